This is an optimization exercise on Yosys and OpenROAD, whose aim is small area, not a production implementation.
In this exercise RTL edits were held to simulation tests only and were not proved equivalent to the original.
The runs stand in the order in which they began. Some may have run side by side, so a run need not build on the results above it, and the first need not be the original design.
Some runs may be left out. An edit can pass the tests and still lose a function that they never use.
Power figures rest on the tool's default switching activity, not on a simulated workload.

[design/flow/run.sh]
#!/bin/bash
# synth_recipe.tcl (not shown) runs the flow's synth.tcl, then flattens the netlist and writes it again
# the make line also repeats each setting of config.mk as NAME=value (left out here)
make -C /OpenROAD-flow-scripts/flow DESIGN_CONFIG=/design/flow/config.mk WORK_HOME=/design/flow/orfs CLKGATE_MAP_FILE= SYNTH_SCRIPT=/design/flow/synth_recipe.tcl finish
[design/flow/config.mk]
export PLATFORM = sky130hd
export DESIGN_NAME = cpu
export DESIGN_NICKNAME = cpu
export VERILOG_FILES = /design/flow/design.v
export SDC_FILE = /design/flow/constraint.sdc
export NUM_CORES = 4
export LEC_CHECK = 0
export CAP_MARGIN = 20
export CORE_MARGIN = 2
export CORE_UTILIZATION = 40
export SLEW_MARGIN = 20
[design/flow/constraint.sdc]
create_clock -name core_clock -period 8.0 [get_ports {clk}]
set_input_delay 1.6000 -clock core_clock [delete_from_list [all_inputs] [get_ports {clk}]]
set_output_delay 1.6000 -clock core_clock [all_outputs]
set_load 0.01 [all_outputs]
[design/flow/design.v]
`timescale 1ns / 1ps
module cpu(
    input clk,
    input reset,
    input  [47-1 : 0] instr,    
    output [10-1 : 0]     pc,
    output                       dwe,      
    output [5-1 : 0]      dwaddr,
    output [31:0]                dwdata
);
reg [10-1 : 0] pc_r, newpc;
assign pc = pc_r;
reg [31:0] Data [0:32 - 1];
reg [47-1 : 0] command_1, command_2, command_3;
wire [5 - 1 : 0] op_2 = command_2 [47 - 1 -: 5];
wire [5 - 1 : 0] op_3 = command_3 [47 - 1 -: 5];
wire [10 - 1 : 0] addr1 = command_2[47 - 1 - 5                           -: 10];
wire [10 - 1 : 0] addr2 = command_2[47 - 1 - 5 - 10              -: 10];
wire [10 - 1 : 0] addr3 = command_2[47 - 1 - 5 - 10 - 10 -: 10];
wire [10 - 1 : 0] new_pc_addr = command_3 [47 - 1 - 5 -: 10];
wire [10 - 1 : 0] addr_to_load = command_3 [47 - 1 - 5  -: 10];
wire [31:0] literal = command_3 [47 - 1 - 5 - 10 -: 32];
reg [31:0] Reg_A, newReg_A;
reg [31:0] Reg_B, newReg_B;
reg [31:0] Reg_C, newReg_C;
reg flag_f, new_flag_f;
reg flag_is_pol, new_flag_is_pol;
integer i;
always@(posedge clk)
    if(reset)
        pc_r <= 0;
    else
        pc_r <= newpc;
always @(posedge clk)
begin
    if(reset)
        begin
            Reg_A <= 0;
            Reg_B <= 0;
            Reg_C <= 0;
            flag_f <= 0;
            flag_is_pol <= 1;
        end
    else
        begin
            Reg_A <= newReg_A;
            Reg_B <= newReg_B;
            Reg_C <= newReg_C;
            flag_f <= new_flag_f;
            flag_is_pol <= new_flag_is_pol;
        end
end
always @*
begin
    newReg_A = Reg_A;
    newReg_B = Reg_B;
    newReg_C = Reg_C;
    case(op_2)
        2, 3:
            begin
                newReg_A = Data[addr1[5-1:0]];
            end
        8,5:
            begin
                newReg_A = Data[addr1[5-1:0]];
                newReg_B = Data[addr2[5-1:0]];
            end
        4:
            begin
                newReg_A = Data[addr1[5-1:0]];
                newReg_B = Data[addr2[5-1:0]];
                newReg_C = Data[addr3[5-1:0]];
            end
        default: ;
    endcase
end
reg        we;
reg [31:0] wdata;
always @*
begin
    we = 1'b1;
    wdata = 32'b0;
    case(op_3)
        2:   wdata = Reg_A + 1;
        3:   wdata = Reg_A - 1;
        9: wdata = {31'b0, flag_is_pol};
        1:   wdata = literal;
        default: we = 1'b0;
    endcase
end
always @(posedge clk)
begin
    if(reset)
        begin
            for(i = 0; i < 32; i = i + 1)
                Data[i] <= 32'b0;
        end
    else if(we)
        Data[addr_to_load[5-1:0]] <= wdata;
end
assign dwe    = we;
assign dwaddr = addr_to_load[5-1:0];
assign dwdata = wdata;
wire bit_ab = (Reg_B < 32) ? Reg_A[Reg_B[4:0]] : 1'b0;
wire bit_ac = (Reg_C < 32) ? Reg_A[Reg_C[4:0]] : 1'b0;
always @*
begin
    new_flag_f = flag_f;
    new_flag_is_pol = flag_is_pol;
    case(op_3)
        5:
            new_flag_f = bit_ab;
        8:
            new_flag_f = (Reg_A < Reg_B || Reg_A == Reg_B);
        4:
            if(bit_ab != bit_ac)
                new_flag_is_pol = 0;
        default: ;
    endcase
end
always@*
begin
    if(( op_3 == 6 && flag_f)||op_3 == 7)
        newpc = new_pc_addr;
    else
        newpc = pc_r + 1;
end
always@(posedge clk)
begin
    if(reset)
        begin
            command_1 <= 0;
            command_2 <= 0;
            command_3 <= 0;
        end
    else
        begin
            command_1 <= instr;
            command_2 <= command_1;
            command_3 <= command_2;
        end
end
endmodule
==> flow_metrics.env, run 1 <==
export IMPL_hold_class="register to register"
export IMPL_hold_violations=0
export IMPL_cts_sinks=1273
export IMPL_route_detailed_vias_per_inst=6.644
export IMPL_cts_buffers_inserted=146
export IMPL_cp_cell_sequence="nand2b_1, nor3_2, nand2_1, inv_1, buf_4, ha_1, nand2_1, or3_1, a311oi_1, nand4b_1, and3_1, or2_1, inv_1, clkdlybuf4s50_1"
export IMPL_cp_data_arrival_time_ns=5.20
export IMPL_synth_edff_count=1024
export IMPL_fmaxAchievable_mhz=147.0
export IMPL_track_usage_pct=30.82
export IMPL_largest_net_degree_at_the_start_of_global_routing=131
export IMPL_setup_tns_ns=0
export IMPL_worstPathRequired_ns=6.40
export IMPL_layout_cells_non_filler=7401
export IMPL_synth_lib_cells_used_distinct=79
export IMPL_num_io_pins=97
export IMPL_timing_final_crit_share_pct=85.05
export IMPL_die_h_microns=426.7
export IMPL_rows=155
export IMPL_grt_overflow_total=0
export IMPL_clk_latency_ns=0.81
export IMPL_maxCapViolCount=0
export IMPL_status="timing/DRC/antenna clean"
export IMPL_netSwitchingFraction_pct=25.88
export IMPL_yosys_area_top_type="edfxtp_1"
export IMPL_path_delay_family="simple AND/OR/NAND/NOR gates"
export IMPL_port_buffer_count=96
export IMPL_drc_errors=0
export IMPL_actual_transition_at_the_worst_max_transition_pin_ns=1.228
export IMPL_clk_path_buf_depth=3
export IMPL_post_cts_hold_buffer_count=0
export IMPL_criticalPathCategory="register to output pin"
export IMPL_critical_path_peak_fanout=30
export IMPL_drt_iter0_drc=7228
export IMPL_syn_to_final_growth_pct=11.48
export IMPL_crit_path_end_kind="output pin"
export IMPL_synthArstFlopShare_pct=0
export IMPL_synth_ff_latch_count=1273
export IMPL_drt_pass1_iterations=6
export IMPL_drv_slew=0
export IMPL_critical_path_max_stage_delay_ns=0.62
export IMPL_clock_transition_at_the_registers_of_the_reported_paths_ns=0.06
export IMPL_tritoncts="yes"
export IMPL_synth_warning_count=1
export IMPL_antenna_found_initial=15
export IMPL_yosys_top_cells_area="edfxtp_1 43%, mux4_2 28%, dfxtp_1 7.0%, nor2_1 6.1%, mux2i_1 4.7%"
export IMPL_clock_root_buffer="clkbuf_16"
export IMPL_reg2reg_setup_slack_ns=3.37
export IMPL_total_wire_length_microns=280100
export IMPL_syn_mean_instance_area_sq_um=14.22
export IMPL_sequential_element_share_of_the_synthesized_area_pct=50.00
export IMPL_avgRoutedWirePerCell_microns=37.84
export IMPL_skew_ns=0.02856
export IMPL_final_setup_viol_count=0
export IMPL_sequential_cell_fraction_of_total_power_pct=47.5
export IMPL_vias_after_detailed_routing=49170
export IMPL_slowest_stage="and3_1"
export IMPL_fill_cells=15780
export IMPL_synth_cell_area_sq_um=71470
export IMPL_clkPwrFrac_pct=41.2
export IMPL_place_detailed_instances=7117
export IMPL_synth_net_count=5140
export IMPL_grt_pass1_wl_microns=387100
export IMPL_p_switching_uw=4169
export IMPL_leak_pwr_uw=0.02470
export IMPL_floorplan_initialDensity_pct=40.14
export IMPL_grt_pass1_vias=48400
export IMPL_die_w_microns=426.7
export IMPL_core_area_sq_um=178000
export IMPL_cts_htree_levels=4
export IMPL_postSynthCellCount=5027
export IMPL_drive_above_1_share_pct=27.84
export IMPL_critical_path_buf_inv_count=4
export IMPL_place_hpwl_microns=165000
export IMPL_design_die_area_sq_um=182100
export IMPL_vdd_drop_max_mv=0.2306
export IMPL_combinationalPowerShare_pct=11.3
export IMPL_detail_route_antenna_nets=0
export IMPL_cellPowerDensity_nw_per_um2=202.2
export IMPL_critical_path_startpoint_type="register"
export IMPL_period_minus_slack_ns=6.804
export IMPL_maxSlewHeadroom_pct=17.93
export IMPL_power_report_internal_total_uw=11940
export IMPL_layout_nets=5024
export IMPL_post_cts_setup_buffer_count=0
export IMPL_dominantRegCellSynth="edfxtp_1"
export IMPL_rsz0062_at_grt="no"
export IMPL_cts_resized=0
export IMPL_share_of_the_synthesized_area_in_the_top_cell_type_pct=43.02
export IMPL_gp_congestion=0.9026
[metal layers]
layer	GRT usage, %	vias to the layer above	share of wire (%)
met5	0	-	0.024
li1	-	19270	-
met3	7.660	828	12
met4	21.25	12	8.4
met1	38.24	25480	34
met2	47.57	3581	45
[registers in the layout, indices dropped and copies added, names as in the netlist, 10 cells and up]
signal	flops
command_2	47
command_3	47
Reg_A	32
pc_r	10
Reg_C	32
Reg_B	32
command_1	47
Data	1024
[placed cells by master (no fill, tap or decap), types with 32 or more instances in the layout]
cell,netlist,layout
nor2_1,1167,1166
clkbuf_1,328,43
inv_1,74,74
a21oi_1,43,41
clkbuf_16,0,150
a211oi_1,112,110
clkdlybuf4s50_1,0,95
ha_1,63,63
buf_4,9,146
edfxtp_1,1024,1024
dfxtp_1,249,234
nand2_2,0,32
nand2_1,80,48
mux2i_1,339,339
mux4_2,898,898
nor2b_1,148,146
[layout make-up]
class	instances	area, sq um	share of cell area [%]
Tap cell	2355	2947	3.698
Clock buffer	201	4025	5.052
Sequential cell	1273	35780	44.91
Inverter	75	281.5	0.3533
Clock inverter	69	616.8	0.7742
Timing Repair Buffer	256	2342	2.940
Antenna cell	13	32.53	0.04083
Multi-Input combinational cell	3159	33650	42.23
[kinds of logic (layout without fill, tap and decap cells)]
group           Yosys count  after routing  synth area share (%)
compound gates          285            285                 2.885
xor+xnor                 29             29                0.3554
fa+ha+maj                64             64                 1.131
buf+inv                 595            601                 3.463
flops                  1273           1273                 50.00
mux                    1239           1239                 33.08
other cells               0             13                     0
simple gates           1542           1542                 9.089
[worst register-to-register path, cell delays in order, from the launching register on]
cell and delay, ns:
dfxtp_1 0.33, nand2b_1 0.18, nor3_2 0.15, nand2_1 0.15
inv_1 0.08, buf_4 0.35, ha_1 0.40, nand2_1 0.11
or3_1 0.43, a311oi_1 0.45, nand4b_1 0.28, and3_1 0.62
or2_1 0.34, buf_4 0.36, nor2_1 0.13
[path summary, 6_finish.rpt]
| path | start | end | cells after the start |
|---|---|---|---|
| worst min-delay path | command_1[36] | command_2[36] | 1 |
| worst min register to register | command_1[36] | command_2[36] | 1 |
| worst max-delay path | command_3[46] | dwdata[31] | 14 |
| worst max register to register | command_3[46] | Data[24][31] | 14 |
[cells in the mapped netlist, types with 42 or more instances]
master / count
inv_1: 74
ha_1: 63
clkbuf_1: 328
mux4_2: 898
nor2_1: 1167
nand2_1: 80
mux2i_1: 339
buf_1: 42
a21oi_1: 43
nor2b_1: 148
a211oi_1: 112
buf_2: 134
dfxtp_1: 249
edfxtp_1: 1024
[power by group through the flow]
stage | Sequential [uW] | Clock [uW] | Combinational, uW
CTS | 7640 | 6670 | 1790
floorplan | 7640 | 0 | 1190
detailed placement | 7780 | 0 | 1790
global placement | 7770 | 0 | 1770
global route | 7680 | 6920 | 1880
finish | 7650 | 6630 | 1830
[through the flow]
step | cell area, sq um | total power (uW) | setup slack [ns] | utilization [%] | hold slack (ns)
finish | 79680 | 16110 | 1.196 | 44.75 | 0.4310
global route | 79670 | 16470 | 0.9072 | 44.75 | 0.4328
CTS | 79620 | 16110 | 1.207 | 44.72 | 0.4241
detailed placement | 74980 | 9567 | 2.067 | 42.11 | 0.4231
global placement | 74970 | 9539 | 2.075 | 42.11 | 0.4167
floorplan | 71470 | 8823 | 1.830 | - | 0.4138
==> run 2, diff against run 1 <==
==> design/flow/design.v (replaced) <==
`timescale 1ns / 1ps
module cpu(
    input clk,
    input reset,
    input  [46:0] instr,    
    output [9:0]  pc,
    output        dwe,      
    output [4:0]  dwaddr,
    output [31:0] dwdata
);
localparam LOAD = 4'd1, INCR = 4'd2, DECR = 4'd3, CHCKPOL = 4'd4, FINDSTRT = 4'd5,
           JMPF = 4'd6, JMP = 4'd7, CMPR = 4'd8, WRTRES = 4'd9;
wire [4:0] op_in = instr[46:42];
wire       op_ok = ~op_in[4] & ~(op_in[3] & (op_in[2] | op_in[1]));
reg  [3:0]  op1, op2;
reg  [36:0] p1, p2;
always @(posedge clk) begin
    op1 <= (op_ok & ~reset) ? op_in[3:0] : 4'd0;
    op2 <= reset ? 4'd0 : op1;
    p1  <= {instr[36:5], instr[43] ? instr[41:37] : instr[4:0]};
    p2  <= p1;
end
reg  [31:0] mem [0:31];
reg  [31:0] big;             
reg        we3, take3;
reg [4:0]  waddr3;
reg [31:0] data3;
wire [31:0] wd     = data3 & {32{~reset}};
wire        wd_big = (|data3[31:5]) & ~reset;
genvar w;
generate
    for (w = 0; w < 32; w = w + 1) begin : g_mem
        wire en = reset | (we3 & (waddr3 == w));
        always @(posedge clk)
            if (en) begin
                mem[w] <= wd;
                big[w] <= wd_big;
            end
    end
endgenerate
wire [4:0] ra1 = p2[36:32];
wire [4:0] ra2 = p2[26:22];
wire [4:0] ra3 = p2[16:12];
reg [31:0] A, B;
reg [4:0]  C;
reg        bigC;
integer k;
always @* begin
    A = 32'd0; B = 32'd0; C = 5'd0; bigC = 1'b0;
    for (k = 0; k < 32; k = k + 1) begin
        A    = A    | (mem[k]      & {32{ra1 == k}});
        B    = B    | (mem[k]      & {32{ra2 == k}});
        C    = C    | (mem[k][4:0] & {5{ra3 == k}});
        bigC = bigC | (big[k]      &    (ra3 == k));
    end
end
wire bigB   = |B[31:5];
wire bit_ab = ~bigB & A[B[4:0]];
wire bit_ac = ~bigC & A[C];
wire is_inc  = (op2 == INCR);
wire is_dec  = (op2 == DECR);
wire is_wr   = (op2 == WRTRES);
wire [32:0] cy;
assign cy[0] = 1'b1;
genvar b;
generate
    for (b = 0; b < 32; b = b + 1) begin : g_incdec
        assign cy[b+1] = cy[b] & (A[b] ^ is_dec);
    end
endgenerate
wire [31:0] incdec = A ^ cy[31:0];
reg flag_f, flag_is_pol;
always @(posedge clk) begin
    if (reset) begin
        flag_f      <= 1'b0;
        flag_is_pol <= 1'b1;
    end else begin
        if (op2 == FINDSTRT) flag_f <= bit_ab;
        if (op2 == CMPR)     flag_f <= (A <= B);
        if (op2 == CHCKPOL && bit_ab != bit_ac) flag_is_pol <= 1'b0;
    end
end
always @(posedge clk) begin
    we3    <= ~reset & (op2 == LOAD || is_inc || is_dec || is_wr);
    take3  <= ~reset & (op2 == JMP || (op2 == JMPF && flag_f));
    waddr3 <= p2[36:32];
    data3  <= (is_inc | is_dec) ? incdec :
              is_wr             ? {31'd0, flag_is_pol} :
                                  p2[31:0];
end
reg [9:0] pc_r;
always @(posedge clk)
    if (reset)
        pc_r <= 10'd0;
    else if (take3)
        pc_r <= {data3[4:0], waddr3};
    else
        pc_r <= pc_r + 10'd1;
assign pc     = pc_r;
assign dwe    = we3;
assign dwaddr = waddr3;
assign dwdata = data3;
endmodule
==> flow_metrics.env, run 2 <==
export IMPL_routed_wl_met2_microns=133400
export IMPL_share_of_the_synthesized_area_in_the_top_cell_type_pct=57.00
export IMPL_skew_ns=0.05047
export IMPL_layout_nets=4634
export IMPL_yosys_area_top_type="edfxtp_1"
export IMPL_power_report_internal_total_uw=11410
export IMPL_postSynthCellCount=4407
export IMPL_drv_slew=0
export IMPL_drt_iter0_drc=12090
export IMPL_slowest_stage="mux2i_1"
export IMPL_post_cts_setup_buffer_count=0
export IMPL_grt_pass1_wl_microns=446200
export IMPL_synth_cell_area_sq_um=55630
export IMPL_clock_transition_at_the_registers_of_the_reported_paths_ns=0.06
export IMPL_dr_wl_met3_microns=58540
export IMPL_vdd_drop_max_mv=0.2012
export IMPL_clock_root_buffer="clkbuf_16"
export IMPL_worstPathRequired_ns=8.69
export IMPL_max_flop_register="mem"
export IMPL_min_path_cells=0
export IMPL_floorplan_initialDensity_pct=40.36
export IMPL_total_wire_length_microns=345000
export IMPL_clk_latency_ns=0.84
export IMPL_synth_warning_count=2
export IMPL_grt_overflow_total=0
export IMPL_clk_path_buf_depth=3
export IMPL_place_detailed_instances=6208
export IMPL_critical_path_peak_fanout=31
export IMPL_maxCapViolCount=0
export IMPL_hold_violations=0
export IMPL_actual_transition_at_the_worst_max_transition_pin_ns=1.432
export IMPL_reg2reg_setup_slack_ns=0.59
export IMPL_cellPowerDensity_nw_per_um2=248.2
export IMPL_cts_sinks=1189
export IMPL_crit_path_end_kind="register"
export IMPL_cts_buffers_inserted=135
export IMPL_sequential_element_share_of_the_synthesized_area_pct=61.79
export IMPL_antenna_found_initial=48
export IMPL_maxSlewHeadroom_pct=4.199
export IMPL_drc_errors=0
export IMPL_path_delay_family="compound AO/OA/AOI/OAI gates"
export IMPL_syn_mean_instance_area_sq_um=12.62
export IMPL_setup_tns_ns=0
export IMPL_layout_cells_non_filler=6497
export IMPL_p_switching_uw=4693
export IMPL_largest_reg_flops=1024
export IMPL_hold_class="register to register"
export IMPL_track_usage_pct=47.43
export IMPL_synth_top_cells_by_count="1056 x edfxtp_1, 466 x a22oi_1, 309 x and3_1"
export IMPL_holdPathEnd="p2[21]"
export IMPL_rr_worst_depth=18
export IMPL_port_buffer_count=96
export IMPL_die_h_microns=376.9
export IMPL_timing_rr_start="p2[32]"
export IMPL_cp_cell_sequence="buf_4, mux2i_1, o32ai_1, a221o_1, or3_1, or4b_1, ha_1, a21o_1, a21o_1, a21oi_1, nor2b_1, o21ai_0, nand2b_1, a21oi_1, nor2b_1, a2111oi_0, and3b_1, o31ai_1"
export IMPL_clkPwrFrac_pct=40.2
export IMPL_design_die_area_sq_um=142100
export IMPL_sequential_cell_fraction_of_total_power_pct=47.0
export IMPL_synth_lib_cells_used_distinct=96
export IMPL_layout_commonest_cell="edfxtp_1"
export IMPL_rows=136
export IMPL_rsz0062_at_grt="no"
export IMPL_detail_route_antenna_nets=0
export IMPL_tritoncts="yes"
export IMPL_synth_ff_latch_count=1189
export IMPL_num_io_pins=97
export IMPL_vias_after_detailed_routing=52000
export IMPL_largest_net_degree_at_the_start_of_global_routing=57
export IMPL_dominantRegCellSynth="edfxtp_1"
export IMPL_status="timing/DRC/antenna clean"
export IMPL_grt_pass1_vias=47070
export IMPL_reg_top3="mem: 1024 flops, p1: 37 flops, p2: 37 flops"
export IMPL_place_hpwl_microns=218500
export IMPL_drive_above_1_share_pct=15.55
export IMPL_route_detailed_vias_per_inst=8.004
export IMPL_yosysMostFrequentCell="edfxtp_1"
export IMPL_timing_final_crit_share_pct=92.63
export IMPL_critical_path_buf_inv_count=1
export IMPL_final_setup_viol_count=0
export IMPL_period_minus_slack_ns=7.411
export IMPL_layout_cells_most_common_list="1056 x edfxtp_1, 466 x a22oi_1, 308 x and3_1"
export IMPL_avgRoutedWirePerCell_microns=53.10
export IMPL_cts_resized=0
export IMPL_top_sig_layer="met5"
export IMPL_critical_path_startpoint_type="register"
export IMPL_syn_to_final_growth_pct=16.66
export IMPL_fmaxAchievable_mhz=134.9
export IMPL_post_cts_hold_buffer_count=0
export IMPL_die_w_microns=376.9
export IMPL_synth_net_count=4489
export IMPL_leak_pwr_uw=0.02376
export IMPL_netSwitchingFraction_pct=29.14
export IMPL_cp_data_arrival_time_ns=8.10
export IMPL_synth_edff_count=1056
export IMPL_synthArstFlopShare_pct=0
export IMPL_core_area_sq_um=137800
export IMPL_gp_congestion=1.076
export IMPL_critical_path_max_stage_delay_ns=0.94
export IMPL_crit_reg2reg_capture="flag_f"
export IMPL_criticalPathCategory="register to register"
export IMPL_drt_pass1_iterations=13
export IMPL_wl_met1_microns=118100
export IMPL_hold_start="p1[21]"
export IMPL_yosys_top_cells_area="edfxtp_1 57%, a22oi_1 6.3%, dfxtp_1 4.8%, and3_1 3.5%, mux2i_1 2.4%"
export IMPL_combinationalPowerShare_pct=12.7
export IMPL_cts_htree_levels=4
-- run 2: changes by cell type after synthesis, moves of 93 or more --
cell       before  now
a2111oi_0       1   94
nor2_1       1167  153
nand4_1        19  139
mux2i_1       339  135
a22oi_1        20  466
nand3_1        17  269
dfxtp_1       249  133
and3_1          7  309
mux4_2        898    4
-- run 2: worst max path at each step --
| stage | start | endpoint | slack [ns] | depth (start not counted) |
|---|---|---|---|---|
| 6_report | p2[32] | flag_f | 0.59 | 18 |
| 2_1_floorplan | p2[32] | flag_f | 3.51 | 21 |
| 3_5_place_dp | p2[26] | flag_f | 1.10 | 17 |
| 3_3_place_gp | p2[26] | flag_f | 0.79 | 16 |
| 5_1_grt | p2[26] | flag_f | 0.69 | 17 |
| 4_1_cts | p2[26] | flag_f | 1.09 | 17 |
-- run 2: power groups by stage --
| stage | combinational, uW | clock, uW | sequential (uW) |
|---|---|---|---|
| after global routing | 1990 | 6700 | 7570 |
| final | 2050 | 6480 | 7570 |
| after CTS | 1870 | 6470 | 7540 |
| after global placement | 1860 | 0 | 7680 |
| after detailed placement | 1860 | 0 | 7660 |
| after floorplan | 886 | 0 | 7460 |
-- run 2: cell type report --
class | count | area (sq um)
antenna | 42 | 105.1
clock buffer | 170 | 3561
clock inverter | 76 | 984.7
fill | 12270 | 72940
inverter | 30 | 112.6
multi-input combinational | 2832 | 20450
sequential | 1189 | 34400
tap | 1794 | 2245
timing repair buffer | 364 | 3034
-- run 2: stage by stage --
stage	setup WS, ns	hold WS (ns)	power (uW)	util [%]	area [sq um]
finish	0.5895	0.3222	16110	47.08	64900
detailed placement	1.101	0.3132	9522	43.66	60180
global placement	0.7881	0.3124	9536	43.59	60080
CTS	1.090	0.3230	15870	46.96	64720
global route	0.6857	0.3296	16270	47.02	64810
floorplan	3.509	0.3096	8342	-	55630
-- run 2: cell families after synthesis --
| kind of cell | Yosys count | synth area share [%] |
|---|---|---|
| xor gates and xnor gates | 52 | 0.8187 |
| DFF | 1189 | 61.79 |
| muxes | 192 | 3.664 |
| and+or+nand+nor | 1470 | 15.00 |
| AOI/OAI and AO/OA | 1085 | 15.00 |
| buffers and inverters | 386 | 2.980 |
| adders and majority gates | 33 | 0.7422 |
-- run 2: metal layers --
| layer | up-vias | global-route usage (%) |
|---|---|---|
| met2 | 6308 | 62.91 |
| met1 | 25450 | 58.20 |
| met5 | - | 1.647 |
| met3 | 1936 | 22.89 |
| li1 | 18270 | - |
| met4 | 40 | 37.29 |
==> run 3, diff against run 2 <==
--- a/design/flow/design.v
+++ b/design/flow/design.v
@@ -38,22 +38,43 @@
             end
     end
 endgenerate
+genvar b;
 wire [4:0] ra1 = p2[36:32];
 wire [4:0] ra2 = p2[26:22];
 wire [4:0] ra3 = p2[16:12];
-reg [31:0] A, B;
-reg [4:0]  C;
-reg        bigC;
-integer k;
-always @* begin
-    A = 32'd0; B = 32'd0; C = 5'd0; bigC = 1'b0;
-    for (k = 0; k < 32; k = k + 1) begin
-        A    = A    | (mem[k]      & {32{ra1 == k}});
-        B    = B    | (mem[k]      & {32{ra2 == k}});
-        C    = C    | (mem[k][4:0] & {5{ra3 == k}});
-        bigC = bigC | (big[k]      &    (ra3 == k));
+wire [31:0] s1, s2, s3;
+genvar w2;
+generate
+    for (w2 = 0; w2 < 32; w2 = w2 + 1) begin : g_sel
+        assign s1[w2] = (ra1 == w2);
+        assign s2[w2] = (ra2 == w2);
+        assign s3[w2] = (ra3 == w2);
     end
-end
+endgenerate
+wire [31:0] col [0:32];
+generate
+    for (b = 0; b < 32; b = b + 1) begin : g_col
+        for (w2 = 0; w2 < 32; w2 = w2 + 1) begin : g_w
+            assign col[b][w2] = mem[w2][b];
+        end
+    end
+    for (w2 = 0; w2 < 32; w2 = w2 + 1) begin : g_wbig
+        assign col[32][w2] = big[w2];
+    end
+endgenerate
+wire [31:0] A, B;
+wire [4:0]  C;
+wire        bigC;
+generate
+    for (b = 0; b < 32; b = b + 1) begin : g_rd
+        rd_or32 u_a (.s(s1), .d(col[b]), .y(A[b]));
+        rd_or32 u_b (.s(s2), .d(col[b]), .y(B[b]));
+        if (b < 5) begin : g_c
+            rd_or32 u_c (.s(s3), .d(col[b]), .y(C[b]));
+        end
+    end
+endgenerate
+rd_or32 u_bigc (.s(s3), .d(col[32]), .y(bigC));
 wire bigB   = |B[31:5];
 wire bit_ab = ~bigB & A[B[4:0]];
 wire bit_ac = ~bigC & A[C];
@@ -62,7 +83,6 @@
 wire is_wr   = (op2 == WRTRES);
 wire [32:0] cy;
 assign cy[0] = 1'b1;
-genvar b;
 generate
     for (b = 0; b < 32; b = b + 1) begin : g_incdec
         assign cy[b+1] = cy[b] & (A[b] ^ is_dec);
@@ -101,3 +121,31 @@
 assign dwaddr = waddr3;
 assign dwdata = data3;
 endmodule
+module rd_or32(input [31:0] s, input [31:0] d, output y);
+wire [10:0] g;
+genvar i;
+generate
+    for (i = 0; i < 10; i = i + 1) begin : g_aoi
+        rd_aoi222 u (.a0(s[3*i]), .b0(d[3*i]), .a1(s[3*i+1]), .b1(d[3*i+1]),
+                     .a2(s[3*i+2]), .b2(d[3*i+2]), .y(g[i]));
+    end
+endgenerate
+rd_aoi22 u_last (.a0(s[30]), .b0(d[30]), .a1(s[31]), .b1(d[31]), .y(g[10]));
+wire h0, h1, h2;
+rd_nand4 u_n0 (.a(g[0]), .b(g[1]), .c(g[2]), .d(g[3]), .y(h0));
+rd_nand4 u_n1 (.a(g[4]), .b(g[5]), .c(g[6]), .d(g[7]), .y(h1));
+rd_nand3 u_n2 (.a(g[8]), .b(g[9]), .c(g[10]), .y(h2));
+assign y = h0 | h1 | h2;
+endmodule
+module rd_aoi222(input a0, b0, a1, b1, a2, b2, output y);
+assign y = ~((a0 & b0) | (a1 & b1) | (a2 & b2));
+endmodule
+module rd_aoi22(input a0, b0, a1, b1, output y);
+assign y = ~((a0 & b0) | (a1 & b1));
+endmodule
+module rd_nand4(input a, b, c, d, output y);
+assign y = ~(a & b & c & d);
+endmodule
+module rd_nand3(input a, b, c, output y);
+assign y = ~(a & b & c);
+endmodule
--- a/design/flow/config.mk
+++ b/design/flow/config.mk
@@ -9,3 +9,4 @@
 export CORE_MARGIN = 2
 export CORE_UTILIZATION = 40
 export SLEW_MARGIN = 20
+export SYNTH_HIERARCHICAL = 1
==> flow_metrics.env, run 3 <==
export IMPL_die_h_microns=352.2
export IMPL_hold_violations=0
export IMPL_worstPathRequired_ns=8.60
export IMPL_timing_rr_start="p2[33]"
export IMPL_netSwitchingFraction_pct=24.51
export IMPL_drv_slew=0
export IMPL_post_cts_hold_buffer_count=0
export IMPL_status="timing/DRC/antenna clean"
export IMPL_use_met1_pct=37.64
export IMPL_critical_path_startpoint_type="register"
export IMPL_hold_class="register to register"
export IMPL_actual_transition_at_the_worst_max_transition_pin_ns=1.133
export IMPL_gr_max_usage_layer="met2"
export IMPL_drc_errors=0
export IMPL_maxCapViolCount=0
export IMPL_final_core_utilization_pct=47.59
export IMPL_rr_worst_depth=13
export IMPL_synth_top_cells_by_count="1056 x edfxtp_1, 700 x a222oi_1, 158 x nor2_1"
export IMPL_num_io_pins=97
export IMPL_reg_top3="mem: 1024 flops, p1: 37 flops, p2: 37 flops"
export IMPL_power_uw=14550
export IMPL_synth_compound_area_share_pct=17.68
export IMPL_place_hpwl_microns=109700
export IMPL_sequential_cell_fraction_of_total_power_pct=51.1
export IMPL_tritoncts="yes"
export IMPL_cts_htree_levels=3
export IMPL_clk_latency_ns=0.73
export IMPL_hold_start="p1[21]"
export IMPL_sequential_element_share_of_the_synthesized_area_pct=70.87
export IMPL_grt_pass1_vias=33710
export IMPL_critical_path_peak_fanout=32
export IMPL_cellPowerDensity_nw_per_um2=254.5
export IMPL_fmaxAchievable_mhz=193.5
export IMPL_setup_tns_ns=0
export IMPL_reg2reg_setup_slack_ns=2.83
export IMPL_synth_net_count=3075
export IMPL_floorplan_initialDensity_pct=40.38
export IMPL_synth_cell_area_sq_um=48500
export IMPL_synth_simple_gate_area_share_pct=7.883
export IMPL_layout_commonest_cell="edfxtp_1"
export IMPL_final_hold_worst_slack_ns=0.3219
export IMPL_largest_reg_flops=1024
export IMPL_yosysMostFrequentCell="edfxtp_1"
export IMPL_clk_path_buf_depth=3
export IMPL_use_met3_pct=7.426
export IMPL_track_usage_pct=28.55
export IMPL_gp_congestion=1.077
export IMPL_syn_mean_instance_area_sq_um=16.21
export IMPL_port_buffer_count=96
export IMPL_synth_edff_count=1056
export IMPL_seqCellArea_sq_um=34370
export IMPL_vdd_drop_max_mv=0.1798
export IMPL_share_of_synthesized_cell_area_in_full_adder_half_adder_and_majority_cells_pct=0.8513
export IMPL_period_minus_slack_ns=5.169
export IMPL_core_area_sq_um=120100
export IMPL_min_path_cells=0
export IMPL_timing_final_crit_share_pct=64.61
export IMPL_dominant_combinational_cell_family_by_area_after_synthesis="compound AO/OA/AOI/OAI gates"
export IMPL_skew_ns=0.01636
export IMPL_maxSlewHeadroom_pct=24.20
export IMPL_total_wire_length_microns=184100
export IMPL_clock_transition_at_the_registers_of_the_reported_paths_ns=0.06
export IMPL_postSynthCellCount=2993
export IMPL_globalRouteMet2Util_pct=42.00
export IMPL_mux_share_of_post_synthesis_cell_area_pct=1.001
export IMPL_syn_to_final_growth_pct=17.87
export IMPL_grt_overflow_total=0
export IMPL_crit_path_end_kind="register"
export IMPL_grt_pass1_wl_microns=255100
export IMPL_fill_cells=10170
export IMPL_drt_iter0_drc=9190
export IMPL_synth_ff_latch_count=1189
export IMPL_drt_pass1_iterations=14
export IMPL_detail_route_antenna_nets=0
export IMPL_crit_reg2reg_capture="flag_f"
export IMPL_layout_nets=3364
export IMPL_rows=127
export IMPL_design_die_area_sq_um=124100
export IMPL_final_setup_viol_count=0
export IMPL_clock_root_buffer="clkbuf_16"
export IMPL_synth_lib_cells_used_distinct=62
export IMPL_drive_above_1_share_pct=16.78
export IMPL_holdPathEnd="p2[21]"
export IMPL_yosys_top_cells_area="edfxtp_1 65%, a222oi_1 14%, dfxtp_1 5.5%, nand4_1 2.0%, a22oi_2 1.8%"
export IMPL_leak_pwr_uw=0.01906
export IMPL_dominantRegCellSynth="edfxtp_1"
export IMPL_avgRoutedWirePerCell_microns=36.81
export IMPL_route_detailed_vias_per_inst=7.236
export IMPL_synth_xor_area_share_pct=0.9390
export IMPL_multiInputGateArea_sq_um=14580
export IMPL_share_of_the_synthesized_area_in_the_top_cell_type_pct=65.38
export IMPL_clkPwrFrac_pct=40.3
export IMPL_p_switching_uw=3566
export IMPL_cts_buffers_inserted=119
export IMPL_max_flop_register="mem"
export IMPL_cts_sinks=1189
export IMPL_cts_resized=0
export IMPL_combinationalPowerShare_pct=8.6
export IMPL_rsz0062_at_grt="no"
export IMPL_antenna_found_initial=4
export IMPL_synth_warning_count=9
export IMPL_post_cts_setup_buffer_count=0
export IMPL_die_w_microns=352.2
export IMPL_criticalPathCategory="register to register"
export IMPL_vias_after_detailed_routing=36190
export IMPL_largest_net_degree_at_the_start_of_global_routing=52
export IMPL_cp_data_arrival_time_ns=5.76
export IMPL_yosys_area_top_type="edfxtp_1"
export IMPL_power_report_internal_total_uw=10980
export IMPL_layout_cells_most_common_list="1056 x edfxtp_1, 700 x a222oi_1, 153 x nand4_1"
export IMPL_synthArstFlopShare_pct=0
[run 3: kinds of logic after synthesis]
family	after synthesis
flops	1189
compound gates	882
simple gates	712
buf+inv	96
xor+xnor	52
fa+ha+maj	33
mux	29
[run 3: power groups by stage]
stage / Sequential [uW] / Clock, uW / Combinational (uW)
2_1_floorplan: 7480 / 0 / 647
3_3_place_gp: 7530 / 0 / 1200
3_5_place_dp: 7540 / 0 / 1210
4_1_cts: 7420 / 5920 / 1210
5_1_grt: 7460 / 6170 / 1300
6_report: 7430 / 5870 / 1250
[run 3: final cells by class]
cell class                      count  area share [%]
Sequential cell                  1189           60.13
Multi-Input combinational cell   1708           25.50
Clock buffer                      142           5.544
Tap cell                         1612           3.528
Timing Repair Buffer              229           3.419
Clock inverter                     82           1.639
Inverter                           35          0.2298
Antenna cell                        4         0.01751
[run 3: per-stage QoR]
step                setup slack (ns)  std cells  cell area, sq um
floorplan                      3.209       2993             48500
finish                         2.831       5001             57170
global route                   2.677       4998             57160
global placement               3.167       4773             53030
detailed placement             3.115       4773             53050
CTS                            3.103       4997             57150
[run 3: Yosys stat by module (local to each module, per instance)]
module,flops+latches,cells inside
rd_aoi22,0,1
rd_aoi222,0,1
rd_or32,0,1
rd_nand4,0,1
rd_nand3,0,1
cpu,1189,1943
[run 3: critical path, cell delays in order (launching register included)]
cell      delay (ns)
dfxtp_1         0.37
nand2b_1        0.80
nor2_4             0
buf_4           0.34
a222oi_1        0.50
nand4_1         0.35
or3_1           0.63
ha_1            0.37
nand4_1         0.09
or2_2           0.29
nor3_1          0.59
o21ai_0         0.32
nand4_1         0.25
a31oi_1         0.10
[run 3: layer usage]
layer	wire, microns	up-vias
met5	14	-
met3	26440	574
met1	64620	17780
li1	-	14520
met2	78800	3311
met4	14230	2
[run 3: worst max-delay path by stage]
| stage | start | slack [ns] | cells past startpoint | to |
|---|---|---|---|---|
| 6_report | p2[33] | 2.83 | 13 | flag_f |
| 5_1_grt | p2[33] | 2.68 | 12 | data3[28] |
| 4_1_cts | p2[36] | 3.10 | 13 | flag_f |
| 3_5_place_dp | p2[36] | 3.12 | 13 | flag_f |
| 3_3_place_gp | p2[36] | 3.17 | 13 | data3[27] |
| 2_1_floorplan | waddr3[2] | 3.21 | 3 | big[20] |
==> run 4, diff against run 3 <==
--- a/design/flow/config.mk
+++ b/design/flow/config.mk
@@ -8,5 +8,8 @@
 export CAP_MARGIN = 20
 export CORE_MARGIN = 2
 export CORE_UTILIZATION = 40
+export CTS_BUF_LIST = sky130_fd_sc_hd__clkbuf_16
+export CTS_CLUSTER_DIAMETER = 80
+export CTS_CLUSTER_SIZE = 24
 export SLEW_MARGIN = 20
 export SYNTH_HIERARCHICAL = 1
==> flow_metrics.env, run 4 <==
export IMPL_status="timing/DRC/antenna clean"
export IMPL_rows=127
export IMPL_vdd_drop_max_mv=0.2114
export IMPL_detail_route_antenna_nets=0
export IMPL_timing_rr_start="p2[34]"
export IMPL_skew_ns=0.03645
export IMPL_fill_cells=10400
export IMPL_drive_above_1_share_pct=13.66
export IMPL_postSynthCellCount=2993
export IMPL_routed_wl_met2_microns=78100
export IMPL_hold_class="register to register"
export IMPL_criticalPathCategory="register to register"
export IMPL_maxCapViolCount=0
export IMPL_synth_warning_count=9
export IMPL_yosys_top_cells_area="edfxtp_1 65%, a222oi_1 14%, dfxtp_1 5.5%, nand4_1 2.0%, a22oi_2 1.8%"
export IMPL_reg2reg_setup_slack_ns=2.70
export IMPL_power_uw=12020
export IMPL_setup_tns_ns=0
export IMPL_rsz0062_at_grt="no"
export IMPL_crit_reg2reg_capture="data3[31]"
export IMPL_dominantRegCellSynth="edfxtp_1"
export IMPL_synth_net_count=3075
export IMPL_design_die_area_sq_um=124100
export IMPL_actual_transition_at_the_worst_max_transition_pin_ns=1.165
export IMPL_clk_latency_ns=0.72
export IMPL_synth_lib_cells_used_distinct=62
export IMPL_tritoncts="yes"
export IMPL_route_detailed_vias_per_inst=7.312
export IMPL_top_sig_layer="met4"
export IMPL_gp_congestion=1.077
export IMPL_layout_cells_most_common_list="1056 x edfxtp_1, 700 x a222oi_1, 153 x nand4_1"
export IMPL_total_wire_length_microns=182500
export IMPL_hold_violations=0
export IMPL_wl_met1_microns=64310
export IMPL_grt_pass1_wl_microns=252700
export IMPL_syn_to_final_growth_pct=12.90
export IMPL_final_area_sq_um=54760
export IMPL_num_io_pins=97
export IMPL_die_w_microns=352.2
export IMPL_cts_sinks=1189
export IMPL_synth_cell_area_sq_um=48500
export IMPL_clock_transition_at_the_registers_of_the_reported_paths_ns=0.10
export IMPL_max_flop_register="mem"
export IMPL_largest_reg_flops=1024
export IMPL_vias_after_detailed_routing=35640
export IMPL_worstSetupStartpoint="p2[34]"
export IMPL_cts_htree_levels=2
export IMPL_dr_wl_met3_microns=25920
export IMPL_cts_resized=0
export IMPL_post_cts_hold_buffer_count=0
export IMPL_track_usage_pct=28.26
export IMPL_reg_top3="mem: 1024 flops, p1: 37 flops, p2: 37 flops"
export IMPL_synthArstFlopShare_pct=0
export IMPL_clk_path_buf_depth=3
export IMPL_grt_overflow_total=0
export IMPL_period_minus_slack_ns=5.297
export IMPL_sequential_element_share_of_the_synthesized_area_pct=70.87
export IMPL_critical_path_startpoint_type="register"
export IMPL_synth_top_cells_by_count="1056 x edfxtp_1, 700 x a222oi_1, 158 x nor2_1"
export IMPL_fmaxAchievable_mhz=188.8
export IMPL_maxSlewHeadroom_pct=22.05
export IMPL_layout_commonest_cell="edfxtp_1"
export IMPL_hold_start="p1[19]"
export IMPL_die_h_microns=352.2
export IMPL_rr_worst_depth=13
export IMPL_antenna_found_initial=2
export IMPL_critical_path_endpoint="data3[31]"
export IMPL_cellPowerDensity_nw_per_um2=219.5
export IMPL_synth_ff_latch_count=1189
export IMPL_port_buffer_count=96
export IMPL_drv_slew=0
export IMPL_drc_errors=0
export IMPL_placed_area_sq_um=53050
export IMPL_layout_nets=3303
export IMPL_share_of_the_synthesized_area_in_the_top_cell_type_pct=65.38
export IMPL_avgRoutedWirePerCell_microns=37.45
export IMPL_largest_net_degree_at_the_start_of_global_routing=52
export IMPL_grt_pass1_vias=33200
export IMPL_place_hpwl_microns=109700
export IMPL_final_setup_viol_count=0
export IMPL_yosysMostFrequentCell="edfxtp_1"
export IMPL_syn_mean_instance_area_sq_um=16.21
export IMPL_post_cts_setup_buffer_count=0
export IMPL_clock_root_buffer="clkbuf_16"
export IMPL_synth_edff_count=1056
export IMPL_drt_iter0_drc=9162
export IMPL_cp_data_arrival_time_ns=5.89
export IMPL_drt_pass1_iterations=15
export IMPL_floorplan_initialDensity_pct=40.38
export IMPL_core_area_sq_um=120100
export IMPL_crit_path_end_kind="register"
export IMPL_cts_buffers_inserted=57
export IMPL_worstPathRequired_ns=8.59
export IMPL_critical_path_peak_fanout=32
export IMPL_yosys_area_top_type="edfxtp_1"
export IMPL_leak_pwr_uw=0.01796
export IMPL_timing_final_crit_share_pct=66.21
-- run 4: how the worst min path moves through the flow --
stage	endpoint	slack, ns	cells past startpoint
2_1_floorplan	p2[0]	0.31	0
3_3_place_gp	p2[6]	0.31	0
3_5_place_dp	p2[15]	0.31	0
4_1_cts	p2[19]	0.32	0
5_1_grt	p2[7]	0.34	0
6_report	p2[19]	0.33	0
-- run 4: routing by layer --
layer / global-route usage [%] / up-vias
met5: 0 / -
met4: 18.07 / 0
met3: 6.887 / 538
met2: 41.69 / 3157
met1: 37.34 / 17660
li1: - / 14290
-- run 4: power breakdown --
part	internal, uW	leakage [uW]	switching (uW)	total, uW
clock	1370	0.000922	1980	3350
combinational	375	0.00506	879	1250
sequential	7180	0.0120	235	7420
total	8930	0.0180	3090	12000
-- run 4: through the flow --
step / cells / setup WS (ns) / util (%) / hold WS, ns
floorplan: 2993 / 3.209 / - / 0.3096
global placement: 4773 / 3.167 / 44.15 / 0.3111
detailed placement: 4773 / 3.115 / 44.16 / 0.3121
CTS: 4869 / 3.059 / 45.56 / 0.3221
global route: 4870 / 2.611 / 45.57 / 0.3403
finish: 4874 / 2.703 / 45.58 / 0.3252
-- run 4: cell families after synthesis --
group | count (synthesis) | share of synthesized area [%]
AND/OR/NAND/NOR | 712 | 7.883
flip-flops | 1189 | 70.87
buffers and inverters | 96 | 0.7816
XOR/XNOR | 52 | 0.9390
adder cells (fa/ha/maj) | 33 | 0.8513
AO/OA/AOI/OAI | 882 | 17.68
multiplexers | 29 | 1.001
-- run 4: critical path: stages (launching register included) --
cell and delay (ns):
dfxtp_1 0.50, nand3b_1 0.63, nor2_4 0.02, buf_4 0.30, a222oi_1 0.46, nand4_1 0.48
or3_1 0.67, nor4_1 0.49, nor4b_2 0.37, o221ai_2 0.22, or2_1 0.47, a2111oi_4 0.29
xnor2_1 0.16, o21ai_1 0.07
-- run 4: cell type report --
class / instances / area, sq um / area share, %
Sequential cell: 1189 / 34370 / 62.77
Timing Repair Buffer: 230 / 1974 / 3.606
Clock inverter: 36 / 178.9 / 0.3268
Clock buffer: 60 / 1501 / 2.742
Inverter: 35 / 131.4 / 0.2399
Antenna cell: 4 / 10.01 / 0.01828
Multi-Input combinational cell: 1708 / 14570 / 26.61
Tap cell: 1612 / 2017 / 3.683
-- run 4: modules after synthesis, one instance, submodules excluded --
module     flip-flops and latches  cells inside  times used
rd_nand3                        0             1          70
rd_aoi222                       0             1         700
rd_nand4                        0             1         140
cpu                          1189          1943           1
rd_aoi22                        0             1          70
rd_or32                         0             1          70
==> run 5, diff against run 4 <==
--- a/design/flow/config.mk
+++ b/design/flow/config.mk
@@ -8,8 +8,8 @@
 export CAP_MARGIN = 20
 export CORE_MARGIN = 2
 export CORE_UTILIZATION = 40
-export CTS_BUF_LIST = sky130_fd_sc_hd__clkbuf_16
-export CTS_CLUSTER_DIAMETER = 80
-export CTS_CLUSTER_SIZE = 24
+export CTS_BUF_LIST = sky130_fd_sc_hd__clkbuf_8
+export CTS_CLUSTER_DIAMETER = 60
+export CTS_CLUSTER_SIZE = 12
 export SLEW_MARGIN = 20
 export SYNTH_HIERARCHICAL = 1
==> flow_metrics.env, run 5 <==
export IMPL_cp_data_arrival_time_ns=5.85
export IMPL_maxSlewHeadroom_pct=22.46
export IMPL_hold_violations=0
export IMPL_synth_edff_count=1056
export IMPL_total_wire_length_microns=184000
export IMPL_combinationalPowerShare_pct=10.2
export IMPL_rows=127
export IMPL_reg2reg_setup_slack_ns=2.83
export IMPL_sequential_element_share_of_the_synthesized_area_pct=70.87
export IMPL_synth_warning_count=9
export IMPL_synth_top_cells_by_count="1056 x edfxtp_1, 700 x a222oi_1, 158 x nor2_1"
export IMPL_share_of_the_synthesized_area_in_the_top_cell_type_pct=65.38
export IMPL_yosys_area_top_type="edfxtp_1"
export IMPL_power_uw=12290
export IMPL_use_met1_pct=37.54
export IMPL_path_delay_family="simple AND/OR/NAND/NOR gates"
export IMPL_synth_lib_cells_used_distinct=62
export IMPL_largest_net_degree_at_the_start_of_global_routing=52
export IMPL_p_switching_uw=3267
export IMPL_reg_top3="mem: 1024 flops, p1: 37 flops, p2: 37 flops"
export IMPL_route_detailed_vias_per_inst=7.260
export IMPL_port_buffer_count=96
export IMPL_fmaxAchievable_mhz=193.4
export IMPL_critical_path_startpoint_type="register"
export IMPL_avgRoutedWirePerCell_microns=37.04
export IMPL_syn_mean_instance_area_sq_um=16.21
export IMPL_final_setup_viol_count=0
export IMPL_post_cts_setup_buffer_count=0
export IMPL_critical_path_max_stage_delay_ns=0.64
export IMPL_place_detailed_instances=4773
export IMPL_track_usage_pct=28.52
export IMPL_critical_path_buf_inv_count=1
export IMPL_clock_root_buffer="clkbuf_8"
export IMPL_drt_iter0_drc=9225
export IMPL_timing_rr_start="p2[34]"
export IMPL_timing_final_crit_share_pct=64.62
export IMPL_layout_cells_non_filler=4967
export IMPL_cts_buffers_inserted=116
export IMPL_postSynthCellCount=2993
export IMPL_critical_path_peak_fanout=32
export IMPL_die_h_microns=352.2
export IMPL_clkPwrFrac_pct=29.5
export IMPL_die_w_microns=352.2
export IMPL_synthArstFlopShare_pct=0
export IMPL_rsz0062_at_grt="no"
export IMPL_post_cts_hold_buffer_count=0
export IMPL_syn_to_final_growth_pct=13.66
export IMPL_criticalPathCategory="register to register"
export IMPL_hold_start="p1[11]"
export IMPL_sequential_cell_fraction_of_total_power_pct=60.3
export IMPL_actual_transition_at_the_worst_max_transition_pin_ns=1.159
export IMPL_synth_cell_area_sq_um=48500
export IMPL_hold_class="register to register"
export IMPL_netSwitchingFraction_pct=26.58
export IMPL_slowest_stage="or3_1"
export IMPL_power_report_internal_total_uw=9026
export IMPL_drt_pass1_iterations=22
export IMPL_layout_cells_most_common_list="1056 x edfxtp_1, 700 x a222oi_1, 153 x nand4_1"
export IMPL_detail_route_antenna_nets=0
export IMPL_gp_congestion=1.077
export IMPL_synth_ff_latch_count=1189
export IMPL_drv_slew=0
export IMPL_cts_htree_levels=3
export IMPL_worstPathRequired_ns=8.68
export IMPL_grt_pass1_wl_microns=255000
export IMPL_clk_path_buf_depth=3
export IMPL_use_met3_pct=7.213
export IMPL_layout_commonest_cell="edfxtp_1"
export IMPL_tritoncts="yes"
export IMPL_grt_overflow_total=0
export IMPL_period_minus_slack_ns=5.169
export IMPL_gr_max_usage_layer="met2"
export IMPL_cellPowerDensity_nw_per_um2=223.0
export IMPL_cts_resized=0
export IMPL_worstSetupStartpoint="p2[34]"
export IMPL_clk_latency_ns=0.84
export IMPL_crit_path_end_kind="register"
export IMPL_place_hpwl_microns=109700
export IMPL_drc_errors=0
export IMPL_layout_nets=3361
export IMPL_leak_pwr_uw=0.01824
export IMPL_grt_pass1_vias=33720
export IMPL_clock_transition_at_the_registers_of_the_reported_paths_ns=0.09
export IMPL_maxCapViolCount=0
export IMPL_skew_ns=0.03502
export IMPL_setup_tns_ns=0
export IMPL_drive_above_1_share_pct=15.36
export IMPL_num_io_pins=97
export IMPL_yosys_top_cells_area="edfxtp_1 65%, a222oi_1 14%, dfxtp_1 5.5%, nand4_1 2.0%, a22oi_2 1.8%"
export IMPL_vias_after_detailed_routing=36060
export IMPL_yosysMostFrequentCell="edfxtp_1"
export IMPL_largest_reg_flops=1024
export IMPL_vdd_drop_max_mv=0.1304
export IMPL_status="timing/DRC/antenna clean"
export IMPL_dominantRegCellSynth="edfxtp_1"
export IMPL_core_area_sq_um=120100
export IMPL_design_die_area_sq_um=124100
export IMPL_cp_cell_sequence="nand3b_1, nor2_4, buf_4, a222oi_1, nand4_1, or3_1, nor4_1, nor4b_2, o221ai_2, or2_1, a2111oi_4, xnor2_1, o21ai_1"
export IMPL_cts_sinks=1189
export IMPL_antenna_found_initial=3
export IMPL_max_flop_register="mem"
export IMPL_floorplan_initialDensity_pct=40.38
export IMPL_globalRouteMet2Util_pct=42.11
export IMPL_synth_net_count=3075
run 5: cell counts after synthesis:
Identical to the previous run, type by type.
run 5: cell families (layout without fill, tap and decap cells):
| logic type | count (synthesis) | count (layout) | synth area share (%) |
|---|---|---|---|
| mux | 29 | 29 | 1.001 |
| flops | 1189 | 1189 | 70.87 |
| fa+ha+maj | 33 | 33 | 0.8513 |
| buf+inv | 96 | 449 | 0.7816 |
| simple gates | 712 | 712 | 7.883 |
| xor+xnor | 52 | 52 | 0.9390 |
| compound gates | 882 | 882 | 17.68 |
| other cells | 0 | 9 | 0 |
run 5: metrics by stage:
stage          utilization [%]  worst slack [ns]  hold slack (ns)  instance area, sq um
6_report                 45.89             2.831           0.3180                 55130
5_1_grt                  45.88             2.662           0.3285                 55110
4_1_cts                  45.87             3.103           0.3232                 55100
3_5_place_dp             44.16             3.115           0.3121                 53050
3_3_place_gp             44.15             3.167           0.3111                 53030
2_1_floorplan                -             3.209           0.3096                 48500
run 5: Yosys stat by module (local to each module, per instance):
module	copies in the design	cells inside	flops+latches	cell area, sq um
rd_nand4	140	1	0	6.256
rd_aoi22	70	1	0	12.51
rd_nand3	70	1	0	5.005
rd_aoi222	700	1	0	10.01
cpu	1	1943	1189	38960
rd_or32	70	1	0	6.256
run 5: power groups by stage:
stage / combinational, uW / sequential, uW / clock [uW]
floorplan: 647 / 7480 / 0
global placement: 1200 / 7530 / 0
detailed placement: 1210 / 7540 / 0
CTS: 1210 / 7400 / 3660
global route: 1300 / 7450 / 3890
finish: 1260 / 7420 / 3620
run 5: final timing paths:
check,depth (start not counted),endpoint
min reg2reg,0,p2[11]
max reg2reg,13,data3[31]
min,0,p2[11]
max,13,data3[31]
run 5: final cells by class:
| class | count | area [sq um] |
|---|---|---|
| fill | 10400 | 65000 |
| sequential | 1189 | 34370 |
| multi-input combinational | 1708 | 14570 |
| tap | 1612 | 2017 |
| timing repair buffer | 229 | 1954 |
| clock buffer | 117 | 1610 |
| clock inverter | 68 | 446.7 |
| inverter | 35 | 131.4 |
| antenna | 9 | 22.52 |
run 5: routing by layer:
metal | vias up | routed length, microns
li1 | 14440 | -
met1 | 17640 | 64310
met2 | 3373 | 78550
met3 | 602 | 26580
met4 | 0 | 14570
met5 | - | 0
==> run 6, diff against run 5 <==
==> design/flow/flow/run.sh (new file) <==
#!/bin/bash
# Standard ORFS layout (standard.sh), with these changes:
#  - CTS with larger sink clusters, clkbuf_16 only, and no dummy loads
#  - port buffers of the smallest buffer cell
#  - power recovery (downsizing of gates off the critical paths) after global route
set -euo pipefail
CTS_ARGS="-sink_clustering_enable -repair_clock_nets -dont_use_dummy_load -sink_clustering_size 24 -sink_clustering_max_diameter 80 -buf_list sky130_fd_sc_hd__clkbuf_16"
bash standard.sh "CTS_ARGS=$CTS_ARGS" \
  "BUFFER_PORTS_ARGS=-buffer_cell sky130_fd_sc_hd__buf_1" \
  RECOVER_POWER=100 \
  finish > make_finish.log 2>&1
==> design/flow/standard.sh (new file) <==
#!/bin/bash
# synth_recipe.tcl (not shown) runs the flow's synth.tcl, then flattens the netlist and writes it again
# the make line also repeats each setting of config.mk as NAME=value (left out here)
make -C /OpenROAD-flow-scripts/flow DESIGN_CONFIG=/design/flow/config.mk WORK_HOME=/design/flow/orfs CLKGATE_MAP_FILE= SYNTH_SCRIPT=/design/flow/synth_recipe.tcl "${@:-finish}"
--- a/design/flow/config.mk
+++ b/design/flow/config.mk
@@ -8,8 +8,5 @@
 export CAP_MARGIN = 20
 export CORE_MARGIN = 2
 export CORE_UTILIZATION = 40
-export CTS_BUF_LIST = sky130_fd_sc_hd__clkbuf_8
-export CTS_CLUSTER_DIAMETER = 60
-export CTS_CLUSTER_SIZE = 12
 export SLEW_MARGIN = 20
 export SYNTH_HIERARCHICAL = 1
removed: design/flow/run.sh
==> flow_metrics.env, run 6 <==
export IMPL_syn_to_final_growth_pct=10.47
export IMPL_port_buffer_count=96
export IMPL_leak_pwr_uw=0.01723
export IMPL_layout_commonest_cell="edfxtp_1"
export IMPL_clock_transition_at_the_registers_of_the_reported_paths_ns=0.09
export IMPL_multiInputGateArea_sq_um=14450
export IMPL_rows=127
export IMPL_avgRoutedWirePerCell_microns=38.49
export IMPL_critical_path_peak_fanout=33
export IMPL_timing_final_crit_share_pct=82.17
export IMPL_place_hpwl_microns=111300
export IMPL_worstPathRequired_ns=8.25
export IMPL_violated_checks="max-capacitance violations, max-slew violations"
export IMPL_synth_ff_latch_count=1189
export IMPL_final_hold_worst_slack_ns=0.3308
export IMPL_layout_cells_most_common_list="1056 x edfxtp_1, 700 x a222oi_1, 153 x nand4_1"
export IMPL_routed_wl_met2_microns=79890
export IMPL_vdd_drop_max_mv=0.1764
export IMPL_cts_resized=0
export IMPL_die_h_microns=352.2
export IMPL_dr_wl_met3_microns=25730
export IMPL_clk_path_buf_depth=3
export IMPL_rsz0062_at_grt="no"
export IMPL_synth_top_cells_by_count="1056 x edfxtp_1, 700 x a222oi_1, 158 x nor2_1"
export IMPL_yosysMostFrequentCell="edfxtp_1"
export IMPL_drt_pass1_iterations=14
export IMPL_cts_htree_levels=2
export IMPL_clock_root_buffer="clkbuf_16"
export IMPL_setup_tns_ns=0
export IMPL_total_wire_length_microns=186000
export IMPL_final_core_utilization_pct=44.60
export IMPL_yosys_top_cells_area="edfxtp_1 65%, a222oi_1 14%, dfxtp_1 5.5%, nand4_1 2.0%, a22oi_2 1.8%"
export IMPL_synth_warning_count=9
export IMPL_status="complete, but fails checks"
export IMPL_floorplan_initialDensity_pct=40.38
export IMPL_layout_nets=3300
export IMPL_gp_congestion=0.9912
export IMPL_drt_iter0_drc=9511
export IMPL_hold_violations=0
export IMPL_drc_errors=0
export IMPL_route_detailed_vias_per_inst=7.444
export IMPL_vias_after_detailed_routing=35970
export IMPL_top_sig_layer="met5"
export IMPL_design_die_area_sq_um=124100
export IMPL_yosys_area_top_type="edfxtp_1"
export IMPL_crit_path_end_kind="register"
export IMPL_wl_met1_microns=65160
export IMPL_dominantRegCellSynth="edfxtp_1"
export IMPL_synth_lib_cells_used_distinct=62
export IMPL_postSynthCellCount=2993
export IMPL_post_cts_setup_buffer_count=0
export IMPL_actual_transition_at_the_worst_max_transition_pin_ns=3.879
export IMPL_cts_buffers_inserted=59
export IMPL_place_ws_ns=2.896
export IMPL_num_io_pins=97
export IMPL_reg2reg_setup_slack_ns=1.60
export IMPL_critical_path_startpoint_type="primary input"
export IMPL_largest_reg_flops=1024
export IMPL_seqCellArea_sq_um=34370
export IMPL_grt_pass1_vias=32950
export IMPL_antenna_found_initial=11
export IMPL_synth_net_count=3075
export IMPL_place_detailed_instances=4769
export IMPL_syn_mean_instance_area_sq_um=16.21
export IMPL_synthArstFlopShare_pct=0
export IMPL_sequential_element_share_of_the_synthesized_area_pct=70.87
export IMPL_reg_top3="mem: 1024 flops, p1: 37 flops, p2: 37 flops"
export IMPL_final_setup_viol_count=0
export IMPL_period_minus_slack_ns=6.573
export IMPL_share_of_the_synthesized_area_in_the_top_cell_type_pct=65.38
export IMPL_cts_sinks=1189
export IMPL_skew_ns=0.04852
export IMPL_maxCapViolCount=57
export IMPL_max_flop_register="mem"
export IMPL_drive_above_1_share_pct=11.04
export IMPL_maxSlewHeadroom_pct=-158.6
export IMPL_finalWorstSetupSlack_ns=1.427
export IMPL_grt_overflow_total=0
export IMPL_cp_data_arrival_time_ns=6.82
export IMPL_tritoncts="yes"
export IMPL_hold_class="register to register"
export IMPL_largest_net_degree_at_the_start_of_global_routing=53
export IMPL_layout_cells_non_filler=4832
export IMPL_drv_slew=1831
export IMPL_fmaxAchievable_mhz=152.1
export IMPL_post_cts_hold_buffer_count=0
export IMPL_grt_pass1_wl_microns=254400
export IMPL_cellPowerDensity_nw_per_um2=221.2
export IMPL_clk_latency_ns=0.72
export IMPL_die_w_microns=352.2
export IMPL_detail_route_antenna_nets=0
export IMPL_synth_edff_count=1056
export IMPL_fill_cells=10670
export IMPL_synth_cell_area_sq_um=48500
export IMPL_criticalPathCategory="primary input to register"
export IMPL_track_usage_pct=28.57
export IMPL_core_area_sq_um=120100
==> run 6: cell counts after synthesis <==
No cell type changed its count.
==> run 6: layout make-up <==
class / instances / share of cell area [%]
diodes: 4 / 0.01868
clock buffers: 59 / 2.755
inverters: 35 / 0.2452
multi-input cells: 1708 / 26.96
flip-flops and latches: 1189 / 64.15
well taps: 1612 / 3.764
repair buffers: 225 / 2.106
==> run 6: report_power, final <==
part,switching [uW],internal (uW)
Sequential,235,7210
Combinational,881,327
Clock,1900,1310
Total,3010,8840
==> run 6: stage by stage <==
| step | area (sq um) | total power (uW) |
|---|---|---|
| 2_1_floorplan | 48500 | 8122 |
| 3_3_place_gp | 52400 | 8709 |
| 3_5_place_dp | 52430 | 8725 |
| 4_1_cts | 53910 | 11820 |
| 5_1_grt | 53570 | 12160 |
| 6_report | 53580 | 11850 |
==> run 6: path summary, 6_finish.rpt <==
check	start	end	cells past startpoint
min	p1[9]	p2[9]	0
max	reset	mem[20][21]	6
min reg2reg	p1[9]	p2[9]	0
max reg2reg	p2[36]	data3[29]	13
==> run 6: per-layer routing <==
layer | global-route usage (%) | up-vias
met5 | 0 | -
met1 | 37.91 | 17770
met2 | 42.67 | 3374
met4 | 18.46 | 4
li1 | - | 14250
met3 | 5.920 | 568
==> run 6: critical path: stages <==
cell and delay, ns:
buf_2 0.07, clkbuf_1 0.99, inv_1 0.75, clkbuf_1 0.89, o41ai_2 0.20, clkbuf_1 2.20
==> run 6: per-module statistics from Yosys, one instance, submodules excluded <==
module / area [sq um] / cells / flip-flops and latches / copies in the design
rd_or32: 6.256 / 1 / 0 / 70
rd_nand3: 5.005 / 1 / 0 / 70
cpu: 38960 / 1943 / 1189 / 1
rd_aoi222: 10.01 / 1 / 0 / 700
rd_aoi22: 12.51 / 1 / 0 / 70
rd_nand4: 6.256 / 1 / 0 / 140
==> run 6: logic make-up after synthesis <==
family	share of synthesized area, %
flip-flops	70.87
AO/OA/AOI/OAI	17.68
AND/OR/NAND/NOR	7.883
buffers and inverters	0.7816
XOR/XNOR	0.9390
adder cells (fa/ha/maj)	0.8513
multiplexers	1.001
==> run 7, diff against run 6 <==
==> design/flow/run.sh (new file) <==
#!/bin/bash
# synth_recipe.tcl (not shown) runs the flow's synth.tcl, then flattens the netlist and writes it again
# the make line also repeats each setting of config.mk as NAME=value (left out here)
make -C /OpenROAD-flow-scripts/flow DESIGN_CONFIG=/design/flow/config.mk WORK_HOME=/design/flow/orfs CLKGATE_MAP_FILE= SYNTH_SCRIPT=/design/flow/synth_recipe.tcl finish
--- a/design/flow/config.mk
+++ b/design/flow/config.mk
@@ -7,6 +7,9 @@
 export LEC_CHECK = 0
 export CAP_MARGIN = 20
 export CORE_MARGIN = 2
-export CORE_UTILIZATION = 40
+export CORE_UTILIZATION = 60
+export CTS_BUF_LIST = sky130_fd_sc_hd__clkbuf_16
+export CTS_CLUSTER_DIAMETER = 80
+export CTS_CLUSTER_SIZE = 24
 export SLEW_MARGIN = 20
 export SYNTH_HIERARCHICAL = 1
removed: design/flow/flow/run.sh
removed: design/flow/standard.sh
==> flow_metrics.env, run 7 <==
export IMPL_status="timing/DRC/antenna clean"
export IMPL_period_minus_slack_ns=5.192
export IMPL_seqCellArea_sq_um=34370
export IMPL_timing_final_crit_share_pct=64.90
export IMPL_tritoncts="yes"
export IMPL_cts_sinks=1189
export IMPL_gp_congestion=1.025
export IMPL_post_cts_hold_buffer_count=0
export IMPL_criticalPathCategory="register to register"
export IMPL_maxCapViolCount=0
export IMPL_sequential_element_share_of_the_synthesized_area_pct=70.87
export IMPL_synth_lib_cells_used_distinct=62
export IMPL_synthArstFlopShare_pct=0
export IMPL_place_hpwl_microns=103700
export IMPL_rows=104
export IMPL_cts_resized=0
export IMPL_grt_overflow_total=0
export IMPL_actual_transition_at_the_worst_max_transition_pin_ns=1.145
export IMPL_synth_ff_latch_count=1189
export IMPL_cp_data_arrival_time_ns=5.73
export IMPL_share_of_the_synthesized_area_in_the_top_cell_type_pct=65.38
export IMPL_route_detailed_vias_per_inst=8.443
export IMPL_cts_buffers_inserted=57
export IMPL_die_h_microns=288.3
export IMPL_clk_latency_ns=0.69
export IMPL_yosys_top_cells_area="edfxtp_1 65%, a222oi_1 14%, dfxtp_1 5.5%, nand4_1 2.0%, a22oi_2 1.8%"
export IMPL_cts_htree_levels=2
export IMPL_clock_transition_at_the_registers_of_the_reported_paths_ns=0.10
export IMPL_max_flop_register="mem"
export IMPL_yosys_area_top_type="edfxtp_1"
export IMPL_maxSlewHeadroom_pct=23.49
export IMPL_synth_edff_count=1056
export IMPL_drc_errors=0
export IMPL_critical_path_startpoint_type="register"
export IMPL_critical_path_buf_inv_count=1
export IMPL_multiInputGateArea_sq_um=14410
export IMPL_hold_class="register to register"
export IMPL_cellPowerDensity_nw_per_um2=222.4
export IMPL_antenna_found_initial=4
export IMPL_reg_top3="mem: 1024 flops, p1: 37 flops, p2: 37 flops"
export IMPL_synth_warning_count=9
export IMPL_yosysMostFrequentCell="edfxtp_1"
export IMPL_clock_root_buffer="clkbuf_16"
export IMPL_detail_route_antenna_nets=0
export IMPL_num_io_pins=97
export IMPL_layout_cells_non_filler=4304
export IMPL_critical_path_peak_fanout=18
export IMPL_grt_pass1_wl_microns=244000
export IMPL_post_cts_setup_buffer_count=0
export IMPL_setup_tns_ns=0
export IMPL_port_buffer_count=96
export IMPL_worstPathRequired_ns=8.54
export IMPL_syn_to_final_growth_pct=11.00
export IMPL_avgRoutedWirePerCell_microns=40.53
export IMPL_rsz0062_at_grt="no"
export IMPL_layout_nets=3286
export IMPL_largest_net_degree_at_the_start_of_global_routing=52
export IMPL_fill_cells=5472
export IMPL_skew_ns=0.02320
export IMPL_slowest_stage="nand2b_1"
export IMPL_die_w_microns=288.3
export IMPL_critical_path_max_stage_delay_ns=0.65
export IMPL_place_detailed_instances=4202
export IMPL_drive_above_1_share_pct=13.14
export IMPL_design_die_area_sq_um=83130
export IMPL_floorplan_initialDensity_pct=60.41
export IMPL_track_usage_pct=41.25
export IMPL_core_area_sq_um=80290
export IMPL_final_setup_viol_count=0
export IMPL_synth_net_count=3075
export IMPL_fmaxAchievable_mhz=192.6
export IMPL_total_wire_length_microns=174400
export IMPL_drt_pass1_iterations=15
export IMPL_vdd_drop_max_mv=0.2358
export IMPL_largest_reg_flops=1024
export IMPL_leak_pwr_uw=0.01794
export IMPL_path_delay_family="simple AND/OR/NAND/NOR gates"
export IMPL_hold_violations=0
export IMPL_cp_cell_sequence="nand2b_1, nor2_4, buf_4, a222oi_1, nand4_1, or3_1, nor2_1, nor4b_1, o221ai_2, a211o_1, nor3_2, xnor2_1, o21ai_0"
export IMPL_grt_pass1_vias=34320
export IMPL_postSynthCellCount=2993
export IMPL_vias_after_detailed_routing=36340
export IMPL_layout_cells_most_common_list="1056 x edfxtp_1, 700 x a222oi_1, 153 x nand4_1"
export IMPL_syn_mean_instance_area_sq_um=16.21
export IMPL_synth_cell_area_sq_um=48500
export IMPL_layout_commonest_cell="edfxtp_1"
export IMPL_drt_iter0_drc=10200
export IMPL_dominantRegCellSynth="edfxtp_1"
export IMPL_crit_path_end_kind="register"
export IMPL_drv_slew=0
export IMPL_synth_top_cells_by_count="1056 x edfxtp_1, 700 x a222oi_1, 158 x nor2_1"
export IMPL_clk_path_buf_depth=3
==> run 7: cell counts after synthesis <==
No cell type changed its count.
==> run 7: per-stage QoR <==
stage | utilization [%] | total power [uW] | worst slack [ns] | hold WS (ns) | area, sq um
6_report | 67.06 | 11970 | 2.808 | 0.3275 | 53840
5_1_grt | 67.05 | 12260 | 2.630 | 0.3322 | 53830
4_1_cts | 66.87 | 11910 | 3.000 | 0.3327 | 53690
3_5_place_dp | 64.75 | 8728 | 3.010 | 0.3121 | 51990
3_3_place_gp | 64.69 | 8675 | 3.149 | 0.3101 | 51940
2_1_floorplan | - | 8122 | 3.209 | 0.3096 | 48500
==> run 7: cell families after synthesis <==
family | Yosys count | synth area share (%)
and+or+nand+nor | 712 | 7.883
DFF | 1189 | 70.87
adders and majority gates | 33 | 0.8513
buffers and inverters | 96 | 0.7816
muxes | 29 | 1.001
xor gates and xnor gates | 52 | 0.9390
AOI/OAI and AO/OA | 882 | 17.68
==> run 7: metal layers <==
layer / global-route usage [%] / wire length, microns
met1: 55.65 / 56520
met5: 0 / 11
met4: 28.23 / 15260
met3: 8.989 / 27560
met2: 60.50 / 75100
==> run 7: where the power goes <==
group | internal [uW] | total (uW) | switching [uW] | leakage (uW)
clock | 1390 | 3310 | 1930 | 0.000926
combinational | 374 | 1240 | 868 | 0.00503
sequential | 7180 | 7420 | 235 | 0.0120
total | 8940 | 12000 | 3030 | 0.0179
==> run 7: path summary, 6_finish.rpt <==
path	cells past startpoint	start	slack, ns	endpoint
min reg2reg	0	p1[3]	0.33	p2[3]
max reg2reg	13	p2[36]	2.81	data3[25]
min	0	p1[3]	0.33	p2[3]
max	13	p2[36]	2.81	data3[25]
==> run 7: Yosys stat by module, one instance, submodules excluded <==
module | times used | flip-flops and latches
cpu | 1 | 1189
rd_nand3 | 70 | 0
rd_or32 | 70 | 0
rd_aoi222 | 700 | 0
rd_aoi22 | 70 | 0
rd_nand4 | 140 | 0
==> run 7: layout make-up <==
class / count / share of cell area (%)
Timing Repair Buffer: 213 / 3.505
Sequential cell: 1189 / 63.85
Tap cell: 1060 / 2.464
Antenna cell: 3 / 0.01394
Multi-Input combinational cell: 1708 / 26.76
Clock buffer: 59 / 2.742
Inverter: 35 / 0.2440
Clock inverter: 37 / 0.4207
==> run 8, diff against run 7 <==
--- a/design/flow/design.v
+++ b/design/flow/design.v
@@ -76,19 +76,16 @@
 endgenerate
 rd_or32 u_bigc (.s(s3), .d(col[32]), .y(bigC));
 wire bigB   = |B[31:5];
-wire bit_ab = ~bigB & A[B[4:0]];
-wire bit_ac = ~bigC & A[C];
+wire sel_ab, sel_ac;
+bitsel32 u_selab (.a(A), .i(B[4:0]), .y(sel_ab));
+bitsel32 u_selac (.a(A), .i(C),      .y(sel_ac));
+wire bit_ab = ~bigB & sel_ab;
+wire bit_ac = ~bigC & sel_ac;
 wire is_inc  = (op2 == INCR);
 wire is_dec  = (op2 == DECR);
 wire is_wr   = (op2 == WRTRES);
-wire [32:0] cy;
-assign cy[0] = 1'b1;
-generate
-    for (b = 0; b < 32; b = b + 1) begin : g_incdec
-        assign cy[b+1] = cy[b] & (A[b] ^ is_dec);
-    end
-endgenerate
-wire [31:0] incdec = A ^ cy[31:0];
+wire [31:0] incdec;
+incdec32 u_incdec (.a(A), .dec(is_dec), .y(incdec));
 reg flag_f, flag_is_pol;
 always @(posedge clk) begin
     if (reset) begin
@@ -149,3 +146,81 @@
 module rd_nand3(input a, b, c, output y);
 assign y = ~(a & b & c);
 endmodule
+module incdec32(input [31:0] a, input dec, output [31:0] y);
+wire [31:0] x, nx;       
+wire [32:0] k;           
+wire [3:0]  all;         
+wire [3:0]  cin;
+genvar i;
+generate
+    for (i = 0; i < 32; i = i + 1) begin : g_x
+        if (i % 2 == 0) begin : g_e
+            g_xor2 u_x (.a(a[i]), .b(dec), .y(x[i]));
+        end else begin : g_o
+            g_xnor2 u_x (.a(a[i]), .b(dec), .y(nx[i]));
+            assign x[i] = ~nx[i];
+        end
+    end
+    for (i = 0; i < 4; i = i + 1) begin : g_blk
+        wire n0, n1;
+        g_nand4 u_n0 (.a(x[8*i]), .b(x[8*i+1]), .c(x[8*i+2]), .d(x[8*i+3]), .y(n0));
+        g_nand4 u_n1 (.a(x[8*i+4]), .b(x[8*i+5]), .c(x[8*i+6]), .d(x[8*i+7]), .y(n1));
+        g_nor2 u_all (.a(n0), .b(n1), .y(all[i]));
+    end
+endgenerate
+assign cin[0] = 1'b1;
+assign cin[1] = all[0];
+assign cin[2] = all[0] & all[1];
+assign cin[3] = all[0] & all[1] & all[2];
+generate
+    for (i = 0; i < 32; i = i + 1) begin : g_c
+        if (i % 8 == 0) begin : g_start
+            assign k[i] = cin[i/8];
+        end
+        if (i == 0) begin : g_0
+            g_xnor2 u_c (.a(a[0]), .b(dec), .y(k[1]));
+            assign y[0] = ~a[0];
+        end else if (i % 2 == 0) begin : g_e
+            g_nand2 u_c (.a(k[i]), .b(x[i]), .y(k[i+1]));
+            g_xor2 u_y (.a(a[i]), .b(k[i]), .y(y[i]));
+        end else begin : g_o
+            if (i % 8 != 7) begin : g_n
+                g_nor2 u_c (.a(k[i]), .b(nx[i]), .y(k[i+1]));
+            end
+            g_xnor2 u_y (.a(a[i]), .b(k[i]), .y(y[i]));
+        end
+    end
+endgenerate
+endmodule
+module bitsel32(input [31:0] a, input [4:0] i, output y);
+wire [7:0] l1;
+wire [1:0] l2;
+genvar j;
+generate
+    for (j = 0; j < 8; j = j + 1) begin : g_l1
+        g_mux4 u (.d(a[4*j+3:4*j]), .s(i[1:0]), .y(l1[j]));
+    end
+    for (j = 0; j < 2; j = j + 1) begin : g_l2
+        g_mux4 u (.d(l1[4*j+3:4*j]), .s(i[3:2]), .y(l2[j]));
+    end
+endgenerate
+assign y = i[4] ? l2[1] : l2[0];
+endmodule
+module g_mux4(input [3:0] d, input [1:0] s, output y);
+assign y = d[s];
+endmodule
+module g_xor2(input a, b, output y);
+assign y = a ^ b;
+endmodule
+module g_xnor2(input a, b, output y);
+assign y = ~(a ^ b);
+endmodule
+module g_nand2(input a, b, output y);
+assign y = ~(a & b);
+endmodule
+module g_nor2(input a, b, output y);
+assign y = ~(a | b);
+endmodule
+module g_nand4(input a, b, c, d, output y);
+assign y = ~(a & b & c & d);
+endmodule
==> design/flow/flow/run.sh (new file) <==
#!/bin/bash
# Standard ORFS layout (standard.sh), with these changes:
#  - CTS with larger sink clusters, clkbuf_16 only, and no dummy loads
#  - port buffers of the smallest buffer cell
set -euo pipefail
CTS_ARGS="-sink_clustering_enable -repair_clock_nets -dont_use_dummy_load -sink_clustering_size 24 -sink_clustering_max_diameter 80 -buf_list sky130_fd_sc_hd__clkbuf_16"
bash standard.sh "CTS_ARGS=$CTS_ARGS" \
  "BUFFER_PORTS_ARGS=-buffer_cell sky130_fd_sc_hd__buf_1" \
  finish > make_finish.log 2>&1
==> design/flow/standard.sh (new file) <==
#!/bin/bash
# synth_recipe.tcl (not shown) runs the flow's synth.tcl, then flattens the netlist and writes it again
# the make line also repeats each setting of config.mk as NAME=value (left out here)
make -C /OpenROAD-flow-scripts/flow DESIGN_CONFIG=/design/flow/config.mk WORK_HOME=/design/flow/orfs CLKGATE_MAP_FILE= SYNTH_SCRIPT=/design/flow/synth_recipe.tcl "${@:-finish}"
--- a/design/flow/config.mk
+++ b/design/flow/config.mk
@@ -8,8 +8,5 @@
 export CAP_MARGIN = 20
 export CORE_MARGIN = 2
 export CORE_UTILIZATION = 60
-export CTS_BUF_LIST = sky130_fd_sc_hd__clkbuf_16
-export CTS_CLUSTER_DIAMETER = 80
-export CTS_CLUSTER_SIZE = 24
 export SLEW_MARGIN = 20
 export SYNTH_HIERARCHICAL = 1
removed: design/flow/run.sh
==> flow_metrics.env, run 8 <==
export IMPL_vias_after_detailed_routing=35460
export IMPL_status="timing/DRC/antenna clean"
export IMPL_die_h_microns=287.5
export IMPL_final_setup_viol_count=0
export IMPL_design_die_area_sq_um=82660
export IMPL_fill_cells=5417
export IMPL_num_io_pins=97
export IMPL_setup_tns_ns=0
export IMPL_synthArstFlopShare_pct=0
export IMPL_drt_iter0_drc=9787
export IMPL_synth_cell_area_sq_um=48230
export IMPL_layout_cells_most_common_list="1056 x edfxtp_1, 700 x a222oi_1, 153 x nand4_1"
export IMPL_clk_path_buf_depth=3
export IMPL_syn_mean_instance_area_sq_um=16.79
export IMPL_maxCapViolCount=0
export IMPL_port_buffer_count=96
export IMPL_criticalPathCategory="register to register"
export IMPL_grt_pass1_vias=34120
export IMPL_sequential_cell_fraction_of_total_power_pct=63.3
export IMPL_critical_path_startpoint_type="register"
export IMPL_yosys_area_top_type="edfxtp_1"
export IMPL_fmaxAchievable_mhz=185.0
export IMPL_sequential_element_share_of_the_synthesized_area_pct=71.28
export IMPL_dominantRegCellSynth="edfxtp_1"
export IMPL_syn_to_final_growth_pct=9.594
export IMPL_route_detailed_vias_per_inst=8.527
export IMPL_p_switching_uw=2902
export IMPL_clock_root_buffer="clkbuf_16"
export IMPL_clkPwrFrac_pct=26.4
export IMPL_timing_final_crit_share_pct=67.58
export IMPL_maxSlewHeadroom_pct=25.75
export IMPL_combinationalPowerShare_pct=10.3
export IMPL_layout_nets=3186
export IMPL_cts_buffers_inserted=58
export IMPL_drc_errors=0
export IMPL_synth_top_cells_by_count="1056 x edfxtp_1, 700 x a222oi_1, 153 x nand4_1"
export IMPL_detail_route_antenna_nets=0
export IMPL_synth_ff_latch_count=1189
export IMPL_rsz0062_at_grt="no"
export IMPL_top_sig_layer="met4"
export IMPL_multiInputGateArea_sq_um=14280
export IMPL_synth_warning_count=9
export IMPL_vdd_drop_max_mv=0.1789
export IMPL_grt_overflow_total=0
export IMPL_total_wire_length_microns=172100
export IMPL_clock_transition_at_the_registers_of_the_reported_paths_ns=0.09
export IMPL_max_flop_register="mem"
export IMPL_dr_wl_met3_microns=27260
export IMPL_antenna_found_initial=5
export IMPL_floorplan_initialDensity_pct=60.85
export IMPL_cts_htree_levels=2
export IMPL_netSwitchingFraction_pct=24.72
export IMPL_share_of_the_synthesized_area_in_the_top_cell_type_pct=65.76
export IMPL_routed_wl_met2_microns=74630
export IMPL_post_cts_hold_buffer_count=0
export IMPL_synth_edff_count=1056
export IMPL_cellPowerDensity_nw_per_um2=222.1
export IMPL_drv_slew=0
export IMPL_cts_resized=0
export IMPL_track_usage_pct=41.21
export IMPL_place_hpwl_microns=101600
export IMPL_rows=103
export IMPL_leak_pwr_uw=0.01771
export IMPL_synth_lib_cells_used_distinct=58
export IMPL_period_minus_slack_ns=5.407
export IMPL_seqCellArea_sq_um=34370
export IMPL_die_w_microns=287.5
export IMPL_core_area_sq_um=79260
export IMPL_final_hold_worst_slack_ns=0.3325
export IMPL_avgRoutedWirePerCell_microns=41.38
export IMPL_yosys_top_cells_area="edfxtp_1 66%, a222oi_1 15%, dfxtp_1 5.5%, nand4_1 2.0%, a22oi_2 1.8%"
export IMPL_hold_class="register to register"
export IMPL_gp_congestion=1.028
export IMPL_tritoncts="yes"
export IMPL_synth_net_count=2955
export IMPL_cp_data_arrival_time_ns=5.96
export IMPL_wl_met1_microns=55450
export IMPL_skew_ns=0.08473
export IMPL_grt_pass1_wl_microns=242200
export IMPL_largest_net_degree_at_the_start_of_global_routing=59
export IMPL_power_report_internal_total_uw=8837
export IMPL_largest_reg_flops=1024
export IMPL_actual_transition_at_the_worst_max_transition_pin_ns=1.086
export IMPL_critical_path_peak_fanout=32
export IMPL_hold_violations=0
export IMPL_reg_top3="mem: 1024 flops, p1: 37 flops, p2: 37 flops"
export IMPL_yosysMostFrequentCell="edfxtp_1"
export IMPL_place_detailed_instances=4092
export IMPL_layout_commonest_cell="edfxtp_1"
export IMPL_drt_pass1_iterations=15
export IMPL_clk_latency_ns=0.69
export IMPL_worstPathRequired_ns=8.56
export IMPL_cts_sinks=1189
export IMPL_postSynthCellCount=2873
export IMPL_drive_above_1_share_pct=13.31
export IMPL_layout_cells_non_filler=4159
export IMPL_crit_path_end_kind="register"
export IMPL_post_cts_setup_buffer_count=0
[run 8: cell count changes after synthesis, moves of 12 or more]
| cell | before | now |
|---|---|---|
| o21ai_0 | 47 | 5 |
| nand2_1 | 72 | 31 |
| a22o_1 | 0 | 31 |
| nand3_1 | 107 | 80 |
| nor2_1 | 158 | 137 |
| xor2_1 | 19 | 35 |
| clkbuf_1 | 49 | 34 |
| o21bai_1 | 1 | 16 |
| inv_1 | 35 | 48 |
| a21o_1 | 3 | 15 |
| nor3_1 | 19 | 7 |
[run 8: Yosys stat by module (local to each module, per instance), a selection]
module	times used	cells inside	area, sq um
cpu	1	1687	37430
bitsel32	2	1	15.01
rd_aoi22	70	1	12.51
rd_aoi222	700	1	10.01
g_xnor2	32	1	8.758
g_nand4	6	1	6.256
rd_nand4	140	1	6.256
rd_nand3	70	1	5.005
[run 8: cells by family (layout without fill, tap and decap cells)]
family          count (synthesis)  count (layout)  share of synthesized area [%]
simple gates                  586             586                          6.650
mux                            31              31                          1.196
compound gates                878             878                          18.07
other cells                     0               7                              0
buf+inv                        85             314                         0.6642
fa+ha+maj                      33              33                         0.8562
xor+xnor                       71              71                          1.289
flops                        1189            1189                          71.28
[run 8: worst max-delay path, stage by stage (launching register included)]
cell      delay [ns]
dfxtp_1         0.38
nand2b_1        0.67
nor2_2          0.10
buf_4           0.35
a222oi_1        0.41
nand4_1         0.37
or3_1           0.60
xnor2_1         0.18
inv_1           0.09
nand4_1         0.10
nor2_1          0.46
and3_1          0.32
nand2_1         0.10
nor2_1          0.18
nand2_1         0.13
nor2_1          0.17
nand2_1         0.11
nor2_1          0.17
nand2_1         0.09
xnor2_1         0.12
a22o_1          0.20
[run 8: path summary, 6_finish.rpt]
kind	startpoint	endpoint	slack (ns)	cells after the start
worst max-delay path	p2[32]	data3[31]	2.59	20
worst min-delay path	p1[31]	p2[31]	0.33	0
worst max register to register	p2[32]	data3[31]	2.59	20
worst min register to register	p1[31]	p2[31]	0.33	0
[run 8: routing by layer]
metal	vias up	track usage (%)
met4	0	26.50
met5	-	0
met1	17110	55.05
li1	13860	-
met3	725	8.930
met2	3770	61.85
[run 8: power by group through the flow]
stage / registers (uW) / clock network (uW) / logic, uW
CTS: 7420 / 3100 / 1150
detailed placement: 7560 / 0 / 1150
global route: 7460 / 3310 / 1250
floorplan: 7470 / 0 / 652
global placement: 7530 / 0 / 1130
finish: 7430 / 3100 / 1210
[run 8: layout make-up]
class / count / share of cell area [%]
antenna: 7 / 0.03314
timing repair buffer: 208 / 2.334
tap: 1050 / 2.486
inverter: 48 / 0.3409
sequential: 1189 / 65.04
clock buffer: 58 / 2.746
multi-input combinational: 1599 / 27.02
[run 8: through the flow]
stage	utilization, %	setup WS, ns	total power, uW	instance area, sq um
detailed placement	64.65	2.812	8707	51240
CTS	66.49	2.772	11680	52690
finish	66.68	2.593	11740	52850
global placement	64.64	2.863	8661	51230
global route	66.66	2.353	12020	52830
floorplan	-	2.649	8124	48230
==> run 9, diff against run 8 <==
==> design/flow/run.sh (new file) <==
#!/bin/bash
# synth_recipe.tcl (not shown) runs the flow's synth.tcl, then flattens the netlist and writes it again
# the make line also repeats each setting of config.mk as NAME=value (left out here)
make -C /OpenROAD-flow-scripts/flow DESIGN_CONFIG=/design/flow/config.mk WORK_HOME=/design/flow/orfs CLKGATE_MAP_FILE= SYNTH_SCRIPT=/design/flow/synth_recipe.tcl finish
--- a/design/flow/config.mk
+++ b/design/flow/config.mk
@@ -8,5 +8,8 @@
 export CAP_MARGIN = 20
 export CORE_MARGIN = 2
 export CORE_UTILIZATION = 60
+export CTS_BUF_LIST = sky130_fd_sc_hd__clkbuf_16
+export CTS_CLUSTER_DIAMETER = 80
+export CTS_CLUSTER_SIZE = 24
 export SLEW_MARGIN = 20
 export SYNTH_HIERARCHICAL = 1
removed: design/flow/flow/run.sh
removed: design/flow/standard.sh
==> flow_metrics.env, run 9 <==
export IMPL_status="timing/DRC/antenna clean"
export IMPL_critical_path_startpoint_type="register"
export IMPL_largest_net_degree_at_the_start_of_global_routing=64
export IMPL_timing_final_crit_share_pct=69.37
export IMPL_crit_path_end_kind="register"
export IMPL_avgRoutedWirePerCell_microns=41.27
export IMPL_post_cts_hold_buffer_count=0
export IMPL_syn_to_final_growth_pct=11.43
export IMPL_synth_xor_area_share_pct=1.289
export IMPL_drive_above_1_share_pct=13.68
export IMPL_rsz0062_at_grt="no"
export IMPL_use_met1_pct=54.97
export IMPL_yosys_top_cells_area="edfxtp_1 66%, a222oi_1 15%, dfxtp_1 5.5%, nand4_1 2.0%, a22oi_2 1.8%"
export IMPL_maxCapViolCount=0
export IMPL_vias_after_detailed_routing=35700
export IMPL_gp_congestion=0.9523
export IMPL_place_detailed_instances=4099
export IMPL_grt_pass1_wl_microns=242600
export IMPL_drv_slew=0
export IMPL_share_of_the_synthesized_area_in_the_top_cell_type_pct=65.76
export IMPL_syn_mean_instance_area_sq_um=16.79
export IMPL_num_io_pins=97
export IMPL_core_area_sq_um=79260
export IMPL_dominantRegCellSynth="edfxtp_1"
export IMPL_synth_ff_latch_count=1189
export IMPL_hold_violations=0
export IMPL_power_report_internal_total_uw=9014
export IMPL_drt_pass1_iterations=15
export IMPL_synth_cell_area_sq_um=48230
export IMPL_grt_overflow_total=0
export IMPL_synth_warning_count=9
export IMPL_post_cts_setup_buffer_count=0
export IMPL_layout_nets=3192
export IMPL_track_usage_pct=41.36
export IMPL_leak_pwr_uw=0.01827
export IMPL_sequential_element_share_of_the_synthesized_area_pct=71.28
export IMPL_clkPwrFrac_pct=28.0
export IMPL_globalRouteMet2Util_pct=60.31
export IMPL_cellPowerDensity_nw_per_um2=224.1
export IMPL_antenna_found_initial=6
export IMPL_place_hpwl_microns=103800
export IMPL_share_of_synthesized_cell_area_in_full_adder_half_adder_and_majority_cells_pct=0.8562
export IMPL_yosysMostFrequentCell="edfxtp_1"
export IMPL_gr_max_usage_layer="met2"
export IMPL_rows=103
export IMPL_fill_cells=5354
export IMPL_synthArstFlopShare_pct=0
export IMPL_max_flop_register="mem"
export IMPL_postSynthCellCount=2873
export IMPL_layout_commonest_cell="edfxtp_1"
export IMPL_actual_transition_at_the_worst_max_transition_pin_ns=1.219
export IMPL_netSwitchingFraction_pct=25.15
export IMPL_combinationalPowerShare_pct=10.3
export IMPL_worstPathRequired_ns=8.56
export IMPL_reg_top3="mem: 1024 flops, p1: 37 flops, p2: 37 flops"
export IMPL_grt_pass1_vias=34110
export IMPL_cts_resized=0
export IMPL_cts_htree_levels=2
export IMPL_drt_iter0_drc=9046
export IMPL_multiInputGateArea_sq_um=14210
export IMPL_layout_cells_most_common_list="1056 x edfxtp_1, 700 x a222oi_1, 153 x nand4_1"
export IMPL_clock_transition_at_the_registers_of_the_reported_paths_ns=0.10
export IMPL_clk_latency_ns=0.70
export IMPL_clk_path_buf_depth=3
export IMPL_period_minus_slack_ns=5.550
export IMPL_detail_route_antenna_nets=0
export IMPL_p_switching_uw=3030
export IMPL_design_die_area_sq_um=82660
export IMPL_cp_data_arrival_time_ns=6.11
export IMPL_setup_tns_ns=0
export IMPL_drc_errors=0
export IMPL_use_met3_pct=10.71
export IMPL_sequential_cell_fraction_of_total_power_pct=61.7
export IMPL_synth_simple_gate_area_share_pct=6.650
export IMPL_hold_class="register to register"
export IMPL_mux_share_of_post_synthesis_cell_area_pct=1.196
export IMPL_die_w_microns=287.5
export IMPL_synth_top_cells_by_count="1056 x edfxtp_1, 700 x a222oi_1, 153 x nand4_1"
export IMPL_largest_reg_flops=1024
export IMPL_cts_buffers_inserted=58
export IMPL_die_h_microns=287.5
export IMPL_synth_compound_area_share_pct=18.07
export IMPL_skew_ns=0.03960
export IMPL_clock_root_buffer="clkbuf_16"
export IMPL_final_setup_viol_count=0
export IMPL_layout_cells_non_filler=4210
export IMPL_critical_path_peak_fanout=18
export IMPL_synth_net_count=2955
export IMPL_seqCellArea_sq_um=34370
export IMPL_fmaxAchievable_mhz=180.2
export IMPL_synth_lib_cells_used_distinct=58
export IMPL_criticalPathCategory="register to register"
export IMPL_route_detailed_vias_per_inst=8.480
export IMPL_cts_sinks=1189
export IMPL_maxSlewHeadroom_pct=18.65
export IMPL_synth_edff_count=1056
export IMPL_yosys_area_top_type="edfxtp_1"
export IMPL_tritoncts="yes"
export IMPL_port_buffer_count=96
export IMPL_dominant_combinational_cell_family_by_area_after_synthesis="compound AO/OA/AOI/OAI gates"
export IMPL_floorplan_initialDensity_pct=60.85
export IMPL_vdd_drop_max_mv=0.2333
export IMPL_total_wire_length_microns=173700
[run 9: changes by cell type in the layout (fill, tap and decap cells not counted), sizes merged]
cell | previous run | this run
clkdlybuf4s50 | 0 | 95
inv | 48 | 91
diode | 7 | 2
buf | 207 | 118
clkinv | 0 | 4
bufinv | 0 | 2
clkbuf | 59 | 60
[run 9: worst max-delay path: stages (launching register included)]
cell and delay (ns):
dfxtp_1 0.74, nand3b_1 0.31, nor2_2 0.84, buf_4 0.42, a222oi_1 0.17, nand3_1 0.12, or3_1 0.57, mux4_2 0.60
mux4_2 0.54, mux2_4 0.28, nor4b_1 0.14, nand4_1 0.12, nor2_1 0.07, xnor2_1 0.18, nand4b_1 0.11, a21o_1 0.18
[run 9: cell type report]
type | instances | share of cell area (%)
tap | 1050 | 2.445
timing repair buffer | 214 | 3.465
antenna | 2 | 0.009313
inverter | 48 | 0.3353
sequential | 1189 | 63.96
clock buffer | 59 | 2.747
multi-input combinational | 1599 | 26.44
clock inverter | 49 | 0.5984
[run 9: per-layer routing]
layer / wire length [microns] / share of wire (%) / vias up
met5: 42 / 0.024 / -
met4: 15070 / 8.7 / 6
met3: 27230 / 16 / 740
met2: 74770 / 43 / 3691
met1: 56630 / 33 / 17340
li1: - / - / 13920
[run 9: worst paths after layout]
| path | startpoint | endpoint | slack, ns | cells past startpoint |
|---|---|---|---|---|
| worst min register to register | p1[27] | p2[27] | 0.33 | 0 |
| worst min-delay path | p1[27] | p2[27] | 0.33 | 0 |
| worst max register to register | p2[26] | flag_is_pol | 2.45 | 15 |
| worst max-delay path | p2[26] | flag_is_pol | 2.45 | 15 |
[run 9: cell families after synthesis]
family | count (synthesis)
mux | 31
fa+ha+maj | 33
buf+inv | 85
simple gates | 586
flops | 1189
compound gates | 878
xor+xnor | 71
[run 9: power groups by stage]
stage / Clock (uW) / Combinational (uW) / Sequential, uW
6_report: 3380 / 1240 / 7430
5_1_grt: 3600 / 1280 / 7460
3_3_place_gp: 0 / 1170 / 7520
3_5_place_dp: 0 / 1190 / 7550
4_1_cts: 3380 / 1190 / 7410
2_1_floorplan: 0 / 652 / 7470
[run 9: metrics by stage]
stage	hold slack [ns]	utilization, %	setup WS, ns	power, uW	cell area (sq um)
global placement	0.3105	65.41	2.659	8695	51840
global route	0.3424	67.80	2.242	12330	53730
CTS	0.3327	67.69	2.571	11980	53650
finish	0.3272	67.80	2.450	12040	53740
detailed placement	0.3121	65.42	2.629	8736	51850
floorplan	0.3096	-	2.649	8124	48230
[run 9: Yosys stat by module, one instance, submodules excluded, excerpt]
module	flip-flops and latches	cells
g_xor2	0	1
cpu	1189	1687
rd_or32	0	1
rd_nand3	0	1
g_xnor2	0	1
rd_aoi22	0	1
rd_nand4	0	1
g_nor2	0	1
g_nand4	0	1
g_nand2	0	1
incdec32	0	15
==> run 10, diff against run 9 <==
--- a/design/flow/design.v
+++ b/design/flow/design.v
@@ -25,12 +25,15 @@
 reg        we3, take3;
 reg [4:0]  waddr3;
 reg [31:0] data3;
-wire [31:0] wd     = data3 & {32{~reset}};
-wire        wd_big = (|data3[31:5]) & ~reset;
+reg         rst_d;
+always @(posedge clk)
+    rst_d <= reset;
+wire [31:0] wd     = data3;
+wire        wd_big = |data3[31:5];
 genvar w;
 generate
     for (w = 0; w < 32; w = w + 1) begin : g_mem
-        wire en = reset | (we3 & (waddr3 == w));
+        wire en = rst_d | (we3 & (waddr3 == w));
         always @(posedge clk)
             if (en) begin
                 mem[w] <= wd;
@@ -97,13 +100,16 @@
         if (op2 == CHCKPOL && bit_ab != bit_ac) flag_is_pol <= 1'b0;
     end
 end
+wire d3_id   = (is_inc | is_dec) & ~reset;
+wire d3_zero = is_wr | reset;
+wire d3_pol  = is_wr & flag_is_pol & ~reset;
 always @(posedge clk) begin
     we3    <= ~reset & (op2 == LOAD || is_inc || is_dec || is_wr);
     take3  <= ~reset & (op2 == JMP || (op2 == JMPF && flag_f));
     waddr3 <= p2[36:32];
-    data3  <= (is_inc | is_dec) ? incdec :
-              is_wr             ? {31'd0, flag_is_pol} :
-                                  p2[31:0];
+    data3  <= d3_id   ? incdec :
+              d3_zero ? {31'd0, d3_pol} :
+                        p2[31:0];
 end
 reg [9:0] pc_r;
 always @(posedge clk)
@@ -119,7 +125,7 @@
 assign dwdata = data3;
 endmodule
 module rd_or32(input [31:0] s, input [31:0] d, output y);
-wire [10:0] g;
+wire [9:0] g;
 genvar i;
 generate
     for (i = 0; i < 10; i = i + 1) begin : g_aoi
@@ -127,24 +133,27 @@
                      .a2(s[3*i+2]), .b2(d[3*i+2]), .y(g[i]));
     end
 endgenerate
-rd_aoi22 u_last (.a0(s[30]), .b0(d[30]), .a1(s[31]), .b1(d[31]), .y(g[10]));
-wire h0, h1, h2;
+wire h0, h1, h2, h;
 rd_nand4 u_n0 (.a(g[0]), .b(g[1]), .c(g[2]), .d(g[3]), .y(h0));
 rd_nand4 u_n1 (.a(g[4]), .b(g[5]), .c(g[6]), .d(g[7]), .y(h1));
-rd_nand3 u_n2 (.a(g[8]), .b(g[9]), .c(g[10]), .y(h2));
-assign y = h0 | h1 | h2;
+rd_nand2 u_n2 (.a(g[8]), .b(g[9]), .y(h2));
+rd_or3 u_or (.a(h0), .b(h1), .c(h2), .y(h));
+rd_ao221 u_last (.a0(s[30]), .b0(d[30]), .a1(s[31]), .b1(d[31]), .c(h), .y(y));
 endmodule
 module rd_aoi222(input a0, b0, a1, b1, a2, b2, output y);
 assign y = ~((a0 & b0) | (a1 & b1) | (a2 & b2));
 endmodule
-module rd_aoi22(input a0, b0, a1, b1, output y);
-assign y = ~((a0 & b0) | (a1 & b1));
+module rd_ao221(input a0, b0, a1, b1, c, output y);
+assign y = (a0 & b0) | (a1 & b1) | c;
+endmodule
+module rd_or3(input a, b, c, output y);
+assign y = a | b | c;
+endmodule
+module rd_nand2(input a, b, output y);
+assign y = ~(a & b);
 endmodule
 module rd_nand4(input a, b, c, d, output y);
 assign y = ~(a & b & c & d);
-endmodule
-module rd_nand3(input a, b, c, output y);
-assign y = ~(a & b & c);
 endmodule
 module incdec32(input [31:0] a, input dec, output [31:0] y);
 wire [31:0] x, nx;       
==> design/flow/flow/run.sh (new file) <==
#!/bin/bash
# Standard ORFS layout (standard.sh), with these changes:
#  - CTS with larger sink clusters, clkbuf_16 only, and no dummy loads
#  - port buffers of the smallest buffer cell
set -euo pipefail
CTS_ARGS="-sink_clustering_enable -repair_clock_nets -dont_use_dummy_load -sink_clustering_size 24 -sink_clustering_max_diameter 80 -buf_list sky130_fd_sc_hd__clkbuf_16"
bash standard.sh "CTS_ARGS=$CTS_ARGS" \
  "BUFFER_PORTS_ARGS=-buffer_cell sky130_fd_sc_hd__buf_1" \
  finish > make_finish.log 2>&1
==> design/flow/standard.sh (new file) <==
#!/bin/bash
# synth_recipe.tcl (not shown) runs the flow's synth.tcl, then flattens the netlist and writes it again
# the make line also repeats each setting of config.mk as NAME=value (left out here)
make -C /OpenROAD-flow-scripts/flow DESIGN_CONFIG=/design/flow/config.mk WORK_HOME=/design/flow/orfs CLKGATE_MAP_FILE= SYNTH_SCRIPT=/design/flow/synth_recipe.tcl "${@:-finish}"
==> design/flow/config.mk (replaced) <==
export PLATFORM = sky130hd
export DESIGN_NAME = cpu
export DESIGN_NICKNAME = cpu
export VERILOG_FILES = /design/flow/design.v
export SDC_FILE = /design/flow/constraint.sdc
export NUM_CORES = 4
export LEC_CHECK = 0
export CAP_MARGIN = 5
export CORE_MARGIN = 2
export CORE_UTILIZATION = 60
export SLEW_MARGIN = 5
export SYNTH_HIERARCHICAL = 1
removed: design/flow/run.sh
==> flow_metrics.env, run 10 <==
export IMPL_total_wire_length_microns=168800
export IMPL_rsz0062_at_grt="no"
export IMPL_cellPowerDensity_nw_per_um2=227.0
export IMPL_criticalPathCategory="register to register"
export IMPL_skew_ns=0.05720
export IMPL_maxCapViolCount=0
export IMPL_top_sig_layer="met4"
export IMPL_tritoncts="yes"
export IMPL_synthArstFlopShare_pct=0
export IMPL_period_minus_slack_ns=5.723
export IMPL_layout_commonest_cell="edfxtp_1"
export IMPL_path_delay_family="simple AND/OR/NAND/NOR gates"
export IMPL_cts_sinks=1190
export IMPL_finalWorstSetupSlack_ns=2.278
export IMPL_yosys_area_top_type="edfxtp_1"
export IMPL_detail_route_antenna_nets=0
export IMPL_final_core_utilization_pct=66.09
export IMPL_clk_path_buf_depth=3
export IMPL_wl_met1_microns=56740
export IMPL_core_area_sq_um=78870
export IMPL_syn_to_final_growth_pct=9.087
export IMPL_dominantRegCellSynth="edfxtp_1"
export IMPL_hold_violations=0
export IMPL_fill_cells=5463
export IMPL_critical_path_buf_inv_count=2
export IMPL_critical_path_max_stage_delay_ns=0.67
export IMPL_cts_resized=0
export IMPL_dr_wl_met3_microns=25510
export IMPL_final_setup_viol_count=0
export IMPL_worstPathRequired_ns=8.57
export IMPL_clk_latency_ns=0.70
export IMPL_die_w_microns=286.2
export IMPL_synth_lib_cells_used_distinct=56
export IMPL_reg_top3="mem: 1024 flops, p1: 37 flops, p2: 37 flops"
export IMPL_layout_cells_most_common_list="1056 x edfxtp_1, 700 x a222oi_1, 158 x nand4_1"
export IMPL_layout_cells_non_filler=4138
export IMPL_largest_reg_flops=1024
export IMPL_cts_htree_levels=2
export IMPL_post_cts_hold_buffer_count=0
export IMPL_slowest_stage="nand2b_1"
export IMPL_design_die_area_sq_um=81910
export IMPL_power_uw=11830
export IMPL_cp_cell_sequence="nand2b_1, nor2_2, buf_4, a222oi_1, nand4_1, or3_1, a221o_1, xnor2_1, inv_1, nand4_1, nor2_1, and3_1, nand2_1, nor2_1, nand2_1, nor2_1, nand2_1, nor2_1, nand2_1, xnor2_1, a22o_1"
export IMPL_place_hpwl_microns=101900
export IMPL_syn_mean_instance_area_sq_um=16.81
export IMPL_drt_pass1_iterations=17
export IMPL_drv_slew=0
export IMPL_clock_transition_at_the_registers_of_the_reported_paths_ns=0.09
export IMPL_critical_path_startpoint_type="register"
export IMPL_track_usage_pct=40.61
export IMPL_routed_wl_met2_microns=72190
export IMPL_yosys_top_cells_area="edfxtp_1 66%, a222oi_1 15%, dfxtp_1 5.6%, nand4_1 2.1%, a221o_1 1.5%"
export IMPL_timing_final_crit_share_pct=71.53
export IMPL_sequential_element_share_of_the_synthesized_area_pct=71.98
export IMPL_place_ws_ns=2.528
export IMPL_floorplan_initialDensity_pct=60.58
export IMPL_actual_transition_at_the_worst_max_transition_pin_ns=1.335
export IMPL_drt_iter0_drc=10450
export IMPL_synth_ff_latch_count=1190
export IMPL_place_detailed_instances=4077
export IMPL_synth_cell_area_sq_um=47780
export IMPL_grt_pass1_vias=33620
export IMPL_yosysMostFrequentCell="edfxtp_1"
export IMPL_route_detailed_vias_per_inst=8.487
export IMPL_synth_warning_count=9
export IMPL_largest_net_degree_at_the_start_of_global_routing=35
export IMPL_leak_pwr_uw=0.01762
export IMPL_maxSlewHeadroom_pct=10.98
export IMPL_crit_path_end_kind="register"
export IMPL_status="timing/DRC/antenna clean"
export IMPL_cp_data_arrival_time_ns=6.29
export IMPL_clock_root_buffer="clkbuf_16"
export IMPL_antenna_found_initial=3
export IMPL_avgRoutedWirePerCell_microns=40.80
export IMPL_drc_errors=0
export IMPL_rows=103
export IMPL_cts_buffers_inserted=57
export IMPL_vdd_drop_max_mv=0.2009
export IMPL_synth_edff_count=1056
export IMPL_post_cts_setup_buffer_count=0
export IMPL_multiInputGateArea_sq_um=13530
export IMPL_drive_above_1_share_pct=10.28
export IMPL_num_io_pins=97
export IMPL_grt_pass1_wl_microns=238600
export IMPL_setup_tns_ns=0
export IMPL_layout_nets=3168
export IMPL_seqCellArea_sq_um=34390
export IMPL_postSynthCellCount=2843
export IMPL_hold_class="register to register"
export IMPL_max_flop_register="mem"
export IMPL_gp_congestion=1.024
export IMPL_die_h_microns=286.2
export IMPL_port_buffer_count=96
export IMPL_fmaxAchievable_mhz=174.7
export IMPL_share_of_the_synthesized_area_in_the_top_cell_type_pct=66.37
export IMPL_grt_overflow_total=0
export IMPL_synth_top_cells_by_count="1056 x edfxtp_1, 700 x a222oi_1, 158 x nand4_1"
export IMPL_synth_net_count=2925
export IMPL_critical_path_peak_fanout=32
export IMPL_vias_after_detailed_routing=35120
run 10: path summary, 6_finish.rpt:
kind / from / end / slack (ns) / cells past startpoint
min: p1[11] / p2[11] / 0.33 / 0
max reg2reg: p2[35] / data3[31] / 2.28 / 21
min reg2reg: p1[11] / p2[11] / 0.33 / 0
max: p2[35] / data3[31] / 2.28 / 21
run 10: final cells by class:
cell class | instances | share of cell area (%)
Inverter | 49 | 0.3529
Antenna cell | 4 | 0.01920
Tap cell | 1050 | 2.521
Timing Repair Buffer | 216 | 2.420
Clock buffer | 57 | 2.737
Multi-Input combinational cell | 1572 | 25.97
Sequential cell | 1190 | 65.98
run 10: routing by layer:
metal / global-route usage [%] / up-vias
met1: 55.18 / 16970
met2: 59.32 / 3627
met3: 8.919 / 702
met5: 0 / -
met4: 27.45 / 0
li1: - / 13820
run 10: cells by family (layout without fill, tap and decap cells):
kind of cell	after synthesis	in the layout	synth area share (%)
compound gates	876	876	17.82
xor+xnor	70	70	1.283
fa+ha+maj	33	33	0.8642
buf+inv	81	322	0.6363
flops	1190	1190	71.98
mux	30	30	1.186
other cells	0	4	0
simple gates	563	563	6.232
run 10: Yosys stat by module, one instance, submodules excluded, a selection:
module	cells inside	times used
g_xnor2	1	32
g_xor2	1	31
rd_aoi222	1	700
bitsel32	1	2
rd_nand4	1	140
incdec32	15	1
rd_or3	1	70
cpu	1657	1
g_mux4	1	20
g_nand4	1	6
g_nand2	1	15
g_nor2	1	15
rd_nand2	1	70
run 10: through the flow:
| stage | hold slack (ns) | area, sq um |
|---|---|---|
| floorplan | 0.3096 | 47780 |
| global placement | 0.3105 | 50690 |
| detailed placement | 0.3136 | 50690 |
| CTS | 0.3316 | 52110 |
| global route | 0.3384 | 52120 |
| finish | 0.3332 | 52120 |
run 10: where the power goes:
group	switching, uW	internal [uW]
combinational	860	403
clock	1840	1270
sequential	253	7210
==> run 11, diff against run 10 <==
==> design/flow/config.mk (replaced) <==
export PLATFORM = sky130hd
export DESIGN_NAME = cpu
export DESIGN_NICKNAME = cpu
export VERILOG_FILES = /design/flow/design.v
export SDC_FILE = /design/flow/constraint.sdc
export NUM_CORES = 4
export LEC_CHECK = 0
export CAP_MARGIN = 20
export CORE_MARGIN = 2
export CORE_UTILIZATION = 60
export SLEW_MARGIN = 20
export SYNTH_HIERARCHICAL = 1
==> flow_metrics.env, run 11 <==
export IMPL_syn_to_final_growth_pct=9.409
export IMPL_actual_transition_at_the_worst_max_transition_pin_ns=1.205
export IMPL_grt_pass1_wl_microns=238600
export IMPL_max_flop_register="mem"
export IMPL_share_of_the_synthesized_area_in_the_top_cell_type_pct=66.37
export IMPL_drc_errors=0
export IMPL_drive_above_1_share_pct=10.46
export IMPL_dominantRegCellSynth="edfxtp_1"
export IMPL_fmaxAchievable_mhz=176.4
export IMPL_final_area_sq_um=52280
export IMPL_drt_iter0_drc=10520
export IMPL_status="timing/DRC/antenna clean"
export IMPL_period_minus_slack_ns=5.668
export IMPL_layout_cells_most_common_list="1056 x edfxtp_1, 700 x a222oi_1, 158 x nand4_1"
export IMPL_rows=103
export IMPL_port_buffer_count=96
export IMPL_layout_nets=3173
export IMPL_clk_latency_ns=0.71
export IMPL_reg_top3="mem: 1024 flops, p1: 37 flops, p2: 37 flops"
export IMPL_synth_top_cells_by_count="1056 x edfxtp_1, 700 x a222oi_1, 158 x nand4_1"
export IMPL_synth_net_count=2925
export IMPL_sequential_element_share_of_the_synthesized_area_pct=71.98
export IMPL_vias_after_detailed_routing=35190
export IMPL_placed_area_sq_um=50810
export IMPL_cellPowerDensity_nw_per_um2=226.5
export IMPL_die_w_microns=286.2
export IMPL_final_setup_viol_count=0
export IMPL_post_cts_hold_buffer_count=0
export IMPL_place_ws_ns=2.525
export IMPL_drt_pass1_iterations=17
export IMPL_crit_path_end_kind="register"
export IMPL_finalWorstSetupSlack_ns=2.332
export IMPL_cp_data_arrival_time_ns=6.23
export IMPL_postSynthCellCount=2843
export IMPL_grt_pass1_vias=33700
export IMPL_antenna_found_initial=3
export IMPL_synth_ff_latch_count=1190
export IMPL_synth_edff_count=1056
export IMPL_place_detailed_instances=4082
export IMPL_yosys_top_cells_area="edfxtp_1 66%, a222oi_1 15%, dfxtp_1 5.6%, nand4_1 2.1%, a221o_1 1.5%"
export IMPL_total_wire_length_microns=169000
export IMPL_detail_route_antenna_nets=0
export IMPL_synth_lib_cells_used_distinct=56
export IMPL_maxCapViolCount=0
export IMPL_synth_warning_count=9
export IMPL_syn_mean_instance_area_sq_um=16.81
export IMPL_layout_cells_non_filler=4143
export IMPL_synth_cell_area_sq_um=47780
export IMPL_hold_violations=0
export IMPL_gp_congestion=1.024
export IMPL_clock_transition_at_the_registers_of_the_reported_paths_ns=0.09
export IMPL_yosys_area_top_type="edfxtp_1"
export IMPL_drv_slew=0
export IMPL_floorplan_initialDensity_pct=60.58
export IMPL_vdd_drop_max_mv=0.1755
export IMPL_maxSlewHeadroom_pct=19.50
export IMPL_tritoncts="yes"
export IMPL_skew_ns=0.07844
export IMPL_leak_pwr_uw=0.01768
export IMPL_largest_net_degree_at_the_start_of_global_routing=35
export IMPL_cts_htree_levels=2
export IMPL_cts_buffers_inserted=57
export IMPL_avgRoutedWirePerCell_microns=40.80
export IMPL_hold_class="register to register"
export IMPL_synthArstFlopShare_pct=0
export IMPL_grt_overflow_total=0
export IMPL_clock_root_buffer="clkbuf_16"
export IMPL_criticalPathCategory="register to register"
export IMPL_worstPathRequired_ns=8.56
export IMPL_place_hpwl_microns=102300
export IMPL_yosysMostFrequentCell="edfxtp_1"
export IMPL_setup_tns_ns=0
export IMPL_core_area_sq_um=78870
export IMPL_timing_final_crit_share_pct=70.85
export IMPL_cts_sinks=1190
export IMPL_critical_path_peak_fanout=32
export IMPL_clk_path_buf_depth=3
export IMPL_final_core_utilization_pct=66.28
export IMPL_route_detailed_vias_per_inst=8.495
export IMPL_critical_path_startpoint_type="register"
export IMPL_layout_commonest_cell="edfxtp_1"
export IMPL_cts_resized=0
export IMPL_num_io_pins=97
export IMPL_design_die_area_sq_um=81910
export IMPL_rsz0062_at_grt="no"
export IMPL_die_h_microns=286.2
export IMPL_track_usage_pct=40.62
export IMPL_largest_reg_flops=1024
export IMPL_post_cts_setup_buffer_count=0
## run 11: final timing paths
check        depth (start not counted)  startpoint         to  slack [ns]
max                                 21      p2[35]  data3[31]        2.33
min                                  0      p1[11]     p2[11]        0.33
max reg2reg                         21      p2[35]  data3[31]        2.33
min reg2reg                          0      p1[11]     p2[11]        0.33
## run 11: critical path, cell delays in order, from the launching register on
cell and delay, ns:
dfxtp_1 0.40, nand2b_1 0.67, nor2_2 0.09, buf_4 0.34
a222oi_1 0.39, nand4_1 0.40, or3_1 0.49, a221o_1 0.37
xnor2_1 0.17, inv_1 0.08, nand4_1 0.07, nor2_1 0.41
and3_1 0.27, nand2_1 0.10, nor2_1 0.23, nand2_1 0.14
nor2_1 0.20, nand2_1 0.12, nor2_1 0.18, nand2_1 0.09
xnor2_1 0.13, a22o_1 0.21
## run 11: power breakdown
group | internal [uW] | switching, uW
Combinational | 411 | 864
Sequential | 7210 | 254
Clock | 1270 | 1840
## run 11: layout make-up
class	count	area, sq um
multi-input combinational	1572	13570
timing repair buffer	221	1376
fill	5467	26590
inverter	49	183.9
clock buffer	57	1426
sequential	1190	34390
tap	1050	1314
antenna	4	10.01
## run 11: metrics by stage
stage	hold slack, ns	total power, uW
after global placement	0.3105	8755
after floorplan	0.3096	8207
final	0.3280	11840
after global routing	0.3379	12110
after detailed placement	0.3132	8807
after CTS	0.3330	11770
## run 11: logic make-up (layout without fill, tap and decap cells)
kind of cell	Yosys count	after routing	share of synthesized area, %
mux	30	30	1.186
compound gates	876	876	17.82
flops	1190	1190	71.98
other cells	0	4	0
xor+xnor	70	70	1.283
simple gates	563	563	6.232
buf+inv	81	327	0.6363
fa+ha+maj	33	33	0.8642
## run 11: Yosys stat by module, one instance, submodules excluded, a selection
module | cell area (sq um) | times used | flip-flops and latches | cells
cpu | 37250 | 1 | 1190 | 1657
g_mux4 | 22.52 | 20 | 0 | 1
rd_aoi222 | 10.01 | 700 | 0 | 1
rd_ao221 | 10.01 | 70 | 0 | 1
bitsel32 | 15.01 | 2 | 0 | 1
rd_or3 | 6.256 | 70 | 0 | 1
g_nor2 | 3.754 | 15 | 0 | 1
rd_nand2 | 3.754 | 70 | 0 | 1
g_xor2 | 8.758 | 31 | 0 | 1
g_xnor2 | 8.758 | 32 | 0 | 1
## run 11: layer usage
| layer | part of all wire, % | up-vias | track usage (%) |
|---|---|---|---|
| met5 | 0.0047 | - | 0 |
| met3 | 15 | 677 | 8.442 |
| li1 | - | 13820 | - |
| met2 | 43 | 3670 | 59.38 |
| met4 | 8.5 | 2 | 27.53 |
| met1 | 33 | 17030 | 55.48 |
==> run 12, diff against run 11 <==
==> design/flow/flow/run.sh (replaced) <==
#!/bin/bash
# Standard ORFS layout (standard.sh), with these changes:
#  - CTS with larger sink clusters, clkbuf_16 only, and no dummy loads
#  - port buffers of the smallest buffer cell
set -euo pipefail
CTS_ARGS="-sink_clustering_enable -repair_clock_nets -dont_use_dummy_load -sink_clustering_size 30 -sink_clustering_max_diameter 80 -buf_list sky130_fd_sc_hd__clkbuf_16"
bash standard.sh "CTS_ARGS=$CTS_ARGS" \
  "BUFFER_PORTS_ARGS=-buffer_cell sky130_fd_sc_hd__buf_1" \
  finish > make_finish.log 2>&1
==> design/flow/config.mk (replaced) <==
export PLATFORM = sky130hd
export DESIGN_NAME = cpu
export DESIGN_NICKNAME = cpu
export VERILOG_FILES = /design/flow/design.v
export SDC_FILE = /design/flow/constraint.sdc
export NUM_CORES = 4
export LEC_CHECK = 0
export CAP_MARGIN = 5
export CORE_MARGIN = 2
export CORE_UTILIZATION = 60
export SLEW_MARGIN = 5
export SYNTH_HIERARCHICAL = 1
==> flow_metrics.env, run 12 <==
export IMPL_maxCapViolCount=0
export IMPL_fill_cells=5475
export IMPL_timing_final_crit_share_pct=70.82
export IMPL_place_detailed_instances=4077
export IMPL_layout_nets=3161
export IMPL_detail_route_antenna_nets=0
export IMPL_drt_iter0_drc=9895
export IMPL_vias_after_detailed_routing=35100
export IMPL_post_cts_hold_buffer_count=0
export IMPL_cts_htree_levels=2
export IMPL_avgRoutedWirePerCell_microns=40.76
export IMPL_synthArstFlopShare_pct=0
export IMPL_gp_congestion=1.024
export IMPL_drc_errors=0
export IMPL_critical_path_max_stage_delay_ns=0.67
export IMPL_path_delay_family="simple AND/OR/NAND/NOR gates"
export IMPL_syn_to_final_growth_pct=8.730
export IMPL_criticalPathCategory="register to register"
export IMPL_dominantRegCellSynth="edfxtp_1"
export IMPL_synth_top_cells_by_count="1056 x edfxtp_1, 700 x a222oi_1, 158 x nand4_1"
export IMPL_syn_mean_instance_area_sq_um=16.81
export IMPL_maxSlewHeadroom_pct=11.76
export IMPL_status="timing/DRC/antenna clean"
export IMPL_globalRouteMet2Util_pct=59.21
export IMPL_final_hold_worst_slack_ns=0.3358
export IMPL_use_met1_pct=54.87
export IMPL_layout_cells_most_common_list="1056 x edfxtp_1, 700 x a222oi_1, 158 x nand4_1"
export IMPL_die_w_microns=286.2
export IMPL_synth_ff_latch_count=1190
export IMPL_tritoncts="yes"
export IMPL_reg_top3="mem: 1024 flops, p1: 37 flops, p2: 37 flops"
export IMPL_crit_path_end_kind="register"
export IMPL_skew_ns=0.08710
export IMPL_share_of_the_synthesized_area_in_the_top_cell_type_pct=66.37
export IMPL_slowest_stage="nand2b_1"
export IMPL_cp_data_arrival_time_ns=6.22
export IMPL_synth_lib_cells_used_distinct=56
export IMPL_drive_above_1_share_pct=10.07
export IMPL_power_uw=11640
export IMPL_floorplan_initialDensity_pct=60.58
export IMPL_die_h_microns=286.2
export IMPL_cts_sinks=1190
export IMPL_setup_tns_ns=0
export IMPL_critical_path_peak_fanout=32
export IMPL_route_detailed_vias_per_inst=8.493
export IMPL_leak_pwr_uw=0.01753
export IMPL_critical_path_startpoint_type="register"
export IMPL_grt_overflow_total=0
export IMPL_cp_cell_sequence="nand2b_1, nor2_2, buf_4, a222oi_1, nand4_1, or3_1, a221o_1, xnor2_1, inv_1, nand4_1, nor2_1, and3_1, nand2_1, nor2_1, nand2_1, nor2_1, nand2_1, nor2_1, nand2_1, xnor2_1, a22o_1"
export IMPL_yosys_area_top_type="edfxtp_1"
export IMPL_antenna_found_initial=1
export IMPL_reg2reg_setup_slack_ns=2.33
export IMPL_post_cts_setup_buffer_count=0
export IMPL_drv_slew=0
export IMPL_multiInputGateArea_sq_um=13530
export IMPL_vdd_drop_max_mv=0.1975
export IMPL_layout_commonest_cell="edfxtp_1"
export IMPL_synth_cell_area_sq_um=47780
export IMPL_worstPathRequired_ns=8.56
export IMPL_total_wire_length_microns=168500
export IMPL_cts_resized=0
export IMPL_synth_net_count=2925
export IMPL_clk_latency_ns=0.69
export IMPL_fmaxAchievable_mhz=176.5
export IMPL_postSynthCellCount=2843
export IMPL_rsz0062_at_grt="no"
export IMPL_actual_transition_at_the_worst_max_transition_pin_ns=1.324
export IMPL_final_setup_viol_count=0
export IMPL_seqCellArea_sq_um=34390
export IMPL_clock_transition_at_the_registers_of_the_reported_paths_ns=0.11
export IMPL_hold_class="register to register"
export IMPL_port_buffer_count=96
export IMPL_core_area_sq_um=78870
export IMPL_gr_max_usage_layer="met2"
export IMPL_yosysMostFrequentCell="edfxtp_1"
export IMPL_cellPowerDensity_nw_per_um2=224.0
export IMPL_drt_pass1_iterations=22
export IMPL_period_minus_slack_ns=5.665
export IMPL_critical_path_buf_inv_count=2
export IMPL_synth_warning_count=9
export IMPL_hold_violations=0
export IMPL_rows=103
export IMPL_clock_root_buffer="clkbuf_16"
export IMPL_sequential_element_share_of_the_synthesized_area_pct=71.98
export IMPL_num_io_pins=97
export IMPL_largest_net_degree_at_the_start_of_global_routing=35
export IMPL_max_flop_register="mem"
export IMPL_layout_cells_non_filler=4133
export IMPL_track_usage_pct=40.49
export IMPL_grt_pass1_wl_microns=237700
export IMPL_design_die_area_sq_um=81910
export IMPL_cts_buffers_inserted=50
export IMPL_synth_edff_count=1056
export IMPL_place_hpwl_microns=101900
export IMPL_grt_pass1_vias=33530
export IMPL_use_met3_pct=8.657
export IMPL_yosys_top_cells_area="edfxtp_1 66%, a222oi_1 15%, dfxtp_1 5.6%, nand4_1 2.1%, a221o_1 1.5%"
export IMPL_largest_reg_flops=1024
export IMPL_clk_path_buf_depth=3
==> run 12: cell counts after synthesis <==
Identical to the previous run, type by type.
==> run 12: logic make-up (layout without fill, tap and decap cells) <==
| kind of cell | Yosys count | count (layout) | synth area share (%) |
|---|---|---|---|
| AOI/OAI and AO/OA | 876 | 876 | 17.82 |
| xor gates and xnor gates | 70 | 70 | 1.283 |
| adders and majority gates | 33 | 33 | 0.8642 |
| buffers and inverters | 81 | 315 | 0.6363 |
| DFF | 1190 | 1190 | 71.98 |
| muxes | 30 | 30 | 1.186 |
| other | 0 | 6 | 0 |
| and+or+nand+nor | 563 | 563 | 6.232 |
==> run 12: final cells by class <==
class | instances | share of cell area (%)
tap | 1050 | 2.529
clock buffer | 50 | 2.408
sequential | 1190 | 66.20
multi-input combinational | 1572 | 26.05
timing repair buffer | 216 | 2.428
inverter | 49 | 0.3540
antenna | 6 | 0.02890
==> run 12: layer usage <==
layer | vias to the layer above | share of wire [%]
met2 | 3605 | 43
met4 | 0 | 8.7
met3 | 731 | 15
li1 | 13790 | -
met1 | 16970 | 33
met5 | - | 0
==> run 12: power breakdown <==
| part | switching, uW | internal (uW) | leakage [uW] |
|---|---|---|---|
| Clock | 1790 | 1120 | 0.000616 |
| Sequential | 254 | 7210 | 0.0118 |
| Combinational | 860 | 403 | 0.00513 |
==> run 12: through the flow <==
stage	area [sq um]	utilization (%)	setup slack, ns
2_1_floorplan	47780	-	2.457
3_3_place_gp	50690	64.26	2.662
3_5_place_dp	50690	64.26	2.528
4_1_cts	51940	65.85	2.529
5_1_grt	51940	65.85	2.159
6_report	51950	65.87	2.335
==> run 12: worst paths after layout <==
| check | start | to | cells past startpoint |
|---|---|---|---|
| worst max register to register | p2[35] | data3[31] | 21 |
| worst min register to register | p1[7] | p2[7] | 0 |
| worst max-delay path | p2[35] | data3[31] | 21 |
| worst min-delay path | p1[7] | p2[7] | 0 |
==> run 12: modules after synthesis, one instance, submodules excluded, a selection <==
module     copies in the design  area [sq um]
g_xnor2                      32         8.758
g_nand4                       6         6.256
rd_or3                       70         6.256
rd_aoi222                   700         10.01
g_nor2                       15         3.754
g_mux4                       20         22.52
rd_nand4                    140         6.256
g_xor2                       31         8.758
rd_ao221                     70         10.01
rd_nand2                     70         3.754
bitsel32                      2         15.01
cpu                           1         37250
incdec32                      1         61.31
g_nand2                      15         3.754
==> run 13, diff against run 12 <==
==> design/flow/flow/run.sh (replaced) <==
#!/bin/bash
# Standard ORFS layout (standard.sh), with these changes:
#  - CTS with larger sink clusters, clkbuf_16 only, and no dummy loads
#  - port buffers of the smallest buffer cell
set -euo pipefail
CTS_ARGS="-sink_clustering_enable -repair_clock_nets -dont_use_dummy_load -sink_clustering_size 24 -sink_clustering_max_diameter 80 -buf_list sky130_fd_sc_hd__clkbuf_16"
bash standard.sh "CTS_ARGS=$CTS_ARGS" \
  "BUFFER_PORTS_ARGS=-buffer_cell sky130_fd_sc_hd__buf_1" \
  finish > make_finish.log 2>&1
--- a/design/flow/config.mk
+++ b/design/flow/config.mk
@@ -7,6 +7,6 @@
 export LEC_CHECK = 0
 export CAP_MARGIN = 5
 export CORE_MARGIN = 2
-export CORE_UTILIZATION = 60
+export CORE_UTILIZATION = 70
 export SLEW_MARGIN = 5
 export SYNTH_HIERARCHICAL = 1
==> flow_metrics.env, run 13 <==
export IMPL_status="timing/DRC/antenna clean"
export IMPL_postSynthCellCount=2843
export IMPL_tritoncts="yes"
export IMPL_hold_violations=0
export IMPL_drt_iter0_drc=11190
export IMPL_setup_tns_ns=0
export IMPL_finalWorstSetupSlack_ns=1.947
export IMPL_drc_errors=0
export IMPL_final_core_utilization_pct=76.93
export IMPL_share_of_the_synthesized_area_in_the_top_cell_type_pct=66.37
export IMPL_die_h_microns=265.3
export IMPL_critical_path_startpoint_type="register"
export IMPL_reg2reg_setup_slack_ns=1.95
export IMPL_post_cts_setup_buffer_count=0
export IMPL_design_die_area_sq_um=70360
export IMPL_cellPowerDensity_nw_per_um2=227.6
export IMPL_drv_slew=0
export IMPL_power_uw=11800
export IMPL_synth_cell_area_sq_um=47780
export IMPL_antenna_found_initial=12
export IMPL_top_sig_layer="met5"
export IMPL_reg_top3="mem: 1024 flops, p1: 37 flops, p2: 37 flops"
export IMPL_synthArstFlopShare_pct=0
export IMPL_fill_cells=3813
export IMPL_period_minus_slack_ns=6.053
export IMPL_wl_met1_microns=50010
export IMPL_final_setup_viol_count=0
export IMPL_rows=95
export IMPL_critical_path_peak_fanout=32
export IMPL_floorplan_initialDensity_pct=70.90
export IMPL_timing_final_crit_share_pct=75.66
export IMPL_cts_htree_levels=2
export IMPL_num_io_pins=97
export IMPL_place_hpwl_microns=99250
export IMPL_synth_ff_latch_count=1190
export IMPL_final_hold_worst_slack_ns=0.3251
export IMPL_grt_overflow_total=0
export IMPL_core_area_sq_um=67400
export IMPL_synth_top_cells_by_count="1056 x edfxtp_1, 700 x a222oi_1, 158 x nand4_1"
export IMPL_leak_pwr_uw=0.01763
export IMPL_routed_wl_met2_microns=70850
export IMPL_yosysMostFrequentCell="edfxtp_1"
export IMPL_track_usage_pct=46.99
export IMPL_cts_sinks=1190
export IMPL_grt_pass1_vias=34550
export IMPL_drt_pass1_iterations=15
export IMPL_vdd_drop_max_mv=0.2409
export IMPL_grt_pass1_wl_microns=236800
export IMPL_layout_commonest_cell="edfxtp_1"
export IMPL_rsz0062_at_grt="no"
export IMPL_yosys_area_top_type="edfxtp_1"
export IMPL_clock_root_buffer="clkbuf_16"
export IMPL_yosys_top_cells_area="edfxtp_1 66%, a222oi_1 15%, dfxtp_1 5.6%, nand4_1 2.1%, a221o_1 1.5%"
export IMPL_hold_class="register to register"
export IMPL_skew_ns=0.06518
export IMPL_cts_buffers_inserted=56
export IMPL_dr_wl_met3_microns=30270
export IMPL_layout_cells_most_common_list="1056 x edfxtp_1, 700 x a222oi_1, 158 x nand4_1"
export IMPL_syn_mean_instance_area_sq_um=16.81
export IMPL_crit_path_end_kind="register"
export IMPL_actual_transition_at_the_worst_max_transition_pin_ns=1.350
export IMPL_synth_lib_cells_used_distinct=56
export IMPL_route_detailed_vias_per_inst=9.182
export IMPL_total_wire_length_microns=167700
export IMPL_dominantRegCellSynth="edfxtp_1"
export IMPL_maxSlewHeadroom_pct=9.969
export IMPL_layout_nets=3171
export IMPL_maxCapViolCount=0
export IMPL_clk_path_buf_depth=3
export IMPL_worstPathRequired_ns=8.56
export IMPL_sequential_element_share_of_the_synthesized_area_pct=71.98
export IMPL_die_w_microns=265.3
export IMPL_synth_edff_count=1056
export IMPL_drive_above_1_share_pct=10.27
export IMPL_largest_net_degree_at_the_start_of_global_routing=35
export IMPL_cts_resized=0
export IMPL_gp_congestion=1.050
export IMPL_port_buffer_count=96
export IMPL_fmaxAchievable_mhz=165.2
export IMPL_synth_warning_count=9
export IMPL_synth_net_count=2925
export IMPL_detail_route_antenna_nets=0
export IMPL_clk_latency_ns=0.71
export IMPL_place_ws_ns=2.612
export IMPL_post_cts_hold_buffer_count=0
export IMPL_max_flop_register="mem"
export IMPL_criticalPathCategory="register to register"
export IMPL_cp_data_arrival_time_ns=6.61
export IMPL_vias_after_detailed_routing=36430
export IMPL_syn_to_final_growth_pct=8.513
export IMPL_clock_transition_at_the_registers_of_the_reported_paths_ns=0.10
export IMPL_largest_reg_flops=1024
export IMPL_avgRoutedWirePerCell_microns=42.27
[run 13: changes by cell type in the layout (fill, tap and decap cells not counted)]
cell / delta
nor2_2: +14
nor2_4: -14
clkbuf_16: +6
buf_4: +4
a21o_1: +3
a21o_2: -3
diode_2: +2
nor3_2: -1
nor3_4: +1
[run 13: worst max-delay path, cell delays in order, from the launching register on]
cell and delay, ns:
dfxtp_1 0.48, or3_1 0.40, nor2_2 0.09, buf_4 0.35, a222oi_1 0.54, nand4_1 0.52, or3_1 0.54, a221o_1 0.38
xnor2_1 0.18, inv_1 0.09, nand4_1 0.10, nor2_1 0.46, nand2_1 0.18, nor2_1 0.18, nand2_1 0.11, nor2_1 0.23
nand2_1 0.14, nor2_1 0.18, nand2_1 0.09, xnor2_1 0.36, a22o_1 0.34
[run 13: worst paths after layout]
check / start / endpoint / cells after the start
max reg2reg: p2[33] / data3[15] / 20
min reg2reg: p1[16] / p2[16] / 0
min: p1[16] / p2[16] / 0
max: p2[33] / data3[15] / 20
[run 13: layout make-up]
type,count,area [sq um],share of cell area (%)
flip-flops and latches,1190,34390,66.33
multi-input cells,1572,13470,25.97
clock buffers,56,1401,2.703
repair buffers,220,1291,2.490
well taps,873,1092,2.107
inverters,49,183.9,0.3547
diodes,8,20.02,0.03861
[run 13: stage by stage]
| step | area [sq um] | std cells |
|---|---|---|
| floorplan | 47780 | 2843 |
| global placement | 50420 | 3904 |
| detailed placement | 50430 | 3904 |
| CTS | 51830 | 3960 |
| finish | 51850 | 3968 |
| global route | 51830 | 3960 |
[run 13: Yosys stat by module, one instance, submodules excluded, a selection]
module     flip-flops and latches  cells inside
cpu                          1190          1657
g_xor2                          0             1
g_nand2                         0             1
g_xnor2                         0             1
rd_or3                          0             1
incdec32                        0            15
rd_ao221                        0             1
bitsel32                        0             1
g_nand4                         0             1
g_mux4                          0             1
g_nor2                          0             1
rd_nand4                        0             1
rd_nand2                        0             1
rd_aoi222                       0             1
[run 13: metal layers]
metal / GRT usage [%] / vias up
met5: 0.4851 / -
met4: 33.79 / 6
met3: 13.50 / 955
met2: 68.41 / 4594
met1: 61.27 / 17050
li1: - / 13820
[run 13: where the power goes]
part	leakage (uW)	switching (uW)	total [uW]	internal, uW
registers	0.0118	260	7470	7210
clock network	0.000690	1810	3050	1250
logic	0.00515	874	1280	404
total	0.0176	2940	11800	8860
[run 13: kinds of logic (layout without fill, tap and decap cells)]
kind of cell,count (synthesis),count (layout),share of synthesized area [%]
compound gates,876,876,17.82
xor+xnor,70,70,1.283
fa+ha+maj,33,33,0.8642
buf+inv,81,325,0.6363
flops,1190,1190,71.98
mux,30,30,1.186
other cells,0,8,0
simple gates,563,563,6.232
==> run 14, diff against run 13 <==
--- a/design/flow/design.v
+++ b/design/flow/design.v
@@ -87,6 +87,8 @@
 wire is_inc  = (op2 == INCR);
 wire is_dec  = (op2 == DECR);
 wire is_wr   = (op2 == WRTRES);
+wire a_le_b;
+cmple32 u_cmp (.a(A), .b(B), .le(a_le_b));
 wire [31:0] incdec;
 incdec32 u_incdec (.a(A), .dec(is_dec), .y(incdec));
 reg flag_f, flag_is_pol;
@@ -96,7 +98,7 @@
         flag_is_pol <= 1'b1;
     end else begin
         if (op2 == FINDSTRT) flag_f <= bit_ab;
-        if (op2 == CMPR)     flag_f <= (A <= B);
+        if (op2 == CMPR)     flag_f <= a_le_b;
         if (op2 == CHCKPOL && bit_ab != bit_ac) flag_is_pol <= 1'b0;
     end
 end
@@ -201,6 +203,45 @@
     end
 endgenerate
 endmodule
+module cmple32(input [31:0] a, input [31:0] b, output le);
+wire [31:0] na;
+wire [16:0] cl, ch;
+wire [7:0]  npr;         
+genvar i;
+generate
+    for (i = 0; i < 32; i = i + 1) begin : g_na
+        g_inv u (.a(a[i]), .y(na[i]));
+    end
+    for (i = 0; i < 16; i = i + 1) begin : g_bit
+        if (i == 0) begin : g_0
+            g_or2  u_l (.a(b[0]), .b(na[0]), .y(cl[1]));
+            g_and2 u_h (.a(b[16]), .b(na[16]), .y(ch[1]));
+        end else begin : g_n
+            g_maj3 u_l (.a(b[i]), .b(na[i]), .c(cl[i]), .y(cl[i+1]));
+            g_maj3 u_h (.a(b[16+i]), .b(na[16+i]), .c(ch[i]), .y(ch[i+1]));
+        end
+    end
+    for (i = 0; i < 8; i = i + 1) begin : g_p
+        g_oai22 u_p (.a0(b[16+2*i]), .a1(na[16+2*i]), .b0(b[17+2*i]), .b1(na[17+2*i]), .y(npr[i]));
+    end
+endgenerate
+assign le = ch[16] | (~|npr & cl[16]);
+endmodule
+module g_and2(input a, b, output y);
+assign y = a & b;
+endmodule
+module g_oai22(input a0, a1, b0, b1, output y);
+assign y = ~((a0 | a1) & (b0 | b1));
+endmodule
+module g_inv(input a, output y);
+assign y = ~a;
+endmodule
+module g_or2(input a, b, output y);
+assign y = a | b;
+endmodule
+module g_maj3(input a, b, c, output y);
+assign y = (a & b) | (a & c) | (b & c);
+endmodule
 module bitsel32(input [31:0] a, input [4:0] i, output y);
 wire [7:0] l1;
 wire [1:0] l2;
==> design/flow/flow/run.sh (replaced) <==
#!/bin/bash
# Standard ORFS layout (standard.sh), with these changes:
#  - CTS with larger sink clusters, clkbuf_16 only, and no dummy loads
#  - port buffers of the smallest buffer cell
set -euo pipefail
CTS_ARGS="-sink_clustering_enable -repair_clock_nets -dont_use_dummy_load -sink_clustering_size 30 -sink_clustering_max_diameter 80 -buf_list sky130_fd_sc_hd__clkbuf_16"
bash standard.sh "CTS_ARGS=$CTS_ARGS" \
  "BUFFER_PORTS_ARGS=-buffer_cell sky130_fd_sc_hd__buf_1" \
  finish > make_finish.log 2>&1
--- a/design/flow/config.mk
+++ b/design/flow/config.mk
@@ -7,6 +7,6 @@
 export LEC_CHECK = 0
 export CAP_MARGIN = 5
 export CORE_MARGIN = 2
-export CORE_UTILIZATION = 70
+export CORE_UTILIZATION = 60
 export SLEW_MARGIN = 5
 export SYNTH_HIERARCHICAL = 1
==> flow_metrics.env, run 14 <==
export IMPL_rows=103
export IMPL_final_core_utilization_pct=66.98
export IMPL_actual_transition_at_the_worst_max_transition_pin_ns=1.318
export IMPL_skew_ns=0.06376
export IMPL_criticalPathCategory="register to register"
export IMPL_drc_errors=0
export IMPL_share_of_the_synthesized_area_in_the_top_cell_type_pct=66.72
export IMPL_leak_pwr_uw=0.01801
export IMPL_postSynthCellCount=2820
export IMPL_status="timing/DRC/antenna clean"
export IMPL_floorplan_initialDensity_pct=60.36
export IMPL_yosys_area_top_type="edfxtp_1"
export IMPL_worstPathRequired_ns=8.50
export IMPL_synth_lib_cells_used_distinct=56
export IMPL_drt_iter0_drc=9369
export IMPL_synthArstFlopShare_pct=0
export IMPL_cts_sinks=1190
export IMPL_synth_edff_count=1056
export IMPL_grt_overflow_total=0
export IMPL_hold_violations=0
export IMPL_period_minus_slack_ns=7.885
export IMPL_place_ws_ns=-0.06679
export IMPL_drv_slew=0
export IMPL_cts_htree_levels=2
export IMPL_cellPowerDensity_nw_per_um2=220.7
export IMPL_power_report_internal_total_uw=8743
export IMPL_placed_area_sq_um=51390
export IMPL_critical_path_startpoint_type="register"
export IMPL_yosysMostFrequentCell="edfxtp_1"
export IMPL_die_w_microns=285.4
export IMPL_critical_path_peak_fanout=8
export IMPL_critical_path_max_stage_delay_ns=0.46
export IMPL_p_switching_uw=2895
export IMPL_crit_path_end_kind="register"
export IMPL_port_buffer_count=96
export IMPL_power_uw=11640
export IMPL_core_area_sq_um=78740
export IMPL_vdd_drop_max_mv=0.2647
export IMPL_gp_congestion=1.049
export IMPL_hold_class="register to register"
export IMPL_synth_warning_count=9
export IMPL_maxCapViolCount=0
export IMPL_finalWorstSetupSlack_ns=0.1152
export IMPL_avgRoutedWirePerCell_microns=41.47
export IMPL_layout_nets=3228
export IMPL_vias_after_detailed_routing=35740
export IMPL_maxSlewHeadroom_pct=12.13
export IMPL_drive_above_1_share_pct=14.77
export IMPL_clock_root_buffer="clkbuf_16"
export IMPL_track_usage_pct=42.20
export IMPL_synth_cell_area_sq_um=47530
export IMPL_sequential_cell_fraction_of_total_power_pct=63.9
export IMPL_clkPwrFrac_pct=25.0
export IMPL_netSwitchingFraction_pct=24.87
export IMPL_max_flop_register="mem"
export IMPL_synth_ff_latch_count=1190
export IMPL_timing_final_crit_share_pct=98.56
export IMPL_clk_latency_ns=0.66
export IMPL_clk_path_buf_depth=3
export IMPL_layout_cells_most_common_list="1056 x edfxtp_1, 700 x a222oi_1, 235 x buf_4"
export IMPL_slowest_stage="or3_1"
export IMPL_place_hpwl_microns=110700
export IMPL_final_setup_viol_count=0
export IMPL_clock_transition_at_the_registers_of_the_reported_paths_ns=0.11
export IMPL_timing_critical_path_mode_cell="maj3_2"
export IMPL_total_wire_length_microns=175300
export IMPL_fmaxAchievable_mhz=126.8
export IMPL_grt_pass1_vias=34270
export IMPL_reg_top3="mem: 1024 flops, p1: 37 flops, p2: 37 flops"
export IMPL_syn_to_final_growth_pct=10.97
export IMPL_cp_data_arrival_time_ns=8.39
export IMPL_num_io_pins=97
export IMPL_rsz0062_at_grt="yes"
export IMPL_synth_top_cells_by_count="1056 x edfxtp_1, 700 x a222oi_1, 149 x nand4_1"
export IMPL_sequential_element_share_of_the_synthesized_area_pct=72.37
export IMPL_yosys_top_cells_area="edfxtp_1 67%, a222oi_1 15%, dfxtp_1 5.6%, nand4_1 2.0%, a221o_1 1.5%"
export IMPL_die_h_microns=285.4
export IMPL_layout_commonest_cell="edfxtp_1"
export IMPL_largest_reg_flops=1024
export IMPL_dominantRegCellSynth="edfxtp_1"
export IMPL_detail_route_antenna_nets=0
export IMPL_largest_net_degree_at_the_start_of_global_routing=35
export IMPL_setup_tns_ns=0
export IMPL_synth_net_count=2870
export IMPL_antenna_found_initial=5
export IMPL_final_area_sq_um=52740
export IMPL_drt_pass1_iterations=19
export IMPL_tritoncts="yes"
export IMPL_combinationalPowerShare_pct=11.1
export IMPL_syn_mean_instance_area_sq_um=16.85
export IMPL_design_die_area_sq_um=81480
export IMPL_grt_pass1_wl_microns=245500
export IMPL_route_detailed_vias_per_inst=8.453
export IMPL_cts_buffers_inserted=50
-- run 14: cell types whose count changed after synthesis, sizes merged, moves of 10 or more --
cell	before	now
maj3	0	30
a21oi	13	3
nand2	106	121
ha	33	1
o21bai	17	0
a21o	16	4
-- run 14: what timing repair did --
item,CTS,global route
hold buffers,0,0
endpoints found under the setup margin,1,1
pin swaps,1,30
gates resized for setup,3,17
setup buffers,1,3
-- run 14: through the flow --
stage	hold slack, ns	cells
detailed placement	0.3138	4172
CTS	0.3286	4223
floorplan	0.3096	2820
global placement	0.3103	4172
global route	0.3337	4226
finish	0.3321	4228
-- run 14: cell families (layout without fill, tap and decap cells) --
logic type | Yosys count | in the layout | synth area share (%)
muxes | 29 | 29 | 1.172
adders and majority gates | 31 | 31 | 0.7371
other | 0 | 2 | 0
xor gates and xnor gates | 69 | 69 | 1.272
AOI/OAI and AO/OA | 849 | 849 | 17.46
DFF | 1190 | 1190 | 72.37
buffers and inverters | 82 | 438 | 0.7108
and+or+nand+nor | 570 | 570 | 6.282
-- run 14: layer usage --
metal / GRT usage [%] / vias up / routed length (microns)
li1: - / 13920 / -
met1: 56.10 / 17450 / 57060
met2: 61.81 / 3629 / 75660
met3: 11.40 / 735 / 27660
met4: 27.63 / 6 / 14900
met5: 0.1744 / - / 46
-- run 14: area by class of cell --
class                      instances  area [sq um]
antenna                            2         5.005
clock buffer                      50          1251
fill                            5389         26000
inverter                          50         187.7
multi-input combinational       1548         13330
sequential                      1190         34400
tap                             1050          1314
timing repair buffer             338          2247
-- run 14: worst paths after layout --
path | from | endpoint | slack (ns) | cells past startpoint
min | p1[36] | p2[36] | 0.33 | 0
max | p2[23] | flag_f | 0.12 | 27
max reg2reg | p2[23] | flag_f | 0.12 | 27
min reg2reg | p1[36] | p2[36] | 0.33 | 0
-- run 14: power groups by stage --
stage	Sequential [uW]	Combinational, uW	Clock, uW
3_5_place_dp	7550	1240	0
5_1_grt	7460	1330	3110
3_3_place_gp	7530	1220	0
4_1_cts	7420	1240	2910
2_1_floorplan	7520	642	0
6_report	7440	1290	2910
-- run 14: worst max-delay path: cells and delay by family, from the launching register on --
family | cells | cell delay, ns
AO/OA/AOI/OAI | 5 | 1.26
adder cells (fa/ha/maj) | 15 | 4.76
buffers and inverters | 3 | 0.42
flip-flops | 1 | 0.36
AND/OR/NAND/NOR | 4 | 0.97
-- run 14: Yosys stat by module (local to each module, per instance), excerpt --
module	times used	flip-flops and latches	area, sq um	cells
rd_nand4	140	0	6.256	1
g_nand4	6	0	6.256	1
incdec32	1	0	61.31	15
cpu	1	1190	36440	1558
g_nand2	15	0	3.754	1
g_nor2	15	0	3.754	1
==> run 15, diff against run 14 <==
--- a/design/flow/design.v
+++ b/design/flow/design.v
@@ -87,8 +87,6 @@
 wire is_inc  = (op2 == INCR);
 wire is_dec  = (op2 == DECR);
 wire is_wr   = (op2 == WRTRES);
-wire a_le_b;
-cmple32 u_cmp (.a(A), .b(B), .le(a_le_b));
 wire [31:0] incdec;
 incdec32 u_incdec (.a(A), .dec(is_dec), .y(incdec));
 reg flag_f, flag_is_pol;
@@ -98,7 +96,7 @@
         flag_is_pol <= 1'b1;
     end else begin
         if (op2 == FINDSTRT) flag_f <= bit_ab;
-        if (op2 == CMPR)     flag_f <= a_le_b;
+        if (op2 == CMPR)     flag_f <= (A <= B);
         if (op2 == CHCKPOL && bit_ab != bit_ac) flag_is_pol <= 1'b0;
     end
 end
@@ -203,45 +201,6 @@
     end
 endgenerate
 endmodule
-module cmple32(input [31:0] a, input [31:0] b, output le);
-wire [31:0] na;
-wire [16:0] cl, ch;
-wire [7:0]  npr;         
-genvar i;
-generate
-    for (i = 0; i < 32; i = i + 1) begin : g_na
-        g_inv u (.a(a[i]), .y(na[i]));
-    end
-    for (i = 0; i < 16; i = i + 1) begin : g_bit
-        if (i == 0) begin : g_0
-            g_or2  u_l (.a(b[0]), .b(na[0]), .y(cl[1]));
-            g_and2 u_h (.a(b[16]), .b(na[16]), .y(ch[1]));
-        end else begin : g_n
-            g_maj3 u_l (.a(b[i]), .b(na[i]), .c(cl[i]), .y(cl[i+1]));
-            g_maj3 u_h (.a(b[16+i]), .b(na[16+i]), .c(ch[i]), .y(ch[i+1]));
-        end
-    end
-    for (i = 0; i < 8; i = i + 1) begin : g_p
-        g_oai22 u_p (.a0(b[16+2*i]), .a1(na[16+2*i]), .b0(b[17+2*i]), .b1(na[17+2*i]), .y(npr[i]));
-    end
-endgenerate
-assign le = ch[16] | (~|npr & cl[16]);
-endmodule
-module g_and2(input a, b, output y);
-assign y = a & b;
-endmodule
-module g_oai22(input a0, a1, b0, b1, output y);
-assign y = ~((a0 | a1) & (b0 | b1));
-endmodule
-module g_inv(input a, output y);
-assign y = ~a;
-endmodule
-module g_or2(input a, b, output y);
-assign y = a | b;
-endmodule
-module g_maj3(input a, b, c, output y);
-assign y = (a & b) | (a & c) | (b & c);
-endmodule
 module bitsel32(input [31:0] a, input [4:0] i, output y);
 wire [7:0] l1;
 wire [1:0] l2;
==> design/flow/config.mk (replaced) <==
export PLATFORM = sky130hd
export DESIGN_NAME = cpu
export DESIGN_NICKNAME = cpu
export VERILOG_FILES = /design/flow/design.v
export SDC_FILE = /design/flow/constraint.sdc
export NUM_CORES = 4
export LEC_CHECK = 0
export CAP_MARGIN = 0
export CORE_MARGIN = 2
export CORE_UTILIZATION = 70
export SLEW_MARGIN = 0
export SYNTH_HIERARCHICAL = 1
==> flow_metrics.env, run 15 <==
export IMPL_synthArstFlopShare_pct=0
export IMPL_design_die_area_sq_um=70360
export IMPL_critical_path_startpoint_type="register"
export IMPL_core_area_sq_um=67400
export IMPL_period_minus_slack_ns=5.890
export IMPL_layout_commonest_cell="edfxtp_1"
export IMPL_layout_cells_most_common_list="1056 x edfxtp_1, 700 x a222oi_1, 158 x nand4_1"
export IMPL_detail_route_antenna_nets=0
export IMPL_sequential_cell_fraction_of_total_power_pct=64.4
export IMPL_postSynthCellCount=2843
export IMPL_status="timing/DRC/antenna clean"
export IMPL_clk_path_buf_depth=3
export IMPL_grt_pass1_wl_microns=235400
export IMPL_total_wire_length_microns=166600
export IMPL_yosys_area_top_type="edfxtp_1"
export IMPL_avgRoutedWirePerCell_microns=42.09
export IMPL_cellPowerDensity_nw_per_um2=224.7
export IMPL_leak_pwr_uw=0.01754
export IMPL_rows=95
export IMPL_rsz0062_at_grt="no"
export IMPL_floorplan_initialDensity_pct=70.90
export IMPL_place_hpwl_microns=99250
export IMPL_gp_congestion=1.050
export IMPL_post_cts_setup_buffer_count=0
export IMPL_yosysMostFrequentCell="edfxtp_1"
export IMPL_drc_errors=0
export IMPL_drive_above_1_share_pct=10.06
export IMPL_synth_top_cells_by_count="1056 x edfxtp_1, 700 x a222oi_1, 158 x nand4_1"
export IMPL_worstPathRequired_ns=8.54
export IMPL_drv_slew=0
export IMPL_sequential_element_share_of_the_synthesized_area_pct=71.98
export IMPL_combinationalPowerShare_pct=10.9
export IMPL_crit_path_end_kind="register"
export IMPL_slowest_stage="a222oi_1"
export IMPL_fmaxAchievable_mhz=169.8
export IMPL_largest_net_degree_at_the_start_of_global_routing=35
export IMPL_clock_root_buffer="clkbuf_16"
export IMPL_vdd_drop_max_mv=0.2602
export IMPL_critical_path_peak_fanout=32
export IMPL_p_switching_uw=2891
export IMPL_cts_resized=0
export IMPL_share_of_the_synthesized_area_in_the_top_cell_type_pct=66.37
export IMPL_drt_iter0_drc=11140
export IMPL_vias_after_detailed_routing=36220
export IMPL_grt_overflow_total=0
export IMPL_final_area_sq_um=51670
export IMPL_die_h_microns=265.3
export IMPL_criticalPathCategory="register to register"
export IMPL_timing_final_crit_share_pct=73.62
export IMPL_dominantRegCellSynth="edfxtp_1"
export IMPL_route_detailed_vias_per_inst=9.150
export IMPL_antenna_found_initial=7
export IMPL_syn_to_final_growth_pct=8.136
export IMPL_actual_transition_at_the_worst_max_transition_pin_ns=1.331
export IMPL_synth_warning_count=9
export IMPL_syn_mean_instance_area_sq_um=16.81
export IMPL_clock_transition_at_the_registers_of_the_reported_paths_ns=0.11
export IMPL_power_report_internal_total_uw=8716
export IMPL_synth_ff_latch_count=1190
export IMPL_cts_buffers_inserted=49
export IMPL_yosys_top_cells_area="edfxtp_1 66%, a222oi_1 15%, dfxtp_1 5.6%, nand4_1 2.1%, a221o_1 1.5%"
export IMPL_die_w_microns=265.3
export IMPL_track_usage_pct=46.65
export IMPL_synth_lib_cells_used_distinct=56
export IMPL_netSwitchingFraction_pct=24.91
export IMPL_cp_cell_sequence="or3_1, nor2_2, buf_4, a222oi_1, nand4_1, or3_1, a221o_1, xor2_1, nand4_1, nor2_1, nand2_1, nor2_1, nand2_1, nor2_1, nand2_1, nor2_1, nand2_1, xnor2_1, a22o_1"
export IMPL_setup_tns_ns=0
export IMPL_grt_pass1_vias=34750
export IMPL_cts_sinks=1190
export IMPL_skew_ns=0.07211
export IMPL_port_buffer_count=96
export IMPL_synth_net_count=2925
export IMPL_synth_edff_count=1056
export IMPL_synth_cell_area_sq_um=47780
export IMPL_hold_violations=0
export IMPL_drt_pass1_iterations=14
export IMPL_clk_latency_ns=0.69
export IMPL_largest_reg_flops=1024
export IMPL_cp_data_arrival_time_ns=6.43
export IMPL_maxSlewHeadroom_pct=11.24
export IMPL_maxCapViolCount=0
export IMPL_reg_top3="mem: 1024 flops, p1: 37 flops, p2: 37 flops"
export IMPL_clkPwrFrac_pct=24.7
export IMPL_critical_path_max_stage_delay_ns=0.51
export IMPL_layout_nets=3164
export IMPL_placed_area_sq_um=50430
export IMPL_post_cts_hold_buffer_count=0
export IMPL_final_setup_viol_count=0
export IMPL_num_io_pins=97
export IMPL_max_flop_register="mem"
export IMPL_tritoncts="yes"
export IMPL_cts_htree_levels=2
export IMPL_hold_class="register to register"
## run 15: changes by cell type in the layout (fill, tap and decap cells not counted), sizes merged, moves of 4 or more
cell	previous run	this run
nand2	121	106
o21ai	13	7
ha	1	33
a21o	4	16
nand2b	9	13
o21bai	0	17
nand4	149	158
a21oi	3	13
maj3	30	0
buf	338	220
o22ai	8	0
o31ai	7	2
diode	2	6
## run 15: cell type report
| type | count | area (sq um) |
|---|---|---|
| inverter | 49 | 183.9 |
| antenna | 6 | 15.01 |
| multi-input combinational | 1572 | 13470 |
| sequential | 1190 | 34390 |
| fill | 3822 | 15730 |
| clock buffer | 49 | 1226 |
| tap | 873 | 1092 |
| timing repair buffer | 220 | 1291 |
## run 15: cells by family (layout without fill, tap and decap cells)
family          count (synthesis)  in the layout  synth area share [%]
mux                            30             30                 1.186
flops                        1190           1190                 71.98
xor+xnor                       70             70                 1.283
buf+inv                        81            318                0.6363
simple gates                  563            563                 6.232
other cells                     0              6                     0
fa+ha+maj                      33             33                0.8642
compound gates                876            876                 17.82
## run 15: Yosys stat by module (local to each module, per instance), excerpt
module	flip-flops and latches	copies in the design
rd_aoi222	0	700
rd_nand2	0	70
g_nand2	0	15
rd_nand4	0	140
g_xnor2	0	32
incdec32	0	1
g_nand4	0	6
rd_or3	0	70
g_xor2	0	31
rd_ao221	0	70
bitsel32	0	2
g_nor2	0	15
g_mux4	0	20
cpu	1190	1
## run 15: metrics by stage
step,hold slack [ns],setup slack (ns),power [uW],utilization (%),std cells
floorplan,0.3096,2.457,8207,-,2843
global placement,0.3106,2.669,8730,74.81,3904
detailed placement,0.3121,2.612,8789,74.82,3904
CTS,0.3344,2.539,11490,76.64,3953
global route,0.3419,2.007,11810,76.65,3954
finish,0.3307,2.110,11610,76.66,3959
## run 15: path summary, 6_finish.rpt
check | from | endpoint | slack (ns) | depth (start not counted)
min reg2reg | p1[10] | p2[10] | 0.33 | 0
max | p2[32] | data3[15] | 2.11 | 19
min | p1[10] | p2[10] | 0.33 | 0
max reg2reg | p2[32] | data3[15] | 2.11 | 19
## run 15: power by group through the flow
stage               sequential (uW)  clock, uW  combinational (uW)
floorplan                      7540          0                 663
global placement               7550          0                1180
detailed placement             7590          0                1200
CTS                            7450       2830                1210
global route                   7500       3010                1300
finish                         7470       2870                1270
## run 15: worst max-delay path, delay by kind of cell, from the launching register on
kind / cells / cell delay (ns)
compound gates: 3 / 1.23
xor+xnor: 2 / 0.58
buf+inv: 1 / 0.35
flops: 1 / 0.48
simple gates: 13 / 3.11
## run 15: metal layers
layer	GRT usage (%)	share of wire, %
met1	60.58	30
met4	35.62	10
met5	0.4851	0
met2	67.49	42
met3	13.01	18
==> run 16, diff against run 15 <==
--- a/design/flow/design.v
+++ b/design/flow/design.v
@@ -87,6 +87,8 @@
 wire is_inc  = (op2 == INCR);
 wire is_dec  = (op2 == DECR);
 wire is_wr   = (op2 == WRTRES);
+wire a_le_b;
+cmple32 u_cmp (.a(A), .b(B), .le(a_le_b));
 wire [31:0] incdec;
 incdec32 u_incdec (.a(A), .dec(is_dec), .y(incdec));
 reg flag_f, flag_is_pol;
@@ -96,7 +98,7 @@
         flag_is_pol <= 1'b1;
     end else begin
         if (op2 == FINDSTRT) flag_f <= bit_ab;
-        if (op2 == CMPR)     flag_f <= (A <= B);
+        if (op2 == CMPR)     flag_f <= a_le_b;
         if (op2 == CHCKPOL && bit_ab != bit_ac) flag_is_pol <= 1'b0;
     end
 end
@@ -201,6 +203,56 @@
     end
 endgenerate
 endmodule
+module cmple32(input [31:0] a, input [31:0] b, output le);
+wire [31:0] na;
+wire [3:0]  gen;         
+wire [3:1]  pass;        
+genvar i, j;
+generate
+    for (i = 0; i < 32; i = i + 1) begin : g_na
+        g_inv u (.a(a[i]), .y(na[i]));
+    end
+    for (i = 0; i < 4; i = i + 1) begin : g_blk
+        wire [8:0] c;
+        wire [3:0] np;
+        for (j = 0; j < 8; j = j + 1) begin : g_bit
+            if (j == 0 && i == 0) begin : g_0
+                g_or2 u (.a(b[0]), .b(na[0]), .y(c[1]));
+            end else if (j == 0) begin : g_z
+                g_and2 u (.a(b[8*i]), .b(na[8*i]), .y(c[1]));
+            end else begin : g_m
+                g_maj3 u (.a(b[8*i+j]), .b(na[8*i+j]), .c(c[j]), .y(c[j+1]));
+            end
+        end
+        if (i > 0) begin : g_pass
+            for (j = 0; j < 4; j = j + 1) begin : g_p
+                g_oai22 u (.a0(b[8*i+2*j]), .a1(na[8*i+2*j]), .b0(b[8*i+2*j+1]), .b1(na[8*i+2*j+1]), .y(np[j]));
+            end
+            assign pass[i] = ~|np;
+        end
+        assign gen[i]  = c[8];
+    end
+endgenerate
+wire c8  = gen[0];
+wire c16 = gen[1] | (pass[1] & c8);
+wire c24 = gen[2] | (pass[2] & c16);
+assign le = gen[3] | (pass[3] & c24);
+endmodule
+module g_and2(input a, b, output y);
+assign y = a & b;
+endmodule
+module g_oai22(input a0, a1, b0, b1, output y);
+assign y = ~((a0 | a1) & (b0 | b1));
+endmodule
+module g_inv(input a, output y);
+assign y = ~a;
+endmodule
+module g_or2(input a, b, output y);
+assign y = a | b;
+endmodule
+module g_maj3(input a, b, c, output y);
+assign y = (a & b) | (a & c) | (b & c);
+endmodule
 module bitsel32(input [31:0] a, input [4:0] i, output y);
 wire [7:0] l1;
 wire [1:0] l2;
==> design/flow/config.mk (replaced) <==
export PLATFORM = sky130hd
export DESIGN_NAME = cpu
export DESIGN_NICKNAME = cpu
export VERILOG_FILES = /design/flow/design.v
export SDC_FILE = /design/flow/constraint.sdc
export NUM_CORES = 4
export LEC_CHECK = 0
export CAP_MARGIN = 5
export CORE_MARGIN = 2
export CORE_UTILIZATION = 60
export SLEW_MARGIN = 5
export SYNTH_HIERARCHICAL = 1
==> flow_metrics.env, run 16 <==
export IMPL_antenna_found_initial=7
export IMPL_dominantRegCellSynth="edfxtp_1"
export IMPL_status="timing/DRC/antenna clean"
export IMPL_drv_slew=0
export IMPL_final_hold_worst_slack_ns=0.3351
export IMPL_grt_pass1_vias=32950
export IMPL_place_hpwl_microns=113700
export IMPL_actual_transition_at_the_worst_max_transition_pin_ns=1.306
export IMPL_setup_tns_ns=0
export IMPL_postSynthCellCount=2828
export IMPL_total_wire_length_microns=174300
export IMPL_yosysMostFrequentCell="edfxtp_1"
export IMPL_share_of_the_synthesized_area_in_the_top_cell_type_pct=66.66
export IMPL_syn_mean_instance_area_sq_um=16.82
export IMPL_timing_critical_path_mode_cell="maj3_2"
export IMPL_drive_above_1_share_pct=11.69
export IMPL_cellPowerDensity_nw_per_um2=222.8
export IMPL_maxSlewHeadroom_pct=12.66
export IMPL_layout_nets=3139
export IMPL_synth_cell_area_sq_um=47570
export IMPL_layout_commonest_cell="edfxtp_1"
export IMPL_avgRoutedWirePerCell_microns=42.07
export IMPL_cp_data_arrival_time_ns=7.24
export IMPL_reg_top3="mem: 1024 flops, p1: 37 flops, p2: 37 flops"
export IMPL_core_area_sq_um=78740
export IMPL_tritoncts="yes"
export IMPL_design_die_area_sq_um=81550
export IMPL_floorplan_initialDensity_pct=60.41
export IMPL_num_io_pins=97
export IMPL_drt_iter0_drc=10140
export IMPL_drc_errors=0
export IMPL_vias_after_detailed_routing=35300
export IMPL_grt_overflow_total=0
export IMPL_layout_cells_most_common_list="1056 x edfxtp_1, 700 x a222oi_1, 149 x nand4_1"
export IMPL_leak_pwr_uw=0.01748
export IMPL_clk_path_buf_depth=3
export IMPL_port_buffer_count=96
export IMPL_critical_path_max_stage_delay_ns=0.64
export IMPL_fill_cells=5423
export IMPL_seqCellArea_sq_um=34390
export IMPL_critical_path_startpoint_type="register"
export IMPL_route_detailed_vias_per_inst=8.523
export IMPL_synth_edff_count=1056
export IMPL_final_area_sq_um=51990
export IMPL_syn_to_final_growth_pct=9.293
export IMPL_post_cts_setup_buffer_count=0
export IMPL_critical_path_buf_inv_count=2
export IMPL_synthArstFlopShare_pct=0
export IMPL_largest_net_degree_at_the_start_of_global_routing=35
export IMPL_synth_ff_latch_count=1190
export IMPL_path_delay_family="simple AND/OR/NAND/NOR gates"
export IMPL_criticalPathCategory="register to register"
export IMPL_yosys_area_top_type="edfxtp_1"
export IMPL_power_uw=11580
export IMPL_max_flop_register="mem"
export IMPL_rsz0062_at_grt="no"
export IMPL_track_usage_pct=41.81
export IMPL_synth_net_count=2878
export IMPL_final_setup_viol_count=0
export IMPL_synth_warning_count=9
export IMPL_critical_path_peak_fanout=19
export IMPL_gp_congestion=0.9804
export IMPL_synth_top_cells_by_count="1056 x edfxtp_1, 700 x a222oi_1, 149 x nand4_1"
export IMPL_yosys_top_cells_area="edfxtp_1 67%, a222oi_1 15%, dfxtp_1 5.6%, nand4_1 2.0%, a221o_1 1.5%"
export IMPL_placed_area_sq_um=50720
export IMPL_hold_class="register to register"
export IMPL_timing_final_crit_share_pct=83.89
export IMPL_largest_reg_flops=1024
export IMPL_synth_lib_cells_used_distinct=56
export IMPL_slowest_stage="nor2_2"
export IMPL_drt_pass1_iterations=14
export IMPL_cp_cell_sequence="or3b_2, nor2_2, buf_4, a222oi_1, nand4_1, or3_1, a221o_1, inv_1, and2_1, maj3_2, maj3_2, maj3_2, maj3_2, maj3_2, maj3_2, maj3_2, or3_1, a21oi_2, nor3_2, o311ai_0, a21oi_1"
export IMPL_multiInputGateArea_sq_um=13380
export IMPL_clk_latency_ns=0.68
export IMPL_vdd_drop_max_mv=0.1913
export IMPL_grt_pass1_wl_microns=241800
export IMPL_cts_buffers_inserted=50
export IMPL_cts_sinks=1190
export IMPL_maxCapViolCount=0
export IMPL_cts_htree_levels=2
export IMPL_hold_violations=0
export IMPL_detail_route_antenna_nets=0
export IMPL_post_cts_hold_buffer_count=0
export IMPL_fmaxAchievable_mhz=149.0
export IMPL_worstPathRequired_ns=8.53
export IMPL_die_w_microns=285.6
export IMPL_clock_transition_at_the_registers_of_the_reported_paths_ns=0.11
export IMPL_sequential_element_share_of_the_synthesized_area_pct=72.30
export IMPL_die_h_microns=285.6
export IMPL_period_minus_slack_ns=6.711
export IMPL_crit_path_end_kind="register"
export IMPL_cts_resized=0
export IMPL_rows=103
export IMPL_clock_root_buffer="clkbuf_16"
export IMPL_skew_ns=0.09602
## run 16: changes by cell type in the layout (fill, tap and decap cells not counted), moves of 16 or more
cell      delta
buf_4       +21
ha_1        -32
maj3_2      +28
nor2_2      -29
nor2_4      +30
o21bai_4    -16
## run 16: per-stage QoR
step	worst slack, ns	std cells	utilization, %
final	1.289	4142	66.02
after global routing	1.108	4138	66.01
after global placement	1.556	4087	64.42
after detailed placement	1.437	4087	64.42
after CTS	1.439	4137	66.01
after floorplan	2.049	2828	-
## run 16: logic make-up after synthesis
kind of cell               after synthesis  share of synthesized area, %
AOI/OAI and AO/OA                      853                         17.50
xor gates and xnor gates                69                         1.270
adders and majority gates               29                        0.6892
buffers and inverters                   82                        0.7102
DFF                                   1190                         72.30
muxes                                   29                         1.171
and+or+nand+nor                        576                         6.358
## run 16: final cells by class
type                            count  share of cell area (%)
Multi-Input combinational cell   1556                   25.74
Sequential cell                  1190                   66.16
Inverter                           50                  0.3610
Antenna cell                        5                 0.02407
Timing Repair Buffer              241                   2.787
Clock buffer                       50                   2.407
Tap cell                         1050                   2.527
## run 16: final timing paths
check                           slack, ns    from  depth (start not counted)  endpoint
worst max-delay path                 1.29  p2[32]                         21    flag_f
worst min-delay path                 0.34  p1[12]                          0    p2[12]
worst max register to register       1.29  p2[32]                         21    flag_f
worst min register to register       0.34  p1[12]                          0    p2[12]
## run 16: where the power goes
| group | internal, uW | switching [uW] |
|---|---|---|
| Sequential | 7190 | 231 |
| Combinational | 395 | 858 |
| Clock | 1120 | 1790 |
| Total | 8710 | 2880 |
## run 16: per-layer routing
metal | global-route usage, % | wire [microns]
met4 | 28.77 | 15500
met1 | 55.54 | 55980
met5 | 0 | 13
met3 | 6.699 | 24650
met2 | 64.08 | 78130
## run 16: per-module statistics from Yosys, one instance, submodules excluded, a selection
| module | flip-flops and latches | cells inside | times used | area, sq um |
|---|---|---|---|---|
| incdec32 | 0 | 15 | 1 | 61.31 |
| g_inv | 0 | 1 | 32 | 3.754 |
| cpu | 1190 | 1558 | 1 | 36440 |
| g_maj3 | 0 | 1 | 28 | 11.26 |
| g_or2 | 0 | 1 | 1 | 6.256 |
| rd_aoi222 | 0 | 1 | 700 | 10.01 |
| g_xnor2 | 0 | 1 | 32 | 8.758 |
| g_nand2 | 0 | 1 | 15 | 3.754 |
| g_xor2 | 0 | 1 | 31 | 8.758 |
| g_nand4 | 0 | 1 | 6 | 6.256 |
| g_and2 | 0 | 1 | 3 | 6.256 |
| g_mux4 | 0 | 1 | 20 | 22.52 |

what the ideal ports hide:
Ports are ideal in the flow. The routed layouts listed here were re-timed in OpenROAD.
Step 1 (the two cells are an assumption about what drives the block):
set clk [get_ports {clk}]
set_driving_cell -lib_cell sky130_fd_sc_hd__clkbuf_16 $clk
set_driving_cell -lib_cell sky130_fd_sc_hd__buf_2 [delete_from_list [all_inputs] $clk]
Step 2 also shifts input and output timing later by t, the mid clock arrival at the registers, as if the neighbouring blocks saw the same clock.
Three values: ideal, step 1, step 2; two values: the first two.
run | t (ns) | setup slack, ns | latest minus earliest clock arrival (ns)
run 1 | 0.889 | 1.196 / 1.105 / 1.993 | 0.032 / 0.031
run 2 | 0.883 | 0.589 / 0.590 / 0.590 | 0.068 / 0.067
run 3 | 0.794 | 2.831 / 2.831 / 2.831 | 0.019 / 0.019
run 4 | 0.779 | 2.703 / 2.703 / 2.703 | 0.041 / 0.042
run 5 | 0.892 | 2.831 / 2.831 / 2.831 | 0.041 / 0.040
run 6 | 0.768 | 1.427 / 1.479 / 0.711 | 0.053 / 0.053
run 7 | 0.740 | 2.808 / 2.808 / 2.808 | 0.030 / 0.030
run 8 | 0.717 | 2.593 / 2.593 / 2.593 | 0.085 / 0.085
run 9 | 0.746 | 2.450 / 2.450 / 2.450 | 0.045 / 0.046
run 10 | 0.740 | 2.278 / 2.277 / 2.277 | 0.057 / 0.058
run 11 | 0.747 | 2.332 / 2.332 / 2.332 | 0.080 / 0.080
run 12 | 0.721 | 2.335 / 2.335 / 2.335 | 0.087 / 0.087
run 13 | 0.746 | 1.947 / 1.947 / 1.947 | 0.067 / 0.067
run 14 | 0.706 | 0.115 / 0.115 / 0.115 | 0.085 / 0.085
run 15 | 0.715 | 2.110 / 2.110 / 2.110 | 0.076 / 0.075
run 16 | 0.703 | 1.289 / 1.289 / 1.289 | 0.098 / 0.099
The setup slack of run 6, which loses most, moves by +0.052 ns with the drivers and by -0.716 ns with both steps.
